Source: an optimization exercise on an open RTL-to-GDS flow (aim: small area). Production flows keep margins and buffers that such runs may drop.
At most, simulation tests tie the RTL to the original design; equivalence was not proved.
The runs stand in the order in which they began. Some may have run side by side, so a run need not build on the results above it, and the first need not be the original design.
Not every run is shown, and edits may drop behaviour that the tests do not exercise.
Function not checked in runs 1, 3 to 6 and 8 to 10: the RTL went through the layout flow alone.
Power figures rest on the tool's default switching activity, not on a simulated workload. No driver is modelled on the clock port, so clocking that relies on it looks cheaper here than on a real chip.

$ cat flow/config.mk
export PLATFORM = sky130hd
export DESIGN_NAME = ufc_top
export DESIGN_NICKNAME = ufc_top
export VERILOG_FILES = /design/flow/design.v
export SDC_FILE = /design/flow/constraint.sdc
export NUM_CORES = 4
export LEC_CHECK = 0
export CAP_MARGIN = 20
export CORE_MARGIN = 2
export CORE_UTILIZATION = 45
export SLEW_MARGIN = 20
$ cat flow/constraint.sdc
create_clock -name core_clock -period 10.0 [get_ports {clk}]
set_input_delay 2.0000 -clock core_clock [delete_from_list [all_inputs] [get_ports {clk}]]
set_output_delay 2.0000 -clock core_clock [all_outputs]
set_load 0.01 [all_outputs]
$ cat flow/design.v
module uart_rx(
    input           rst_n,
    input           mosi,
    input           start_rx,
    input           clk,
    input           tick,
    output          ok,
    output reg[7:0] data
);
reg[4:0] cnt,next_cnt;
reg      rx_ok,next_rx_ok;
reg[7:0] next_data;
reg[3:0] state,next_state;
reg[7:0] rx,next_rx;
assign ok  = rx_ok;
always@(posedge clk or negedge rst_n)begin
    if(!rst_n)begin
        state <= 0;
        cnt   <= 0;
        rx    <= 0;
        rx_ok <= 0;
        data  <= 0;
    end
    else if(tick)begin
        state <= next_state;
        rx_ok <= next_rx_ok;
        cnt   <= next_cnt;
        rx    <= next_rx;
        data  <= next_data;
    end
end
parameter idle     = 0;
parameter rec_data = 1;
parameter done     = 2;
parameter wait_dmy = 3;
always@(*)begin
    next_state = state;
    next_rx_ok = rx_ok;
    next_rx    = rx;
    next_data  = data;
    next_cnt   = cnt - |cnt;
    case(state)
        idle:begin
            next_rx_ok = 1'b0;
            if(start_rx&!mosi)begin
                next_state = rec_data;
                next_cnt   = 8;
            end
        end
        rec_data:begin
            if(|cnt)begin
                next_rx = {mosi,rx[7:1]};
            end
            else if(mosi)begin
                next_rx_ok = 1'b1;
                next_data  = rx;
                next_state = idle;
            end
            else begin 
                next_rx_ok = 1'b0;
                next_state = wait_dmy;
                next_cnt   = 8;
            end
        end
        wait_dmy:begin
            if(|cnt) next_state = idle;
        end        
    endcase
end
endmodule
module uart_tx(
    input      rst_n,
    input      clk,
    input      tick,
    input      start,
    input[7:0] data,
    output     miso,
    output reg ok
);
reg[7:0] tx_cnt,next_tx_cnt;
reg[2:0] state,next_state;
reg      tx,next_tx;
reg      next_ok;
reg[7:0] data_tmp,next_data_tmp;
assign miso = tx;
parameter idle      = 0;
parameter send_data = 1;
always@(posedge clk or negedge rst_n)begin
    if(!rst_n)begin
        state    <= idle; 
        tx_cnt   <= 0;
        tx       <= 1;
        data_tmp <= 0;
        ok       <= 1'b0;
    end
    else if(tick)begin
        state    <= next_state;
        tx_cnt   <= next_tx_cnt;
        tx       <= next_tx;
        data_tmp <= next_data_tmp;
        ok       <= next_ok;
    end
end
always@(*)begin
    next_state    = state;
    next_tx_cnt   = tx_cnt - |tx_cnt;
    next_tx       = tx;
    next_data_tmp = data_tmp;
    next_ok       = ok;
    case(state)
        idle:begin
            next_ok = 1'b0;
            if(start)begin
                next_state    = send_data;
                next_tx_cnt   = 8;
                next_tx       = 1'b0;
            end
        end
        send_data:begin
            if(|tx_cnt)begin
                next_tx    = data[8-tx_cnt];
            end
            else begin
                next_state = idle;
                next_ok    = 1'b1;
                next_tx    = 1'b1;
            end
        end
    endcase
end
endmodule
module baud_sel(
    input      clk,
    input      rst_n,
    output reg clk_bps,
    output     bps_tick, 
    input      mosi,
    input[2:0] mode
);
reg[12:0] cnt;
reg[7:0]  rx;
reg       clk_bps_q;
wire[12:0] cmp;
parameter bps9600=15;
assign cmp = mode==0 ? bps9600 : 0;
wire resync;
always@(posedge clk or negedge rst_n)begin
    if(!rst_n)begin
        cnt <= 0;
    end
    else if(resync)begin
        cnt <= 0;
    end
    else begin
        cnt <= cnt < cmp ? cnt + 1 : 0;
    end
end
always@(posedge clk or negedge rst_n)begin
    if(!rst_n)begin
        clk_bps <= 1'b0;
    end
    else if(resync)begin
        clk_bps <= 1'b0;
    end
    else begin
        clk_bps <= cnt==cmp ? ~clk_bps : clk_bps;
    end
end
always@(posedge clk or negedge rst_n)begin
    if(!rst_n)begin
        clk_bps_q <= 1'b0;
    end
    else begin
        clk_bps_q <= clk_bps;
    end
end
assign bps_tick = clk_bps & ~clk_bps_q & ~resync & ~(rx[0] & ~mosi);
always@(posedge clk or negedge rst_n)begin
    if(!rst_n)begin
        rx[7:0] <= 8'hff;     
    end
    else begin
        rx[7:0] <= {rx[6:0],mosi};
    end
end
assign resync = (|rx[7:1])&(~rx[0]); 
endmodule
module fifo(
    input           clk,
    input           wclk, 
    input           rclk, 
    input           rst_n,
    input[7:0]      mosi,
    output reg[7:0] miso,
    output          rdy
);
reg[516:0][7:0] ram; 
reg[9:0] wcnt;
reg      wclk_q,rclk_q;
wire     wen = wclk & ~wclk_q;
wire     ren = rclk & ~rclk_q;
always@(posedge clk or negedge rst_n)begin
    if(!rst_n)begin
        wclk_q <= 1'b0;
        rclk_q <= 1'b0;
    end
    else begin
        wclk_q <= wclk;
        rclk_q <= rclk;
    end
end
always@(posedge clk or negedge rst_n)begin
    if(!rst_n)begin
        wcnt <= 0;
    end
    else if(!wen)begin
    end
    else if(wcnt==516)begin
        wcnt <= 0;
    end
    else begin
        wcnt <= wcnt + 1;
    end
end
reg[9:0] rcnt;
always@(posedge clk or negedge rst_n)begin
    if(!rst_n)begin
        rcnt <= 0;
    end
    else if(!ren)begin
    end
    else if(rcnt==516)begin
        rcnt <= 0;
    end
    else begin
        rcnt <= rcnt + 1;
    end
end
always@(posedge clk or negedge rst_n)begin
    if(!rst_n)begin
        miso <= 8'h00;
    end
    else if(ren)begin
        miso <= ram[rcnt];
    end
end
always@(posedge clk)begin
    if(wen)begin
        ram[wcnt] <= mosi;
    end
end
assign rdy = wcnt == rcnt; 
endmodule
module fifo_top(
    input       clk,       
    input       rst_n,     
    input       mosi,      
    output      miso,      
    input       en_fifo,   
    output      clk_bps,   
    output      bps_tick,  
    output      rok,       
    output      wok,       
    input[2:0]  mode,      
    input[7:0]  mosi_data, 
    input[7:0]  miso_data, 
    output[7:0] miso_fifo,
    output[7:0] miso_rx,
    output      fifo_rdy,
    input       start_tx,
    input       start_rx,
    input       wclk,
    input       rclk
);
wire[7:0] miso_tx;
wire[7:0] mosi_fifo;
assign mosi_fifo = en_fifo ? mosi_data : miso_rx;
assign miso_tx   = en_fifo ? miso_data : miso_fifo;
baud_sel baud_sel(
     .clk    (clk    )
    ,.rst_n  (rst_n  )
    ,.clk_bps(clk_bps)
    ,.bps_tick(bps_tick)
    ,.mosi   (mosi   )
    ,.mode   (mode   )
);
uart_rx uart_rx(
     .clk      (clk       )
    ,.tick     (bps_tick  )
    ,.rst_n    (rst_n     )
    ,.mosi     (mosi      )
    ,.ok       (rok       )
    ,.data     (miso_rx   )
    ,.start_rx (start_rx  )
);
fifo fifo(
     .clk  (clk       )
    ,.wclk (wclk      )
    ,.rclk (rclk      )
    ,.rst_n(rst_n     )
    ,.mosi (mosi_fifo )
    ,.miso (miso_fifo )
    ,.rdy  (fifo_rdy  )
);
uart_tx uart_tx(
     .rst_n(rst_n          )
    ,.clk  (clk            )
    ,.tick (bps_tick       )
    ,.start(start_tx       )
    ,.data (miso_tx        )
    ,.miso (miso           )
    ,.ok   (wok            )
);
endmodule
module fifo_control(
    input       clk,   
    input       rst_n,
    input       mosi,
    output      miso,
    output[7:0] miso_rx,
    input[7:0]  cmd,
    output      fifo_done,
    output      fifo_busy,
    output      rok,
    output      clk_bps,
    output      bps_tick,
    input[15:0] rx_cnt,
    input       fe_done,
    output reg  sd_init,
    input       init_ok,
    output reg  sd_ren,
    output reg  sd_wen,
    input       sd_read_ok,
    input       sd_write_ok,
    input[7:0]  mosi_data,
    input       mosi_wclk,
    input       mosi_rclk,
    input       en_fc,
    output reg  set_fifo,
    output[7:0] miso_fifo,
    output      fifo_rdy
);
wire wok;
reg[7:0] state,next_state;
parameter idle       = 0,
          send_rx    = 1,
          send_tx    = 2,
          done       = 3,
          initial_sd = 4,
          sd_read    = 5,
          sd_write   = 6;
reg        start_rx,next_start_rx;
reg        start_tx,next_start_tx;
reg        en_fifo,next_en_fifo;
reg[15:0]  cnt,next_cnt;
reg        rclk,next_rclk;
reg        wclk,next_wclk;
reg        req,next_req;
reg        next_sd_init;
reg        next_sd_ren;
reg        next_sd_wen;
reg       fe_done_sync,fe_done_sync1;
always@(posedge clk or negedge rst_n)begin
    if(!rst_n)begin
        fe_done_sync  <= 1'b0;
        fe_done_sync1 <= 1'b0;
    end
    else begin
        fe_done_sync  <= fe_done;
        fe_done_sync1 <= fe_done_sync;
    end
end
reg next_set_fifo;
wire fifo_fe_done;
assign fifo_fe_done = fe_done_sync1&!fe_done_sync;
always@(posedge clk or negedge rst_n)begin
    if(!rst_n)begin
        state    <= idle;
        start_rx <= 1'b0;
        start_tx <= 1'b0;
        en_fifo  <= 1'b0;
        cnt      <= 0;
        req      <= 1'b0;
        wclk     <= 1'b0;
        rclk     <= 1'b0;
        sd_init  <= 1'b0;
        sd_ren   <= 1'b0;
        sd_wen   <= 1'b0;
        set_fifo <= 1'b0;
    end
    else begin
        state    <= next_state;
        start_rx <= next_start_rx;
        start_tx <= next_start_tx;
        en_fifo  <= next_en_fifo;
        cnt      <= next_cnt;
        req      <= next_req;
        wclk     <= next_wclk;
        rclk     <= next_rclk;
        sd_init  <= next_sd_init;
        sd_ren   <= next_sd_ren;
        sd_wen   <= next_sd_wen;
        set_fifo <= next_set_fifo;
    end
end
reg en;
always@(*)begin
    next_state    = state;
    next_start_rx = start_rx;
    next_start_tx = start_tx;
    next_en_fifo  = en_fifo;
    next_cnt      = cnt;
    next_req      = req;
    next_wclk     = wclk;
    next_rclk     = rclk;
    en            = 1'b0;
    next_sd_init  = sd_init;
    next_sd_ren   = sd_ren;
    next_sd_wen   = sd_wen;
    next_set_fifo = set_fifo;
    case(state)
        idle:begin
            next_start_rx = 1'b1;
            if(en_fc)begin
                if(cmd==8'h01)begin
                    next_state    = send_rx;
                    next_cnt      = rx_cnt;
                    next_set_fifo = 1'b0;
                end
                else if(cmd==8'h02)begin
                    next_state    = initial_sd;
                    next_cnt      = rx_cnt;
                end
                else if(cmd==8'h03)begin
                    next_state    = sd_read;
                    next_sd_ren   = 1'b1;
                end
                else if(cmd==8'h04)begin
                    next_state  = sd_write;
                    next_sd_wen = 1'b1;
                end
                else if(cmd==8'h06)begin
                    next_set_fifo = 1'b1;
                    next_state    = send_rx;
                    next_cnt      = rx_cnt;
                end
            end
        end
        send_rx:begin
            next_req      = rok;
            en            = !req&rok;
            next_cnt      = en ? cnt - |cnt : cnt;
            if(en&(|cnt))begin
                next_wclk = 1'b1;
            end
            else if(rok&(~|cnt))begin
                if(set_fifo)begin
                    next_state     = done;
                end
                else begin
                    next_state    = send_tx;
                    next_rclk     = 1'b1;
                end
                next_wclk     = 1'b0;
                next_start_tx = 1'b1;
            end
            else begin
                next_wclk = 1'b0;
            end
        end
        send_tx:begin
            next_req = wok;
            en       = !req&wok;
            if(fifo_rdy&en)begin
                next_rclk  = 1'b0;
                next_state = done;
            end
            else if(en)begin
                next_rclk = 1'b1;
            end
            else begin
                next_rclk = 1'b0;
            end
        end
        initial_sd:begin
            next_req = rok;
            en       = !req&rok;
            next_cnt = en ? cnt - |cnt : cnt;
            if(|cnt)begin
            end
            else if(init_ok)begin
                next_state   = done;
                next_sd_init = 1'b0;
            end
            else begin
                next_sd_init  = 1'b1;
            end
        end
        sd_read:begin
            next_wclk    = mosi_wclk;
            next_en_fifo = 1'b1;
            if(sd_read_ok)begin
                next_en_fifo = 1'b0;
                next_state   = send_tx;
                next_sd_ren  = 1'b0;
                next_rclk    = 1'b1;
                next_start_tx = 1'b1;
            end
        end
        sd_write:begin
            next_rclk     = mosi_rclk;
            if(sd_write_ok)begin
                next_state  = done;
                next_sd_wen = 1'b0;
            end
            else if(set_fifo)begin
            end
        end
        done:begin
            next_start_tx = 1'b0;
            if(fifo_fe_done)begin
                next_state   = idle;
            end
        end
    endcase
end
assign fifo_done =  state == done;
assign fifo_busy = !(state==idle);
fifo_top fifo_top(
     .clk       (clk       )
    ,.rst_n     (rst_n     )
    ,.mosi      (mosi      )
    ,.miso      (miso      )
    ,.en_fifo   (en_fifo   )
    ,.mode      (3'd0      ) 
    ,.mosi_data (mosi_data )
    ,.miso_data (8'd0      ) 
    ,.start_tx  (start_tx  )
    ,.start_rx  (start_rx  )
    ,.miso_rx   (miso_rx   )
    ,.fifo_rdy  (fifo_rdy  )
    ,.rok       (rok       )
    ,.wok       (wok       )
    ,.clk_bps   (clk_bps   )
    ,.bps_tick  (bps_tick  )
    ,.wclk      (wclk      )
    ,.rclk      (rclk      )
    ,.miso_fifo (miso_fifo )
);
endmodule
module FELOGIC(
    input             clk,
    input             tick,
    input             rst_n,
    input             rok,
    input             fifo_done,
    input[7:0]        mosi,
    output reg[7:0]   cmd,
    output reg[15:0]  rx_cnt,
    output            fe_done,
    input             fifo_busy,
    output reg[31:0]  sec,
    output reg        en_fc
);
    reg[6:0] rx_flag;
    reg      busy,busy_sync,busy_sync1;
    reg      cmd_05;
    always@(posedge clk or negedge rst_n)begin
        if(!rst_n)begin
            busy       <= 1'b0;
            busy_sync  <= 1'b0;
            busy_sync1 <= 1'b0;
        end
        else if(tick)begin
            busy       <= fifo_done;
            busy_sync  <= busy;
            busy_sync1 <= busy_sync;
        end
    end
    always@(posedge clk or negedge rst_n)begin
        if(!rst_n)begin
            en_fc <= 1'b0;
        end
        else if(tick&rok&rx_flag[2])begin
            en_fc <= 1'b1;
        end
        else if(tick&rx_flag[0])begin
            en_fc <= 1'b0;
        end
    end
    assign fe_done = !busy_sync1&busy_sync;
    always@(posedge clk or negedge rst_n)begin
        if(!rst_n)begin
            rx_cnt <= 0;
        end
        else if(tick&rok&(|rx_flag[1:0]))begin
            rx_cnt <= {rx_cnt[7:0],mosi};
        end
    end
    always@(posedge clk or negedge rst_n)begin
        if(!rst_n)begin
            rx_flag <= 1;
        end
        else if(tick&fifo_done)begin
            rx_flag <= 1;
        end
        else if(tick&rok&rx_flag[2]&mosi==8'h03)begin
            rx_flag <= 1'b1;
        end
        else if(tick&rok&cmd_05&rx_flag[6])begin
            rx_flag <= 1'b1;
        end
        else if(tick&rok)begin
            rx_flag <= rx_flag << 1;
        end
    end
    always@(posedge clk or negedge rst_n)begin
        if(!rst_n)begin
            cmd <= 0;
        end
        else if(tick&rok&rx_flag[2])begin
            cmd <= mosi;
        end
    end
    always@(posedge clk or negedge rst_n)begin
        if(!rst_n)begin
            cmd_05 <= 1'b0;
        end
        else if(tick&rok&rx_flag[2]&mosi==8'h05)begin
            cmd_05 <= 1'b1;
        end
        else if(tick&rok&rx_flag[0])begin
            cmd_05 <= 0;
        end
    end
    always@(posedge clk or negedge rst_n)begin
        if(!rst_n)begin
            sec <= 0;
        end
        else if(tick&cmd_05&rok)begin
            sec <= |rx_flag[6:3] ? {sec[23:0],mosi} : sec;
        end
    end
endmodule
module sd_initial(
    input           rst_n,
    input           clk,
    output reg      sd_ck,
    input           sd_miso,
    output reg      sd_mosi,
    output reg      sd_csn,
    input           sd_init, 
    output reg      init_ok,
    input           sd_ren,
    input           sd_wen,
    input           fifo_busy,
    output reg      wclk,
    output reg      rclk,
    output reg[7:0] miso_data,
    output reg      rd_ok,
    output reg      wr_ok,
    input[31:0]     sec,
    input           set_fifo,
    input[7:0]      mosi_data,
    input           fifo_rdy
);
wire[47:0] write_single_cmd;
wire[47:0] read_single_cmd;
assign read_single_cmd  = {8'h51,8'h0,8'h0,8'h0,8'h0,8'hff}|(sec<<8);
assign write_single_cmd = {8'h58,8'h0,8'h0,8'h0,8'h0,8'hff}|(sec<<8);
reg[3:0] cnt_clk;
reg      fifo_empty,next_fifo_empty;
always@(posedge clk or negedge rst_n)begin
    if(!rst_n)begin
        cnt_clk <= 0;
    end
    else begin
        cnt_clk <= cnt_clk==5 ? 0 :cnt_clk + 1;
    end
end
always@(posedge clk or negedge rst_n)begin
    if(!rst_n)begin
        sd_ck <= 1'b0;
    end
    else begin
        sd_ck <= cnt_clk==5 ? ~sd_ck : sd_ck;
    end
end
reg      en; 
reg      rx_valid;
reg[47:0]rx;
reg[7:0] next_miso_data;
reg[5:0] state,next_state;
reg      next_init_ok;
reg      next_sd_mosi;
reg      next_sd_csn;
reg[5:0] tx_cnt,next_tx_cnt;
reg[47:0]data,next_data;
reg[10:0]cnt,next_cnt;
reg[2:0] req,next_req;
reg[7:0] rx_cnt,next_rx_cnt;
reg      next_wclk;
reg      next_rclk;
reg      next_rd_ok;
reg      next_wr_ok;
reg      sd_ck_q;
wire     sd_rise = sd_ck & ~sd_ck_q; 
wire     sd_fall = ~sd_ck & sd_ck_q; 
always@(posedge clk or negedge rst_n)begin
    if(!rst_n)begin
        sd_ck_q <= 1'b0;
    end
    else begin
        sd_ck_q <= sd_ck;
    end
end
always@(posedge clk or negedge rst_n)begin
    if(!rst_n)begin
        rx <= 48'hff_ff_ff_ff_ff_ff;
    end
    else if(!sd_rise)begin
    end
    else if(!sd_mosi)begin
        rx <= 48'hff_ff_ff_ff_ff_ff;
    end
    else begin
        rx <= {rx[46:0],sd_miso};
    end
end
always@(posedge clk or negedge rst_n)begin
    if(!rst_n)begin
        state     <= 0;
        init_ok   <= 1'b0;
        sd_mosi   <= 1'b1;
        sd_csn    <= 1'b1;
        tx_cnt    <= 0;
        rx_cnt    <= 0;
        data      <= 0;
        cnt       <= 0;
        req       <= 0;
        miso_data <= 0;
        wclk      <= 0;
        rclk      <= 0;
        rd_ok     <= 0;
        wr_ok     <= 0;
        fifo_empty <= 1'b0;
    end
    else if(sd_fall)begin
        state     <= next_state;
        init_ok   <= next_init_ok;
        sd_mosi   <= next_sd_mosi;
        sd_csn    <= next_sd_csn;
        tx_cnt    <= next_tx_cnt;
        rx_cnt    <= next_rx_cnt;
        data      <= next_data;
        cnt       <= next_cnt;
        req       <= next_req;
        miso_data <= next_miso_data;
        wclk      <= next_wclk;
        rclk      <= next_rclk;
        rd_ok     <= next_rd_ok;
        wr_ok     <= next_wr_ok;
        fifo_empty <= next_fifo_empty;
    end
end
always@(*)begin
    next_state     = state;
    next_tx_cnt    = tx_cnt - |tx_cnt;
    next_rx_cnt    = rx_cnt - |rx_cnt;
    next_init_ok   = init_ok;
    next_sd_mosi   = sd_mosi;
    next_sd_csn    = sd_csn;
    next_data      = data;
    next_cnt       = cnt; 
    next_req       = req;
    next_miso_data = miso_data;
    next_wclk      = wclk;
    next_rclk      = rclk;
    next_rd_ok     = rd_ok;
    next_wr_ok     = wr_ok;
    next_fifo_empty = fifo_empty;
    case(state)
        0:begin
            next_sd_csn     = 1'b1;
            next_sd_mosi    = 1'b1;
            next_init_ok    = init_ok;
            if(!init_ok&sd_init)begin
                next_cnt       = 1023;
                next_state     = 1;
            end
            else if(init_ok&sd_ren)begin 
                next_state     = 5;
                next_sd_mosi   = read_single_cmd>>47;
                next_data      = read_single_cmd;
                next_tx_cnt    = 47;
                next_sd_csn    = 1'b0;
            end
            else if(init_ok&sd_wen)begin
                next_state     = 6;
                next_sd_mosi   = write_single_cmd>>47;
                next_data      = write_single_cmd;
                next_tx_cnt    = 47;
                next_sd_csn    = 1'b0;
            end
        end
        1:begin
            next_cnt       = cnt  - |cnt;
            if(|cnt)begin
                next_state = 1;
            end
            else begin
                next_sd_csn = 1'b1;
                next_state  = 8;
                next_data   = {8'h40,8'h00,8'h00,8'h00,8'h00,8'h95};
                next_tx_cnt = 48;
            end
        end
        8:begin 
            if(|tx_cnt)begin
                next_sd_csn  = 1'b0;
                next_sd_mosi = data[tx_cnt-1];
            end
            else if(rx[47:40]==8'h01)begin
                next_state   = 2;
                next_sd_mosi = {8'h48,8'h00,8'h00,8'h01,8'haa,8'h87}>>47;
                next_data    = {8'h48,8'h00,8'h00,8'h01,8'haa,8'h87};
                next_tx_cnt  = 47;
            end
            else begin
                next_sd_mosi = 1'b1;
            end
        end
        2:begin
            if(|tx_cnt)begin
                next_sd_mosi = data[tx_cnt-1];
            end
            else if(rx[47:40]==8'h01)begin
                next_state   = 3;
                next_sd_mosi = {8'h77,8'h00,8'h00,8'h00,8'h00,8'hff}>>47;
                next_data    = {8'h77,8'h00,8'h00,8'h00,8'h00,8'hff};
                next_tx_cnt  = 47;
            end
            else begin
                next_sd_mosi = 1'b1;
            end
        end
        3:begin
            if(|tx_cnt)begin
                next_sd_mosi = data[tx_cnt-1];
            end
            else if(rx[47:40]==8'h01)begin
                next_state   = 4;
                next_sd_mosi = {8'h69,8'h40,8'h00,8'h00,8'h00,8'hff}>>47;
                next_data    = {8'h69,8'h40,8'h00,8'h00,8'h00,8'hff};
                next_tx_cnt  = 47;
            end
            else begin
                next_sd_mosi = 1'b1;
            end
        end
        4:begin
            if(|tx_cnt)begin
                next_sd_mosi = data[tx_cnt-1];
            end
            else if(rx[47:40]==8'h00)begin
                next_state   = 8'ha;
                next_init_ok = 1'b1;
                next_sd_csn  = 1'b1;
                next_sd_mosi = 1'b1;
            end
            else if(rx[47:40]==8'h01)begin
                next_state   = 3;
                next_sd_mosi = {8'h77,8'h00,8'h00,8'h00,8'h00,8'hff}>>47;
                next_data    = {8'h77,8'h00,8'h00,8'h00,8'h00,8'hff};
                next_tx_cnt  = 47;
            end
            else begin
                next_sd_mosi = 1'b1;
            end
        end
        5:begin
            if(|tx_cnt)begin
                next_sd_mosi = data[tx_cnt-1];
            end
            else if(rx[47:40]==8'h0)begin
                 next_state = 7;
            end
            else begin
                next_sd_mosi = 1'b1;
            end
        end
        6:begin
            if(|tx_cnt)begin
                next_sd_mosi = data[tx_cnt-1];
            end
            else if(rx[47:40]==8'h0)begin
                 next_state      = 9;
                 next_sd_mosi    = 1'b1;
                 next_data       = 8'hfe;
                 next_tx_cnt     = 7;
                 next_rclk       = fifo_rdy ? 1'b0 : 1'b1;
                 next_fifo_empty = fifo_rdy;
            end
            else begin
                next_sd_mosi = 1'b1;
            end
        end
        9:begin
            next_rclk = 1'b0;
            if(req==1'b0)begin 
                if(|tx_cnt)begin
                    next_sd_mosi = data[tx_cnt-1];
                end
                else begin
                    next_fifo_empty = fifo_rdy;
                    next_sd_mosi    = fifo_empty ? 0  : mosi_data >>7;
                    next_data       = fifo_empty ? 0  : mosi_data;
                    next_tx_cnt     = 7;
                    next_req        = 1;
                    next_cnt        = 511;
                    next_rclk       = fifo_rdy ? 1'b0 : 1'b1;
                end
            end
            else if(req==1)begin 
                if(|tx_cnt)begin
                    next_sd_mosi = data[tx_cnt-1];
                end
                else if(|cnt)begin
                    next_fifo_empty = fifo_rdy;
                    next_sd_mosi    = fifo_empty ? 0  : mosi_data >>7;
                    next_data       = fifo_empty ? 0  : mosi_data;
                    next_tx_cnt     = 7;
                    next_cnt        = cnt - |cnt;
                    next_rclk       = fifo_rdy ? 1'b0 : 1'b1;
                end
                else begin
                    next_sd_mosi = 8'hff;
                    next_data    = 8'hff;
                    next_tx_cnt  = 7;
                    next_req     = 2;
                    next_cnt     = 1;
                end
            end
            else if(req==2)begin 
                if(|tx_cnt)begin
                    next_sd_mosi = data[tx_cnt-1];
                end
                else if(|cnt)begin
                    next_sd_mosi = 8'hff>>7;
                    next_data    = 8'hff;
                    next_tx_cnt  = 7;
                    next_cnt     = cnt - |cnt;
                end
                else begin
                    next_state  = 8'hc;
                    next_req    = 1'b0;
                    next_sd_csn = 1'b1;
                    next_wr_ok  = 1'b1;
                end
            end
        end
        7:begin
            if(req==1'b0&rx[7:0]==8'hfe)begin
                next_req    = 1'b1;
                next_rx_cnt = 7;
                next_cnt    = 512+2; 
            end
            else if(req==1'b1)begin
                next_cnt       =|rx_cnt ? cnt : cnt - 1;
                next_rx_cnt    = (|cnt)&rx_cnt==0 ? 7 :rx_cnt - |rx_cnt;
                next_wclk      = rx_cnt == 0;
                next_miso_data = rx_cnt==0 ? rx[7:0] : miso_data;
                next_req       = cnt==0&rx_cnt==0 ? 2'b10 : req;
                if(cnt==0&rx_cnt==0)begin
                    next_req    = 2'b10;
                    next_sd_csn = 1'b1;
                    next_cnt    = 7;
                end
            end
            else if(req==2'b10)begin
                next_wclk  = 1'b0;
                next_state = 8'hb;
                next_rd_ok = 1'b1;
                next_req   = 0;
            end
        end
        8'ha:begin
            if(fifo_busy)begin
                next_state = 0;
            end
        end
        8'hb:begin
            if(fifo_busy)begin
                next_state = 0;
                next_rd_ok = 1'b0;
            end
        end
        8'hc:begin
            if(fifo_busy)begin
                next_state = 0;
                next_wr_ok = 1'b0;
            end
        end
    endcase
end
endmodule
module ufc_top(
    input  clk,
    input  rst_n,
    input  mosi,
    output miso,
    output sd_ck,
    output sd_mosi,
    output sd_csn,
    input  sd_miso
);
wire[7:0]  mosi_rx;
wire[7:0]  cmd;
wire[15:0] rx_cnt;
wire[7:0]  mosi_data;
wire[31:0] sec;
wire[7:0]  miso_fifo;
wire       fifo_done,rok,clk_bps,bps_tick,sd_init,init_ok,fifo_busy,fe_done;
wire       sd_ren,sd_wen,rd_ok,wr_ok,wclk,rclk,en_fc,set_fifo,fifo_rdy;
fifo_control fifo_control(
     .clk        (clk         )
    ,.rst_n      (rst_n       )
    ,.mosi       (mosi        )
    ,.miso       (miso        )
    ,.miso_rx    (mosi_rx     )
    ,.cmd        (cmd         )
    ,.fifo_done  (fifo_done   )
    ,.rok        (rok         )
    ,.clk_bps    (clk_bps     )
    ,.bps_tick   (bps_tick    )
    ,.rx_cnt     (rx_cnt      )
    ,.sd_init    (sd_init     )
    ,.init_ok    (init_ok     )
    ,.fifo_busy  (fifo_busy   )
    ,.fe_done    (fe_done     )
    ,.sd_ren     (sd_ren      )
    ,.sd_wen     (sd_wen      )
    ,.sd_read_ok (rd_ok       )
    ,.sd_write_ok(wr_ok       )
    ,.mosi_data  (mosi_data   )
    ,.mosi_wclk  (wclk        )
    ,.mosi_rclk  (rclk        )
    ,.en_fc      (en_fc       )
    ,.set_fifo   (set_fifo    )
    ,.miso_fifo  (miso_fifo   )
    ,.fifo_rdy   (fifo_rdy    )
);
FELOGIC FELOGIC(
     .rst_n     (rst_n     )
    ,.rok       (rok       )
    ,.mosi      (mosi_rx   )
    ,.clk       (clk       )
    ,.tick      (bps_tick  )
    ,.cmd       (cmd       )
    ,.rx_cnt    (rx_cnt    )
    ,.fe_done   (fe_done   )
    ,.fifo_done (fifo_done )
    ,.fifo_busy (fifo_busy )
    ,.sec       (sec       )
    ,.en_fc     (en_fc     )
);
sd_initial sd_initial(
     .rst_n     (rst_n     )
    ,.clk       (clk       )
    ,.sd_ck     (sd_ck     )
    ,.sd_miso   (sd_miso   )
    ,.sd_mosi   (sd_mosi   )
    ,.sd_init   (sd_init   )
    ,.init_ok   (init_ok   )
    ,.sd_csn    (sd_csn    )
    ,.fifo_busy (fifo_busy )
    ,.sd_ren    (sd_ren    )
    ,.sd_wen    (sd_wen    )
    ,.wclk      (wclk      )
    ,.rclk      (rclk      )
    ,.miso_data (mosi_data )
    ,.rd_ok     (rd_ok     )
    ,.wr_ok     (wr_ok     )
    ,.sec       (sec       )
    ,.set_fifo  (set_fifo  )
    ,.mosi_data (miso_fifo )
    ,.fifo_rdy  (fifo_rdy  )
);
endmodule
$ cat flow/run.sh
#!/bin/bash
# synth_recipe.tcl (not shown) runs the flow's synth.tcl, then flattens the netlist and writes it again
# the make line also repeats each setting of config.mk as NAME=value (left out here)
make -C /OpenROAD-flow-scripts/flow DESIGN_CONFIG=/design/flow/config.mk WORK_HOME=/design/flow/orfs CLKGATE_MAP_FILE= SYNTH_SCRIPT=/design/flow/synth_recipe.tcl finish
==> results of run 1 <==
## stage by stage
step	hold WS (ps)	utilization, %
6_report	358	49.4
5_1_grt	364	49.4
4_1_cts	363	49.3
3_5_place_dp	357	46.2
3_3_place_gp	355	46.1
2_1_floorplan	354	-
## area by class of cell
type,instances,share of cell area [%]
multi-input cells,12559,33.3
clock inverters,263,1.03
flip-flops and latches,4472,55.3
diodes,29,0.0303
inverters,47,0.0903
repair buffers,366,1.48
clock buffers,608,5.32
well taps,6450,3.37
## cell usage in the layout, fill, tap and decap left out, types with 30 or more instances in the layout
master	count
buf_4	297
nor4_1	45
o22ai_1	34
nor2b_1	74
mux2i_1	375
nand4_1	37
nor2_2	177
nor3_1	97
clkbuf_16	486
clkinv_1	101
nand3_1	222
inv_1	42
a211oi_1	36
a31oi_1	49
a221o_1	32
nor3_2	56
o21ai_0	1687
or3_1	32
a21oi_1	2965
o31ai_1	30
dfstp_2	60
clkbuf_1	105
edfxtp_1	4136
buf_12	53
a22oi_1	152
mux4_2	928
nand2b_1	48
nand2_1	1731
mux2_2	115
dfrtp_1	269
bufinv_16	35
clkinv_2	87
a221oi_1	121
nor2_1	3030
## cell families after synthesis
family / synth area share [%]
AOI/OAI and AO/OA: 13.0
xor gates and xnor gates: 0.196
adders and majority gates: 0.160
buffers and inverters: 3.30
DFF: 60.6
muxes: 11.9
other: 0.00171
and+or+nand+nor: 10.8
## worst register-to-register path, stage by stage (launching register included)
cell and delay, ps:
dfrtp_4 660, buf_4 390, buf_4 410, nor2_4 600, buf_12 510, a221oi_1 370
a22oi_1 240, nand2_1 150, o211ai_1 920, nand3_1 440, a211oi_1 650, o21ai_0 170
## sequential cells by signal (all words and copies together), names as in the netlist, 7 cells and up
| signal | count |
|---|---|
| fifo_control.fifo_top.fifo.rcnt | 10 |
| sd_initial.miso_data | 8 |
| sd_initial.rx | 48 |
| fifo_control.fifo_top.fifo.ram | 4136 |
| FELOGIC.sec | 32 |
| FELOGIC.cmd | 8 |
| fifo_control.fifo_top.baud_sel.rx | 8 |
| FELOGIC.rx_cnt | 16 |
| sd_initial.data | 46 |
| sd_initial.rx_cnt | 8 |
| fifo_control.fifo_top.fifo.wcnt | 10 |
| fifo_control.fifo_top.uart_rx.rx | 8 |
| fifo_control.cnt | 16 |
| FELOGIC.rx_flag | 7 |
| fifo_control.fifo_top.fifo.miso | 8 |
| fifo_control.fifo_top.baud_sel.cnt | 13 |
| fifo_control.fifo_top.uart_rx.data | 8 |
| fifo_control.fifo_top.uart_tx.tx_cnt | 8 |
| sd_initial.cnt | 11 |
## routing by layer
layer	global-route usage (%)	part of all wire [%]	vias to the layer above
met3	6.15	11	1262
met4	11.2	4.4	26
li1	-	-	68228
met2	41.5	44	7781
met5	0	0.032	-
met1	39.7	41	76053
## path summary, 6_finish.rpt
kind	to	slack (ps)	cells past startpoint
min in group asynchronous	sd_initial.tx_cnt[5]	820	1
min reg2reg	fifo_control.fifo_top.baud_sel.rx[6]	360	0
max	fifo_control.fifo_top.fifo.miso[6]	4330	11
max reg2reg	fifo_control.fifo_top.fifo.miso[6]	4330	11
min	fifo_control.fifo_top.baud_sel.rx[6]	360	0
max in group asynchronous	fifo_control.fifo_top.fifo.rcnt[1]	7690	2
## synthesized netlist by cell type, drive strengths merged, types with 18 or more instances
cell / n / area, um2
a211oi: 38 / 295
a21oi: 2966 / 14800
a221o: 32 / 320
a221oi: 121 / 1060
a22o: 24 / 210
a22oi: 152 / 1140
a31oi: 49 / 307
and2: 21 / 131
buf: 506 / 2840
clkbuf: 1120 / 4210
dfrtp: 276 / 6910
dfstp: 60 / 1580
edfxtp: 4136 / 124000
ha: 28 / 350
inv: 46 / 173
mux2: 115 / 1290
mux2i: 383 / 3830
mux4: 928 / 20900
nand2: 1758 / 6600
nand2b: 52 / 325
nand3: 225 / 1130
nand4: 37 / 231
nor2: 3215 / 12300
nor2b: 82 / 513
nor3: 173 / 1250
nor4: 47 / 300
o21ai: 1694 / 8480
o221ai: 19 / 166
o22ai: 38 / 250
o31ai: 30 / 225
or2: 18 / 113
or3: 33 / 206
xnor2: 28 / 245
xor2: 21 / 184
==> flow_metrics.tcl, run 1 <==
set metrics [dict create \
    async_flop_share_pct 7.51 \
    crit_type "reg2reg" \
    drv_slew 0 \
    max_cap_violations 0 \
    syn_avg_cell_area_um2 11.7 \
    tightest_slew_ps 1240 \
    synth_edf_count 4136 \
    core_area_um2 485000 \
    grt_max_degree 171 \
    finalCritPeriodShare_pct 56.7 \
    fill_cells 42700 \
    rows 256 \
    place_inst 23885 \
    final-hold-violation-count 0 \
    clkTransAtPathRegs_ps 60 \
    nets 17956 \
    synth.distinct_cells 90 \
    cts_buffer_depth 4 \
    cts_tree "built" \
    grt_antenna_before_repair 39 \
    stdcell_count 24794 \
    cts_buffers 478 \
    insertion_delay_ps 1150 \
    grt-ovfl-total 0 \
    slew_headroom_pct 17.2 \
    min_path_type "reg2reg" \
    fp.dieArea_um2 492000 \
    syn2layout_area_growth_pct 9.50 \
    drc 0 \
    drt_first_pass_iters 7 \
    h-tree-depth 5 \
    cts_sinks 4472 \
    preCtsSetupSlack_ps 4410 \
    cp-end-kind "flop" \
    fmax_mhz 177 \
    finalSetupTns_ps 0 \
    synthCells 18697 \
    finalSetupViolCount 0 \
    ys_warn_count 7 \
    die_w_um 702 \
    start_kind "flop" \
    fin_skew_ps 101 \
    worst-path-max-fanout 62 \
    portBuffers 7 \
    critPathLaunch "fifo_control.fifo_top.fifo.rcnt[1]" \
    yosysSeqAreaShare_pct 60.6 \
    worst_path_largest_cell_delay_ps 920 \
    rsz0062_at_grt "false" \
    die_y_um 702 \
    grt_pass1_vias 141797 \
    min_period_ps 5670 \
    cp_common_cell "buf_4" \
    syn_area_um2 219000 \
    drtIter0Drc 21354 \
    place_area_um2 224000 \
    start_util_pct 45.1 \
    num_vias 153350 \
    required_ps 10980 \
    place.gp.congestion 0.921 \
    io_pins 8 \
    postCtsHoldBufs 0 \
    post_cts_buffers 0 \
    ys_dominant_reg_cell "edfxtp_1" \
    root_buffer "clkbuf_16" \
    via_per_inst 6.18 \
    grt_pass1_wl_mm 1020 \
    hpwl_mm 427 \
    regArea_um2 133000 \
    final_area_um2 240000 \
    ant_nets 0 \
    layout-drive-gt1-share_pct 13.7 \
    crit_chain "buf_4, buf_4, nor2_4, buf_12, a221oi_1, a22oi_1, nand2_1, o211ai_1, nand3_1, a211oi_1, o21ai_0" \
    status "finished clean" \
    r2r-start "fifo_control.fifo_top.fifo.rcnt[1]" \
    worst_hold_startpoint "fifo_control.fifo_top.baud_sel.rx[5]" \
    path_buf_inv 3 \
    track_usage_pct 27.8 \
    finalWirelength_mm 702 \
    crit_family "compound AO/OA/AOI/OAI gates" \
    multi_input_area_um2 80000 \
    wl_per_cell_um 28.3 \
    arrival_ps 6640 \
    ctsResizeCount 0 \
    crit_slowest_cell "o211ai_1" \
    postLayoutSetupSlackWorst_ps 4330 \
    synth_seq_cells 4472 \
]
Power of run 1 is not shown: the default activity estimate is doubtful for this run.
==> inputs of run 2 (changes only) <==
--- a/flow/design.v
+++ b/flow/design.v
@@ -196,4 +196,11 @@
 );
-reg[516:0][7:0] ram; 
-reg[9:0] wcnt;
+localparam RING  = 11;
+localparam SLOTS = 47; 
+reg[SLOTS*8-1:0] ring[0:RING-1];
+reg[5:0] phase; 
+always@(posedge clk)begin
+    phase <= phase >= SLOTS-1 ? 6'd0 : phase + 6'd1;
+end
+reg[3:0] wr,rr;
+reg[5:0] ws,rs;
 reg      wclk_q,rclk_q;
@@ -211,35 +218,69 @@
 end
+wire[3:0] wr_n = wr==RING-1 ? 4'd0 : wr + 4'd1;
+wire[5:0] ws_n = wr!=RING-1 ? ws : ws==SLOTS-1 ? 6'd0 : ws + 6'd1;
+wire[3:0] rr_n = rr==RING-1 ? 4'd0 : rr + 4'd1;
+wire[5:0] rs_n = rr!=RING-1 ? rs : rs==SLOTS-1 ? 6'd0 : rs + 6'd1;
 always@(posedge clk or negedge rst_n)begin
     if(!rst_n)begin
-        wcnt <= 0;
-    end
-    else if(!wen)begin
+        wr <= 0;
+        ws <= 0;
     end
-    else if(wcnt==516)begin
-        wcnt <= 0;
-    end
-    else begin
-        wcnt <= wcnt + 1;
+    else if(wen)begin
+        wr <= wr_n;
+        ws <= ws_n;
     end
 end
-reg[9:0] rcnt;
 always@(posedge clk or negedge rst_n)begin
     if(!rst_n)begin
-        rcnt <= 0;
+        rr <= 0;
+        rs <= 0;
     end
-    else if(!ren)begin
+    else if(ren)begin
+        rr <= rr_n;
+        rs <= rs_n;
     end
-    else if(rcnt==516)begin
-        rcnt <= 0;
+end
+reg      pw;
+reg[3:0] pwr;
+reg[5:0] pws;
+reg[7:0] pwd;
+wire     commit = pw & (pws == phase);
+always@(posedge clk)begin
+    if(wen)begin
+        pw  <= 1'b1;
+        pwr <= wr;
+        pws <= ws;
+        pwd <= mosi;
     end
-    else begin
-        rcnt <= rcnt + 1;
+    else if(commit)begin
+        pw  <= 1'b0;
     end
 end
+genvar g;
+generate
+    for(g=0;g<RING;g=g+1)begin:rings
+        wire[7:0] tap = ring[g][SLOTS*8-1 -: 8];
+        always@(posedge clk)begin
+            ring[g] <= {ring[g][SLOTS*8-9:0], (commit & pwr==g) ? pwd : tap};
+        end
+    end
+endgenerate
+reg      pv;
+reg[7:0] pre;
+wire[7:0] tap_r = ring[rr][SLOTS*8-1 -: 8];
+wire      fetch = ~pv & (rs == phase);
+wire[7:0] fdata = (pw & pwr==rr & pws==rs) ? pwd : tap_r;
+wire      w_at_r = ren ? (wr==rr_n & ws==rs_n) : (wr==rr & ws==rs);
 always@(posedge clk or negedge rst_n)begin
     if(!rst_n)begin
-        miso <= 8'h00;
+        pv  <= 1'b0;
+    end
+    else if(wen & w_at_r)begin
+        pv  <= 1'b1;
     end
     else if(ren)begin
-        miso <= ram[rcnt];
+        pv  <= 1'b0;
+    end
+    else if(fetch)begin
+        pv  <= 1'b1;
     end
@@ -247,7 +288,18 @@
 always@(posedge clk)begin
-    if(wen)begin
-        ram[wcnt] <= mosi;
+    if(wen & w_at_r)begin
+        pre <= mosi;
+    end
+    else if(fetch)begin
+        pre <= fdata;
+    end
+end
+always@(posedge clk or negedge rst_n)begin
+    if(!rst_n)begin
+        miso <= 8'h00;
+    end
+    else if(ren)begin
+        miso <= pre;
     end
 end
-assign rdy = wcnt == rcnt; 
+assign rdy = wr==rr & ws==rs; 
 endmodule
==> run 2 against run 1 <==
- synthesized area is 52% lower
- cell area decreased by 49%
- first-iteration DRC count is 90% lower
==> flow_metrics.tcl, run 2 <==
set metrics [dict create \
    finalSetupTns_ps 0 \
    rows 176 \
    min_period_ps 4680 \
    cp.depth 1 \
    place.gp.congestion 0.827 \
    hold_depth 0 \
    crit_type "reg2out" \
    die_y_um 486 \
    layout-drive-gt1-share_pct 14.1 \
    wl_per_cell_um 15.5 \
    root_buffer "clkbuf_16" \
    drv_slew 0 \
    syn_area_um2 104000 \
    place_inst 9288 \
    track_usage_pct 13.2 \
    clkTransAtPathRegs_ps 60 \
    crit_slowest_cell "dfstp_2" \
    drc 0 \
    postCtsHoldBufs 0 \
    async_flop_share_pct 7.48 \
    fmax_mhz 214 \
    path_buf_inv 1 \
    final_cell_mix "dfxtp_1 (4143), clkbuf_16 (415), dfrtp_1 (277), nand2_1 (234), mux2_2 (202)" \
    synthCells 6376 \
    finalWirelength_mm 155 \
    drt_first_pass_iters 5 \
    crit_family "flip-flops" \
    num_vias 43390 \
    drtIter0Drc 2111 \
    core_area_um2 230000 \
    cts_buffers 404 \
    synth_top_area_share_pct 79.4 \
    place_area_um2 108000 \
    cp-end-kind "primary output" \
    worst_path_largest_cell_delay_ps 1100 \
    synth_area_leaders "dfxtp_1 (79%), dfrtp_1 (6.6%), mux2_2 (2.2%), dfstp_2 (1.5%), nand2_1 (0.84%)" \
    die_w_um 486 \
    synth_seq_cells 4506 \
    largest_register "fifo_control.fifo_top.fifo.ring" \
    yosysMostFrequentCell "dfxtp_1" \
    start_util_pct 45.3 \
    cts_sinks 4506 \
    synth_edf_count 26 \
    via_per_inst 4.33 \
    final_area_um2 122000 \
    final_common_cell "dfxtp_1" \
    largest_reg_flops 4136 \
    grt_max_degree 132 \
    ys_warn_count 8 \
    status "finished clean" \
    ctsResizeCount 0 \
    tightest_slew_ps 1110 \
    io_pins 8 \
    fin_skew_ps 90.3 \
    yosys.area.top_type "dfxtp_1" \
    post_cts_buffers 0 \
    reg_top3 "fifo_control.fifo_top.fifo.ring (4136), sd_initial.rx (48), sd_initial.data (46)" \
    cts_buffer_depth 4 \
    worst-path-max-fanout 50 \
    grt_antenna_before_repair 4 \
    synth.distinct_cells 97 \
    grt-ovfl-total 0 \
    syn_avg_cell_area_um2 16.4 \
    syn2layout_area_growth_pct 16.5 \
    min_path_type "reg2reg" \
    required_ps 8000 \
    reg2reg_depth 10 \
    h-tree-depth 5 \
    ys_dominant_reg_cell "dfxtp_1" \
    insertion_delay_ps 960 \
    portBuffers 7 \
    final-hold-violation-count 0 \
    hpwl_mm 91.4 \
    synthTopCellsByCount "dfxtp_1 (4143), dfrtp_1 (277), nand2_1 (234), mux2_2 (202), o21ai_0 (166)" \
    grt_pass1_wl_mm 245 \
    arrival_ps 2680 \
    nets 6701 \
    slew_headroom_pct 26.0 \
    crit_chain "clkdlybuf4s50_1" \
    finalSetupViolCount 0 \
    start_kind "flop" \
    fp.dieArea_um2 236000 \
    finalCritPeriodShare_pct 46.8 \
    yosysSeqAreaShare_pct 88.3 \
    fin_hold_ws_ps 241 \
    grt_pass1_vias 43760 \
    rsz0062_at_grt "false" \
    stdcell_count 10019 \
    max_cap_violations 0 \
    ant_nets 0 \
    cts_tree "built" \
]
## run 2: worst paths after layout
path | start | end | slack [ps]
worst max-delay path | sd_initial.sd_mosi | sd_mosi | 5320
worst min-delay path | fifo_control.fifo_top.fifo.ring[2][144] | fifo_control.fifo_top.fifo.ring[2][152] | 240
worst max register to register | sd_initial.tx_cnt[0] | sd_initial.data[38] | 5350
worst min register to register | fifo_control.fifo_top.fifo.ring[2][144] | fifo_control.fifo_top.fifo.ring[2][152] | 240
max in group asynchronous | rst_n | fifo_control.cnt[5] | 7360
min in group asynchronous | rst_n | FELOGIC.sec[17] | 990
## run 2: cell families (layout without fill, tap and decap cells)
| kind of cell | after synthesis | after routing | share of synthesized area, % |
|---|---|---|---|
| compound gates | 531 | 531 | 3.28 |
| xor+xnor | 63 | 63 | 0.528 |
| fa+ha+maj | 28 | 28 | 0.335 |
| buf+inv | 246 | 852 | 0.957 |
| flops | 4506 | 4506 | 88.3 |
| mux | 273 | 273 | 3.05 |
| other cells | 1 | 12 | 0.00359 |
| simple gates | 728 | 728 | 3.54 |
## run 2: metal layers
metal  share of wire, %  global-route usage, %
met2                 42                   19.4
met5                  0                      0
met3                3.9                   2.72
met1                 50                   18.6
met4                4.0                   6.08
## run 2: layout make-up
cell class | count | area, um2
Inverter | 96 | 363
Fill cell | 18362 | 109000
Multi-Input combinational cell | 1631 | 11300
Clock inverter | 146 | 1930
Sequential cell | 4506 | 92200
Antenna cell | 4 | 10.0
Timing Repair Buffer | 30 | 272
Clock buffer | 580 | 11800
Tap cell | 3026 | 3790
## run 2: per-stage QoR
stage	util [%]	worst slack, ps
floorplan	-	6430
global placement	46.8	4990
detailed placement	46.8	5020
CTS	52.8	5220
global route	52.8	4990
finish	52.8	5320
Power of run 2 is not shown: the default activity estimate is doubtful for this run.
==> inputs of run 3 (changes only) <==
--- a/flow/design.v
+++ b/flow/design.v
@@ -7,10 +7,10 @@
     output          ok,
-    output reg[7:0] data
+    output[7:0]     data
 );
-reg[4:0] cnt,next_cnt;
+reg[3:0] cnt,next_cnt;
 reg      rx_ok,next_rx_ok;
-reg[7:0] next_data;
-reg[3:0] state,next_state;
+reg[1:0] state,next_state;
 reg[7:0] rx,next_rx;
-assign ok  = rx_ok;
+assign ok   = rx_ok;
+assign data = rx;
 always@(posedge clk or negedge rst_n)begin
@@ -21,3 +21,2 @@
         rx_ok <= 0;
-        data  <= 0;
     end
@@ -28,3 +27,2 @@
         rx    <= next_rx;
-        data  <= next_data;
     end
@@ -39,3 +37,2 @@
     next_rx    = rx;
-    next_data  = data;
     next_cnt   = cnt - |cnt;
@@ -55,3 +52,2 @@
                 next_rx_ok = 1'b1;
-                next_data  = rx;
                 next_state = idle;
@@ -79,4 +75,4 @@
 );
-reg[7:0] tx_cnt,next_tx_cnt;
-reg[2:0] state,next_state;
+reg[3:0] tx_cnt,next_tx_cnt;
+reg      state,next_state;
 reg      tx,next_tx;
@@ -139,6 +135,6 @@
 );
-reg[12:0] cnt;
+reg[3:0]  cnt;
 reg[7:0]  rx;
 reg       clk_bps_q;
-wire[12:0] cmp;
+wire[3:0]  cmp;
 parameter bps9600=15;
@@ -395,3 +391,3 @@
 wire wok;
-reg[7:0] state,next_state;
+reg[2:0] state,next_state;
 parameter idle       = 0,
@@ -710,3 +706,3 @@
     output reg      rclk,
-    output reg[7:0] miso_data,
+    output[7:0]     miso_data,
     output reg      rd_ok,
@@ -722,3 +718,3 @@
 assign write_single_cmd = {8'h58,8'h0,8'h0,8'h0,8'h0,8'hff}|(sec<<8);
-reg[3:0] cnt_clk;
+reg[2:0] cnt_clk;
 reg      fifo_empty,next_fifo_empty;
@@ -743,4 +739,3 @@
 reg[47:0]rx;
-reg[7:0] next_miso_data;
-reg[5:0] state,next_state;
+reg[3:0] state,next_state;
 reg      next_init_ok;
@@ -749,6 +744,9 @@
 reg[5:0] tx_cnt,next_tx_cnt;
-reg[47:0]data,next_data;
-reg[10:0]cnt,next_cnt;
-reg[2:0] req,next_req;
-reg[7:0] rx_cnt,next_rx_cnt;
+reg[47:0]sh; 
+reg      ld_cmd,ld_byte;
+reg[47:0]cmd_val;
+reg[6:0] byte_val;
+reg[9:0] cnt,next_cnt;
+reg[1:0] req,next_req;
+reg[2:0] rx_cnt,next_rx_cnt;
 reg      next_wclk;
@@ -789,6 +787,4 @@
         rx_cnt    <= 0;
-        data      <= 0;
         cnt       <= 0;
         req       <= 0;
-        miso_data <= 0;
         wclk      <= 0;
@@ -806,6 +802,4 @@
         rx_cnt    <= next_rx_cnt;
-        data      <= next_data;
         cnt       <= next_cnt;
         req       <= next_req;
-        miso_data <= next_miso_data;
         wclk      <= next_wclk;
@@ -817,2 +811,14 @@
 end
+always@(posedge clk)begin
+    if(sd_fall)begin
+        if(ld_cmd)begin
+            sh <= cmd_val;
+        end
+        else begin
+            sh <= {sh[46:0],1'b0};
+            if(ld_byte) sh[47:41] <= byte_val;
+        end
+    end
+end
+assign miso_data = rx[7:0];
 always@(*)begin
@@ -824,6 +830,8 @@
     next_sd_csn    = sd_csn;
-    next_data      = data;
+    ld_cmd         = 1'b0;
+    ld_byte        = 1'b0;
+    cmd_val        = 48'd0;
+    byte_val       = 7'd0;
     next_cnt       = cnt; 
     next_req       = req;
-    next_miso_data = miso_data;
     next_wclk      = wclk;
@@ -845,3 +853,4 @@
                 next_sd_mosi   = read_single_cmd>>47;
-                next_data      = read_single_cmd;
+                ld_cmd         = 1'b1;
+                cmd_val        = {read_single_cmd[46:0],1'b0};
                 next_tx_cnt    = 47;
@@ -852,3 +861,4 @@
                 next_sd_mosi   = write_single_cmd>>47;
-                next_data      = write_single_cmd;
+                ld_cmd         = 1'b1;
+                cmd_val        = {write_single_cmd[46:0],1'b0};
                 next_tx_cnt    = 47;
@@ -865,3 +875,4 @@
                 next_state  = 8;
-                next_data   = {8'h40,8'h00,8'h00,8'h00,8'h00,8'h95};
+                ld_cmd         = 1'b1;
+                cmd_val        = {8'h40,8'h00,8'h00,8'h00,8'h00,8'h95};
                 next_tx_cnt = 48;
@@ -872,3 +883,3 @@
                 next_sd_csn  = 1'b0;
-                next_sd_mosi = data[tx_cnt-1];
+                next_sd_mosi = sh[47];
             end
@@ -877,3 +888,4 @@
                 next_sd_mosi = {8'h48,8'h00,8'h00,8'h01,8'haa,8'h87}>>47;
-                next_data    = {8'h48,8'h00,8'h00,8'h01,8'haa,8'h87};
+                ld_cmd         = 1'b1;
+                cmd_val        = {8'h48,8'h00,8'h00,8'h01,8'haa,8'h87}<<1;
                 next_tx_cnt  = 47;
@@ -886,3 +898,3 @@
             if(|tx_cnt)begin
-                next_sd_mosi = data[tx_cnt-1];
+                next_sd_mosi = sh[47];
             end
@@ -891,3 +903,4 @@
                 next_sd_mosi = {8'h77,8'h00,8'h00,8'h00,8'h00,8'hff}>>47;
-                next_data    = {8'h77,8'h00,8'h00,8'h00,8'h00,8'hff};
+                ld_cmd         = 1'b1;
+                cmd_val        = {8'h77,8'h00,8'h00,8'h00,8'h00,8'hff}<<1;
                 next_tx_cnt  = 47;
@@ -900,3 +913,3 @@
             if(|tx_cnt)begin
-                next_sd_mosi = data[tx_cnt-1];
+                next_sd_mosi = sh[47];
             end
@@ -905,3 +918,4 @@
                 next_sd_mosi = {8'h69,8'h40,8'h00,8'h00,8'h00,8'hff}>>47;
-                next_data    = {8'h69,8'h40,8'h00,8'h00,8'h00,8'hff};
+                ld_cmd         = 1'b1;
+                cmd_val        = {8'h69,8'h40,8'h00,8'h00,8'h00,8'hff}<<1;
                 next_tx_cnt  = 47;
@@ -914,3 +928,3 @@
             if(|tx_cnt)begin
-                next_sd_mosi = data[tx_cnt-1];
+                next_sd_mosi = sh[47];
             end
@@ -925,3 +939,4 @@
                 next_sd_mosi = {8'h77,8'h00,8'h00,8'h00,8'h00,8'hff}>>47;
-                next_data    = {8'h77,8'h00,8'h00,8'h00,8'h00,8'hff};
+                ld_cmd         = 1'b1;
+                cmd_val        = {8'h77,8'h00,8'h00,8'h00,8'h00,8'hff}<<1;
                 next_tx_cnt  = 47;
@@ -934,3 +949,3 @@
             if(|tx_cnt)begin
-                next_sd_mosi = data[tx_cnt-1];
+                next_sd_mosi = sh[47];
             end
@@ -945,3 +960,3 @@
             if(|tx_cnt)begin
-                next_sd_mosi = data[tx_cnt-1];
+                next_sd_mosi = sh[47];
             end
@@ -950,3 +965,4 @@
                  next_sd_mosi    = 1'b1;
-                 next_data       = 8'hfe;
+                 ld_byte        = 1'b1;
+                 byte_val       = 7'h7e;
                  next_tx_cnt     = 7;
@@ -963,3 +979,3 @@
                 if(|tx_cnt)begin
-                    next_sd_mosi = data[tx_cnt-1];
+                    next_sd_mosi = sh[47];
                 end
@@ -968,3 +984,4 @@
                     next_sd_mosi    = fifo_empty ? 0  : mosi_data >>7;
-                    next_data       = fifo_empty ? 0  : mosi_data;
+                    ld_byte        = 1'b1;
+                    byte_val       = fifo_empty ? 7'd0 : mosi_data[6:0];
                     next_tx_cnt     = 7;
@@ -977,3 +994,3 @@
                 if(|tx_cnt)begin
-                    next_sd_mosi = data[tx_cnt-1];
+                    next_sd_mosi = sh[47];
                 end
@@ -982,3 +999,4 @@
                     next_sd_mosi    = fifo_empty ? 0  : mosi_data >>7;
-                    next_data       = fifo_empty ? 0  : mosi_data;
+                    ld_byte        = 1'b1;
+                    byte_val       = fifo_empty ? 7'd0 : mosi_data[6:0];
                     next_tx_cnt     = 7;
@@ -989,3 +1007,4 @@
                     next_sd_mosi = 8'hff;
-                    next_data    = 8'hff;
+                    ld_byte        = 1'b1;
+                    byte_val       = 7'h7f;
                     next_tx_cnt  = 7;
@@ -997,3 +1016,3 @@
                 if(|tx_cnt)begin
-                    next_sd_mosi = data[tx_cnt-1];
+                    next_sd_mosi = sh[47];
                 end
@@ -1001,3 +1020,4 @@
                     next_sd_mosi = 8'hff>>7;
-                    next_data    = 8'hff;
+                    ld_byte        = 1'b1;
+                    byte_val       = 7'h7f;
                     next_tx_cnt  = 7;
@@ -1023,3 +1043,2 @@
                 next_wclk      = rx_cnt == 0;
-                next_miso_data = rx_cnt==0 ? rx[7:0] : miso_data;
                 next_req       = cnt==0&rx_cnt==0 ? 2'b10 : req;
--- a/flow/config.mk
+++ b/flow/config.mk
@@ -9,3 +9,6 @@
 export CORE_MARGIN = 2
-export CORE_UTILIZATION = 45
+export CORE_UTILIZATION = 65
+export CTS_BUF_LIST = sky130_fd_sc_hd__clkbuf_8
+export CTS_CLUSTER_DIAMETER = 40
+export CTS_CLUSTER_SIZE = 20
 export SLEW_MARGIN = 20
==> run 3 against run 2 <==
- clock-buffer cell count down 186
- highest routed layer unchanged
- non-clock buffer count up 7
- hold slack better by 12 ps
- largest cell class unchanged
- flip-flop and latch count down 37
==> flow_metrics.tcl, run 3 <==
set metrics [dict create \
    status "finished clean" \
    drt_first_pass_iters 5 \
    ctsResizeCount 0 \
    cts_buffer_depth 4 \
    drtIter0Drc 2363 \
    fin_skew_ps 111 \
    post_cts_buffers 0 \
    synth_top_area_share_pct 81.4 \
    fmax_mhz 224 \
    arrival_ps 2470 \
    min_period_ps 4470 \
    synth_seq_cells 4469 \
    synth_area_leaders "dfxtp_1 (81%), dfrtp_1 (4.7%), edfxtp_1 (2.2%), mux2_2 (1.8%), dfstp_2 (1.5%)" \
    synthTopCellsByCount "dfxtp_1 (4143), nand2_1 (217), dfrtp_1 (192), o21ai_0 (169), mux2_2 (165)" \
    largest_reg_flops 4136 \
    slew_headroom_pct 26.9 \
    min_path_type "reg2reg" \
    wl_per_cell_um 16.8 \
    grt_pass1_vias 40978 \
    ant_nets 0 \
    tightest_slew_ps 1090 \
    syn_avg_cell_area_um2 16.7 \
    ys_warn_count 8 \
    cp-end-kind "primary output" \
    layout-drive-gt1-share_pct 13.5 \
    synth.distinct_cells 92 \
    nets 6425 \
    rows 145 \
    max_cap_violations 0 \
    final-hold-violation-count 0 \
    yosys.area.top_type "dfxtp_1" \
    largest_register "fifo_control.fifo_top.fifo.ring" \
    async_flop_share_pct 5.64 \
    fill_cells 9532 \
    regArea_um2 91500 \
    h-tree-depth 5 \
    busiest_layer "met1" \
    met2_usage_pct 27.0 \
    postLayoutCoreUtil_pct 72.0 \
    yosysSeqAreaShare_pct 89.8 \
    finalSetupViolCount 0 \
    die_y_um 400 \
    finalCritPeriodShare_pct 44.7 \
    die_w_um 400 \
    reg_top3 "fifo_control.fifo_top.fifo.ring (4136), sd_initial.rx (48), sd_initial.sh (48)" \
    rsz0062_at_grt "false" \
    start_kind "flop" \
    fp.dieArea_um2 160000 \
    grt-ovfl-total 0 \
    final_common_cell "dfxtp_1" \
    final_cell_mix "dfxtp_1 (4143), clkbuf_8 (394), nand2_1 (217), dfrtp_1 (192), o21ai_0 (168)" \
    hpwl_mm 85.5 \
    crit_type "reg2out" \
    portBuffers 7 \
    start_util_pct 65.3 \
    met1_usage_pct 27.1 \
    syn_area_um2 102000 \
    syn2layout_area_growth_pct 10.3 \
    ys_dominant_reg_cell "dfxtp_1" \
    place_inst 8076 \
    track_usage_pct 18.5 \
    via_per_inst 4.71 \
    clkTransAtPathRegs_ps 110 \
    root_buffer "clkbuf_8" \
    grt_pass1_wl_mm 228 \
    drc 0 \
    preCtsSetupSlack_ps 5140 \
    stdcell_count 8728 \
    core_area_um2 156000 \
    worst-path-max-fanout 50 \
    finalWirelength_mm 146 \
    io_pins 8 \
    finalSetupTns_ps 0 \
    postLayoutSetupSlackWorst_ps 5530 \
    multi_input_area_um2 9600 \
    grt_antenna_before_repair 12 \
    cts_sinks 4469 \
    postCtsHoldBufs 0 \
    grt_max_degree 146 \
    place.gp.congestion 0.841 \
    yosysMostFrequentCell "dfxtp_1" \
    insertion_delay_ps 1040 \
    required_ps 8000 \
    drv_slew 0 \
    synth_edf_count 74 \
    cts_tree "built" \
    cts_buffers 373 \
    synthCells 6114 \
    gr-usage-met3_pct 3.51 \
    num_vias 41125 \
]
## run 3: layout make-up
| class | count | share of cell area, % |
|---|---|---|
| Antenna cell | 13 | 0.0289 |
| Clock buffer | 394 | 4.83 |
| Clock inverter | 245 | 2.39 |
| Inverter | 55 | 0.184 |
| Multi-Input combinational cell | 1457 | 8.54 |
| Sequential cell | 4469 | 81.5 |
| Tap cell | 2058 | 2.29 |
| Timing Repair Buffer | 37 | 0.278 |
## run 3: worst paths after layout
| kind | depth (start not counted) | slack [ps] | from | endpoint |
|---|---|---|---|---|
| worst max-delay path | 2 | 5530 | sd_initial.sd_mosi | sd_mosi |
| worst min-delay path | 0 | 250 | fifo_control.fifo_top.fifo.ring[0][321] | fifo_control.fifo_top.fifo.ring[0][329] |
| worst max register to register | 6 | 6300 | fifo_control.fifo_top.fifo.rr[3] | fifo_control.fifo_top.fifo.pre[4] |
| worst min register to register | 0 | 250 | fifo_control.fifo_top.fifo.ring[0][321] | fifo_control.fifo_top.fifo.ring[0][329] |
| max in group asynchronous | 2 | 7620 | rst_n | fifo_control.fifo_top.fifo.wr[3] |
| min in group asynchronous | 1 | 1010 | rst_n | fifo_control.fifo_top.baud_sel.cnt[3] |
## run 3: stage by stage
| stage | hold WS, ps | cell area [um2] |
|---|---|---|
| global placement | 310 | 104000 |
| CTS | 254 | 112000 |
| floorplan | 310 | 102000 |
| global route | 252 | 112000 |
| finish | 253 | 112000 |
| detailed placement | 312 | 104000 |
## run 3: cell families (layout without fill, tap and decap cells)
kind of cell             count (synthesis)  count (layout)  synth area share [%]
AND/OR/NAND/NOR                        641             641                  3.09
AO/OA/AOI/OAI                          541             541                  3.38
adder cells (fa/ha/maj)                 28              28                 0.344
multiplexers                           190             190                  2.10
flip-flops                            4469            4469                  89.8
XOR/XNOR                                57              57                 0.490
buffers and inverters                  188             731                 0.742
other                                    0              13                     0
## run 3: critical path, cell delays in order, from the launching register on
cell,delay [ps]
dfstp_2,520
buf_4,340
clkdlybuf4s50_1,620
## run 3: layer usage
metal / up-vias / routed length (um)
li1: 20512 / -
met3: 365 / 5330
met2: 700 / 62300
met5: - / 0
met1: 19548 / 73100
met4: 0 / 5580
Power of run 3 is not shown: the default activity estimate is doubtful for this run.
==> inputs of run 4 (changes only) <==
--- a/flow/config.mk
+++ b/flow/config.mk
@@ -10,5 +10,5 @@
 export CORE_UTILIZATION = 65
-export CTS_BUF_LIST = sky130_fd_sc_hd__clkbuf_8
-export CTS_CLUSTER_DIAMETER = 40
-export CTS_CLUSTER_SIZE = 20
+export CTS_BUF_LIST = sky130_fd_sc_hd__clkbuf_16
+export CTS_CLUSTER_DIAMETER = 50
+export CTS_CLUSTER_SIZE = 30
 export SLEW_MARGIN = 20
==> run 4 against run 3 <==
- still clean
- register-to-register slack got worse by 20 ps
- critical path depth is the same
- clock skew shrank 56 ps
- critical endpoint unchanged
- largest cell class unchanged
==> flow_metrics.tcl, run 4 <==
set metrics [dict create \
    status "finished clean" \
    async_flop_share_pct 5.64 \
    final_cell_mix "dfxtp_1 (4143), nand2_1 (217), clkbuf_16 (211), dfrtp_1 (192), o21ai_0 (168)" \
    synthCells 6114 \
    place_inst 8076 \
    drc 0 \
    fmax_mhz 232 \
    grt_pass1_wl_mm 237 \
    cts_buffers 206 \
    postCtsHoldBufs 0 \
    place.gp.congestion 0.841 \
    num_vias 40297 \
    slew_headroom_pct 29.4 \
    drtIter0Drc 2464 \
    synth_top_area_share_pct 81.4 \
    required_ps 8000 \
    final_common_cell "dfxtp_1" \
    ys_warn_count 8 \
    ant_nets 0 \
    ys_dominant_reg_cell "dfxtp_1" \
    cts_sinks 4469 \
    tightest_slew_ps 1050 \
    insertion_delay_ps 850 \
    grt-ovfl-total 0 \
    fp.dieArea_um2 160000 \
    core_area_um2 156000 \
    syn_area_um2 102000 \
    nets 6258 \
    worst_hold_startpoint "fifo_control.fifo_top.fifo.ring[3][14]" \
    track_usage_pct 19.4 \
    start_kind "flop" \
    layout-drive-gt1-share_pct 9.57 \
    arrival_ps 2320 \
    stdcell_count 8434 \
    grt_max_degree 146 \
    finalSetupViolCount 0 \
    fin_skew_ps 55.6 \
    hpwl_mm 85.5 \
    postLayoutCoreUtil_pct 71.3 \
    die_w_um 400 \
    min_path_type "reg2reg" \
    h-tree-depth 4 \
    root_buffer "clkbuf_16" \
    cts_tree "built" \
    wl_per_cell_um 18.2 \
    synthTopCellsByCount "dfxtp_1 (4143), nand2_1 (217), dfrtp_1 (192), o21ai_0 (169), mux2_2 (165)" \
    yosys.area.top_type "dfxtp_1" \
    ctsResizeCount 0 \
    largest_register "fifo_control.fifo_top.fifo.ring" \
    drv_slew 0 \
    via_per_inst 4.78 \
    yosysMostFrequentCell "dfxtp_1" \
    cts_buffer_depth 3 \
    drt_first_pass_iters 7 \
    yosysSeqAreaShare_pct 89.8 \
    synth_seq_cells 4469 \
    max_cap_violations 0 \
    cp-end-kind "primary output" \
    r2r-start "sd_initial.cnt[0]" \
    portBuffers 7 \
    crit_type "reg2out" \
    synth_area_leaders "dfxtp_1 (81%), dfrtp_1 (4.7%), edfxtp_1 (2.2%), mux2_2 (1.8%), dfstp_2 (1.5%)" \
    min_period_ps 4320 \
    finalWirelength_mm 153 \
    worst-path-max-fanout 50 \
    synth_edf_count 74 \
    fin_hold_ws_ps 295 \
    largest_reg_flops 4136 \
    synth.distinct_cells 92 \
    syn_avg_cell_area_um2 16.7 \
    syn2layout_area_growth_pct 9.14 \
    reg_top3 "fifo_control.fifo_top.fifo.ring (4136), sd_initial.rx (48), sd_initial.sh (48)" \
    post_cts_buffers 0 \
    start_util_pct 65.3 \
    finalSetupTns_ps 0 \
    finalCritPeriodShare_pct 43.2 \
    final-hold-violation-count 0 \
    grt_antenna_before_repair 9 \
    io_pins 8 \
    rows 145 \
    die_y_um 400 \
    clkTransAtPathRegs_ps 100 \
    grt_pass1_vias 41122 \
    critPathLaunch "sd_initial.sd_mosi" \
    rsz0062_at_grt "false" \
]
[run 4: worst paths after layout]
check | slack (ps) | cells after the start | endpoint
min in group asynchronous | 1210 | 1 | fifo_control.fifo_top.baud_sel.cnt[2]
worst min-delay path | 290 | 0 | fifo_control.fifo_top.fifo.ring[3][22]
worst max register to register | 6280 | 12 | sd_initial.cnt[6]
worst max-delay path | 5680 | 2 | sd_mosi
worst min register to register | 290 | 0 | fifo_control.fifo_top.fifo.ring[3][22]
max in group asynchronous | 7480 | 2 | fifo_control.fifo_top.fifo.rs[1]
[run 4: critical path, stage by stage (launching register included)]
cell	delay, ps
dfstp_2	520
buf_4	350
clkdlybuf4s50_1	620
[run 4: cell families (layout without fill, tap and decap cells)]
| group | count (synthesis) | count (layout) | synth area share, % |
|---|---|---|---|
| multiplexers | 190 | 190 | 2.10 |
| adder cells (fa/ha/maj) | 28 | 28 | 0.344 |
| AO/OA/AOI/OAI | 541 | 541 | 3.38 |
| flip-flops | 4469 | 4469 | 89.8 |
| buffers and inverters | 188 | 438 | 0.742 |
| XOR/XNOR | 57 | 57 | 0.490 |
| AND/OR/NAND/NOR | 641 | 641 | 3.09 |
| other | 0 | 12 | 0 |
[run 4: metal layers]
layer,routed length (um),global-route usage [%]
met5,0,0
met4,4800,6.56
met3,4950,2.97
met2,68100,29.8
met1,75400,28.4
[run 4: layout make-up]
class                           count  area (um2)
Multi-Input combinational cell   1457        9600
Clock inverter                    135        1660
Sequential cell                  4469       91500
Tap cell                         2058        2570
Fill cell                        9434       44800
Inverter                           55         206
Antenna cell                       12        30.0
Clock buffer                      211        5280
Timing Repair Buffer               37         313
[run 4: metrics by stage]
step	setup WS (ps)	area [um2]
finish	5680	111000
global route	5580	111000
CTS	5600	111000
detailed placement	5140	104000
global placement	5170	104000
floorplan	6220	102000
Power of run 4 is not shown: the default activity estimate is doubtful for this run.
==> inputs of run 5 (changes only) <==
--- a/flow/design.v
+++ b/flow/design.v
@@ -136,3 +136,3 @@
 reg[3:0]  cnt;
-reg[7:0]  rx;
+reg[3:0]  zr; 
 reg       clk_bps_q;
@@ -172,12 +172,12 @@
 end
-assign bps_tick = clk_bps & ~clk_bps_q & ~resync & ~(rx[0] & ~mosi);
+assign bps_tick = clk_bps & ~clk_bps_q & ~resync & ~(zr==0 & ~mosi);
 always@(posedge clk or negedge rst_n)begin
     if(!rst_n)begin
-        rx[7:0] <= 8'hff;     
+        zr <= 0;
     end
     else begin
-        rx[7:0] <= {rx[6:0],mosi};
+        zr <= mosi ? 4'd0 : zr[3] ? zr : zr + 4'd1;
     end
 end
-assign resync = (|rx[7:1])&(~rx[0]); 
+assign resync = zr!=0 & ~zr[3]; 
 endmodule
@@ -368,3 +368,3 @@
     output[7:0] miso_rx,
-    input[7:0]  cmd,
+    input[2:0]  cmd,
     output      fifo_done,
@@ -472,3 +472,3 @@
             if(en_fc)begin
-                if(cmd==8'h01)begin
+                if(cmd==3'd1)begin
                     next_state    = send_rx;
@@ -477,3 +477,3 @@
                 end
-                else if(cmd==8'h02)begin
+                else if(cmd==3'd2)begin
                     next_state    = initial_sd;
@@ -481,3 +481,3 @@
                 end
-                else if(cmd==8'h03)begin
+                else if(cmd==3'd3)begin
                     next_state    = sd_read;
@@ -485,3 +485,3 @@
                 end
-                else if(cmd==8'h04)begin
+                else if(cmd==3'd4)begin
                     next_state  = sd_write;
@@ -489,3 +489,3 @@
                 end
-                else if(cmd==8'h06)begin
+                else if(cmd==3'd6)begin
                     next_set_fifo = 1'b1;
@@ -605,3 +605,3 @@
     input[7:0]        mosi,
-    output reg[7:0]   cmd,
+    output reg[2:0]   cmd, 
     output reg[15:0]  rx_cnt,
@@ -669,3 +669,3 @@
         else if(tick&rok&rx_flag[2])begin
-            cmd <= mosi;
+            cmd <= |mosi[7:3] ? 3'd0 : mosi[2:0];
         end
@@ -755,13 +755,4 @@
 reg      next_wr_ok;
-reg      sd_ck_q;
-wire     sd_rise = sd_ck & ~sd_ck_q; 
-wire     sd_fall = ~sd_ck & sd_ck_q; 
-always@(posedge clk or negedge rst_n)begin
-    if(!rst_n)begin
-        sd_ck_q <= 1'b0;
-    end
-    else begin
-        sd_ck_q <= sd_ck;
-    end
-end
+wire     sd_rise = sd_ck & cnt_clk==0; 
+wire     sd_fall = ~sd_ck & cnt_clk==0; 
 always@(posedge clk or negedge rst_n)begin
@@ -1088,3 +1079,3 @@
 wire[7:0]  mosi_rx;
-wire[7:0]  cmd;
+wire[2:0]  cmd;
 wire[15:0] rx_cnt;
==> flow/flow/run.sh (new file) <==
#!/bin/bash
# The standard layout, with clock tree settings of our own: larger leaf clusters and no
# dummy loads. Each tool's output goes to a log file here; ORFS keeps its own logs under orfs/logs.
set -euo pipefail
export CTS_ARGS="-sink_clustering_enable -repair_clock_nets -dont_use_dummy_load -buf_list sky130_fd_sc_hd__clkbuf_16 -sink_clustering_size 30 -sink_clustering_max_diameter 50"
bash standard.sh > standard_sh.log 2>&1
==> flow/standard.sh (new file) <==
#!/bin/bash
# synth_recipe.tcl (not shown) runs the flow's synth.tcl, then flattens the netlist and writes it again
# the make line also repeats each setting of config.mk as NAME=value (left out here)
make -C /OpenROAD-flow-scripts/flow DESIGN_CONFIG=/design/flow/config.mk WORK_HOME=/design/flow/orfs CLKGATE_MAP_FILE= SYNTH_SCRIPT=/design/flow/synth_recipe.tcl "${@:-finish}"
--- a/flow/config.mk
+++ b/flow/config.mk
@@ -10,5 +10,2 @@
 export CORE_UTILIZATION = 65
-export CTS_BUF_LIST = sky130_fd_sc_hd__clkbuf_16
-export CTS_CLUSTER_DIAMETER = 50
-export CTS_CLUSTER_SIZE = 30
 export SLEW_MARGIN = 20
removed: flow/run.sh
==> run 5 against run 4 <==
- still clean on timing, DRC and antenna
- first-iteration DRC count shrank 0.97%
- clock-buffer cell count shrank 8
- flip-flop and latch count shrank 10
- critical path depth grew 4
- critical endpoint is now FELOGIC.sec[30]
- highest routed layer unchanged
==> flow_metrics.tcl, run 5 <==
set metrics [dict create \
    status "finished clean" \
    grt_antenna_before_repair 10 \
    final_common_cell "dfxtp_1" \
    grt-ovfl-total 0 \
    synthTopCellsByCount "dfxtp_1 (4143), o21ai_0 (225), dfrtp_1 (190), nand2_1 (169), mux2_2 (142)" \
    grt_max_degree 100 \
    cp-end-kind "flop" \
    tightest_slew_ps 979 \
    synth_top_area_share_pct 81.3 \
    required_ps 10650 \
    syn_avg_cell_area_um2 16.6 \
    start_util_pct 65.3 \
    syn2layout_area_growth_pct 7.21 \
    root_buffer "clkbuf_16" \
    rows 145 \
    yosys.area.top_type "dfxtp_1" \
    crit_slowest_cell "nand3_2" \
    async_flop_share_pct 5.43 \
    drtIter0Drc 2440 \
    syn_area_um2 102000 \
    crit_family "simple AND/OR/NAND/NOR gates" \
    finalCritPeriodShare_pct 40.1 \
    arrival_ps 4660 \
    core_area_um2 156000 \
    min_period_ps 4010 \
    fill_cells 9937 \
    drc 0 \
    synth_edf_count 74 \
    final-hold-violation-count 0 \
    place.gp.congestion 0.833 \
    portBuffers 7 \
    cts_tree "built" \
    postCtsHoldBufs 0 \
    max_cap_violations 0 \
    largest_reg_flops 4136 \
    min_path_type "reg2reg" \
    cts_buffer_depth 3 \
    ant_nets 0 \
    layout-drive-gt1-share_pct 7.59 \
    wl_per_cell_um 17.3 \
    die_w_um 400 \
    track_usage_pct 18.1 \
    crit_chain "clkdlybuf4s50_1, a21oi_1, nor3b_2, and2_1, nand3_2, mux2_2" \
    fmax_mhz 250 \
    num_vias 40099 \
    synthCells 6158 \
    finalSetupTns_ps 0 \
    reg_top3 "fifo_control.fifo_top.fifo.ring (4136), sd_initial.rx (48), sd_initial.sh (48)" \
    largest_register "fifo_control.fifo_top.fifo.ring" \
    ctsResizeCount 0 \
    io_pins 8 \
    via_per_inst 4.82 \
    insertion_delay_ps 850 \
    final_cell_mix "dfxtp_1 (4143), o21ai_0 (224), clkbuf_16 (203), dfrtp_1 (190), nand2_1 (169)" \
    synth.distinct_cells 97 \
    post_cts_buffers 0 \
    drv_slew 0 \
    cts_buffers 203 \
    synth_area_leaders "dfxtp_1 (81%), dfrtp_1 (4.7%), edfxtp_1 (2.2%), mux2_2 (1.6%), dfstp_2 (1.3%)" \
    yosysSeqAreaShare_pct 89.5 \
    h-tree-depth 4 \
    cts_sinks 4459 \
    worst_path_largest_cell_delay_ps 710 \
    worst-path-max-fanout 33 \
    clkTransAtPathRegs_ps 100 \
    rsz0062_at_grt "false" \
    fin_skew_ps 119 \
    finalSetupViolCount 0 \
    grt_pass1_wl_mm 222 \
    crit_type "in2reg" \
    drt_first_pass_iters 7 \
    die_y_um 400 \
    nets 6283 \
    start_kind "input port" \
    grt_pass1_vias 39147 \
    fp.dieArea_um2 160000 \
    finalWirelength_mm 144 \
    ys_dominant_reg_cell "dfxtp_1" \
    synth_seq_cells 4459 \
    yosysMostFrequentCell "dfxtp_1" \
    slew_headroom_pct 34.4 \
    path_buf_inv 1 \
    hpwl_mm 85.6 \
    ys_warn_count 8 \
]
run 5: changes by cell type in the layout (fill, tap and decap cells not counted), sizes merged, moves of 9 or more:
cell | before | now
mux2 | 169 | 160
bufinv | 13 | 0
nand2b | 27 | 15
nand2 | 217 | 170
o31ai | 7 | 20
o22ai | 30 | 18
o21ai | 173 | 237
nor2b | 72 | 31
a21oi | 121 | 133
clkinv | 58 | 1
run 5: final cells by class:
type | count | area [um2] | share of cell area (%)
flip-flops and latches | 4459 | 91300 | 83.5
repair buffers | 33 | 268 | 0.245
diodes | 6 | 15.0 | 0.0137
inverters | 106 | 403 | 0.369
multi-input cells | 1446 | 9690 | 8.86
well taps | 2058 | 2570 | 2.36
clock buffers | 203 | 5080 | 4.65
run 5: stage by stage:
stage | hold slack, ps | utilization, % | setup WS [ps] | std cells | instance area [um2]
4_1_cts | 279 | 70.0 | 6000 | 8304 | 109000
3_3_place_gp | 309 | 66.8 | 5190 | 8101 | 104000
5_1_grt | 281 | 70.0 | 5800 | 8305 | 109000
3_5_place_dp | 312 | 66.8 | 5170 | 8101 | 104000
6_report | 273 | 70.1 | 5990 | 8311 | 109000
2_1_floorplan | 310 | - | 6260 | 6158 | 102000
run 5: cell families after synthesis:
family | synth area share, %
and+or+nand+nor | 2.74
DFF | 89.5
xor gates and xnor gates | 0.498
buffers and inverters | 0.999
AOI/OAI and AO/OA | 3.86
adders and majority gates | 0.368
muxes | 2.00
run 5: path summary, 6_finish.rpt:
check / slack (ps) / to / startpoint / cells past startpoint
setup reg to reg: 6380 / sd_initial.cnt[8] / sd_initial.req[1] / 10
min in group asynchronous: 1210 / sd_initial.state[2] / rst_n / 1
max in group asynchronous: 7220 / fifo_control.fifo_top.baud_sel.zr[2] / rst_n / 2
hold / removal: 270 / fifo_control.fifo_top.fifo.ring[5][42] / fifo_control.fifo_top.fifo.ring[5][34] / 0
hold reg to reg: 270 / fifo_control.fifo_top.fifo.ring[5][42] / fifo_control.fifo_top.fifo.ring[5][34] / 0
setup / recovery: 5990 / FELOGIC.sec[30] / mosi / 6
run 5: per-layer routing:
metal | up-vias | share of wire, % | track usage [%]
li1 | 20025 | - | -
met1 | 19203 | 50 | 27.1
met2 | 597 | 43 | 26.9
met3 | 274 | 3.5 | 3.01
met4 | 0 | 3.3 | 6.41
met5 | - | 0 | 0
Power of run 5 is not shown: the default activity estimate is doubtful for this run.
==> inputs of run 6 (changes only) <==
--- a/flow/design.v
+++ b/flow/design.v
@@ -192,11 +192,12 @@
 );
-localparam RING  = 11;
-localparam SLOTS = 47; 
+localparam RING  = 6;
+localparam SLOTS = 86; 
 reg[SLOTS*8-1:0] ring[0:RING-1];
-reg[5:0] phase; 
+reg[7:0]         last; 
+reg[6:0] phase; 
 always@(posedge clk)begin
-    phase <= phase >= SLOTS-1 ? 6'd0 : phase + 6'd1;
+    phase <= phase >= SLOTS-1 ? 7'd0 : phase + 7'd1;
 end
-reg[3:0] wr,rr;
-reg[5:0] ws,rs;
+reg[2:0] wr,rr;
+reg[6:0] ws,rs;
 reg      wclk_q,rclk_q;
@@ -214,6 +215,6 @@
 end
-wire[3:0] wr_n = wr==RING-1 ? 4'd0 : wr + 4'd1;
-wire[5:0] ws_n = wr!=RING-1 ? ws : ws==SLOTS-1 ? 6'd0 : ws + 6'd1;
-wire[3:0] rr_n = rr==RING-1 ? 4'd0 : rr + 4'd1;
-wire[5:0] rs_n = rr!=RING-1 ? rs : rs==SLOTS-1 ? 6'd0 : rs + 6'd1;
+wire[2:0] wr_n = wr==RING ? 3'd0 : wr!=RING-1 ? wr + 3'd1 : ws==SLOTS-1 ? RING : 3'd0;
+wire[6:0] ws_n = wr==RING ? 7'd0 : wr!=RING-1 ? ws : ws==SLOTS-1 ? 7'd0 : ws + 7'd1;
+wire[2:0] rr_n = rr==RING ? 3'd0 : rr!=RING-1 ? rr + 3'd1 : rs==SLOTS-1 ? RING : 3'd0;
+wire[6:0] rs_n = rr==RING ? 7'd0 : rr!=RING-1 ? rs : rs==SLOTS-1 ? 7'd0 : rs + 7'd1;
 always@(posedge clk or negedge rst_n)begin
@@ -239,6 +240,6 @@
 reg      pw;
-reg[3:0] pwr;
-reg[5:0] pws;
+reg[2:0] pwr;
+reg[6:0] pws;
 reg[7:0] pwd;
-wire     commit = pw & (pws == phase);
+wire     commit = pw & (pwr==RING | pws==phase);
 always@(posedge clk)begin
@@ -263,6 +264,11 @@
 endgenerate
+always@(posedge clk)begin
+    if(commit & pwr==RING)begin
+        last <= pwd;
+    end
+end
 reg      pv;
 reg[7:0] pre;
-wire[7:0] tap_r = ring[rr][SLOTS*8-1 -: 8];
-wire      fetch = ~pv & (rs == phase);
+wire[7:0] tap_r = rr==RING ? last : ring[rr][SLOTS*8-1 -: 8];
+wire      fetch = ~pv & (rr==RING | rs==phase);
 wire[7:0] fdata = (pw & pwr==rr & pws==rs) ? pwd : tap_r;
==> flow/flow/run.sh (replaced) <==
#!/bin/bash
# The standard layout, with clock tree settings of our own: larger leaf clusters and no
# dummy loads. Each tool's output goes to a log file here; ORFS keeps its own logs under orfs/logs.
set -euo pipefail
export CTS_ARGS="-sink_clustering_enable -repair_clock_nets -dont_use_dummy_load -buf_list sky130_fd_sc_hd__clkbuf_16 -sink_clustering_size 34 -sink_clustering_max_diameter 45"
bash standard.sh > standard_sh.log 2>&1
==> run 6 against run 5 <==
- hold slack got worse by 20 ps
- non-clock buffer count fell by 5
- via count down 1.2%
- global-route usage shrank 0.67 points
- critical path depth up 1
- flip-flop and latch count increased by 1
- worst setup slack got worse by 220 ps
- register-to-register slack got worse by 400 ps
- clock skew shrank 31 ps
- cell area up 0.84%
- highest routed layer unchanged
==> flow_metrics.tcl, run 6 <==
set metrics [dict create \
    status "finished clean" \
    grt_antenna_before_repair 5 \
    final-hold-violation-count 0 \
    tightest_slew_ps 1050 \
    cts_buffers 277 \
    synth_top_area_share_pct 82.0 \
    min_path_type "reg2reg" \
    reg2reg_depth 7 \
    worst_hold_startpoint "fifo_control.fifo_top.fifo.ring[2][581]" \
    cts_tree "built" \
    finalWirelength_mm 136 \
    worst_path_largest_cell_delay_ps 730 \
    worst-path-max-fanout 33 \
    finalSetupTns_ps 0 \
    fp.dieArea_um2 158000 \
    hpwl_mm 70.9 \
    largest_register "fifo_control.fifo_top.fifo.ring" \
    crit_type "in2reg" \
    wl_per_cell_um 16.4 \
    yosysSeqAreaShare_pct 90.5 \
    place.gp.congestion 0.838 \
    h-tree-depth 5 \
    drt_first_pass_iters 5 \
    min_period_ps 4230 \
    postCtsHoldBufs 0 \
    cts_sinks 4460 \
    syn_avg_cell_area_um2 16.8 \
    finalCritPeriodShare_pct 42.3 \
    nets 6255 \
    die_y_um 398 \
    reg_top3 "fifo_control.fifo_top.fifo.ring (4128), sd_initial.rx (48), sd_initial.sh (48)" \
    regToRegSetupSlack_ps 5980 \
    hold-path-endpoint "fifo_control.fifo_top.fifo.ring[2][589]" \
    num_vias 39610 \
    root_buffer "clkbuf_16" \
    slew_headroom_pct 29.0 \
    ctsResizeCount 0 \
    yosys.area.top_type "dfxtp_1" \
    via_per_inst 4.80 \
    grt_pass1_vias 40094 \
    finalSetupViolCount 0 \
    cts_buffer_depth 4 \
    r2r_end "sd_initial.cnt[6]" \
    crit_slowest_cell "nand3_2" \
    stdcell_count 8257 \
    rsz0062_at_grt "false" \
    ys_dominant_reg_cell "dfxtp_1" \
    cp-end-kind "flop" \
    syn_area_um2 101000 \
    synth.distinct_cells 92 \
    syn2layout_area_growth_pct 9.19 \
    synth_area_leaders "dfxtp_1 (82%), dfrtp_1 (4.7%), edfxtp_1 (2.4%), mux2_2 (1.4%), dfstp_2 (1.4%)" \
    insertion_delay_ps 880 \
    layout-drive-gt1-share_pct 8.18 \
    clkTransAtPathRegs_ps 110 \
    drc 0 \
    synthCells 6021 \
    async_flop_share_pct 5.43 \
    r2r-start "sd_initial.cnt_clk[0]" \
    synth_edf_count 82 \
    fin_skew_ps 87.8 \
    hold_depth 0 \
    crit_family "simple AND/OR/NAND/NOR gates" \
    yosysMostFrequentCell "dfxtp_1" \
    drtIter0Drc 2313 \
    ys_warn_count 8 \
    max_cap_violations 0 \
    core_area_um2 154000 \
    grt_pass1_wl_mm 220 \
    required_ps 10700 \
    die_w_um 398 \
    final_cell_mix "dfxtp_1 (4136), clkbuf_16 (277), o21ai_0 (209), dfrtp_1 (190), nand2_1 (168)" \
    ant_nets 0 \
    largest_reg_flops 4128 \
    fmax_mhz 236 \
    grt_max_degree 97 \
    rows 144 \
    synthTopCellsByCount "dfxtp_1 (4136), o21ai_0 (211), dfrtp_1 (190), nand2_1 (168), nor2_1 (142)" \
    arrival_ps 4930 \
    grt-ovfl-total 0 \
    place_inst 7978 \
    path_buf_inv 2 \
    crit_chain "clkdlybuf4s50_1, a21oi_1, nor3b_1, buf_4, and2_1, nand3_2, mux2_2" \
    portBuffers 7 \
    start_util_pct 65.5 \
    track_usage_pct 17.4 \
    final_common_cell "dfxtp_1" \
    start_kind "input port" \
    io_pins 8 \
    drv_slew 0 \
    post_cts_buffers 0 \
    synth_seq_cells 4460 \
]
run 6: cell types whose count changed after synthesis, moves of 9 or more:
cell and change:
mux2_2 -20, mux2_1 -16, nor2b_1 -16, clkbuf_1 -14
nor2_1 +14, o21ai_0 -14, a22oi_1 -11, buf_2 -11
o21ai_1 -11, mux2i_1 -10, xor2_1 +10, a22o_1 -9
run 6: layer usage:
layer | track usage, % | up-vias | wire, um
met5 | 0 | - | 0
met4 | 6.19 | 0 | 4190
met3 | 2.90 | 313 | 4430
met2 | 25.3 | 568 | 57300
met1 | 26.6 | 19052 | 69800
li1 | - | 19677 | -
run 6: final cells by class:
cell class              count  area (um2)
diodes                      2        5.00
clock buffers             277        6930
fillers                  9678       44000
inverters                 109         409
multi-input cells        1337        8710
flip-flops and latches   4460       91400
well taps                2044        2560
repair buffers             28         236
run 6: per-stage QoR:
stage	setup slack (ps)	area, um2	hold slack (ps)	util [%]
floorplan	6200	101000	310	-
global placement	4940	103000	310	67.0
detailed placement	4940	103000	312	67.0
CTS	5770	110000	251	71.5
global route	5610	110000	250	71.5
finish	5770	110000	253	71.5
run 6: logic make-up after synthesis:
family	share of synthesized area [%]
compound gates	3.44
xor+xnor	0.547
fa+ha+maj	0.471
buf+inv	0.864
flops	90.5
mux	1.52
simple gates	2.64
run 6: worst max-delay path by stage:
stage / from / end / slack [ps] / depth (start not counted)
finish: mosi / FELOGIC.sec[30] / 5770 / 7
detailed placement: mosi / FELOGIC.sec[18] / 4940 / 7
global route: mosi / FELOGIC.sec[31] / 5610 / 7
global placement: mosi / FELOGIC.sec[20] / 4940 / 7
floorplan: mosi / FELOGIC.sec[10] / 6200 / 8
CTS: sd_initial.sd_csn / sd_csn / 5770 / 1
Power of run 6 is not shown: the default activity estimate is doubtful for this run.
==> inputs of run 7 (changes only) <==
--- a/flow/design.v
+++ b/flow/design.v
@@ -18,4 +18,2 @@
         state <= 0;
-        cnt   <= 0;
-        rx    <= 0;
         rx_ok <= 0;
@@ -25,2 +23,6 @@
         rx_ok <= next_rx_ok;
+    end
+end
+always@(posedge clk)begin
+    if(tick)begin
         cnt   <= next_cnt;
@@ -81,2 +83,7 @@
 assign miso = tx;
+always@(posedge clk)begin
+    if(tick)begin
+        tx_cnt   <= next_tx_cnt;
+    end
+end
 parameter idle      = 0;
@@ -86,3 +93,2 @@
         state    <= idle; 
-        tx_cnt   <= 0;
         tx       <= 1;
@@ -93,3 +99,2 @@
         state    <= next_state;
-        tx_cnt   <= next_tx_cnt;
         tx       <= next_tx;
@@ -435,3 +440,2 @@
         en_fifo  <= 1'b0;
-        cnt      <= 0;
         req      <= 1'b0;
@@ -449,3 +453,2 @@
         en_fifo  <= next_en_fifo;
-        cnt      <= next_cnt;
         req      <= next_req;
@@ -459,2 +462,5 @@
 end
+always@(posedge clk)begin
+    cnt <= next_cnt;
+end
 reg en;
@@ -645,7 +651,4 @@
     assign fe_done = !busy_sync1&busy_sync;
-    always@(posedge clk or negedge rst_n)begin
-        if(!rst_n)begin
-            rx_cnt <= 0;
-        end
-        else if(tick&rok&(|rx_flag[1:0]))begin
+    always@(posedge clk)begin
+        if(tick&rok&(|rx_flag[1:0]))begin
             rx_cnt <= {rx_cnt[7:0],mosi};
@@ -670,7 +673,4 @@
     end
-    always@(posedge clk or negedge rst_n)begin
-        if(!rst_n)begin
-            cmd <= 0;
-        end
-        else if(tick&rok&rx_flag[2])begin
+    always@(posedge clk)begin
+        if(tick&rok&rx_flag[2])begin
             cmd <= |mosi[7:3] ? 3'd0 : mosi[2:0];
@@ -750,5 +750,5 @@
 reg[5:0] tx_cnt,next_tx_cnt;
-reg[47:0]sh; 
+reg[31:0]sh;
 reg      ld_cmd,ld_byte;
-reg[47:0]cmd_val;
+reg[31:0]cmd_val;
 reg[6:0] byte_val;
@@ -782,5 +782,2 @@
         sd_csn    <= 1'b1;
-        tx_cnt    <= 0;
-        rx_cnt    <= 0;
-        cnt       <= 0;
         req       <= 0;
@@ -797,5 +794,2 @@
         sd_csn    <= next_sd_csn;
-        tx_cnt    <= next_tx_cnt;
-        rx_cnt    <= next_rx_cnt;
-        cnt       <= next_cnt;
         req       <= next_req;
@@ -814,4 +808,4 @@
         else begin
-            sh <= {sh[46:0],1'b0};
-            if(ld_byte) sh[47:41] <= byte_val;
+            if(tx_cnt<=40) sh <= {sh[30:0],1'b0};
+            if(ld_byte) sh[31:25] <= byte_val;
         end
@@ -819,3 +813,19 @@
 end
+wire[7:0] c1 = state==8   ? 8'h40 :
+               state==2   ? 8'h48 :
+               state==3  ? 8'h77 :
+               state==4 ? 8'h69 :
+               state==5  ? 8'h51 : 8'h58;
+wire[7:0] c2 = state==8   ? 8'h95 :
+               state==2   ? 8'h87 : 8'hff;
+wire[2:0] idx = tx_cnt[2:0] - 3'd1; 
+wire      dbit = tx_cnt > 40 ? c1[idx] : (tx_cnt > 8 | state==9) ? sh[31] : c2[idx];
 assign miso_data = rx[7:0];
+always@(posedge clk)begin
+    if(sd_fall)begin
+        tx_cnt    <= next_tx_cnt;
+        rx_cnt    <= next_rx_cnt;
+        cnt       <= next_cnt;
+    end
+end
 always@(*)begin
@@ -829,3 +839,3 @@
     ld_byte        = 1'b0;
-    cmd_val        = 48'd0;
+    cmd_val        = 32'd0;
     byte_val       = 7'd0;
@@ -851,3 +861,3 @@
                 ld_cmd         = 1'b1;
-                cmd_val        = {read_single_cmd[46:0],1'b0};
+                cmd_val        = sec;
                 next_tx_cnt    = 47;
@@ -859,3 +869,3 @@
                 ld_cmd         = 1'b1;
-                cmd_val        = {write_single_cmd[46:0],1'b0};
+                cmd_val        = sec;
                 next_tx_cnt    = 47;
@@ -873,3 +883,3 @@
                 ld_cmd         = 1'b1;
-                cmd_val        = {8'h40,8'h00,8'h00,8'h00,8'h00,8'h95};
+                cmd_val        = 32'h00000000;
                 next_tx_cnt = 48;
@@ -880,3 +890,3 @@
                 next_sd_csn  = 1'b0;
-                next_sd_mosi = sh[47];
+                next_sd_mosi = dbit;
             end
@@ -886,3 +896,3 @@
                 ld_cmd         = 1'b1;
-                cmd_val        = {8'h48,8'h00,8'h00,8'h01,8'haa,8'h87}<<1;
+                cmd_val        = 32'h000001aa;
                 next_tx_cnt  = 47;
@@ -895,3 +905,3 @@
             if(|tx_cnt)begin
-                next_sd_mosi = sh[47];
+                next_sd_mosi = dbit;
             end
@@ -901,3 +911,3 @@
                 ld_cmd         = 1'b1;
-                cmd_val        = {8'h77,8'h00,8'h00,8'h00,8'h00,8'hff}<<1;
+                cmd_val        = 32'h00000000;
                 next_tx_cnt  = 47;
@@ -910,3 +920,3 @@
             if(|tx_cnt)begin
-                next_sd_mosi = sh[47];
+                next_sd_mosi = dbit;
             end
@@ -916,3 +926,3 @@
                 ld_cmd         = 1'b1;
-                cmd_val        = {8'h69,8'h40,8'h00,8'h00,8'h00,8'hff}<<1;
+                cmd_val        = 32'h40000000;
                 next_tx_cnt  = 47;
@@ -925,3 +935,3 @@
             if(|tx_cnt)begin
-                next_sd_mosi = sh[47];
+                next_sd_mosi = dbit;
             end
@@ -937,3 +947,3 @@
                 ld_cmd         = 1'b1;
-                cmd_val        = {8'h77,8'h00,8'h00,8'h00,8'h00,8'hff}<<1;
+                cmd_val        = 32'h00000000;
                 next_tx_cnt  = 47;
@@ -946,3 +956,3 @@
             if(|tx_cnt)begin
-                next_sd_mosi = sh[47];
+                next_sd_mosi = dbit;
             end
@@ -957,3 +967,3 @@
             if(|tx_cnt)begin
-                next_sd_mosi = sh[47];
+                next_sd_mosi = dbit;
             end
@@ -976,3 +986,3 @@
                 if(|tx_cnt)begin
-                    next_sd_mosi = sh[47];
+                    next_sd_mosi = dbit;
                 end
@@ -991,3 +1001,3 @@
                 if(|tx_cnt)begin
-                    next_sd_mosi = sh[47];
+                    next_sd_mosi = dbit;
                 end
@@ -1013,3 +1023,3 @@
                 if(|tx_cnt)begin
-                    next_sd_mosi = sh[47];
+                    next_sd_mosi = dbit;
                 end
==> flow/flow/run.sh (replaced) <==
#!/bin/bash
# The standard layout, with clock tree settings of our own: larger leaf clusters and no
# dummy loads. Each tool's output goes to a log file here; ORFS keeps its own logs under orfs/logs.
set -euo pipefail
export CTS_ARGS="-sink_clustering_enable -repair_clock_nets -dont_use_dummy_load -buf_list sky130_fd_sc_hd__clkbuf_16 -sink_clustering_size 30 -sink_clustering_max_diameter 50"
bash standard.sh > standard_sh.log 2>&1
==> run 7 against run 6 <==
- still clean
- via count shrank 4.0%
- register-to-register slack lost 60 ps
- routed wire length decreased by 9.3%
- critical endpoint is now fifo_control.fifo_top.uart_rx.rx[5]
- synthesized cell count fell by 2.3%
==> flow_metrics.tcl, run 7 <==
set metrics [dict create \
    postCtsHoldBufs 0 \
    place.gp.congestion 0.848 \
    cts_tree "built" \
    final-hold-violation-count 0 \
    ctsResizeCount 0 \
    hold-path-endpoint "fifo_control.fifo_top.fifo.ring[2][404]" \
    largest_reg_flops 4128 \
    final_cell_mix "dfxtp_1 (4136), o21ai_0 (205), clkbuf_16 (204), nand2_1 (198), edfxtp_1 (136)" \
    met1_usage_pct 25.1 \
    r2r_end "fifo_control.fifo_top.fifo.pre[1]" \
    syn2layout_area_growth_pct 7.44 \
    async_flop_share_pct 3.87 \
    root_buffer "clkbuf_16" \
    r2r-start "fifo_control.fifo_top.fifo.rr[2]" \
    synth_compound_area_share_pct 3.01 \
    fin_hold_ws_ps 272 \
    place_inst 7847 \
    syn_area_um2 100000 \
    drt_first_pass_iters 8 \
    grt_antenna_before_repair 5 \
    reg_top3 "fifo_control.fifo_top.fifo.ring (4128), sd_initial.rx (48)" \
    hpwl_mm 69.7 \
    ant_nets 0 \
    crit_type "in2reg" \
    synth-simple-area-share_pct 2.55 \
    drc 0 \
    grt_max_degree 90 \
    postLayoutSetupSlackWorst_ps 5380 \
    ys_dominant_reg_cell "dfxtp_1" \
    insertion_delay_ps 800 \
    io_pins 8 \
    stdcell_count 8054 \
    busiest_layer "met1" \
    layout-drive-gt1-share_pct 6.73 \
    met2_usage_pct 22.2 \
    synth_top_area_share_pct 82.7 \
    max_cap_violations 0 \
    post_cts_buffers 0 \
    worst_hold_startpoint "fifo_control.fifo_top.fifo.ring[2][396]" \
    hold_depth 0 \
    arrival_ps 4980 \
    synth.area.mux_share_pct 1.28 \
    wl_per_cell_um 15.3 \
    die_y_um 396 \
    portBuffers 7 \
    nets 6050 \
    gr-usage-met3_pct 2.98 \
    required_ps 10360 \
    fp.dieArea_um2 157000 \
    synth_seq_cells 4444 \
    finalCritPeriodShare_pct 46.2 \
    synth_edf_count 136 \
    cts_buffer_depth 3 \
    min_period_ps 4620 \
    cts_sinks 4444 \
    drv_slew 0 \
    rsz0062_at_grt "false" \
    finalSetupTns_ps 0 \
    cts_buffers 204 \
    min_path_type "reg2reg" \
    num_vias 38045 \
    core_area_um2 154000 \
    rows 144 \
    syn_avg_cell_area_um2 17.0 \
    status "finished clean" \
    synth_top_family_by_area "compound AO/OA/AOI/OAI gates" \
    largest_register "fifo_control.fifo_top.fifo.ring" \
    finalWirelength_mm 123 \
    yosys.area.top_type "dfxtp_1" \
    grt_pass1_wl_mm 200 \
    final_common_cell "dfxtp_1" \
    finalSetupViolCount 0 \
    synthXorXnorAreaFrac_pct 0.744 \
    yosysMostFrequentCell "dfxtp_1" \
    synthTopCellsByCount "dfxtp_1 (4136), o21ai_0 (205), nand2_1 (198), edfxtp_1 (136), dfrtp_1 (120)" \
    slew_headroom_pct 27.9 \
    preCtsSetupSlack_ps 4680 \
    fin_skew_ps 94.6 \
    regToRegSetupSlack_ps 5920 \
    ys_warn_count 8 \
    synthCells 5885 \
    grt_pass1_vias 37107 \
    grt-ovfl-total 0 \
    track_usage_pct 15.9 \
    start_kind "input port" \
    reg2reg_depth 9 \
    via_per_inst 4.72 \
    h-tree-depth 4 \
    cp-end-kind "flop" \
    clkTransAtPathRegs_ps 100 \
    drtIter0Drc 2309 \
    tightest_slew_ps 1070 \
    worst-path-max-fanout 18 \
    synth_fa_ha_area_share_pct 0.462 \
    die_w_um 396 \
    start_util_pct 65.2 \
    fmax_mhz 216 \
    yosysSeqAreaShare_pct 91.2 \
    synth_area_leaders "dfxtp_1 (83%), edfxtp_1 (4.1%), dfrtp_1 (3.0%), dfstp_2 (1.4%), mux2_2 (1.2%)" \
    synth.distinct_cells 92 \
]
[run 7: how the worst max path moves through the flow]
stage,from,to,cells after the start
finish,mosi,fifo_control.fifo_top.uart_rx.rx[5],6
global route,mosi,fifo_control.fifo_top.uart_rx.rx[5],6
CTS,mosi,fifo_control.fifo_top.uart_rx.rx[5],6
detailed placement,mosi,fifo_control.fifo_top.uart_rx.rx[4],6
global placement,mosi,fifo_control.fifo_top.uart_rx.rx[6],6
floorplan,mosi,fifo_control.fifo_top.uart_rx.rx[0],8
[run 7: area by class of cell]
type	count	area (um2)
antenna	3	7.51
clock buffer	204	5100
fill	10115	45900
inverter	101	379
multi-input combinational	1237	8080
sequential	4444	91300
tap	2044	2560
timing repair buffer	21	180
[run 7: cell families after synthesis]
logic type | count (synthesis)
AO/OA/AOI/OAI | 475
AND/OR/NAND/NOR | 527
flip-flops | 4444
XOR/XNOR | 85
buffers and inverters | 204
adder cells (fa/ha/maj) | 37
multiplexers | 113
[run 7: through the flow]
| step | instance area (um2) | util [%] |
|---|---|---|
| 2_1_floorplan | 100000 | - |
| 3_3_place_gp | 102000 | 66.7 |
| 3_5_place_dp | 102000 | 66.7 |
| 4_1_cts | 108000 | 70.1 |
| 5_1_grt | 108000 | 70.1 |
| 6_report | 108000 | 70.1 |
[run 7: layer usage]
layer / share of wire, % / wire [um]
met5: 0 / 0
met1: 53 / 65600
met2: 40 / 49500
met4: 2.5 / 3120
met3: 4.0 / 4890
[run 7: critical path, cell delays in order]
cell and delay, ps:
clkdlybuf4s50_1 690, a21oi_1 110, or3b_2 590, inv_1 510, nand2_1 210, nor3_1 850
Power of run 7 is not shown: the default activity estimate is doubtful for this run.
==> inputs of run 8 (changes only) <==
--- a/flow/design.v
+++ b/flow/design.v
@@ -385,3 +385,3 @@
     output      bps_tick,
-    input[15:0] rx_cnt,
+    input       cnt_ld,
     input       fe_done,
@@ -463,3 +463,8 @@
 always@(posedge clk)begin
-    cnt <= next_cnt;
+    if(cnt_ld)begin
+        cnt <= {cnt[7:0],miso_rx};
+    end
+    else begin
+        cnt <= next_cnt;
+    end
 end
@@ -486,3 +491,2 @@
                     next_state    = send_rx;
-                    next_cnt      = rx_cnt;
                     next_set_fifo = 1'b0;
@@ -491,3 +495,2 @@
                     next_state    = initial_sd;
-                    next_cnt      = rx_cnt;
                 end
@@ -504,3 +507,2 @@
                     next_state    = send_rx;
-                    next_cnt      = rx_cnt;
                 end
@@ -618,3 +620,3 @@
     output reg[2:0]   cmd, 
-    output reg[15:0]  rx_cnt,
+    output            cnt_ld, 
     output            fe_done,
@@ -651,7 +653,3 @@
     assign fe_done = !busy_sync1&busy_sync;
-    always@(posedge clk)begin
-        if(tick&rok&(|rx_flag[1:0]))begin
-            rx_cnt <= {rx_cnt[7:0],mosi};
-        end
-    end
+    assign cnt_ld = tick&rok&(|rx_flag[1:0]);
     always@(posedge clk or negedge rst_n)begin
@@ -763,5 +761,6 @@
 wire     sd_fall = ~sd_ck & cnt_clk==0; 
+reg[47:0]nrx;
 always@(posedge clk or negedge rst_n)begin
     if(!rst_n)begin
-        rx <= 48'hff_ff_ff_ff_ff_ff;
+        nrx <= 48'h0;
     end
@@ -770,8 +769,9 @@
     else if(!sd_mosi)begin
-        rx <= 48'hff_ff_ff_ff_ff_ff;
+        nrx <= 48'h0;
     end
     else begin
-        rx <= {rx[46:0],sd_miso};
+        nrx <= {nrx[46:0],~sd_miso};
     end
 end
+always@(*) rx = ~nrx;
 always@(posedge clk or negedge rst_n)begin
@@ -1096,3 +1096,3 @@
 wire[2:0]  cmd;
-wire[15:0] rx_cnt;
+wire       cnt_ld;
 wire[7:0]  mosi_data;
@@ -1113,3 +1113,3 @@
     ,.bps_tick   (bps_tick    )
-    ,.rx_cnt     (rx_cnt      )
+    ,.cnt_ld     (cnt_ld      )
     ,.sd_init    (sd_init     )
@@ -1137,3 +1137,3 @@
     ,.cmd       (cmd       )
-    ,.rx_cnt    (rx_cnt    )
+    ,.cnt_ld    (cnt_ld    )
     ,.fe_done   (fe_done   )
==> flow/flow/run.sh (replaced) <==
#!/bin/bash
# The standard layout, with clock tree settings of our own: larger leaf clusters and no
# dummy loads. Each tool's output goes to a log file here; ORFS keeps its own logs under orfs/logs.
set -euo pipefail
export CTS_ARGS="-sink_clustering_enable -repair_clock_nets -dont_use_dummy_load -buf_list sky130_fd_sc_hd__clkbuf_16 -sink_clustering_size 32 -sink_clustering_max_diameter 55"
bash standard.sh > standard_sh.log 2>&1
==> run 8 against run 7 <==
- hold slack worse by 47 ps
- clock skew is 1.5 ps higher
- non-clock buffer count is 11 higher
- final cell count is 0.47% lower
- clock-buffer cell count is 18 lower
- core utilization hardly changed
- routed wire length is 2.1% higher
- synthesized cell count is 0.19% lower
- synthesized area is 0.53% lower
- critical path depth is 2 higher
- via count is 0.77% lower
- sequential share of layout area is 0.23 points higher
- critical endpoint is now FELOGIC.rx_flag[5]
- largest cell class unchanged
- highest routed layer unchanged
==> flow_metrics.tcl, run 8 <==
set metrics [dict create \
    drv_slew 0 \
    reg2reg_depth 9 \
    min_path_type "reg2reg" \
    largest_register "fifo_control.fifo_top.fifo.ring" \
    yosys.area.top_type "dfxtp_1" \
    synth.distinct_cells 92 \
    num_vias 37751 \
    slew_headroom_pct 32.0 \
    hold_depth 0 \
    fp.dieArea_um2 156000 \
    wl_met3_mm 6.17 \
    hold-path-endpoint "fifo_control.fifo_top.fifo.ring[2][367]" \
    preCtsSetupSlack_ps 4450 \
    grt_antenna_before_repair 3 \
    final_common_cell "dfxtp_1" \
    synth_area_leaders "dfxtp_1 (83%), dfrtp_1 (4.2%), edfxtp_1 (3.6%), nand2_1 (1.0%), mux2_2 (0.93%)" \
    place_inst 7826 \
    grt-ovfl-total 0 \
    synth_top_area_share_pct 83.1 \
    fill_cells 9807 \
    tightest_slew_ps 1010 \
    synth_seq_cells 4428 \
    synth_edf_count 120 \
    start_kind "input port" \
    die_y_um 395 \
    final-hold-violation-count 0 \
    clkTransAtPathRegs_ps 110 \
    final_area_um2 107000 \
    worst_hold_startpoint "fifo_control.fifo_top.fifo.ring[2][359]" \
    core_area_um2 152000 \
    fmax_mhz 208 \
    cts_sinks 4428 \
    max_cap_violations 0 \
    via_per_inst 4.71 \
    status "finished clean" \
    ys_warn_count 8 \
    r2r_end "sd_initial.sh[30]" \
    arrival_ps 5400 \
    nets 6028 \
    yosysSeqAreaShare_pct 91.1 \
    rows 143 \
    root_buffer "clkbuf_16" \
    cts_tree "built" \
    finalWirelength_mm 126 \
    cts_buffers 186 \
    r2r-start "sd_initial.tx_cnt[0]" \
    fin_skew_ps 96.1 \
    io_pins 8 \
    largest_reg_flops 4128 \
    hpwl_mm 71.0 \
    place_area_um2 102000 \
    min_period_ps 4810 \
    postLayoutSetupSlackWorst_ps 5190 \
    finalSetupTns_ps 0 \
    final_cell_mix "dfxtp_1 (4136), nand2_1 (270), clkbuf_16 (186), dfrtp_1 (168), o21ai_0 (151)" \
    insertion_delay_ps 820 \
    layout-drive-gt1-share_pct 5.70 \
    async_flop_share_pct 3.88 \
    syn_area_um2 99600 \
    yosysMostFrequentCell "dfxtp_1" \
    required_ps 10590 \
    portBuffers 7 \
    crit_type "in2reg" \
    drtIter0Drc 2475 \
    regToRegSetupSlack_ps 5380 \
    synthCells 5874 \
    ant_nets 0 \
    grt_pass1_vias 37189 \
    grt_max_degree 97 \
    grt_pass1_wl_mm 202 \
    worst-path-max-fanout 19 \
    reg_top3 "fifo_control.fifo_top.fifo.ring (4128), sd_initial.nrx (48)" \
    start_util_pct 65.5 \
    met1_length_mm 65.4 \
    finalSetupViolCount 0 \
    h-tree-depth 4 \
    track_usage_pct 16.2 \
    post_cts_buffers 0 \
    stdcell_count 8016 \
    cts_buffer_depth 3 \
    topRoutingLayerUsed "met4" \
    regArea_um2 90700 \
    wl_per_cell_um 15.7 \
    cp-end-kind "flop" \
    postCtsHoldBufs 0 \
    drt_first_pass_iters 6 \
    place.gp.congestion 0.827 \
    ctsResizeCount 0 \
    syn_avg_cell_area_um2 17.0 \
    syn2layout_area_growth_pct 7.08 \
    rsz0062_at_grt "false" \
    die_w_um 395 \
    multi_input_area_um2 8240 \
    wl_met2_mm 51.0 \
    ys_dominant_reg_cell "dfxtp_1" \
    finalCritPeriodShare_pct 48.1 \
    drc 0 \
    synthTopCellsByCount "dfxtp_1 (4136), nand2_1 (270), dfrtp_1 (168), o21ai_0 (151)" \
]
-- run 8: cell count changes after synthesis, moves of 9 or more --
cell / before / now
a21oi_1: 80 / 97
dfrtp_1: 120 / 168
dfstp_2: 52 / 4
edfxtp_1: 136 / 120
inv_1: 98 / 57
mux2_2: 103 / 82
mux2i_1: 7 / 16
nand2_1: 198 / 270
nor2b_1: 23 / 14
o21ai_0: 205 / 151
o31ai_1: 10 / 20
-- run 8: area by class of cell --
cell class | instances | area share, %
antenna | 2 | 0.00469
inverter | 60 | 0.211
clock buffer | 186 | 4.36
timing repair buffer | 32 | 0.241
sequential | 4428 | 85.1
multi-input combinational | 1278 | 7.73
tap | 2030 | 2.38
-- run 8: worst max-delay path, stage by stage --
cell and delay, ps:
clkdlybuf4s50_1 740, a21oi_1 120, or3b_2 590, inv_1 510
and2_1 420, nand3_1 170, o32ai_1 750, a21oi_1 100
-- run 8: metrics by stage --
| stage | hold slack (ps) | util, % |
|---|---|---|
| floorplan | 310 | - |
| global placement | 310 | 67.0 |
| detailed placement | 312 | 67.0 |
| CTS | 218 | 70.1 |
| global route | 207 | 70.1 |
| finish | 225 | 70.1 |
-- run 8: worst max path at each step --
stage	start	endpoint	slack (ps)	depth (start not counted)
2_1_floorplan	mosi	fifo_control.fifo_top.uart_rx.rx[0]	5490	8
3_3_place_gp	mosi	FELOGIC.rx_flag[5]	4630	8
3_5_place_dp	mosi	FELOGIC.rx_flag[5]	4450	8
4_1_cts	mosi	FELOGIC.rx_flag[5]	5290	8
5_1_grt	mosi	FELOGIC.rx_flag[5]	5010	8
6_report	mosi	FELOGIC.rx_flag[5]	5190	8
-- run 8: cells by family after synthesis --
family / after synthesis / share of synthesized area, %
AO/OA/AOI/OAI: 451 / 2.93
XOR/XNOR: 84 / 0.739
flip-flops: 4428 / 91.1
buffers and inverters: 168 / 0.670
AND/OR/NAND/NOR: 597 / 2.84
multiplexers: 108 / 1.25
adder cells (fa/ha/maj): 38 / 0.477
-- run 8: metal layers --
metal | up-vias | global-route usage (%)
met1 | 17950 | 25.0
met4 | 0 | 4.63
met3 | 222 | 3.65
met2 | 561 | 23.1
met5 | - | 0
li1 | 19018 | -
Power of run 8 is not shown: the default activity estimate is doubtful for this run.
==> inputs of run 9 (changes only) <==
--- a/flow/design.v
+++ b/flow/design.v
@@ -276,5 +276,5 @@
 reg[7:0] pre;
-wire[7:0] tap_r = rr==RING ? last : ring[rr][SLOTS*8-1 -: 8];
-wire      fetch = ~pv & (rr==RING | rs==phase);
-wire[7:0] fdata = (pw & pwr==rr & pws==rs) ? pwd : tap_r;
+wire[6:0] rs_1  = rs==SLOTS-1 ? 7'd0 : rs + 7'd1;
+wire      fetch = ~pv & (rr==RING ? ~(pw & pwr==RING) : rs_1==phase);
+wire[7:0] fdata = rr==RING ? last : ring[rr][7:0];
 wire      w_at_r = ren ? (wr==rr_n & ws==rs_n) : (wr==rr & ws==rs);
==> flow/flow/run.sh (replaced) <==
#!/bin/bash
# The standard layout, with clock tree settings of our own: larger leaf clusters and no
# dummy loads. Each tool's output goes to a log file here; ORFS keeps its own logs under orfs/logs.
set -euo pipefail
export CTS_ARGS="-sink_clustering_enable -repair_clock_nets -dont_use_dummy_load -buf_list sky130_fd_sc_hd__clkbuf_16 -sink_clustering_size 36 -sink_clustering_max_diameter 55"
bash standard.sh > standard_sh.log 2>&1
==> run 9 against run 8 <==
- sequential share of layout area up 0.23 points
- die area down 0.12%
- maximum frequency up 6.9%
- hold slack better by 4.6 ps
- clock skew up 16 ps
- first-iteration DRC count down 12%
- synthesized cell count about the same
- register-to-register slack better by 330 ps
- cell area down 0.27%
- clock-buffer cell count down 7
- critical path type unchanged
- global-route usage down 0.24 points
- non-clock buffer count down 6
==> flow_metrics.tcl, run 9 <==
set metrics [dict create \
    status "finished clean" \
    grt-ovfl-total 0 \
    reg2reg_depth 9 \
    final_common_cell "dfxtp_1" \
    portBuffers 7 \
    num_vias 37557 \
    drt_first_pass_iters 7 \
    slew_headroom_pct 29.4 \
    synth.area.mux_share_pct 1.27 \
    ys_warn_count 8 \
    fill_cells 9830 \
    postCtsHoldBufs 0 \
    start_util_pct 65.5 \
    post_cts_buffers 0 \
    hold_depth 0 \
    reg_top3 "fifo_control.fifo_top.fifo.ring (4128), sd_initial.nrx (48)" \
    synth-simple-area-share_pct 2.75 \
    synth_top_family_by_area "compound AO/OA/AOI/OAI gates" \
    fin_skew_ps 112 \
    rsz0062_at_grt "false" \
    max_cap_violations 0 \
    regArea_um2 90700 \
    track_usage_pct 16.0 \
    start_kind "input port" \
    finalSetupViolCount 0 \
    fp.dieArea_um2 156000 \
    crit_type "in2reg" \
    postLayoutCoreUtil_pct 70.0 \
    tightest_slew_ps 1050 \
    synthTopCellsByCount "dfxtp_1 (4136), nand2_1 (260), dfrtp_1 (168), o21ai_0 (144), nor2_1 (122)" \
    worst-path-max-fanout 20 \
    cts_buffer_depth 3 \
    min_path_type "reg2reg" \
    synth_fa_ha_area_share_pct 0.465 \
    synthXorXnorAreaFrac_pct 0.595 \
    finalCritPeriodShare_pct 45.0 \
    root_buffer "clkbuf_16" \
    nets 6019 \
    place.gp.congestion 0.834 \
    regToRegSetupSlack_ps 5710 \
    synth.distinct_cells 98 \
    drv_slew 0 \
    io_pins 8 \
    layout-drive-gt1-share_pct 5.49 \
    final_cell_mix "dfxtp_1 (4136), nand2_1 (260), clkbuf_16 (179), dfrtp_1 (168), o21ai_0 (144)" \
    synth_edf_count 120 \
    fmax_mhz 222 \
    async_flop_share_pct 3.88 \
    syn_area_um2 99500 \
    required_ps 10570 \
    die_y_um 395 \
    synth_top_area_share_pct 83.2 \
    grt_pass1_wl_mm 200 \
    synth_seq_cells 4428 \
    grt_max_degree 97 \
    syn_avg_cell_area_um2 16.9 \
    finalSetupTns_ps 0 \
    multi_input_area_um2 8100 \
    clkTransAtPathRegs_ps 110 \
    core_area_um2 152000 \
    hpwl_mm 70.3 \
    yosysMostFrequentCell "dfxtp_1" \
    syn2layout_area_growth_pct 6.92 \
    h-tree-depth 4 \
    cp-end-kind "flop" \
    ant_nets 0 \
    final-hold-violation-count 0 \
    cts_tree "built" \
    cts_buffers 179 \
    drtIter0Drc 2177 \
    grt_pass1_vias 36953 \
    via_per_inst 4.69 \
    synth_compound_area_share_pct 3.02 \
    yosysSeqAreaShare_pct 91.2 \
    grt_antenna_before_repair 10 \
    finalWirelength_mm 124 \
    ctsResizeCount 0 \
    synth_area_leaders "dfxtp_1 (83%), dfrtp_1 (4.2%), edfxtp_1 (3.6%), mux2_2 (1.0%), nand2_1 (0.98%)" \
    die_w_um 395 \
    insertion_delay_ps 790 \
    rows 143 \
    cts_sinks 4428 \
    largest_reg_flops 4128 \
    ys_dominant_reg_cell "dfxtp_1" \
    drc 0 \
    synthCells 5872 \
    largest_register "fifo_control.fifo_top.fifo.ring" \
    wl_per_cell_um 15.4 \
    arrival_ps 5070 \
    yosys.area.top_type "dfxtp_1" \
    min_period_ps 4500 \
]
-- run 9: cell types whose count changed in the layout (fill, tap and decap cells not counted), sizes merged, moves of 8 or more --
cell,delta
inv,+17
nand2,-9
nand3,+15
a21oi,+12
a222oi,+8
o22ai,+10
xnor2,-17
o31ai,+11
a221oi,-13
clkbuf,-8
-- run 9: kinds of logic (layout without fill, tap and decap cells) --
family,Yosys count,count (layout)
flip-flops,4428,4428
AND/OR/NAND/NOR,587,587
multiplexers,112,112
other,0,5
XOR/XNOR,66,66
buffers and inverters,179,283
AO/OA/AOI/OAI,463,463
adder cells (fa/ha/maj),37,37
-- run 9: worst paths after layout --
kind	startpoint	end
min	fifo_control.fifo_top.fifo.ring[0][68]	fifo_control.fifo_top.fifo.ring[0][76]
max	mosi	FELOGIC.rx_flag[1]
min in group asynchronous	rst_n	sd_initial.nrx[28]
min reg2reg	fifo_control.fifo_top.fifo.ring[0][68]	fifo_control.fifo_top.fifo.ring[0][76]
max reg2reg	sd_initial.cnt[0]	sd_initial.sh[27]
max in group asynchronous	rst_n	sd_initial.nrx[6]
-- run 9: metal layers --
| metal | global-route usage (%) | share of wire (%) |
|---|---|---|
| met1 | 25.4 | 54 |
| met2 | 22.4 | 40 |
| met3 | 2.84 | 3.8 |
| met4 | 4.91 | 2.7 |
| met5 | 0 | 0.026 |
-- run 9: worst max-delay path, cell delays in order --
cell	delay, ps
clkdlybuf4s50_1	690
a21oi_1	110
or3b_1	520
inv_2	370
and2_1	390
nand3_1	160
o32ai_1	740
a21oi_1	100
-- run 9: layout make-up --
type	count	share of cell area [%]
Clock buffer	179	4.21
Timing Repair Buffer	26	0.201
Tap cell	2030	2.39
Inverter	78	0.275
Sequential cell	4428	85.3
Multi-Input combinational cell	1265	7.62
Antenna cell	5	0.0118
-- run 9: per-stage QoR --
| stage | setup WS [ps] | cells | hold WS [ps] | area [um2] |
|---|---|---|---|---|
| 3_3_place_gp | 4840 | 7827 | 310 | 102000 |
| 3_5_place_dp | 4780 | 7827 | 312 | 102000 |
| 4_1_cts | 5530 | 8006 | 229 | 106000 |
| 2_1_floorplan | 5730 | 5872 | 310 | 99500 |
| 5_1_grt | 5280 | 8006 | 226 | 106000 |
| 6_report | 5500 | 8011 | 230 | 106000 |
Power of run 9 is not shown: the default activity estimate is doubtful for this run.
==> inputs of run 10 (changes only) <==
==> flow/flow/run.sh (replaced) <==
#!/bin/bash
# The standard layout, with clock tree settings of our own: larger leaf clusters and no
# dummy loads. Each tool's output goes to a log file here; ORFS keeps its own logs under orfs/logs.
set -euo pipefail
export CTS_ARGS="-sink_clustering_enable -repair_clock_nets -dont_use_dummy_load -buf_list sky130_fd_sc_hd__clkbuf_16 -sink_clustering_size 34 -sink_clustering_max_diameter 60"
bash standard.sh > standard_sh.log 2>&1
==> run 10 against run 9 <==
- still clean on timing, DRC and antenna
- core utilization shrank 0.14 points
- routed wire length shrank 0.90%
- final cell count shrank 0.14%
- clock skew shrank 7.9 ps
- critical endpoint unchanged
==> flow_metrics.tcl, run 10 <==
set metrics [dict create \
    syn_avg_cell_area_um2 16.9 \
    ys_dominant_reg_cell "dfxtp_1" \
    core_area_um2 152000 \
    cts_buffers 171 \
    ctsResizeCount 0 \
    postLayoutCoreUtil_pct 69.9 \
    post_cts_buffers 0 \
    crit_type "in2reg" \
    num_vias 37522 \
    root_buffer "clkbuf_16" \
    r2r_end "sd_initial.sh[25]" \
    drc 0 \
    synthCells 5872 \
    insertion_delay_ps 790 \
    fp.dieArea_um2 156000 \
    tightest_slew_ps 1060 \
    cp-end-kind "flop" \
    drt_first_pass_iters 6 \
    drtIter0Drc 2046 \
    grt_pass1_vias 36698 \
    grt-ovfl-total 0 \
    required_ps 10580 \
    regToRegSetupSlack_ps 5710 \
    finalSetupViolCount 0 \
    yosysSeqAreaShare_pct 91.2 \
    synthTopCellsByCount "dfxtp_1 (4136), nand2_1 (260), dfrtp_1 (168), o21ai_0 (144), nor2_1 (122)" \
    reg_top3 "fifo_control.fifo_top.fifo.ring (4128), sd_initial.nrx (48)" \
    cts_tree "built" \
    finalWirelength_mm 122 \
    die_y_um 395 \
    syn2layout_area_growth_pct 6.71 \
    hold-path-endpoint "fifo_control.fifo_top.fifo.ring[1][67]" \
    async_flop_share_pct 3.88 \
    met1_length_mm 65.8 \
    topRoutingLayerUsed "met5" \
    final-hold-violation-count 0 \
    final_common_cell "dfxtp_1" \
    yosysMostFrequentCell "dfxtp_1" \
    via_per_inst 4.69 \
    synth_area_leaders "dfxtp_1 (83%), dfrtp_1 (4.2%), edfxtp_1 (3.6%), mux2_2 (1.0%), nand2_1 (0.98%)" \
    fin_skew_ps 104 \
    status "finished clean" \
    synth.distinct_cells 98 \
    cts_sinks 4428 \
    wl_per_cell_um 15.3 \
    place.gp.congestion 0.834 \
    finalCritPeriodShare_pct 44.7 \
    final_area_um2 106000 \
    ys_warn_count 8 \
    synth_edf_count 120 \
    wl_met2_mm 48.5 \
    start_kind "input port" \
    synth_top_area_share_pct 83.2 \
    h-tree-depth 4 \
    arrival_ps 5060 \
    hold_depth 0 \
    wl_met3_mm 4.85 \
    rsz0062_at_grt "false" \
    fill_cells 9852 \
    worst-path-max-fanout 20 \
    nets 6011 \
    min_period_ps 4470 \
    track_usage_pct 15.9 \
    hpwl_mm 70.3 \
    io_pins 8 \
    worst_hold_startpoint "fifo_control.fifo_top.fifo.ring[1][59]" \
    rows 143 \
    postCtsHoldBufs 0 \
    synth_seq_cells 4428 \
    fmax_mhz 223 \
    portBuffers 7 \
    largest_reg_flops 4128 \
    largest_register "fifo_control.fifo_top.fifo.ring" \
    grt_antenna_before_repair 11 \
    max_cap_violations 0 \
    r2r-start "sd_initial.cnt[0]" \
    finalSetupTns_ps 0 \
    ant_nets 0 \
    grt_max_degree 97 \
    cts_buffer_depth 3 \
    drv_slew 0 \
    yosys.area.top_type "dfxtp_1" \
    grt_pass1_wl_mm 199 \
    final_cell_mix "dfxtp_1 (4136), nand2_1 (260), clkbuf_16 (171), dfrtp_1 (168), o21ai_0 (144)" \
    syn_area_um2 99500 \
    slew_headroom_pct 29.1 \
    layout-drive-gt1-share_pct 5.36 \
    min_path_type "reg2reg" \
    reg2reg_depth 9 \
    die_w_um 395 \
    clkTransAtPathRegs_ps 110 \
    place_area_um2 102000 \
    start_util_pct 65.5 \
]
-- run 10: cell counts after synthesis --
Identical to the previous run, type by type.
-- run 10: logic make-up (layout without fill, tap and decap cells) --
| kind of cell | count (synthesis) | after routing | share of synthesized area [%] |
|---|---|---|---|
| and+or+nand+nor | 587 | 587 | 2.75 |
| DFF | 4428 | 4428 | 91.2 |
| other | 0 | 2 | 0 |
| muxes | 112 | 112 | 1.27 |
| xor gates and xnor gates | 66 | 66 | 0.595 |
| AOI/OAI and AO/OA | 463 | 463 | 3.02 |
| buffers and inverters | 179 | 275 | 0.708 |
| adders and majority gates | 37 | 37 | 0.465 |
-- run 10: metrics by stage --
step	hold WS [ps]	worst slack [ps]	cells
after floorplan	310	5730	5872
after global placement	310	4840	7827
after detailed placement	312	4780	7827
after CTS	275	5530	7998
after global routing	275	5290	7998
final	273	5530	8000
-- run 10: per-layer routing --
metal,global-route usage [%],vias up
li1,-,18966
met2,22.0,512
met5,0,-
met4,4.98,4
met3,2.82,223
met1,25.3,17817
-- run 10: how the worst max path moves through the flow --
stage	startpoint	endpoint	slack (ps)	depth (start not counted)
4_1_cts	sd_initial.sd_mosi	sd_mosi	5530	1
3_5_place_dp	mosi	FELOGIC.rx_flag[1]	4780	8
3_3_place_gp	mosi	FELOGIC.rx_flag[5]	4840	8
5_1_grt	mosi	FELOGIC.rx_flag[2]	5290	8
2_1_floorplan	mosi	fifo_control.cnt[0]	5730	10
6_report	mosi	FELOGIC.rx_flag[1]	5530	8
-- run 10: area by class of cell --
| cell class | instances | area, um2 | area share, % |
|---|---|---|---|
| repair buffers | 26 | 214 | 0.202 |
| clock buffers | 171 | 4280 | 4.03 |
| well taps | 2030 | 2540 | 2.39 |
| diodes | 2 | 5.00 | 0.00472 |
| flip-flops and latches | 4428 | 90700 | 85.5 |
| inverters | 78 | 293 | 0.276 |
| multi-input cells | 1265 | 8100 | 7.63 |
-- run 10: worst max-delay path: stages --
cell and delay, ps:
clkdlybuf4s50_1 690, a21oi_1 110, or3b_1 520, inv_2 370
and2_1 380, nand3_1 160, o32ai_1 720, a21oi_1 100
Power of run 10 is not shown: the default activity estimate is doubtful for this run.
==> inputs of run 11 (changes only) <==
--- a/flow/design.v
+++ b/flow/design.v
@@ -250,11 +250,4 @@
 always@(posedge clk)begin
-    if(wen)begin
-        pw  <= 1'b1;
-        pwr <= wr;
-        pws <= ws;
-        pwd <= mosi;
-    end
-    else if(commit)begin
-        pw  <= 1'b0;
-    end
+    pw  <= wen | (pw & ~commit);
+    {pwr,pws,pwd} <= ({18{wen}} & {wr,ws,mosi}) | ({18{~wen}} & {pwr,pws,pwd});
 end
@@ -269,6 +262,5 @@
 endgenerate
+wire     wlast = commit & pwr==RING;
 always@(posedge clk)begin
-    if(commit & pwr==RING)begin
-        last <= pwd;
-    end
+    last <= ({8{wlast}} & pwd) | ({8{~wlast}} & last);
 end
@@ -294,9 +286,7 @@
 end
+wire     pre_w = wen & w_at_r;
+wire     pre_f = ~pre_w & fetch;
+wire     pre_h = ~pre_w & ~fetch;
 always@(posedge clk)begin
-    if(wen & w_at_r)begin
-        pre <= mosi;
-    end
-    else if(fetch)begin
-        pre <= fdata;
-    end
+    pre <= ({8{pre_w}} & mosi) | ({8{pre_f}} & fdata) | ({8{pre_h}} & pre);
 end
@@ -762,14 +752,6 @@
 reg[47:0]nrx;
-always@(posedge clk or negedge rst_n)begin
-    if(!rst_n)begin
-        nrx <= 48'h0;
-    end
-    else if(!sd_rise)begin
-    end
-    else if(!sd_mosi)begin
-        nrx <= 48'h0;
-    end
-    else begin
-        nrx <= {nrx[46:0],~sd_miso};
-    end
+wire     nrx_sh = sd_rise & sd_mosi; 
+wire     nrx_hd = ~sd_rise; 
+always@(posedge clk)begin
+    nrx <= ({48{nrx_sh}} & {nrx[46:0],~sd_miso}) | ({48{nrx_hd}} & nrx);
 end
@@ -787,3 +769,2 @@
         wr_ok     <= 0;
-        fifo_empty <= 1'b0;
     end
@@ -799,3 +780,2 @@
         wr_ok     <= next_wr_ok;
-        fifo_empty <= next_fifo_empty;
     end
@@ -827,2 +807,3 @@
         rx_cnt    <= next_rx_cnt;
+        fifo_empty <= next_fifo_empty;
         cnt       <= next_cnt;
--- a/flow/config.mk
+++ b/flow/config.mk
@@ -7,2 +7,3 @@
 export LEC_CHECK = 0
+export ABC_AREA = 1
 export CAP_MARGIN = 20
==> run 11 against run 10 <==
- flip-flop and latch count stayed put
- global-route usage is 0.26 points higher
- maximum frequency is 3.9% lower
- die area is 0.73% lower
- routed wire length is 0.16% lower
- first-iteration DRC count is 13% lower
- register-to-register slack better by 740 ps
- worst setup slack worse by 180 ps
- synthesized cell count is 4.5% higher
- non-clock buffer count is 9 lower
- cell area is 0.53% lower
- largest cell class unchanged
==> flow_metrics.tcl, run 11 <==
set metrics [dict create \
    status "finished clean" \
    ant_nets 0 \
    cts_sinks 4428 \
    via_per_inst 4.58 \
    worst_path_largest_cell_delay_ps 780 \
    final-hold-violation-count 0 \
    nets 6317 \
    max_cap_violations 0 \
    wl_per_cell_um 14.7 \
    cp-end-kind "flop" \
    finalSetupViolCount 0 \
    hpwl_mm 70.9 \
    async_flop_share_pct 2.78 \
    grt_max_degree 77 \
    preCtsSetupSlack_ps 4500 \
    fp.dieArea_um2 155000 \
    layout-drive-gt1-share_pct 3.68 \
    post_cts_buffers 0 \
    postLayoutSetupSlackWorst_ps 5340 \
    io_pins 8 \
    crit_family "simple AND/OR/NAND/NOR gates" \
    drc 0 \
    hold_depth 0 \
    min_path_type "reg2reg" \
    drtIter0Drc 1778 \
    syn_area_um2 98700 \
    finalCritPeriodShare_pct 46.6 \
    root_buffer "clkbuf_16" \
    grt_pass1_vias 37742 \
    yosys.area.top_type "dfxtp_1" \
    syn2layout_area_growth_pct 6.93 \
    grt-ovfl-total 0 \
    hold-path-endpoint "fifo_control.fifo_top.fifo.ring[5][487]" \
    synthCells 6137 \
    fmax_mhz 215 \
    die_w_um 394 \
    crit_chain "clkdlybuf4s50_1, nor2_1, nor4_4, inv_2, nor2_4, o21ai_1, buf_4, nand2_1" \
    ctsResizeCount 0 \
    grt_pass1_wl_mm 201 \
    crit_type "in2reg" \
    min_period_ps 4660 \
    worst_hold_startpoint "fifo_control.fifo_top.fifo.ring[5][479]" \
    rows 143 \
    core_area_um2 151000 \
    cp.depth 8 \
    synth_seq_cells 4428 \
    synth_edf_count 113 \
    r2r_end "sd_initial.sh[17]" \
    largest_register "fifo_control.fifo_top.fifo.ring" \
    reg2reg_depth 11 \
    slew_headroom_pct 32.7 \
    path_buf_inv 3 \
    synth_area_leaders "dfxtp_1 (85%), edfxtp_1 (3.4%), dfrtp_1 (3.0%), nand2_1 (1.7%), o21ai_0 (1.2%)" \
    multi_input_area_um2 7000 \
    syn_avg_cell_area_um2 16.1 \
    portBuffers 7 \
    fin_hold_ws_ps 281 \
    required_ps 10340 \
    ys_dominant_reg_cell "dfxtp_1" \
    synth_top_area_share_pct 85.0 \
    cts_buffer_depth 3 \
    yosysSeqAreaShare_pct 91.6 \
    postCtsHoldBufs 0 \
    drt_first_pass_iters 5 \
    place.gp.congestion 0.824 \
    insertion_delay_ps 800 \
    track_usage_pct 16.1 \
    cts_buffers 175 \
    largest_reg_flops 4128 \
    clkTransAtPathRegs_ps 100 \
    num_vias 38005 \
    fill_cells 10025 \
    start_util_pct 65.2 \
    grt_antenna_before_repair 4 \
    tightest_slew_ps 1010 \
    finalSetupTns_ps 0 \
    regArea_um2 90400 \
    r2r-start "sd_initial.cnt[0]" \
    worst-path-max-fanout 31 \
    final_cell_mix "dfxtp_1 (4192), nand2_1 (458), inv_1 (289), o21ai_0 (229), clkbuf_16 (175)" \
    yosysMostFrequentCell "dfxtp_1" \
    start_kind "input port" \
    crit_slowest_cell "nor4_4" \
    arrival_ps 4990 \
    drv_slew 0 \
    h-tree-depth 4 \
    die_y_um 394 \
    finalWirelength_mm 122 \
    final_common_cell "dfxtp_1" \
    synth.distinct_cells 60 \
    rsz0062_at_grt "false" \
    synthTopCellsByCount "dfxtp_1 (4192), nand2_1 (458), inv_1 (289), o21ai_0 (229), nor2_1 (170)" \
    fin_skew_ps 90.1 \
    reg_top3 "fifo_control.fifo_top.fifo.ring (4128), sd_initial.nrx (48)" \
    cts_tree "built" \
    regToRegSetupSlack_ps 6450 \
    ys_warn_count 8 \
]
-- run 11: changes by cell type in the layout (fill, tap and decap cells not counted), moves of 50 or more --
cell     before   now
a21oi_1     107    57
dfxtp_1    4136  4192
inv_1        72   289
mux2_2       88     1
nand2_1     260   458
nand3_1      45   115
o21ai_0     144   229
-- run 11: layout make-up --
cell class	count	share of cell area, %
well taps	2030	2.41
inverters	298	1.06
multi-input cells	1356	6.63
clock buffers	175	4.15
flip-flops and latches	4428	85.6
diodes	1	0.00237
repair buffers	17	0.139
-- run 11: routing by layer --
metal	track usage, %	vias up	share of wire [%]
met1	25.2	17895	53
met5	0	-	0
met2	22.9	460	41
met4	5.56	0	3.0
li1	-	19426	-
met3	2.70	224	3.5
-- run 11: cells by family (layout without fill, tap and decap cells) --
family | after synthesis | count (layout) | share of synthesized area, %
flops | 4428 | 4428 | 91.6
simple gates | 835 | 835 | 3.62
fa+ha+maj | 37 | 37 | 0.469
buf+inv | 353 | 490 | 1.37
xor+xnor | 52 | 52 | 0.461
other cells | 0 | 1 | 0
mux | 2 | 2 | 0.0228
compound gates | 430 | 430 | 2.50
-- run 11: worst max-delay path by stage --
stage | from | to | slack [ps]
2_1_floorplan | mosi | fifo_control.cnt[0] | 6010
3_3_place_gp | mosi | fifo_control.cnt[12] | 4580
3_5_place_dp | mosi | fifo_control.cnt[12] | 4500
4_1_cts | mosi | fifo_control.cnt[15] | 5310
5_1_grt | mosi | fifo_control.cnt[10] | 5030
6_report | mosi | fifo_control.cnt[10] | 5340
-- run 11: metrics by stage --
stage | std cells | util [%] | instance area [um2]
floorplan | 6137 | - | 98700
global placement | 8129 | 66.9 | 101000
detailed placement | 8129 | 66.9 | 101000
CTS | 8304 | 69.7 | 106000
global route | 8304 | 69.7 | 106000
finish | 8305 | 69.8 | 106000
-- run 11: worst reg2reg max path: stages, from the launching register on --
cell and delay [ps]:
edfxtp_1 430, inv_1 130, ha_1 210, nand2_1 100
nor2_1 180, nand3_1 410, nor2_1 370, nor3_2 80
buf_4 250, inv_1 80, o21ai_0 100, inv_1 790
Power of run 11 is not shown: the default activity estimate is doubtful for this run.
==> inputs of run 12 (changes only) <==
==> flow/flow/run.sh (replaced) <==
#!/bin/bash
# The standard layout, with clock tree settings of our own: larger leaf clusters and no
# dummy loads. Each tool's output goes to a log file here; ORFS keeps its own logs under orfs/logs.
set -euo pipefail
export CTS_ARGS="-sink_clustering_enable -repair_clock_nets -dont_use_dummy_load -buf_list sky130_fd_sc_hd__buf_12 -sink_clustering_size 34 -sink_clustering_max_diameter 60"
bash standard.sh > standard_sh.log 2>&1
==> run 12 against run 11 <==
- worst setup slack got worse by 66 ps
- via count about the same
- sequential share of layout area increased by 0.72 points
- synthesized cell count unchanged
- final cell count unchanged
- largest cell class unchanged
==> flow_metrics.tcl, run 12 <==
set metrics [dict create \
    drc 0 \
    required_ps 10290 \
    synth.distinct_cells 60 \
    ant_nets 0 \
    async_flop_share_pct 2.78 \
    grt_pass1_wl_mm 200 \
    final-hold-violation-count 0 \
    largest_register "fifo_control.fifo_top.fifo.ring" \
    layout-drive-gt1-share_pct 3.68 \
    max_cap_violations 0 \
    grt_max_degree 77 \
    crit_type "in2reg" \
    grt-ovfl-total 0 \
    reg_top3 "fifo_control.fifo_top.fifo.ring (4128), sd_initial.nrx (48)" \
    synth_seq_cells 4428 \
    status "finished clean" \
    root_buffer "buf_12" \
    grt_pass1_vias 37520 \
    die_y_um 394 \
    largest_reg_flops 4128 \
    insertion_delay_ps 750 \
    rsz0062_at_grt "false" \
    finalWirelength_mm 122 \
    hpwl_mm 70.9 \
    synth_edf_count 113 \
    final_common_cell "dfxtp_1" \
    io_pins 8 \
    start_util_pct 65.2 \
    fin_skew_ps 99.0 \
    drtIter0Drc 1837 \
    ys_dominant_reg_cell "dfxtp_1" \
    finalSetupTns_ps 0 \
    die_w_um 394 \
    syn_area_um2 98700 \
    finalCritPeriodShare_pct 47.2 \
    min_period_ps 4720 \
    cts_sinks 4428 \
    rows 143 \
    via_per_inst 4.58 \
    num_vias 38016 \
    tightest_slew_ps 1020 \
    final_cell_mix "dfxtp_1 (4192), nand2_1 (458), inv_1 (289), o21ai_0 (229), buf_12 (175)" \
    synth_top_area_share_pct 85.0 \
    synth_area_leaders "dfxtp_1 (85%), edfxtp_1 (3.4%), dfrtp_1 (3.0%), nand2_1 (1.7%), o21ai_0 (1.2%)" \
    place.gp.congestion 0.824 \
    worst-path-max-fanout 31 \
    start_kind "input port" \
    clkTransAtPathRegs_ps 110 \
    nets 6317 \
    portBuffers 7 \
    track_usage_pct 16.0 \
    yosysMostFrequentCell "dfxtp_1" \
    h-tree-depth 4 \
    drt_first_pass_iters 5 \
    core_area_um2 151000 \
    fmax_mhz 212 \
    drv_slew 0 \
    yosysSeqAreaShare_pct 91.6 \
    min_path_type "reg2reg" \
    cp-end-kind "flop" \
    postCtsHoldBufs 0 \
    cts_tree "built" \
    synthTopCellsByCount "dfxtp_1 (4192), nand2_1 (458), inv_1 (289), o21ai_0 (229), nor2_1 (170)" \
    yosys.area.top_type "dfxtp_1" \
    syn2layout_area_growth_pct 6.05 \
    arrival_ps 5010 \
    slew_headroom_pct 31.9 \
    post_cts_buffers 0 \
    cts_buffer_depth 3 \
    ctsResizeCount 0 \
    grt_antenna_before_repair 3 \
    wl_per_cell_um 14.6 \
    syn_avg_cell_area_um2 16.1 \
    synthCells 6137 \
    fp.dieArea_um2 155000 \
    ys_warn_count 8 \
    cts_buffers 175 \
    finalSetupViolCount 0 \
]
[run 12: path summary, 6_finish.rpt]
kind	from	end	slack, ps	depth (start not counted)
worst max register to register	sd_initial.cnt[0]	sd_initial.sh[19]	6410	11
worst min-delay path	fifo_control.fifo_top.fifo.ring[5][479]	fifo_control.fifo_top.fifo.ring[5][487]	270	0
worst min register to register	fifo_control.fifo_top.fifo.ring[5][479]	fifo_control.fifo_top.fifo.ring[5][487]	270	0
min in group asynchronous	rst_n	sd_initial.req[1]	1360	1
max in group asynchronous	rst_n	sd_initial.init_ok	7420	2
worst max-delay path	mosi	fifo_control.cnt[15]	5280	8
[run 12: critical path, cell delays in order]
cell	delay [ps]
clkdlybuf4s50_1	600
nor2_1	150
nor4_4	790
inv_2	280
nor2_4	250
o21ai_1	90
buf_4	240
nand2_1	590
[run 12: layer usage]
metal	global-route usage, %	wire, um	vias up
li1	-	-	19455
met1	25.2	64800	17884
met2	22.6	48800	447
met3	2.71	4130	230
met4	5.37	3800	0
met5	0	0	-
[run 12: cell type report]
class                      instances  area, um2
antenna                            1       2.50
clock buffer                     175       3500
fill                           10107      46700
inverter                         298       1120
multi-input combinational       1356       7000
sequential                      4428      90400
tap                             2030       2540
timing repair buffer              17        146
[run 12: stage by stage]
step / hold slack [ps] / util [%] / worst slack, ps / instance area, um2 / instances
2_1_floorplan: 310 / - / 6010 / 98700 / 6137
3_3_place_gp: 310 / 66.9 / 4580 / 101000 / 8129
3_5_place_dp: 312 / 66.9 / 4500 / 101000 / 8129
4_1_cts: 278 / 69.2 / 5250 / 105000 / 8304
5_1_grt: 276 / 69.2 / 4980 / 105000 / 8304
6_report: 272 / 69.2 / 5280 / 105000 / 8305
[run 12: kinds of logic after synthesis]
logic type	count (synthesis)	share of synthesized area, %
DFF	4428	91.6
and+or+nand+nor	835	3.62
AOI/OAI and AO/OA	430	2.50
buffers and inverters	353	1.37
xor gates and xnor gates	52	0.461
adders and majority gates	37	0.469
muxes	2	0.0228
Power of run 12 is not shown: the default activity estimate is doubtful for this run.
==> inputs of run 13 (changes only) <==
==> flow/flow/run.sh (replaced) <==
#!/bin/bash
# The standard layout, with clock tree settings of our own: larger leaf clusters and no
# dummy loads. Each tool's output goes to a log file here; ORFS keeps its own logs under orfs/logs.
set -euo pipefail
export CTS_ARGS="-sink_clustering_enable -repair_clock_nets -dont_use_dummy_load -buf_list sky130_fd_sc_hd__buf_12 -sink_clustering_size 30 -sink_clustering_max_diameter 80"
bash standard.sh > standard_sh.log 2>&1
==> run 13 against run 12 <==
- flip-flop and latch count unchanged
- first-iteration DRC count up 1.8%
- synthesized area unchanged
- maximum frequency up 0.23%
- hold slack worse by 23 ps
- non-clock buffer count unchanged
- critical path type unchanged
- critical endpoint is now fifo_control.cnt[14]
- largest cell class unchanged
==> flow_metrics.tcl, run 13 <==
set metrics [dict create \
    status "finished clean" \
    yosysSeqAreaShare_pct 91.6 \
    hpwl_mm 70.9 \
    drtIter0Drc 1870 \
    syn_area_um2 98700 \
    layout-drive-gt1-share_pct 3.68 \
    synth_top_area_share_pct 85.0 \
    synth_edf_count 113 \
    nets 6317 \
    grt-ovfl-total 0 \
    crit_slowest_cell "nor4_4" \
    grt_antenna_before_repair 4 \
    via_per_inst 4.59 \
    cp-end-kind "flop" \
    die_y_um 394 \
    rows 143 \
    cts_tree "built" \
    core_area_um2 151000 \
    finalSetupViolCount 0 \
    place.gp.congestion 0.824 \
    final-hold-violation-count 0 \
    min_period_ps 4710 \
    fin_hold_ws_ps 249 \
    grt_max_degree 77 \
    largest_register "fifo_control.fifo_top.fifo.ring" \
    crit_family "simple AND/OR/NAND/NOR gates" \
    io_pins 8 \
    grt_pass1_vias 37702 \
    portBuffers 7 \
    tightest_slew_ps 1000 \
    synthTopCellsByCount "dfxtp_1 (4192), nand2_1 (458), inv_1 (289), o21ai_0 (229), nor2_1 (170)" \
    yosys.area.top_type "dfxtp_1" \
    drv_slew 0 \
    synthCells 6137 \
    final_common_cell "dfxtp_1" \
    track_usage_pct 16.1 \
    start_util_pct 65.2 \
    die_w_um 394 \
    post_cts_buffers 0 \
    postCtsHoldBufs 0 \
    synth_seq_cells 4428 \
    clkTransAtPathRegs_ps 110 \
    finalCritPeriodShare_pct 47.1 \
    finalWirelength_mm 123 \
    ys_dominant_reg_cell "dfxtp_1" \
    place_area_um2 101000 \
    cts_buffers 175 \
    start_kind "input port" \
    min_path_type "reg2reg" \
    fin_skew_ps 117 \
    slew_headroom_pct 33.0 \
    grt_pass1_wl_mm 201 \
    max_cap_violations 0 \
    ys_warn_count 8 \
    crit_type "in2reg" \
    reg_top3 "fifo_control.fifo_top.fifo.ring (4128), sd_initial.nrx (48)" \
    final_area_um2 105000 \
    worst-path-max-fanout 31 \
    reg2reg_depth 11 \
    path_buf_inv 3 \
    fill_cells 10125 \
    final_cell_mix "dfxtp_1 (4192), nand2_1 (458), inv_1 (289), o21ai_0 (229), buf_12 (175)" \
    arrival_ps 5020 \
    yosysMostFrequentCell "dfxtp_1" \
    insertion_delay_ps 750 \
    drc 0 \
    fmax_mhz 212 \
    ctsResizeCount 0 \
    syn2layout_area_growth_pct 6.05 \
    drt_first_pass_iters 5 \
    regToRegSetupSlack_ps 6450 \
    root_buffer "buf_12" \
    synth_area_leaders "dfxtp_1 (85%), edfxtp_1 (3.4%), dfrtp_1 (3.0%), nand2_1 (1.7%), o21ai_0 (1.2%)" \
    crit_chain "clkdlybuf4s50_1, nor2_1, nor4_4, inv_2, nor2_4, o21ai_1, buf_4, nand2_1" \
    worst_path_largest_cell_delay_ps 790 \
    rsz0062_at_grt "false" \
    wl_per_cell_um 14.8 \
    cts_buffer_depth 3 \
    finalSetupTns_ps 0 \
    ant_nets 0 \
    async_flop_share_pct 2.78 \
    hold_depth 0 \
    h-tree-depth 4 \
    cp.depth 8 \
    required_ps 10310 \
    synth.distinct_cells 60 \
    cts_sinks 4428 \
    syn_avg_cell_area_um2 16.1 \
    num_vias 38094 \
    fp.dieArea_um2 155000 \
    largest_reg_flops 4128 \
]
-- run 13: cell types whose count changed in the layout (fill, tap and decap cells not counted), sizes merged --
cell,delta
diode,+1
-- run 13: through the flow --
step	setup slack, ps	cells	util, %
2_1_floorplan	6010	6137	-
3_5_place_dp	4500	8129	66.9
3_3_place_gp	4580	8129	66.9
4_1_cts	5280	8304	69.2
5_1_grt	5000	8304	69.2
6_report	5290	8306	69.2
-- run 13: final timing paths --
check / from / to
min in group asynchronous: rst_n / sd_initial.req[1]
min: fifo_control.fifo_top.fifo.ring[5][255] / fifo_control.fifo_top.fifo.ring[5][263]
max reg2reg: sd_initial.cnt[0] / sd_initial.sh[17]
max in group asynchronous: rst_n / fifo_control.state[1]
max: mosi / fifo_control.cnt[14]
min reg2reg: fifo_control.fifo_top.fifo.ring[5][255] / fifo_control.fifo_top.fifo.ring[5][263]
-- run 13: cell type report --
cell class	count	area [um2]	share of cell area (%)
diodes	2	5.00	0.00478
clock buffers	175	3500	3.35
inverters	298	1120	1.07
multi-input cells	1356	7000	6.68
flip-flops and latches	4428	90400	86.3
well taps	2030	2540	2.43
repair buffers	17	146	0.140
-- run 13: worst register-to-register path: stages (launching register included) --
cell      delay [ps]
edfxtp_1         430
inv_1            130
ha_1             210
nand2_1          100
nor2_1           180
nand3_1          410
nor2_1           360
nor3_2            80
buf_4            260
inv_1             80
o21ai_0          100
inv_1            790
-- run 13: logic make-up after synthesis --
family / synth area share, %
multiplexers: 0.0228
flip-flops: 91.6
AND/OR/NAND/NOR: 3.62
XOR/XNOR: 0.461
adder cells (fa/ha/maj): 0.469
AO/OA/AOI/OAI: 2.50
buffers and inverters: 1.37
-- run 13: per-layer routing --
metal | global-route usage (%) | share of wire [%] | wire, um | vias to the layer above
li1 | - | - | - | 19440
met1 | 25.2 | 53 | 65100 | 17916
met2 | 23.0 | 40 | 49500 | 489
met3 | 2.68 | 3.4 | 4190 | 247
met4 | 5.41 | 3.2 | 3870 | 2
met5 | 0 | 0.011 | 13 | -
Power of run 13 is not shown: the default activity estimate is doubtful for this run.
==> inputs of run 14 (changes only) <==
--- a/flow/design.v
+++ b/flow/design.v
@@ -326,3 +326,3 @@
 assign mosi_fifo = en_fifo ? mosi_data : miso_rx;
-assign miso_tx   = en_fifo ? miso_data : miso_fifo;
+assign miso_tx   = miso_fifo;
 baud_sel baud_sel(
@@ -400,3 +400,2 @@
           sd_write   = 6;
-reg        start_rx,next_start_rx;
 reg        start_tx,next_start_tx;
@@ -427,3 +426,2 @@
         state    <= idle;
-        start_rx <= 1'b0;
         start_tx <= 1'b0;
@@ -440,3 +438,2 @@
         state    <= next_state;
-        start_rx <= next_start_rx;
         start_tx <= next_start_tx;
@@ -463,3 +460,2 @@
     next_state    = state;
-    next_start_rx = start_rx;
     next_start_tx = start_tx;
@@ -477,3 +473,2 @@
         idle:begin
-            next_start_rx = 1'b1;
             if(en_fc)begin
@@ -590,3 +585,3 @@
     ,.start_tx  (start_tx  )
-    ,.start_rx  (start_rx  )
+    ,.start_rx  (1'b1      ) 
     ,.miso_rx   (miso_rx   )
@@ -743,4 +738,4 @@
 reg[9:0] cnt,next_cnt;
+wire[5:0] rx_cnt = tx_cnt;
 reg[1:0] req,next_req;
-reg[2:0] rx_cnt,next_rx_cnt;
 reg      next_wclk;
@@ -806,3 +801,2 @@
         tx_cnt    <= next_tx_cnt;
-        rx_cnt    <= next_rx_cnt;
         fifo_empty <= next_fifo_empty;
@@ -814,3 +808,2 @@
     next_tx_cnt    = tx_cnt - |tx_cnt;
-    next_rx_cnt    = rx_cnt - |rx_cnt;
     next_init_ok   = init_ok;
@@ -1024,3 +1017,3 @@
                 next_req    = 1'b1;
-                next_rx_cnt = 7;
+                next_tx_cnt = 7;
                 next_cnt    = 512+2; 
@@ -1029,3 +1022,3 @@
                 next_cnt       =|rx_cnt ? cnt : cnt - 1;
-                next_rx_cnt    = (|cnt)&rx_cnt==0 ? 7 :rx_cnt - |rx_cnt;
+                next_tx_cnt    = (|cnt)&rx_cnt==0 ? 7 :rx_cnt - |rx_cnt;
                 next_wclk      = rx_cnt == 0;
--- a/flow/flow/run.sh
+++ b/flow/flow/run.sh
@@ -1,3 +1,4 @@
 #!/bin/bash
-# The standard layout, with clock tree settings of our own: larger leaf clusters and no
+# The standard layout, with clock tree settings of our own: buf_12 clock buffers, larger leaf
+# clusters and no
 # dummy loads. Each tool's output goes to a log file here; ORFS keeps its own logs under orfs/logs.
==> run 14 against run 13 <==
- via count rose by 0.23%
- maximum frequency grew 19%
- routed wire length is 1.4% lower
- clock skew fell by 15 ps
- hold slack worse by 25 ps
- synthesized area about the same
- cell area fell by 0.19%
- die area is essentially flat
- still clean on timing, DRC and antenna
- synthesized cell count is essentially flat
==> flow_metrics.tcl, run 14 <==
set metrics [dict create \
    synth_seq_cells 4424 \
    async_flop_share_pct 2.76 \
    start_kind "input port" \
    worst_path_largest_cell_delay_ps 560 \
    grt_antenna_before_repair 5 \
    post_cts_buffers 0 \
    insertion_delay_ps 770 \
    grt_pass1_vias 37597 \
    reg2reg_depth 11 \
    synth_compound_area_share_pct 2.69 \
    postCtsHoldBufs 0 \
    clkTransAtPathRegs_ps 110 \
    ys_warn_count 8 \
    syn_area_um2 98700 \
    synth_area_leaders "dfxtp_1 (85%), edfxtp_1 (3.3%), dfrtp_1 (3.0%), nand2_1 (1.6%), o21ai_0 (1.1%)" \
    place_area_um2 101000 \
    required_ps 10310 \
    reg_top3 "fifo_control.fifo_top.fifo.ring (4128), sd_initial.nrx (48)" \
    num_vias 38182 \
    slew_headroom_pct 31.5 \
    cp-end-kind "flop" \
    fmax_mhz 252 \
    synth_top_area_share_pct 85.0 \
    path_buf_inv 2 \
    finalSetupTns_ps 0 \
    final_cell_mix "dfxtp_1 (4192), nand2_1 (431), inv_1 (291), o21ai_0 (219), nor2_1 (183)" \
    max_cap_violations 0 \
    nets 6303 \
    track_usage_pct 15.8 \
    grt_max_degree 65 \
    die_y_um 394 \
    synth_top_family_by_area "simple AND/OR/NAND/NOR gates" \
    largest_register "fifo_control.fifo_top.fifo.ring" \
    fin_hold_ws_ps 225 \
    die_w_um 394 \
    cts_buffer_depth 3 \
    min_path_type "reg2reg" \
    crit_slowest_cell "clkdlybuf4s50_1" \
    regToRegSetupSlack_ps 6160 \
    final-hold-violation-count 0 \
    status "finished clean" \
    yosys.area.top_type "dfxtp_1" \
    yosysSeqAreaShare_pct 91.5 \
    synth.area.mux_share_pct 0 \
    drc 0 \
    ys_dominant_reg_cell "dfxtp_1" \
    hold_depth 0 \
    wl_per_cell_um 14.6 \
    final_common_cell "dfxtp_1" \
    tightest_slew_ps 1030 \
    critPathLaunch "mosi" \
    synthTopCellsByCount "dfxtp_1 (4192), nand2_1 (432), inv_1 (291), o21ai_0 (219), nor2_1 (184)" \
    synth.distinct_cells 59 \
    min_period_ps 3970 \
    fp.dieArea_um2 155000 \
    root_buffer "buf_12" \
    finalCritPeriodShare_pct 39.7 \
    crit_type "in2reg" \
    grt-ovfl-total 0 \
    drv_slew 0 \
    r2r-start "sd_initial.tx_cnt[0]" \
    start_util_pct 65.6 \
    cp.depth 8 \
    synth-simple-area-share_pct 3.54 \
    worst-path-max-fanout 33 \
    crit_end "fifo_control.cnt[11]" \
    drt_first_pass_iters 5 \
    syn_avg_cell_area_um2 16.1 \
    crit_family "simple AND/OR/NAND/NOR gates" \
    core_area_um2 150000 \
    synthCells 6132 \
    synth_edf_count 110 \
    fin_skew_ps 102 \
    rsz0062_at_grt "false" \
    finalWirelength_mm 121 \
    crit_chain "clkdlybuf4s50_1, nor2_1, nor3_1, nand2_1, nor2_2, o21ai_1, buf_4, nand2_1" \
    layout-drive-gt1-share_pct 3.67 \
    synthXorXnorAreaFrac_pct 0.453 \
    place.gp.congestion 0.842 \
    ctsResizeCount 0 \
    rows 142 \
    grt_pass1_wl_mm 199 \
    synth_fa_ha_area_share_pct 0.444 \
    h-tree-depth 4 \
    io_pins 8 \
    largest_reg_flops 4128 \
    drtIter0Drc 1851 \
    portBuffers 7 \
    r2r_end "sd_initial.sh[12]" \
    yosysMostFrequentCell "dfxtp_1" \
    cts_tree "built" \
    hpwl_mm 69.7 \
    ant_nets 0 \
    cts_sinks 4424 \
    cp_common_cell "nand2_1" \
    arrival_ps 4290 \
    final_area_um2 105000 \
    via_per_inst 4.61 \
    cts_buffers 170 \
    syn2layout_area_growth_pct 5.91 \
    finalSetupViolCount 0 \
]
-- run 14: cell types whose count changed after synthesis, moves of 5 or more --
cell | before | now
nand2_1 | 458 | 432
nor2_1 | 170 | 184
nand4_1 | 21 | 30
o221ai_1 | 3 | 9
a41oi_1 | 1 | 10
o2111ai_1 | 4 | 10
nand3_1 | 115 | 98
xnor2_1 | 17 | 12
o21ai_0 | 229 | 219
a21oi_1 | 57 | 69
o211ai_1 | 26 | 7
-- run 14: logic make-up (layout without fill, tap and decap cells) --
group,Yosys count,count (layout)
buffers and inverters,353,483
AO/OA/AOI/OAI,452,452
other,0,1
adder cells (fa/ha/maj),35,35
AND/OR/NAND/NOR,817,817
flip-flops,4424,4424
XOR/XNOR,51,51
-- run 14: worst min path at each step --
stage | from | end | slack, ps
after CTS | fifo_control.fifo_top.fifo.ring[0][233] | fifo_control.fifo_top.fifo.ring[0][241] | 230
after global placement | fifo_control.fifo_top.fifo.ring[0][201] | fifo_control.fifo_top.fifo.ring[0][209] | 310
after detailed placement | fifo_control.fifo_top.fifo.ring[0][277] | fifo_control.fifo_top.fifo.ring[0][285] | 310
after global routing | fifo_control.fifo_top.fifo.ring[0][185] | fifo_control.fifo_top.fifo.ring[0][193] | 230
after floorplan | fifo_control.fifo_top.fifo.ring[0][92] | fifo_control.fifo_top.fifo.ring[0][100] | 310
final | fifo_control.fifo_top.fifo.ring[0][185] | fifo_control.fifo_top.fifo.ring[0][193] | 220
-- run 14: layout make-up --
cell class                      count  area (um2)
Timing Repair Buffer               16         135
Antenna cell                        1        2.50
Sequential cell                  4424       90300
Clock buffer                      170        3400
Inverter                          297        1110
Fill cell                       10101       45800
Multi-Input combinational cell   1355        7050
Tap cell                         2016        2520
-- run 14: stage by stage --
step / std cells / utilization (%) / worst slack [ps]
after floorplan: 6132 / - / 6390
after global placement: 8108 / 67.3 / 5340
after detailed placement: 8108 / 67.3 / 5280
after CTS: 8278 / 69.5 / 6060
after global routing: 8278 / 69.5 / 5720
final: 8279 / 69.5 / 6030
-- run 14: worst register-to-register path: cells and delay by family, from the launching register on --
kind,cells,cell delay [ps]
adder cells (fa/ha/maj),1,230
AND/OR/NAND/NOR,7,1510
flip-flops,1,510
buffers and inverters,3,1130
-- run 14: metal layers --
metal  wire length (um)  track usage, %
met2              47700            22.2
met3               4640            2.63
met1              65100            25.1
met5                  0               0
met4               3390            4.89
Power of run 14 is not shown: the default activity estimate is doubtful for this run.
==> inputs of run 15 (changes only) <==
==> flow/flow/run.sh (replaced) <==
#!/bin/bash
# The standard layout, with clock tree settings of our own: buf_12 clock buffers, larger leaf
# clusters and no
# dummy loads. Each tool's output goes to a log file here; ORFS keeps its own logs under orfs/logs.
set -euo pipefail
export CTS_ARGS="-sink_clustering_enable -repair_clock_nets -dont_use_dummy_load -buf_list sky130_fd_sc_hd__buf_12 -sink_clustering_size 34 -sink_clustering_max_diameter 70 -apply_ndr full"
bash standard.sh > standard_sh.log 2>&1
==> run 15 against run 14 <==
- still clean on timing, DRC and antenna
- maximum frequency increased by 0.31%
- via count shrank 0.27%
- global-route usage is essentially flat
- flip-flop and latch count unchanged
- final cell count down 0.11%
- core utilization fell by 0.12 points
- clock skew up 13 ps
- die area is the same
- routed wire length shrank 0.11%
- hold slack better by 43 ps
- cell area decreased by 0.17%
- register-to-register slack is essentially flat
- critical path type unchanged
- highest routed layer unchanged
==> flow_metrics.tcl, run 15 <==
set metrics [dict create \
    status "finished clean" \
    finalSetupTns_ps 0 \
    finalSetupViolCount 0 \
    min_path_type "reg2reg" \
    final_common_cell "dfxtp_1" \
    largest_reg_flops 4128 \
    grt-ovfl-total 0 \
    track_usage_pct 15.8 \
    grt_pass1_wl_mm 198 \
    finalWirelength_mm 121 \
    via_per_inst 4.60 \
    cp.depth 8 \
    r2r_end "sd_initial.sh[12]" \
    postCtsHoldBufs 0 \
    h-tree-depth 4 \
    yosysSeqAreaShare_pct 91.5 \
    insertion_delay_ps 750 \
    reg2reg_depth 11 \
    wl_per_cell_um 14.6 \
    final_cell_mix "dfxtp_1 (4192), nand2_1 (431), inv_1 (291), o21ai_0 (219), nor2_1 (183)" \
    cts_sinks 4424 \
    finalCritPeriodShare_pct 39.6 \
    yosysMostFrequentCell "dfxtp_1" \
    largest_register "fifo_control.fifo_top.fifo.ring" \
    path_buf_inv 2 \
    arrival_ps 4300 \
    synth_edf_count 110 \
    drc 0 \
    grt_max_degree 65 \
    die_w_um 394 \
    syn_area_um2 98700 \
    grt_pass1_vias 37495 \
    final-hold-violation-count 0 \
    cts_buffer_depth 3 \
    fin_hold_ws_ps 267 \
    cts_buffers 161 \
    crit_end "fifo_control.cnt[14]" \
    drt_first_pass_iters 5 \
    nets 6294 \
    hpwl_mm 69.7 \
    synth_top_area_share_pct 85.0 \
    cts_tree "built" \
    portBuffers 7 \
    crit_slowest_cell "clkdlybuf4s50_1" \
    place.gp.congestion 0.842 \
    post_cts_buffers 0 \
    ys_dominant_reg_cell "dfxtp_1" \
    r2r-start "sd_initial.tx_cnt[0]" \
    start_util_pct 65.6 \
    fin_skew_ps 115 \
    ctsResizeCount 0 \
    min_period_ps 3960 \
    rows 142 \
    num_vias 38077 \
    crit_family "simple AND/OR/NAND/NOR gates" \
    critPathLaunch "mosi" \
    cp-end-kind "flop" \
    ant_nets 0 \
    synthTopCellsByCount "dfxtp_1 (4192), nand2_1 (432), inv_1 (291), o21ai_0 (219), nor2_1 (184)" \
    synth_seq_cells 4424 \
    grt_antenna_before_repair 4 \
    slew_headroom_pct 32.7 \
    start_kind "input port" \
    async_flop_share_pct 2.76 \
    tightest_slew_ps 1010 \
    fp.dieArea_um2 155000 \
    reg_top3 "fifo_control.fifo_top.fifo.ring (4128), sd_initial.nrx (48)" \
    postLayoutCoreUtil_pct 69.4 \
    worst-path-max-fanout 33 \
    die_y_um 394 \
    root_buffer "buf_12" \
    core_area_um2 150000 \
    drv_slew 0 \
    synth.distinct_cells 59 \
    required_ps 10330 \
    fmax_mhz 252 \
    ys_warn_count 8 \
    worst_path_largest_cell_delay_ps 550 \
    regToRegSetupSlack_ps 6150 \
    layout-drive-gt1-share_pct 3.53 \
    max_cap_violations 0 \
    clkTransAtPathRegs_ps 110 \
    synthCells 6132 \
    cp_common_cell "nand2_1" \
    drtIter0Drc 1919 \
    io_pins 8 \
    fill_cells 10134 \
    syn_avg_cell_area_um2 16.1 \
    synth_area_leaders "dfxtp_1 (85%), edfxtp_1 (3.3%), dfrtp_1 (3.0%), nand2_1 (1.6%), o21ai_0 (1.1%)" \
    syn2layout_area_growth_pct 5.73 \
    crit_chain "clkdlybuf4s50_1, nor2_1, nor3_1, nand2_1, nor2_2, o21ai_1, buf_4, nand2_1" \
    yosys.area.top_type "dfxtp_1" \
    crit_type "in2reg" \
    rsz0062_at_grt "false" \
]
==> run 15: cell counts after synthesis <==
Identical to the previous run, type by type.
==> run 15: layout make-up <==
class,count,area (um2),share of cell area (%)
Sequential cell,4424,90300,86.5
Multi-Input combinational cell,1355,7050,6.76
Clock buffer,161,3220,3.09
Tap cell,2016,2520,2.42
Inverter,297,1110,1.07
Timing Repair Buffer,16,135,0.130
Antenna cell,1,2.50,0.00240
==> run 15: how the worst min path moves through the flow <==
stage,slack (ps),start,cells after the start,to
floorplan,310,fifo_control.fifo_top.fifo.ring[0][92],0,fifo_control.fifo_top.fifo.ring[0][100]
global placement,310,fifo_control.fifo_top.fifo.ring[0][201],0,fifo_control.fifo_top.fifo.ring[0][209]
detailed placement,310,fifo_control.fifo_top.fifo.ring[0][277],0,fifo_control.fifo_top.fifo.ring[0][285]
CTS,270,fifo_control.fifo_top.fifo.ring[2][117],0,fifo_control.fifo_top.fifo.ring[2][125]
global route,260,fifo_control.fifo_top.fifo.ring[2][117],0,fifo_control.fifo_top.fifo.ring[2][125]
finish,270,fifo_control.fifo_top.fifo.ring[1][117],0,fifo_control.fifo_top.fifo.ring[1][125]
==> run 15: through the flow <==
step	instance area [um2]	setup slack (ps)	cells
3_3_place_gp	101000	5340	8108
4_1_cts	104000	6090	8269
2_1_floorplan	98700	6390	6132
5_1_grt	104000	5730	8269
6_report	104000	6040	8270
3_5_place_dp	101000	5280	8108
==> run 15: cell families (layout without fill, tap and decap cells) <==
family	Yosys count	count (layout)	share of synthesized area, %
flip-flops	4424	4424	91.5
AND/OR/NAND/NOR	817	817	3.54
AO/OA/AOI/OAI	452	452	2.69
buffers and inverters	353	474	1.38
XOR/XNOR	51	51	0.453
adder cells (fa/ha/maj)	35	35	0.444
other	0	1	0
==> run 15: worst register-to-register path, cell delays in order, from the launching register on <==
cell	delay [ps]
edfxtp_1	520
inv_1	160
ha_1	230
nand3_1	580
nor2_1	450
nand2_1	140
nand2_1	130
nor2_2	50
buf_4	230
nand2_1	110
nand2_1	60
inv_1	730
==> run 15: metal layers <==
| metal | global-route usage [%] | share of wire, % | up-vias |
|---|---|---|---|
| li1 | - | - | 19421 |
| met1 | 25.2 | 54 | 17945 |
| met2 | 22.0 | 39 | 485 |
| met3 | 2.72 | 3.6 | 226 |
| met4 | 4.87 | 2.9 | 0 |
| met5 | 0 | 0 | - |
Power of run 15 is not shown: the default activity estimate is doubtful for this run.
==> inputs of run 16 (changes only) <==
==> flow/flow/run.sh (replaced) <==
#!/bin/bash
# The standard layout, with clock tree settings of our own: buf_12 clock buffers, larger leaf
# clusters and no
# dummy loads. Each tool's output goes to a log file here; ORFS keeps its own logs under orfs/logs.
set -euo pipefail
export CTS_ARGS="-sink_clustering_enable -repair_clock_nets -dont_use_dummy_load -buf_list sky130_fd_sc_hd__buf_12 -sink_clustering_size 32 -sink_clustering_max_diameter 70"
bash standard.sh > standard_sh.log 2>&1
==> run 16 against run 15 <==
- still clean
- clock-buffer cell count is 7 higher
- final cell count hardly changed
- clock skew is 4.0 ps lower
==> flow_metrics.tcl, run 16 <==
set metrics [dict create \
    fin_skew_ps 111 \
    yosys.area.top_type "dfxtp_1" \
    met1_usage_pct 25.2 \
    worst-path-max-fanout 33 \
    finalWirelength_mm 121 \
    fmax_mhz 253 \
    grt_pass1_vias 37708 \
    grt_pass1_wl_mm 199 \
    grt_max_degree 65 \
    synthCells 6132 \
    grt_antenna_before_repair 5 \
    yosysSeqAreaShare_pct 91.5 \
    finalSetupViolCount 0 \
    via_per_inst 4.60 \
    cts_buffers 168 \
    slew_headroom_pct 32.1 \
    busiest_layer "met1" \
    synth.distinct_cells 59 \
    largest_reg_flops 4128 \
    cts_tree "built" \
    min_path_type "reg2reg" \
    portBuffers 7 \
    synth_edf_count 110 \
    yosysMostFrequentCell "dfxtp_1" \
    finalSetupTns_ps 0 \
    required_ps 10330 \
    place.gp.congestion 0.842 \
    rows 142 \
    cts_sinks 4424 \
    wl_per_cell_um 14.6 \
    tightest_slew_ps 1020 \
    crit_type "in2reg" \
    hpwl_mm 69.7 \
    start_kind "input port" \
    core_area_um2 150000 \
    cp-end-kind "flop" \
    status "finished clean" \
    clkTransAtPathRegs_ps 110 \
    syn2layout_area_growth_pct 5.87 \
    largest_register "fifo_control.fifo_top.fifo.ring" \
    post_cts_buffers 0 \
    ys_warn_count 8 \
    fp.dieArea_um2 155000 \
    min_period_ps 3960 \
    cts_buffer_depth 3 \
    track_usage_pct 15.8 \
    ys_dominant_reg_cell "dfxtp_1" \
    start_util_pct 65.6 \
    nets 6301 \
    die_y_um 394 \
    arrival_ps 4280 \
    drt_first_pass_iters 7 \
    rsz0062_at_grt "false" \
    reg_top3 "fifo_control.fifo_top.fifo.ring (4128), sd_initial.nrx (48)" \
    die_w_um 394 \
    synth_area_leaders "dfxtp_1 (85%), edfxtp_1 (3.3%), dfrtp_1 (3.0%), nand2_1 (1.6%), o21ai_0 (1.1%)" \
    async_flop_share_pct 2.76 \
    root_buffer "buf_12" \
    synthTopCellsByCount "dfxtp_1 (4192), nand2_1 (432), inv_1 (291), o21ai_0 (219), nor2_1 (184)" \
    syn_area_um2 98700 \
    final_common_cell "dfxtp_1" \
    final_cell_mix "dfxtp_1 (4192), nand2_1 (431), inv_1 (291), o21ai_0 (219), nor2_1 (183)" \
    drtIter0Drc 1935 \
    io_pins 8 \
    grt-ovfl-total 0 \
    insertion_delay_ps 740 \
    max_cap_violations 0 \
    postCtsHoldBufs 0 \
    synth_top_area_share_pct 85.0 \
    h-tree-depth 4 \
    ant_nets 0 \
    synth_seq_cells 4424 \
    final-hold-violation-count 0 \
    met2_usage_pct 22.1 \
    ctsResizeCount 0 \
    gr-usage-met3_pct 2.83 \
    drv_slew 0 \
    syn_avg_cell_area_um2 16.1 \
    finalCritPeriodShare_pct 39.6 \
    drc 0 \
    layout-drive-gt1-share_pct 3.64 \
    fill_cells 10112 \
    num_vias 38094 \
]
==> run 16: changes by cell type in the layout (fill, tap and decap cells not counted), sizes merged <==
cell	previous run	this run
buf	171	178
==> run 16: final timing paths <==
check                      slack (ps)                                    start  cells past startpoint                                      end
setup / recovery                 6040                                     mosi                      8                     fifo_control.cnt[14]
hold / removal                    250  fifo_control.fifo_top.fifo.ring[1][117]                      0  fifo_control.fifo_top.fifo.ring[1][125]
setup reg to reg                 6140                     sd_initial.tx_cnt[0]                     11                         sd_initial.sh[5]
hold reg to reg                   250  fifo_control.fifo_top.fifo.ring[1][117]                      0  fifo_control.fifo_top.fifo.ring[1][125]
max in group asynchronous        7140                                    rst_n                      2         fifo_control.fifo_top.fifo.rs[1]
min in group asynchronous        1330                                    rst_n                      1                        sd_initial.req[0]
==> run 16: worst max-delay path, cell delays in order <==
cell and delay [ps]:
clkdlybuf4s50_1 550, nor2_1 100, nor3_1 130, nand2_1 270, nor2_2 340, o21ai_1 110, buf_4 240, nand2_1 550
==> run 16: cells by family (layout without fill, tap and decap cells) <==
kind of cell | Yosys count | in the layout | share of synthesized area, %
adder cells (fa/ha/maj) | 35 | 35 | 0.444
XOR/XNOR | 51 | 51 | 0.453
AND/OR/NAND/NOR | 817 | 817 | 3.54
other | 0 | 1 | 0
flip-flops | 4424 | 4424 | 91.5
AO/OA/AOI/OAI | 452 | 452 | 2.69
buffers and inverters | 353 | 481 | 1.38
==> run 16: layer usage <==
| metal | up-vias | part of all wire (%) | wire (um) |
|---|---|---|---|
| met1 | 17955 | 54 | 66000 |
| met5 | - | 0.011 | 13 |
| li1 | 19438 | - | - |
| met3 | 215 | 3.7 | 4470 |
| met2 | 484 | 39 | 47600 |
| met4 | 2 | 2.6 | 3180 |
==> run 16: through the flow <==
step | setup slack, ps | cell area (um2) | utilization (%) | instances | hold slack [ps]
global route | 5760 | 104000 | 69.5 | 8276 | 242
finish | 6040 | 104000 | 69.5 | 8277 | 251
CTS | 6080 | 104000 | 69.5 | 8276 | 245
floorplan | 6390 | 98700 | - | 6132 | 310
detailed placement | 5280 | 101000 | 67.3 | 8108 | 312
global placement | 5340 | 101000 | 67.3 | 8108 | 310
==> run 16: final cells by class <==
class	instances	area [um2]	share of cell area [%]
Multi-Input combinational cell	1355	7050	6.75
Antenna cell	1	2.50	0.00240
Sequential cell	4424	90300	86.4
Tap cell	2016	2520	2.41
Timing Repair Buffer	16	135	0.129
Clock buffer	168	3360	3.22
Inverter	297	1110	1.07
Power of run 16 is not shown: the default activity estimate is doubtful for this run.
==> inputs of run 17 (changes only) <==
--- a/flow/design.v
+++ b/flow/design.v
@@ -609,2 +609,3 @@
     output reg[31:0]  sec,
+    input             sec_rot, 
     output reg        en_fc
@@ -676,4 +677,7 @@
         end
-        else if(tick&cmd_05&rok)begin
-            sec <= |rx_flag[6:3] ? {sec[23:0],mosi} : sec;
+        else if(tick&cmd_05&rok&(|rx_flag[6:3]))begin
+            sec <= {sec[23:0],mosi};
+        end
+        else if(sec_rot)begin
+            sec <= {sec[30:0],sec[31]};
         end
@@ -699,2 +703,3 @@
     input[31:0]     sec,
+    output          sec_rot, 
     input           set_fifo,
@@ -733,5 +738,4 @@
 reg[5:0] tx_cnt,next_tx_cnt;
-reg[31:0]sh;
-reg      ld_cmd,ld_byte;
-reg[31:0]cmd_val;
+reg[6:0] bsh;
+reg      ld_byte;
 reg[6:0] byte_val;
@@ -779,11 +783,7 @@
     if(sd_fall)begin
-        if(ld_cmd)begin
-            sh <= cmd_val;
-        end
-        else begin
-            if(tx_cnt<=40) sh <= {sh[30:0],1'b0};
-            if(ld_byte) sh[31:25] <= byte_val;
-        end
+        bsh <= ld_byte ? byte_val : {bsh[5:0],1'b0};
     end
 end
+wire      cmd_sec = state==5 | state==6;
+assign    sec_rot = sd_fall & cmd_sec & tx_cnt <= 40 & tx_cnt > 8;
 wire[7:0] c1 = state==8   ? 8'h40 :
@@ -796,3 +796,6 @@
 wire[2:0] idx = tx_cnt[2:0] - 3'd1; 
-wire      dbit = tx_cnt > 40 ? c1[idx] : (tx_cnt > 8 | state==9) ? sh[31] : c2[idx];
+wire[31:0] cm = state==2   ? 32'h000001aa :
+                state==4 ? 32'h40000000 : 32'h00000000;
+wire[5:0] mi = tx_cnt - 6'd9;
+wire      dbit = tx_cnt > 40 ? c1[idx] : state==9 ? bsh[6] : tx_cnt > 8 ? (cmd_sec ? sec[31] : cm[mi[4:0]]) : c2[idx];
 assign miso_data = rx[7:0];
@@ -811,5 +814,3 @@
     next_sd_csn    = sd_csn;
-    ld_cmd         = 1'b0;
     ld_byte        = 1'b0;
-    cmd_val        = 32'd0;
     byte_val       = 7'd0;
@@ -834,4 +835,2 @@
                 next_sd_mosi   = read_single_cmd>>47;
-                ld_cmd         = 1'b1;
-                cmd_val        = sec;
                 next_tx_cnt    = 47;
@@ -842,4 +841,2 @@
                 next_sd_mosi   = write_single_cmd>>47;
-                ld_cmd         = 1'b1;
-                cmd_val        = sec;
                 next_tx_cnt    = 47;
@@ -856,4 +853,2 @@
                 next_state  = 8;
-                ld_cmd         = 1'b1;
-                cmd_val        = 32'h00000000;
                 next_tx_cnt = 48;
@@ -869,4 +864,2 @@
                 next_sd_mosi = {8'h48,8'h00,8'h00,8'h01,8'haa,8'h87}>>47;
-                ld_cmd         = 1'b1;
-                cmd_val        = 32'h000001aa;
                 next_tx_cnt  = 47;
@@ -884,4 +877,2 @@
                 next_sd_mosi = {8'h77,8'h00,8'h00,8'h00,8'h00,8'hff}>>47;
-                ld_cmd         = 1'b1;
-                cmd_val        = 32'h00000000;
                 next_tx_cnt  = 47;
@@ -899,4 +890,2 @@
                 next_sd_mosi = {8'h69,8'h40,8'h00,8'h00,8'h00,8'hff}>>47;
-                ld_cmd         = 1'b1;
-                cmd_val        = 32'h40000000;
                 next_tx_cnt  = 47;
@@ -920,4 +909,2 @@
                 next_sd_mosi = {8'h77,8'h00,8'h00,8'h00,8'h00,8'hff}>>47;
-                ld_cmd         = 1'b1;
-                cmd_val        = 32'h00000000;
                 next_tx_cnt  = 47;
@@ -1073,2 +1060,3 @@
 wire[31:0] sec;
+wire       sec_rot;
 wire[7:0]  miso_fifo;
@@ -1116,2 +1104,3 @@
     ,.sec       (sec       )
+    ,.sec_rot   (sec_rot   )
     ,.en_fc     (en_fc     )
@@ -1136,2 +1125,3 @@
     ,.sec       (sec       )
+    ,.sec_rot   (sec_rot   )
     ,.set_fifo  (set_fifo  )
==> flow/flow/run.sh (replaced) <==
#!/bin/bash
# The standard layout, with clock tree settings of our own: buf_12 clock buffers, larger leaf
# clusters and no
# dummy loads. Each tool's output goes to a log file here; ORFS keeps its own logs under orfs/logs.
set -euo pipefail
export CTS_ARGS="-sink_clustering_enable -repair_clock_nets -dont_use_dummy_load -buf_list sky130_fd_sc_hd__buf_12 -sink_clustering_size 30 -sink_clustering_max_diameter 80"
bash standard.sh > standard_sh.log 2>&1
==> run 17 against run 16 <==
- still clean
- critical path depth grew 2
- core utilization is 0.21 points lower
- global-route usage down 0.068 points
- die area decreased by 0.88%
- flip-flop and latch count decreased by 25
- non-clock buffer count is 1 higher
- clock-buffer cell count up 4
- register-to-register slack better by 450 ps
- largest cell class unchanged
==> flow_metrics.tcl, run 17 <==
set metrics [dict create \
    cp-end-kind "flop" \
    met1_length_mm 65.3 \
    arrival_ps 5210 \
    rsz0062_at_grt "false" \
    finalSetupTns_ps 0 \
    fp.dieArea_um2 154000 \
    grt-ovfl-total 0 \
    drtIter0Drc 1828 \
    worst_path_largest_cell_delay_ps 880 \
    drc 0 \
    synthTopCellsByCount "dfxtp_1 (4192), nand2_1 (383), inv_1 (288), nor2_1 (180), o21ai_0 (166)" \
    start_util_pct 65.4 \
    yosys.area.top_type "dfxtp_1" \
    drv_slew 0 \
    syn_area_um2 97800 \
    min_path_type "reg2reg" \
    fin_skew_ps 122 \
    nets 6210 \
    max_cap_violations 0 \
    synth_edf_count 85 \
    largest_reg_flops 4128 \
    cts_buffers 172 \
    wl_per_cell_um 14.5 \
    r2r_end "FELOGIC.sec[0]" \
    crit_chain "clkdlybuf4s50_1, nor2_1, nor4_4, buf_4, nand2_2, nor2_1, nand2_1, inv_2, or2_1, o221ai_1" \
    postLayoutSetupSlackWorst_ps 5300 \
    post_cts_buffers 0 \
    crit_type "in2reg" \
    async_flop_share_pct 2.77 \
    wl_met3_mm 4.39 \
    syn_avg_cell_area_um2 16.2 \
    cts_sinks 4399 \
    final_cell_mix "dfxtp_1 (4192), nand2_1 (383), inv_1 (288), nor2_1 (180), buf_12 (172)" \
    io_pins 8 \
    clkTransAtPathRegs_ps 110 \
    status "finished clean" \
    grt_antenna_before_repair 0 \
    synth_top_area_share_pct 85.8 \
    die_y_um 392 \
    core_area_um2 150000 \
    grt_pass1_wl_mm 193 \
    reg2reg_depth 11 \
    cp_common_cell "nor2_1" \
    min_period_ps 4700 \
    synth.distinct_cells 66 \
    yosysSeqAreaShare_pct 91.5 \
    largest_register "fifo_control.fifo_top.fifo.ring" \
    synth_seq_cells 4399 \
    hold-path-endpoint "fifo_control.fifo_top.fifo.ring[0][544]" \
    crit_slowest_cell "or2_1" \
    h-tree-depth 4 \
    grt_pass1_vias 36376 \
    portBuffers 7 \
    worst-path-max-fanout 33 \
    syn2layout_area_growth_pct 6.00 \
    wl_met2_mm 46.1 \
    grt_max_degree 71 \
    ys_dominant_reg_cell "dfxtp_1" \
    track_usage_pct 15.8 \
    rows 142 \
    slew_headroom_pct 29.4 \
    r2r-start "fifo_control.fifo_top.baud_sel.zr[0]" \
    tightest_slew_ps 1060 \
    ant_nets 0 \
    finalCritPeriodShare_pct 47.0 \
    via_per_inst 4.56 \
    final-hold-violation-count 0 \
    insertion_delay_ps 780 \
    num_vias 37276 \
    layout-drive-gt1-share_pct 3.97 \
    diodes 0 \
    postCtsHoldBufs 0 \
    regToRegSetupSlack_ps 6590 \
    finalSetupViolCount 0 \
    yosysMostFrequentCell "dfxtp_1" \
    cts_tree "built" \
    worst_hold_startpoint "fifo_control.fifo_top.fifo.ring[0][536]" \
    synthCells 6034 \
    reg_top3 "fifo_control.fifo_top.fifo.ring (4128), sd_initial.nrx (48), FELOGIC.sec (32)" \
    root_buffer "buf_12" \
    finalWirelength_mm 119 \
    hpwl_mm 67.0 \
    topRoutingLayerUsed "met4" \
    hold_depth 0 \
    drt_first_pass_iters 5 \
    preCtsSetupSlack_ps 4610 \
    ctsResizeCount 0 \
    cts_buffer_depth 3 \
    die_w_um 392 \
    synth_area_leaders "dfxtp_1 (86%), dfrtp_1 (3.0%), edfxtp_1 (2.6%), nand2_1 (1.5%), inv_1 (1.1%)" \
    final_common_cell "dfxtp_1" \
    fmax_mhz 213 \
    required_ps 10510 \
    place.gp.congestion 0.824 \
    ys_warn_count 8 \
    start_kind "input port" \
]
-- run 17: how the worst max path moves through the flow --
stage                                to  from  slack (ps)  cells past startpoint
global route             FELOGIC.sec[0]  mosi        5090                     10
floorplan           fifo_control.cnt[0]  mosi        5950                      7
CTS                      FELOGIC.sec[0]  mosi        5400                     10
detailed placement       FELOGIC.sec[0]  mosi        4610                     10
finish                   FELOGIC.sec[0]  mosi        5300                     10
global placement        FELOGIC.sec[13]  mosi        4830                     10
-- run 17: kinds of logic (layout without fill, tap and decap cells) --
logic type	after synthesis	count (layout)	synth area share, %
muxes	4	4	0.0435
and+or+nand+nor	788	788	3.58
xor gates and xnor gates	54	54	0.484
adders and majority gates	37	37	0.473
buffers and inverters	358	491	1.42
AOI/OAI and AO/OA	394	394	2.46
DFF	4399	4399	91.5
-- run 17: area by class of cell --
cell class | count | area, um2
Sequential cell | 4399 | 89500
Multi-Input combinational cell | 1277 | 6890
Fill cell | 10026 | 45900
Clock buffer | 172 | 3440
Inverter | 302 | 1130
Timing Repair Buffer | 17 | 143
Tap cell | 2016 | 2520
-- run 17: critical path: cells and delay by family --
kind | cells | cell delay (ps)
buffers and inverters | 3 | 1240
AND/OR/NAND/NOR | 6 | 1700
AO/OA/AOI/OAI | 1 | 260
-- run 17: metrics by stage --
step / area, um2 / std cells / hold slack, ps / util, %
after detailed placement: 100000 / 8011 / 312 / 67.0
after CTS: 104000 / 8183 / 248 / 69.3
after floorplan: 97800 / 6034 / 310 / -
after global routing: 104000 / 8183 / 255 / 69.3
after global placement: 100000 / 8011 / 310 / 67.0
final: 104000 / 8183 / 251 / 69.3
-- run 17: layer usage --
layer  up-vias  GRT usage (%)
met4         0           5.00
met1     17491           25.2
li1      19131              -
met2       452           21.8
met5         -              0
met3       202           2.89
Power of run 17 is not shown: the default activity estimate is doubtful for this run.
==> inputs of run 18 (changes only) <==
==> flow/flow/run.sh (replaced) <==
#!/bin/bash
set -uo pipefail
SLEW_OK_PS=121
export PLATFORM_DIR=$FLOW_HOME/platforms/$FLOW_PLATFORM
RESULTS=orfs/results/$FLOW_PLATFORM/ufc_top/base
export RESULTS
settings=("34 70" "33 75" "32 80" "30 80" "28 60")
n=0
for s in "${settings[@]}"; do
  n=$((n+1))
  set -- $s
  export CTS_ARGS="-sink_clustering_enable -repair_clock_nets -dont_use_dummy_load -buf_list sky130_fd_sc_hd__buf_12 -sink_clustering_size $1 -sink_clustering_max_diameter $2"
  if [[ $n -gt 1 ]]; then
    rm -f $RESULTS/4_* $RESULTS/5_* $RESULTS/6_* out/final.def
  fi
  bash standard.sh > standard_sh_$n.log 2>&1 || { echo "attempt $n: layout failed"; continue; }
  openroad -no_init -exit flow/slew.tcl > slew_$n.log 2>&1
  slew=$(awk '/^MAXSLEW/{print $2}' slew_$n.log)
  echo "attempt $n: clusters $1 / $2 um, clock-pin slew ${slew:-unknown} ps"
  if [[ -n "$slew" ]] && awk -v s="$slew" -v ok="$SLEW_OK_PS" 'BEGIN{exit !(s < ok)}'; then
    exit 0
  fi
done
# none met the target: the last attempt's layout stays in out/final.def
exit 0
==> flow/flow/slew.tcl (new file) <==
set R $::env(RESULTS)
set P $::env(PLATFORM_DIR)
read_liberty $P/lib/sky130_fd_sc_hd__tt_025C_1v80.lib
read_db $R/6_final.odb
read_sdc $R/6_final.sdc
read_spef $R/6_final.spef
set w 0
foreach pin [all_registers -clock_pins -edge_triggered] {
  foreach e {rise fall} {
    foreach a {max min} {
      set s [get_property $pin slew_${a}_$e]
      if {[string is double -strict $s]} { set w [expr {max($w, [sta::time_ui_sta $s] * 1e12)}] } else { set w 1e9 }
    }
  }
}
puts "MAXSLEW $w"
==> run 18 against run 17 <==
- worst setup slack got worse by 57 ps
- first-iteration DRC count rose by 3.2%
- clock skew is 35 ps lower
- hold slack better by 2.9 ps
- largest cell class unchanged
- core utilization down 0.13 points
- register-to-register slack about the same
- critical path type unchanged
- still clean on timing, DRC and antenna
- via count up 0.22%
==> flow_metrics.tcl, run 18 <==
set metrics [dict create \
    crit_family "simple AND/OR/NAND/NOR gates" \
    status "finished clean" \
    finalSetupViolCount 0 \
    postCtsHoldBufs 0 \
    cts_buffer_depth 3 \
    yosys.area.top_type "dfxtp_1" \
    arrival_ps 5240 \
    async_flop_share_pct 2.77 \
    drtIter0Drc 1886 \
    cp.depth 10 \
    cts_buffers 162 \
    final_cell_mix "dfxtp_1 (4192), nand2_1 (383), inv_1 (288), nor2_1 (180), o21ai_0 (166)" \
    ant_nets 0 \
    yosysSeqAreaShare_pct 91.5 \
    r2r_end "FELOGIC.sec[0]" \
    worst_path_largest_cell_delay_ps 880 \
    drc 0 \
    place.gp.congestion 0.824 \
    crit_end "FELOGIC.sec[0]" \
    start_kind "input port" \
    cts_sinks 4399 \
    nets 6200 \
    drt_first_pass_iters 5 \
    diodes 0 \
    largest_register "fifo_control.fifo_top.fifo.ring" \
    cp_common_cell "nor2_1" \
    synth.distinct_cells 66 \
    grt_pass1_wl_mm 194 \
    fin_skew_ps 86.8 \
    cp-end-kind "flop" \
    root_buffer "buf_12" \
    core_area_um2 150000 \
    min_path_type "reg2reg" \
    io_pins 8 \
    final_common_cell "dfxtp_1" \
    insertion_delay_ps 730 \
    syn2layout_area_growth_pct 5.79 \
    largest_reg_flops 4128 \
    met1_length_mm 65.2 \
    cts_tree "built" \
    synthTopCellsByCount "dfxtp_1 (4192), nand2_1 (383), inv_1 (288), nor2_1 (180), o21ai_0 (166)" \
    finalWirelength_mm 119 \
    layout-drive-gt1-share_pct 3.82 \
    drv_slew 0 \
    reg2reg_depth 11 \
    portBuffers 7 \
    yosysMostFrequentCell "dfxtp_1" \
    ys_dominant_reg_cell "dfxtp_1" \
    post_cts_buffers 0 \
    min_period_ps 4760 \
    syn_avg_cell_area_um2 16.2 \
    final-hold-violation-count 0 \
    hpwl_mm 67.0 \
    rsz0062_at_grt "false" \
    crit_slowest_cell "or2_1" \
    grt_antenna_before_repair 0 \
    synth_seq_cells 4399 \
    synth_edf_count 85 \
    required_ps 10480 \
    die_y_um 392 \
    ctsResizeCount 0 \
    synth_top_area_share_pct 85.8 \
    fp.dieArea_um2 154000 \
    slew_headroom_pct 29.6 \
    critPathLaunch "mosi" \
    die_w_um 392 \
    grt_pass1_vias 36438 \
    synth_area_leaders "dfxtp_1 (86%), dfrtp_1 (3.0%), edfxtp_1 (2.6%), nand2_1 (1.5%), inv_1 (1.1%)" \
    h-tree-depth 4 \
    r2r-start "fifo_control.fifo_top.baud_sel.zr[1]" \
    start_util_pct 65.4 \
    num_vias 37358 \
    rows 142 \
    via_per_inst 4.57 \
    fmax_mhz 210 \
    tightest_slew_ps 1060 \
    grt_max_degree 71 \
    path_buf_inv 3 \
    crit_chain "clkdlybuf4s50_1, nor2_1, nor4_4, buf_4, nand2_2, nor2_1, nand2_1, inv_2, or2_1, o221ai_1" \
    grt-ovfl-total 0 \
    wl_met3_mm 4.10 \
    reg_top3 "fifo_control.fifo_top.fifo.ring (4128), sd_initial.nrx (48), FELOGIC.sec (32)" \
    worst-path-max-fanout 33 \
    topRoutingLayerUsed "met4" \
    syn_area_um2 97800 \
    regToRegSetupSlack_ps 6600 \
    track_usage_pct 15.8 \
    wl_per_cell_um 14.6 \
    max_cap_violations 0 \
    clkTransAtPathRegs_ps 100 \
    ys_warn_count 8 \
    finalSetupTns_ps 0 \
    crit_type "in2reg" \
    synthCells 6034 \
    finalCritPeriodShare_pct 47.6 \
    wl_met2_mm 46.8 \
]
==> run 18: how the worst min path moves through the flow <==
stage / to / from / cells past startpoint / slack [ps]
2_1_floorplan: fifo_control.fifo_top.fifo.ring[0][100] / fifo_control.fifo_top.fifo.ring[0][92] / 0 / 310
3_3_place_gp: fifo_control.fifo_top.fifo.ring[4][204] / fifo_control.fifo_top.fifo.ring[4][196] / 0 / 310
3_5_place_dp: fifo_control.fifo_top.fifo.ring[0][119] / fifo_control.fifo_top.fifo.ring[0][111] / 0 / 310
4_1_cts: fifo_control.fifo_top.fifo.ring[1][591] / fifo_control.fifo_top.fifo.ring[1][583] / 0 / 260
5_1_grt: fifo_control.fifo_top.fifo.ring[1][591] / fifo_control.fifo_top.fifo.ring[1][583] / 0 / 250
6_report: fifo_control.fifo_top.fifo.ring[1][591] / fifo_control.fifo_top.fifo.ring[1][583] / 0 / 250
==> run 18: layout make-up <==
| class | instances | area [um2] |
|---|---|---|
| well taps | 2016 | 2520 |
| multi-input cells | 1277 | 6890 |
| repair buffers | 17 | 143 |
| clock buffers | 162 | 3240 |
| fillers | 10036 | 46100 |
| inverters | 302 | 1130 |
| flip-flops and latches | 4399 | 89500 |
==> run 18: per-layer routing <==
| layer | GRT usage, % | up-vias |
|---|---|---|
| li1 | - | 19107 |
| met3 | 2.66 | 212 |
| met2 | 22.2 | 453 |
| met1 | 25.3 | 17586 |
| met5 | 0 | - |
| met4 | 4.87 | 0 |
==> run 18: cells by family (layout without fill, tap and decap cells) <==
logic type	count (synthesis)	in the layout	share of synthesized area [%]
compound gates	394	394	2.46
xor+xnor	54	54	0.484
fa+ha+maj	37	37	0.473
buf+inv	358	481	1.42
flops	4399	4399	91.5
mux	4	4	0.0435
simple gates	788	788	3.58
==> run 18: per-stage QoR <==
stage,instance area [um2],std cells,hold WS (ps),setup slack [ps],util (%)
global placement,100000,8011,310,4830,67.0
detailed placement,100000,8011,312,4610,67.0
floorplan,97800,6034,310,5950,-
CTS,103000,8173,259,5360,69.2
finish,103000,8173,254,5240,69.2
global route,103000,8173,246,5060,69.2
Power of run 18 is not shown: the default activity estimate is doubtful for this run.
==> inputs of run 19 (changes only) <==
--- a/flow/config.mk
+++ b/flow/config.mk
@@ -11,2 +11,4 @@
 export CORE_UTILIZATION = 65
+export GPL_ROUTABILITY_DRIVEN = 0
+export GPL_TIMING_DRIVEN = 0
 export SLEW_MARGIN = 20
==> run 19 against run 18 <==
- still clean on timing, DRC and antenna
- worst setup slack got worse by 190 ps
- synthesized cell count stayed put
- clock-buffer cell count fell by 4
- flip-flop and latch count did not move
- final cell count is 0.56% higher
- hold slack gained 8.0 ps
- clock skew fell by 2.4 ps
- via count rose by 0.79%
- critical path depth fell by 2
- cell area rose by 0.14%
- first-iteration DRC count is 7.8% higher
- die area unchanged
- critical path type unchanged
==> flow_metrics.tcl, run 19 <==
set metrics [dict create \
    clkTransAtPathRegs_ps 110 \
    num_vias 37653 \
    grt_antenna_before_repair 4 \
    postCtsHoldBufs 0 \
    max_cap_violations 0 \
    via_per_inst 4.58 \
    tightest_slew_ps 1100 \
    h-tree-depth 4 \
    cp-end-kind "flop" \
    finalWirelength_mm 112 \
    reg_top3 "fifo_control.fifo_top.fifo.ring (4128), sd_initial.nrx (48), FELOGIC.sec (32)" \
    cts_sinks 4399 \
    min_period_ps 4950 \
    hpwl_mm 64.6 \
    largest_reg_flops 4128 \
    grt_pass1_vias 35993 \
    wl_per_cell_um 13.6 \
    synthCells 6034 \
    nets 6246 \
    grt_max_degree 86 \
    required_ps 10310 \
    fp.dieArea_um2 154000 \
    fin_hold_ws_ps 262 \
    rows 142 \
    status "finished clean" \
    synth_edf_count 85 \
    arrival_ps 5250 \
    insertion_delay_ps 740 \
    worst-path-max-fanout 16 \
    core_area_um2 150000 \
    synth_top_area_share_pct 85.8 \
    drt_first_pass_iters 6 \
    ant_nets 0 \
    die_y_um 392 \
    cts_buffer_depth 3 \
    largest_register "fifo_control.fifo_top.fifo.ring" \
    ys_dominant_reg_cell "dfxtp_1" \
    final_cell_mix "dfxtp_1 (4192), nand2_1 (383), inv_1 (288), nor2_1 (180), o21ai_0 (166)" \
    post_cts_buffers 0 \
    rsz0062_at_grt "false" \
    grt_pass1_wl_mm 183 \
    root_buffer "buf_12" \
    track_usage_pct 14.7 \
    crit_type "in2reg" \
    portBuffers 7 \
    syn2layout_area_growth_pct 5.94 \
    async_flop_share_pct 2.77 \
    cts_tree "built" \
    layout-drive-gt1-share_pct 3.93 \
    grt-ovfl-total 0 \
    critPathLaunch "mosi" \
    synth_area_leaders "dfxtp_1 (86%), dfrtp_1 (3.0%), edfxtp_1 (2.6%), nand2_1 (1.5%), inv_1 (1.1%)" \
    yosysSeqAreaShare_pct 91.5 \
    drc 0 \
    yosysMostFrequentCell "dfxtp_1" \
    drv_slew 0 \
    final_common_cell "dfxtp_1" \
    start_kind "input port" \
    ys_warn_count 8 \
    die_w_um 392 \
    syn_area_um2 97800 \
    synthTopCellsByCount "dfxtp_1 (4192), nand2_1 (383), inv_1 (288), nor2_1 (180), o21ai_0 (166)" \
    yosys.area.top_type "dfxtp_1" \
    r2r-start "fifo_control.fifo_top.baud_sel.zr[0]" \
    finalCritPeriodShare_pct 49.5 \
    cts_buffers 158 \
    syn_avg_cell_area_um2 16.2 \
    synth_seq_cells 4399 \
    min_path_type "reg2reg" \
    fmax_mhz 202 \
    start_util_pct 65.4 \
    worst_hold_startpoint "fifo_control.fifo_top.fifo.ring[0][247]" \
    synth.distinct_cells 66 \
    io_pins 8 \
    slew_headroom_pct 25.9 \
    final-hold-violation-count 0 \
    fin_skew_ps 84.4 \
    finalSetupTns_ps 0 \
    drtIter0Drc 2033 \
    diodes 0 \
    ctsResizeCount 0 \
    finalSetupViolCount 0 \
]
## run 19: cells by family (layout without fill, tap and decap cells)
kind of cell / after synthesis / count (layout) / synth area share (%)
AOI/OAI and AO/OA: 394 / 394 / 2.46
xor gates and xnor gates: 54 / 54 / 0.484
buffers and inverters: 358 / 527 / 1.42
and+or+nand+nor: 788 / 788 / 3.58
adders and majority gates: 37 / 37 / 0.473
DFF: 4399 / 4399 / 91.5
muxes: 4 / 4 / 0.0435
## run 19: final cells by class
class                           count  area [um2]
Buffer                             56         254
Clock buffer                      158        3160
Fill cell                       10308       46000
Inverter                          302        1130
Multi-Input combinational cell   1277        6890
Sequential cell                  4399       89500
Tap cell                         2016        2520
Timing Repair Buffer               11         120
## run 19: routing by layer
layer  wire length (um)  vias up  global-route usage [%]
met2              43100      554                    20.1
met4               3270        0                    4.95
met5                  0        -                       0
li1                   -    19207                       -
met3               4610      223                    2.78
met1              60800    17669                    23.6
## run 19: per-stage QoR
step	util (%)	setup slack, ps	cells	area [um2]
finish	69.3	5050	8219	104000
global route	69.3	4850	8219	104000
CTS	69.3	5170	8219	104000
detailed placement	67.1	4390	8061	100000
global placement	67.1	1890	8057	100000
floorplan	-	5950	6034	97800
## run 19: worst paths after layout
check / endpoint / slack, ps / cells after the start
max in group asynchronous: fifo_control.fifo_top.fifo.rs[0] / 8060 / 2
worst max-delay path: fifo_control.cnt[3] / 5050 / 8
worst max register to register: fifo_control.cnt[3] / 6420 / 9
worst min-delay path: fifo_control.fifo_top.fifo.ring[0][255] / 260 / 0
min in group asynchronous: fifo_control.fifo_top.baud_sel.cnt[3] / 1160 / 1
worst min register to register: fifo_control.fifo_top.fifo.ring[0][255] / 260 / 0
## run 19: critical path, cell delays in order
cell,delay (ps)
clkdlybuf4s50_1,600
nor2_1,140
nor4_4,910
nand2_2,290
inv_1,270
o21ai_1,160
clkbuf_1,270
nand2_1,610
Power of run 19 is not shown: the default activity estimate is doubtful for this run.
==> inputs of run 20 (changes only) <==
--- a/flow/design.v
+++ b/flow/design.v
@@ -612,3 +612,4 @@
 );
-    reg[6:0] rx_flag;
+    reg[2:0] fpos;
+    wire[6:0] rx_flag = fpos==3'd7 ? 7'd0 : 7'd1 << fpos;
     reg      busy,busy_sync,busy_sync1;
@@ -642,15 +643,15 @@
         if(!rst_n)begin
-            rx_flag <= 1;
+            fpos <= 3'd0;
         end
         else if(tick&fifo_done)begin
-            rx_flag <= 1;
+            fpos <= 3'd0;
         end
         else if(tick&rok&rx_flag[2]&mosi==8'h03)begin
-            rx_flag <= 1'b1;
+            fpos <= 3'd0;
         end
         else if(tick&rok&cmd_05&rx_flag[6])begin
-            rx_flag <= 1'b1;
+            fpos <= 3'd0;
         end
         else if(tick&rok)begin
-            rx_flag <= rx_flag << 1;
+            fpos <= fpos==3'd7 ? 3'd7 : fpos + 3'd1;
         end
--- a/flow/config.mk
+++ b/flow/config.mk
@@ -11,4 +11,2 @@
 export CORE_UTILIZATION = 65
-export GPL_ROUTABILITY_DRIVEN = 0
-export GPL_TIMING_DRIVEN = 0
 export SLEW_MARGIN = 20
==> run 20 against run 19 <==
- sequential share of layout area about the same
- synthesized area decreased by 0.16%
- clock-buffer cell count increased by 13
- non-clock buffer count decreased by 50
- register-to-register slack got worse by 40 ps
- via count decreased by 0.70%
- cell area decreased by 0.11%
- routed wire length increased by 6.7%
- critical path depth decreased by 1
- flip-flop and latch count decreased by 4
- global-route usage increased by 1.0 points
- largest cell class unchanged
==> flow_metrics.tcl, run 20 <==
set metrics [dict create \
    cts_tree "built" \
    final_cell_mix "dfxtp_1 (4192), nand2_1 (384), inv_1 (303), o21ai_0 (176), nor2_1 (174)" \
    synth.distinct_cells 65 \
    power_switching_w 0.00557 \
    fmax_mhz 220 \
    core_area_um2 149000 \
    die_y_um 392 \
    cts_sinks 4395 \
    crit_type "in2reg" \
    start_kind "input port" \
    crit_slowest_cell "nor4_4" \
    fill_cells 9895 \
    final-hold-violation-count 0 \
    status "finished clean" \
    seqPwrFrac_pct 67.8 \
    tightest_slew_ps 1050 \
    io_pins 8 \
    drc 0 \
    place_inst 8007 \
    postLayoutSetupSlackWorst_ps 5450 \
    fin_skew_ps 87.2 \
    final_common_cell "dfxtp_1" \
    preCtsSetupSlack_ps 4350 \
    swShare_pct 21.1 \
    cts_buffer_depth 3 \
    h-tree-depth 4 \
    share_comb_of_total_power_pct 4.2 \
    place_area_um2 100000 \
    hpwl_mm 67.9 \
    worst_path_largest_cell_delay_ps 780 \
    yosysMostFrequentCell "dfxtp_1" \
    via_per_inst 4.57 \
    insertion_delay_ps 730 \
    rsz0062_at_grt "false" \
    postCtsHoldBufs 0 \
    finalSetupViolCount 0 \
    min_path_type "reg2reg" \
    finalSetupTns_ps 0 \
    cellInternalPower_w 0.0208 \
    largest_register "fifo_control.fifo_top.fifo.ring" \
    regArea_um2 89400 \
    die_w_um 392 \
    yosys.area.top_type "dfxtp_1" \
    syn_area_um2 97600 \
    cts_buffers 171 \
    syn_avg_cell_area_um2 16.2 \
    synthTopCellsByCount "dfxtp_1 (4192), nand2_1 (386), inv_1 (303), o21ai_0 (176), nor2_1 (174)" \
    min_period_ps 4550 \
    syn2layout_area_growth_pct 5.99 \
    finalCritPeriodShare_pct 45.5 \
    layout-drive-gt1-share_pct 3.77 \
    async_flop_share_pct 2.68 \
    synth_seq_cells 4395 \
    p_leak_nw 41.7 \
    arrival_ps 4880 \
    nets 6208 \
    wl_per_cell_um 14.6 \
    fp.dieArea_um2 153000 \
    required_ps 10340 \
    synthCells 6030 \
    ctsResizeCount 0 \
    ys_warn_count 8 \
    finalWirelength_mm 119 \
    root_buffer "buf_12" \
    fin_hold_ws_ps 248 \
    power_density_nw_per_um2 254 \
    grt_antenna_before_repair 1 \
    synth_edf_count 85 \
    yosysSeqAreaShare_pct 91.6 \
    num_vias 37390 \
    start_util_pct 65.3 \
    drt_first_pass_iters 6 \
    track_usage_pct 15.8 \
    largest_reg_flops 4128 \
    max_cap_violations 0 \
    grt_pass1_vias 36484 \
    post_cts_buffers 0 \
    pwr-share-clk_pct 28.0 \
    crit_chain "clkdlybuf4s50_1, nor2_1, nor4_4, nand2_2, inv_1, o211ai_4, nand2_1" \
    multi_input_area_um2 6810 \
    place.gp.congestion 0.825 \
    synth_top_area_share_pct 86.0 \
    rows 142 \
    clkTransAtPathRegs_ps 100 \
    synth_area_leaders "dfxtp_1 (86%), dfrtp_1 (2.9%), edfxtp_1 (2.6%), nand2_1 (1.5%), inv_1 (1.2%)" \
    reg_top3 "fifo_control.fifo_top.fifo.ring (4128), sd_initial.nrx (48), FELOGIC.sec (32)" \
    drtIter0Drc 1946 \
    ant_nets 0 \
    cp-end-kind "flop" \
    slew_headroom_pct 29.8 \
    final_area_um2 103000 \
    grt-ovfl-total 0 \
    grt_pass1_wl_mm 193 \
    portBuffers 7 \
    ir_worst_vdd_uv 202 \
    ys_dominant_reg_cell "dfxtp_1" \
    grt_max_degree 64 \
    worst-path-max-fanout 31 \
    drv_slew 0 \
    stdcell_count 8179 \
]
-- run 20: changes by cell type after synthesis, sizes merged, moves of 4 or more --
cell / change
nand4: -4
nor2: -7
o21ai: +7
a21oi: +4
inv: +11
-- run 20: area by class of cell --
| cell class | instances | share of cell area [%] |
|---|---|---|
| multi-input combinational | 1269 | 6.58 |
| tap | 2016 | 2.44 |
| inverter | 310 | 1.12 |
| antenna | 1 | 0.00242 |
| sequential | 4395 | 86.4 |
| timing repair buffer | 17 | 0.138 |
| clock buffer | 171 | 3.31 |
-- run 20: cell families (layout without fill, tap and decap cells) --
logic type / Yosys count / in the layout / share of synthesized area (%)
buf+inv: 366 / 498 / 1.46
mux: 2 / 2 / 0.0231
simple gates: 763 / 763 / 3.38
flops: 4395 / 4395 / 91.6
compound gates: 413 / 413 / 2.57
fa+ha+maj: 40 / 40 / 0.513
xor+xnor: 51 / 51 / 0.457
other cells: 0 / 1 / 0
-- run 20: final timing paths --
| kind | start | slack, ps | to | depth (start not counted) |
|---|---|---|---|---|
| hold / removal | fifo_control.fifo_top.fifo.ring[0][179] | 250 | fifo_control.fifo_top.fifo.ring[0][187] | 0 |
| min in group asynchronous | rst_n | 1360 | sd_initial.state[1] | 1 |
| max in group asynchronous | rst_n | 7300 | FELOGIC.sec[5] | 2 |
| hold reg to reg | fifo_control.fifo_top.fifo.ring[0][179] | 250 | fifo_control.fifo_top.fifo.ring[0][187] | 0 |
| setup / recovery | mosi | 5450 | fifo_control.cnt[13] | 7 |
| setup reg to reg | sd_initial.tx_cnt[0] | 6380 | sd_initial.cnt[7] | 8 |
-- run 20: critical path: cells and delay by family --
kind | cells | cell delay, ps
AO/OA/AOI/OAI | 1 | 270
buffers and inverters | 2 | 780
AND/OR/NAND/NOR | 4 | 1820
-- run 20: layer usage --
metal	global-route usage, %	vias up	routed length (um)
li1	-	19119	-
met2	21.9	461	47100
met3	2.80	223	4480
met4	5.22	0	3480
met1	25.1	17587	64200
met5	0	-	0
-- run 20: stage by stage --
step / total power [W] / utilization (%)
5_1_grt: 0.0273 / 69.3
3_3_place_gp: 0.0193 / 67.0
4_1_cts: 0.0266 / 69.3
3_5_place_dp: 0.0194 / 67.0
2_1_floorplan: 0.0190 / -
6_report: 0.0263 / 69.3
-- run 20: power groups by stage --
stage | Sequential [W] | Clock (W) | Combinational, W
2_1_floorplan | 0.0182 | 0 | 0.000854
3_3_place_gp | 0.0182 | 0 | 0.00109
3_5_place_dp | 0.0182 | 0 | 0.00110
4_1_cts | 0.0178 | 0.00763 | 0.00111
5_1_grt | 0.0179 | 0.00821 | 0.00127
6_report | 0.0178 | 0.00737 | 0.00111
==> inputs of run 21 (changes only) <==
--- a/flow/flow/run.sh
+++ b/flow/flow/run.sh
@@ -2,3 +2,3 @@
 set -uo pipefail
-SLEW_OK_PS=121
+SLEW_OK_PS=123
 export PLATFORM_DIR=$FLOW_HOME/platforms/$FLOW_PLATFORM
@@ -6,3 +6,3 @@
 export RESULTS
-settings=("34 70" "33 75" "32 80" "30 80" "28 60")
+settings=("34 70" "33 75" "32 80" "32 70" "30 80" "28 60")
 n=0
==> run 21 against run 20 <==
- still clean
- final cell count decreased by 0.13%
- cell area is 0.21% lower
- routed wire length is 0.54% lower
- non-clock buffer count stayed put
- sequential share of layout area increased by 0.18 points
- combinational power hardly changed
- core utilization is 0.15 points lower
- sequential power barely moved
==> flow_metrics.tcl, run 21 <==
set metrics [dict create \
    syn_area_um2 97600 \
    required_ps 10330 \
    syn2layout_area_growth_pct 5.77 \
    via_per_inst 4.55 \
    root_buffer "buf_12" \
    post_cts_buffers 0 \
    synth_seq_cells 4395 \
    largest_reg_flops 4128 \
    place_inst 8007 \
    drv_slew 0 \
    fmax_mhz 219 \
    finalCritPeriodShare_pct 45.7 \
    cts_sinks 4395 \
    grt_pass1_vias 36176 \
    drc 0 \
    final_cell_mix "dfxtp_1 (4192), nand2_1 (384), inv_1 (303), o21ai_0 (176), nor2_1 (174)" \
    synth_area_leaders "dfxtp_1 (86%), dfrtp_1 (2.9%), edfxtp_1 (2.6%), nand2_1 (1.5%), inv_1 (1.2%)" \
    fin_skew_ps 98.9 \
    largest_register "fifo_control.fifo_top.fifo.ring" \
    clkTransAtPathRegs_ps 110 \
    start_kind "input port" \
    reg_top3 "fifo_control.fifo_top.fifo.ring (4128), sd_initial.nrx (48), FELOGIC.sec (32)" \
    finalSetupViolCount 0 \
    fill_cells 9965 \
    critPathLaunch "mosi" \
    stdcell_count 8168 \
    drtIter0Drc 1945 \
    synth_edf_count 85 \
    die_w_um 392 \
    async_flop_share_pct 2.68 \
    slew_headroom_pct 29.6 \
    tightest_slew_ps 1050 \
    min_path_type "reg2reg" \
    arrival_ps 4900 \
    postCtsHoldBufs 0 \
    max_cap_violations 0 \
    wl_per_cell_um 14.5 \
    track_usage_pct 15.7 \
    r2r-start "sd_initial.tx_cnt[0]" \
    fp.dieArea_um2 153000 \
    ys_warn_count 8 \
    ir_worst_vdd_uv 188 \
    insertion_delay_ps 740 \
    finalSetupTns_ps 0 \
    synthTopCellsByCount "dfxtp_1 (4192), nand2_1 (386), inv_1 (303), o21ai_0 (176), nor2_1 (174)" \
    cp-end-kind "flop" \
    p_leak_nw 41.6 \
    multi_input_area_um2 6810 \
    grt_pass1_wl_mm 192 \
    num_vias 37127 \
    synth_top_area_share_pct 86.0 \
    yosys.area.top_type "dfxtp_1" \
    rsz0062_at_grt "false" \
    regArea_um2 89400 \
    place.gp.congestion 0.825 \
    ys_dominant_reg_cell "dfxtp_1" \
    final_common_cell "dfxtp_1" \
    yosysSeqAreaShare_pct 91.6 \
    reg2reg_depth 8 \
    grt_max_degree 64 \
    r2r_end "sd_initial.cnt[4]" \
    hpwl_mm 67.9 \
    die_y_um 392 \
    final-hold-violation-count 0 \
    ant_nets 0 \
    cts_buffers 160 \
    crit_end "fifo_control.cnt[1]" \
    finalWirelength_mm 119 \
    start_util_pct 65.3 \
    status "finished clean" \
    cts_tree "built" \
    syn_avg_cell_area_um2 16.2 \
    grt_antenna_before_repair 2 \
    drt_first_pass_iters 5 \
    h-tree-depth 4 \
    crit_type "in2reg" \
    min_period_ps 4570 \
    io_pins 8 \
    core_area_um2 149000 \
    nets 6197 \
    cts_buffer_depth 3 \
    ctsResizeCount 0 \
    grt-ovfl-total 0 \
    layout-drive-gt1-share_pct 3.59 \
    regToRegSetupSlack_ps 6460 \
    power_density_nw_per_um2 253 \
    portBuffers 7 \
    synth.distinct_cells 65 \
    synthCells 6030 \
    worst-path-max-fanout 31 \
    yosysMostFrequentCell "dfxtp_1" \
    rows 142 \
]
==> run 21: area by class of cell <==
cell class | instances | share of cell area, %
Timing Repair Buffer | 17 | 0.138
Clock buffer | 160 | 3.10
Tap cell | 2016 | 2.44
Multi-Input combinational cell | 1269 | 6.59
Inverter | 310 | 1.13
Sequential cell | 4395 | 86.6
Antenna cell | 1 | 0.00242
==> run 21: how the worst min path moves through the flow <==
stage	from	to	slack, ps	cells past startpoint
6_report	fifo_control.fifo_top.fifo.ring[0][213]	fifo_control.fifo_top.fifo.ring[0][221]	270	0
5_1_grt	fifo_control.fifo_top.fifo.ring[0][493]	fifo_control.fifo_top.fifo.ring[0][501]	270	0
4_1_cts	fifo_control.fifo_top.fifo.ring[0][181]	fifo_control.fifo_top.fifo.ring[0][189]	270	0
3_5_place_dp	fifo_control.fifo_top.fifo.ring[0][253]	fifo_control.fifo_top.fifo.ring[0][261]	310	0
3_3_place_gp	fifo_control.fifo_top.fifo.ring[3][573]	fifo_control.fifo_top.fifo.ring[3][581]	310	0
2_1_floorplan	fifo_control.fifo_top.fifo.ring[0][92]	fifo_control.fifo_top.fifo.ring[0][100]	310	0
==> run 21: cell families after synthesis <==
family / synth area share, %
fa+ha+maj: 0.513
mux: 0.0231
buf+inv: 1.46
xor+xnor: 0.457
compound gates: 2.57
simple gates: 3.38
flops: 91.6
==> run 21: metal layers <==
layer | part of all wire [%] | GRT usage, %
met4 | 3.0 | 5.36
met2 | 39 | 21.5
met5 | 0 | 0
met3 | 3.7 | 2.82
met1 | 54 | 25.2
==> run 21: where the power goes <==
part / leakage (nW) / total [W] / switching (W) / internal [W]
Sequential: 36.1 / 0.0178 / 0.000133 / 0.0177
Combinational: 4.02 / 0.00112 / 0.000739 / 0.000376
Clock: 1.50 / 0.00717 / 0.00467 / 0.00251
==> run 21: metrics by stage <==
step                util [%]  hold WS [ps]  area [um2]  total power (W)  setup slack [ps]
floorplan                  -           310       97600           0.0190              6000
global placement        67.0           310      100000           0.0193              4490
detailed placement      67.0           312      100000           0.0194              4350
CTS                     69.1           266      103000           0.0264              5140
global route            69.1           267      103000           0.0271              5130
finish                  69.1           266      103000           0.0261              5430
==> run 21: worst max-delay path: stages <==
cell and delay [ps]:
clkdlybuf4s50_1 580, nor2_1 130, nor4_4 790, nand2_2 250
inv_1 200, o211ai_4 280, nand2_1 660

-- static timing again, ports no longer ideal --
No port has a modelled driver above. Below, the same layouts with a new extraction and two added sets of constraints.
Step 1 sets driving cells, clkbuf_16 on the clock port and buf_2 on the other inputs (assumed; they add their load-dependent delay and slew).
Step 2, shift: input delay + t, output delay - t, t = (earliest + latest rising clock arrival at the registers) / 2. This alone moves slack from input paths to output paths.
a / b / c = ideal ports / drivers / drivers and shift; a / b = the first two.
| run | t (ns) | setup WS [ns] | slew at the worst register clock pin (ns) | pins driven straight from the clock port |
|---|---|---|---|---|
| run 1 | 1.190 | 4.335 / 4.335 / 4.335 | 0.07 / 0.07 | 1 |
| run 2 | 0.996 | 5.323 / 5.240 / 5.008 | 0.07 / 0.07 | 1 |
| run 3 | 1.060 | 5.532 / 5.458 / 5.124 | 0.12 / 0.12 | 1 |
| run 4 | 0.899 | 5.682 / 5.603 / 5.097 | 0.12 / 0.12 | 1 |
| run 5 | 0.875 | 5.993 / 6.003 / 5.156 | 0.11 / 0.11 | 1 |
| run 6 | 0.924 | 5.769 / 5.732 / 4.886 | 0.11 / 0.11 | 1 |
| run 7 | 0.841 | 5.378 / 5.279 / 4.438 | 0.11 / 0.11 | 1 |
| run 8 | 0.842 | 5.189 / 5.172 / 4.331 | 0.11 / 0.11 | 1 |
| run 9 | 0.839 | 5.498 / 5.521 / 4.723 | 0.12 / 0.12 | 1 |
| run 10 | 0.831 | 5.525 / 5.532 / 4.756 | 0.11 / 0.11 | 1 |
| run 11 | 0.832 | 5.345 / 5.372 / 4.540 | 0.11 / 0.11 | 1 |
| run 12 | 0.783 | 5.279 / 5.310 / 4.526 | 0.12 / 0.12 | 1 |
| run 13 | 0.795 | 5.290 / 5.320 / 4.525 | 0.12 / 0.12 | 1 |
| run 14 | 0.785 | 6.025 / 6.082 / 5.297 | 0.11 / 0.11 | 1 |
| run 15 | 0.787 | 6.038 / 6.097 / 5.310 | 0.12 / 0.12 | 1 |
| run 16 | 0.781 | 6.041 / 6.092 / 5.311 | 0.12 / 0.12 | 1 |
| run 17 | 0.810 | 5.301 / 5.358 / 4.548 | 0.11 / 0.11 | 1 |
| run 18 | 0.775 | 5.244 / 5.299 / 4.524 | 0.12 / 0.12 | 1 |
| run 19 | 0.778 | 5.053 / 5.114 / 4.335 | 0.12 / 0.12 | 1 |
| run 20 | 0.787 | 5.453 / 5.507 / 4.719 | 0.11 / 0.11 | 1 |
| run 21 | 0.789 | 5.435 / 5.488 / 4.699 | 0.12 / 0.12 | 1 |
After both steps every run listed still meets setup and hold. The setup slack of run 7, which loses most, moves by -0.099 ns with the drivers and by -0.940 ns with both steps.
